From an optimization exercise on the open Yosys and OpenROAD flow, aimed at small area and a short achievable clock period; shortcuts taken in it are not production practice. The RTL was checked by simulation tests, not by an equivalence proof against the original design. The runs stand in the order in which they began. Some may have run side by side, so a run need not build on the results above it, and the first need not be the original design. The series may have gaps, and a smaller design here may also do less where the tests do not look. No activity file was given, so power comes from the tool's default toggle rates.

<file path="flow/design.v">
`timescale 1ns / 1ps
module mux32(control, a, b, out);
    input                   control;
    input   [31:0]           a;
    input   [31:0]           b;
    output  reg [31:0]    out;
    always @(*) begin
        case(control)
            0:out = a;
            1:out = b;
        endcase
    end
endmodule
`timescale 1ns / 1ps
module mux6(control, a, b, out);
    input                   control;
    input   [4:0]           a;
    input   [4:0]           b;
    output  reg [4:0]    out;
    always @(*) begin
        case(control)
            0:out = a;
            1:out = b;
        endcase
    end
endmodule
`timescale 1ns / 1ps
module mux4input(pcsrc, in0, imm, in2, in3, out);
    input [1:0] pcsrc;
    input [31:0] in0;
    input [31:0] in2;
    input [31:0] in3;
    input [31:0] imm;
    output reg [31:0] out;
    reg [31:0] temp;
    always @(*) begin
        temp = in0 + imm;
        case (pcsrc)
            0: out = in0;
            1: out = {14'b0, temp[17:0]};
            2: out = in2;
            3: out = in3;
        endcase
    end
endmodule
`timescale 1ns / 1ps
module selection(shift, a, b, out);
    input                   shift;
    input   [31:0]          a;
    input   [4:0]           b;
    output  reg [31:0]    out;
    always @(*) begin
        case(shift)
            0:out = a;
            1:out = b;
        endcase
    end
endmodule
`timescale 1ns / 1ps
module sign(imm, sext, out);
    input   [15:0]  imm;
    input           sext;
    output reg [31:0]   out;
    always @(*) begin
        if (sext) begin
            if (imm[15])
                out = {16'hffff, imm[15:0]};
            else 
                out = {16'h0000, imm[15:0]};
        end
        else 
            out = {16'h0000, imm[15:0]};
    end
endmodule
`timescale 1ns / 1ps
module instruction(ins, op, func, rs, rt, rd, sa, imm, addr);
    input   [31:0]  ins;
    output  [5:0]   op;
    output  [5:0]   func;
    output  [4:0]   rs;
    output  [4:0]   rt;
    output  [4:0]   rd;
    output  [4:0]   sa;
    output  [15:0]  imm;
    output  [25:0]  addr;
    assign op = {ins[31:26]};
    assign rs = {ins[25:21]};
    assign rt = {ins[20:16]};
    assign rd = {ins[15:11]};
    assign sa = {ins[10:6]};
    assign func = {ins[5:0]};
    assign imm = {ins[15:0]};
    assign addr = {ins[25:0]};
endmodule
`timescale 1ns / 1ps
module control(zero, op, func, m2reg, pcsrc, wmem, aluc, shift, aluimm, wreg, regrt, sext, jal);
     input          zero;
     input  [5:0]   op;
     input  [5:0]   func;
     output reg         m2reg;
     output reg [1:0]   pcsrc;
     output reg         wmem;
     output reg [3:0]   aluc;
     output reg         shift;
     output reg         aluimm;
     output reg         wreg;
     output reg         regrt;
     output reg         sext;
     output reg         jal;
     always @(zero, op, func) begin
        m2reg = 0;
        pcsrc = 0;
        wmem = 0;
        aluc = 4'b0;
        shift = 0;
        aluimm = 0;
        wreg = 0;
        regrt = 0;
        sext = 0;
        jal = 0;
        if (op == 0) begin
            wreg = 1;
            regrt = 0;
            jal = 0;
            m2reg = 0;
            shift = 0;
            aluimm = 0;
            wmem = 0;
            pcsrc = 0;
            case(func)
                6'b100000:         aluc = 4'b0;  
                6'b100010:         aluc = 4'b100;    
                6'b100100:         aluc = 4'b001;    
                6'b100101:         aluc = 4'b101;    
                6'b100110:         aluc = 4'b010;    
                6'b0:              aluc = 4'b0011;   
                6'b10:             aluc = 4'b0111;   
                6'b11:             aluc = 4'b1111;   
                6'b1000:           aluc = 4'b110;    
                default:           wreg = 1'b0;      
            endcase
            if (func == 6'b001000) begin
                wreg = 1'b0;
                pcsrc = 2'b10;
            end
            case(aluc)
                4'b0011: shift = 1;
                4'b0111: shift = 1;
                4'b1111: shift = 1;
            endcase
        end
        else begin
            regrt = 1;
            jal = 0;
            m2reg = 0;
            shift = 0;
            wmem = 0;
            pcsrc = 0;
            case(op)
                6'b001000:begin
                    wreg = 1;
                    aluimm = 1;
                    sext = 1;
                    aluc = 4'b0;
                end
                6'b001100: begin
                    wreg = 1;
                    aluimm = 1;
                    sext = 0;
                    aluc = 4'b1;
                end
                6'b001101:begin
                     wreg = 1;
                     aluimm = 1;
                     sext = 0;
                     aluc = 4'b101;
                end
                6'b001110:begin
                     wreg = 1;
                     aluimm = 1;
                     sext = 0;
                     aluc = 4'b010;
                end
                6'b100011:begin
                     wreg = 1; 
                     m2reg = 1;
                     aluimm = 1;
                     sext = 1;
                     aluc = 4'b0;
                end
                6'b101011:begin
                    wreg = 0;
                    aluimm = 1;
                    sext = 1;
                    aluc = 4'b0;
                    wmem = 1;
                end
                6'b000100:begin
                    wreg = 0;
                    aluimm = 0;
                    sext = 1;
                    aluc = 4'b010;
                    if (zero)
                        pcsrc = 2'b01;                    
                end
                6'b000101:begin
                    wreg = 0;
                    aluimm = 0;
                    sext = 1;
                    aluc = 4'b010;
                    if (~zero)
                        pcsrc = 2'b01;                    
                end
                6'b001111:begin
                    wreg = 1;
                    aluimm = 1;
                    aluc = 4'b110;
                end
                6'b000010:begin
                    wreg = 0;
                    pcsrc = 2'b11;
                end
                6'b000011:begin
                    wreg = 1;
                    jal = 1;
                    pcsrc = 2'b11;
                end                
                default: wreg = 0;   
            endcase
        end
     end
endmodule
`timescale 1ns / 1ps
module alu(aluc, a, b, r, zero);
    input   [3:0]   aluc;
    input   [31:0]  a;
    input   [31:0]  b;
    output reg [31:0]  r;
    output reg         zero;
    always @(aluc, a, b) begin
        r = 32'b0;
        zero = (a == b);
        case (aluc)
            4'b0000:  r = a+b;
            4'b0100:  r = a-b;
            4'b0001:  r = a&b;
            4'b0101:  r = a|b;
            4'b0011:  r = b << a;
            4'b0111:  r = b >> a;
            4'b1111:  r = $signed(b) >>> a;
            4'b0010:  r = a^b;
            4'b0110:  r = {b[15:0],16'b0};        
        endcase
    end
endmodule
`timescale 1ns / 1ps
module regfile (rna,rnb,d,wn,we,clk,clrn,qa,qb);      
    input  [31:0] d;                                  
    input   [4:0] rna;                                
    input   [4:0] rnb;                                
    input   [4:0] wn;                                 
    input         we;                                 
    input         clk, clrn;                          
    output wire [31:0] qa, qb;                             
    reg    [31:0] register [0:31];                    
    assign qa = (rna == 0)? 0 : register[rna];        
    assign qb = (rnb == 0)? 0 : register[rnb];        
    integer i;     
    always @(posedge clk or negedge clrn)             
        if (!clrn)begin                         
            for (i = 11; i < 32; i = i + 1)                 
                 register[i]  <= 0;                    
            register[0] <= 32'h0;
            register[1] <= 32'ha00000aa;
            register[2] <= 32'h10000011;
            register[3] <= 32'h20000022;
            register[4] <= 32'h30000033;
            register[5] <= 32'h40000044;
            register[6] <= 32'h50000055;
            register[7] <= 32'h60000066;
            register[8] <= 32'h00000002;
            register[9] <= 32'h80000088;
            register[10] <= 32'h90000099;
        end
        else                    
            if ((wn != 0) && we)                      
                register[wn] <= d;                    
endmodule 
`timescale 1ns / 1ps
module program_counter(in, clk, reset, current, next, out);
    input [31:0] in;
    input       clk;
    input       reset;
    output  reg [31:0]  current;
    output  reg [31:0]  next; 
    output  reg      out;   
    reg     [31:0]  pc;
    wire    [2:0]   increment;
    assign increment = 4;
    always @(posedge clk, negedge reset) begin
        if (!reset)
            pc <= 0;
        else
            pc <= in;
    end
    always @(*) begin
        current = pc;
        next = pc + increment;
        if (pc == 32'h5c)
            out = 1;
        else
            out = 0;
    end
endmodule
`timescale 1ns / 1ps
module cpu(clk, clrn, o, imem_addr, imem_data, dmem_addr, dmem_wdata, dmem_we, dmem_rdata);
    input                    clk;
    input                    clrn;
    output                   o;
    output          [31:0]   imem_addr;
    input           [31:0]   imem_data;
    output          [31:0]   dmem_addr;
    output          [31:0]   dmem_wdata;
    output                   dmem_we;
    input           [31:0]   dmem_rdata;
    wire            [31:0]   out;
    wire            [31:0]  pc;
    wire            [31:0]  current;
    wire            [31:0]  next;
    wire             [5:0]   op;
    wire             [5:0]   func;
    wire             [4:0]   rs;
    wire             [4:0]   rt;
    wire             [4:0]   rd;
    wire            [4:0]    sa;
    wire            [15:0]  imm;
    wire            [25:0]  addr;
    wire                    zero;
    wire                    m2reg;
    wire             [1:0]  pcsrc;
    wire                    wmem;    
    wire             [3:0]   aluc;
    wire                    shift;
    wire                    aluimm;
    wire                     wreg;
    wire                    regrt;
    wire                    sext;
    wire                    jal;
    wire            [4:0]   wnn;
    wire            [4:0]   wn;
    wire            [31:0]  d;
    wire            [31:0]   qa;
    wire            [31:0]   qb;
    wire            [31:0]   a;
    wire            [31:0]  imm_ext;
    wire            [31:0]   b;
    wire            [31:0]  r;
    wire            [31:0]  dataout;
    program_counter m_counter(pc, clk, clrn, current, next, o);
    assign imem_addr = current;
    instruction m_instruction(imem_data, op, func, rs, rt, rd, sa, imm, addr);
    control m_control(zero, op, func, m2reg, pcsrc, wmem, aluc, shift, aluimm, wreg, regrt, sext, jal);
    mux6 mux_wn(regrt, rd, rt, wnn);
    mux6 mux_j(jal, wnn, 5'b11111, wn);
    mux32 mux_d(jal, out, next, d);
    regfile m_regfile(rs,rt,d,wn,wreg,clk,clrn,qa,qb);
    selection select(shift, qa, sa, a);
    sign m_sign(imm, sext, imm_ext);
    mux32 mux_b(aluimm, qb, imm_ext, b);
    alu Alu(aluc, a, b, r, zero);
    assign dmem_addr  = r;
    assign dmem_wdata = qb;
    assign dmem_we    = wmem;
    assign dataout    = dmem_rdata;
    mux32 mux_datamem(m2reg, r, dataout, out);
    mux4input mux_4input(pcsrc, next, {14'b0, imm_ext[15:0], 2'b0}, qa, {4'b0, addr[25:0], 2'b0}, pc);
endmodule
</file>
<file path="flow/run.sh">
#!/bin/bash
# synth_recipe.tcl (not shown) runs the flow's synth.tcl, then flattens the netlist and writes it again
# the make line also repeats each setting of config.mk as NAME=value (left out here)
make -C /OpenROAD-flow-scripts/flow DESIGN_CONFIG=/design/flow/config.mk WORK_HOME=/design/flow/orfs CLKGATE_MAP_FILE= SYNTH_SCRIPT=/design/flow/synth_recipe.tcl finish
</file>
<file path="flow/constraint.sdc">
create_clock -name core_clock -period 12.0 [get_ports {clk}]
set_input_delay 2.4000 -clock core_clock [delete_from_list [all_inputs] [get_ports {clk}]]
set_output_delay 2.4000 -clock core_clock [all_outputs]
set_load 0.01 [all_outputs]
</file>
<file path="flow/config.mk">
export PLATFORM = sky130hd
export DESIGN_NAME = cpu
export DESIGN_NICKNAME = cpu
export VERILOG_FILES = /design/flow/design.v
export SDC_FILE = /design/flow/constraint.sdc
export NUM_CORES = 4
export LEC_CHECK = 0
export CAP_MARGIN = 20
export CORE_MARGIN = 2
export CORE_UTILIZATION = 30
export SETUP_SLACK_MARGIN = 0.5
export SLEW_MARGIN = 20
</file>
==> metrics.cfg, run 1 <==
[clock_network]
path_clk_slew_ns = 0.07
cts_buffer_depth = 3
clk_latency_ns = 0.85
postCtsHoldBufs = 0
cts_buffers = 117
cts.sinks = 1024
cts_root_buffer = clkbuf_16
tritoncts = built
htreeDepth = 3

[timing]
grt_setup_unrepaired = true
fin_crit_ns = 11.60
setup_viol = 0
slew_viol_final = 0
setup_slack_ns = 0.399
finClkSkew_ns = 0.0888
tightest_slew_ns = 1.32
fin_crit_sh_pct = 96.7
relSlewSlack_pct = 9.85
fmaxAchievable_ghz = 0.0862
hold_viol = 0

[floorplan]
die_x_um = 475
rows = 173
io_pins = 164
core_area_um2 = 221000
start_util_pct = 30.1
die_h_um = 475
die_area_um2 = 226000

[worst_hold_path]
min_from = m_regfile.register[11][9]$_DFFE_PN0P_
hold_depth = 2
min_path_type = flip-flop to flip-flop
whs_endpoint = m_regfile.register[11][9]$_DFFE_PN0P_

[layout]
drive_gt1_share_pct = 21.5
fillers = 22500
post-route-util_pct = 36.8
nets = 8341
area_delta_synth_final_pct = 22.2

[critical_path]
crit_type = input pin to primary output
crit_buf_inv = 9
worst_r2r_path_depth = 27
start_kind = input pin
reg2reg_to = m_regfile.register[21][24]$_DFFE_PN0P_
reg2reg_from = m_regfile.register[11][10]$_DFFE_PN0P_
cpMostUsedCell = buf_4
critical_path_arrival_ns = 9.20
end_kind = primary output
critPathSlowestCell = a21oi_1
r2r_setup_slack_ns = 4.78
critPathTopFamily = buffers and inverters
max_stage_delay_ns = 0.77
worstPathRequired_ns = 9.60
path_cells = buf_4, buf_4, or3b_2, nor2_4, buf_4, buf_4, buf_4, a22oi_1, nand4_1, o31ai_1, buf_4, a21oi_1, clkinv_1, mux2_2, mux2i_1, a22oi_2, o22ai_1, nor4_2, buf_4, o211ai_1, clkdlybuf4s50_1
critical_path.max_fanout = 20

[synth]
syn_inst = 7710
synth_area_um2 = 66600
ys_warn_count = 10
synth-edff-count = 0
synth_top_cells_by_area = dfrtp_1, nand2_1, mux2_2, o21ai_0, and3_1
ys_types = 120
synth_top_cell_area_share_pct = 36.8
async_reset_ff_share_pct = 100
synthFlopType = dfrtp_1
syn_avg_cell_area_um2 = 8.64
synth_top_area_cell = dfrtp_1
ys_seq_area_share_pct = 38.5
ys_ff_latch = 1024

[routing]
vias = 77100
drtIter0Drc = 14200
firstDrtPassIters = 9
drc = 0
wl_um = 499000
wl_per_cell_um = 44.2
ant_nets = 0
routed_via_density = 6.83

[global_routing]
grt_pass1_wl_um = 657000
grt_max_degree = 174
grt_use_total_pct = 42.8
antenna_found_initial = 82
first_global_vias = 70600
overflow = 0

[pwr]
peakVddDrop_uv = 114
power_frac_seq_pct = 36.4
p_sw_mw = 4.34
internal_power_mw = 7.05
p_leak_nw = 36.3
clockPowerShare_pct = 35.1
swShare_pct = 38.1
powerDensity_nw_per_um2 = 140
comb_power_share_pct = 28.5

[placed_design]
pre_cts_ws_ns = -0.127
place.gp.congestion = 1.10
hpwl_um = 359000
port_buffers = 163

[status]
status = complete, no violations

[run]
max-cap-violations = 0

-- worst min-delay path, delay by kind of cell (launching register included) --
kind	cells	cell delay, ns
flops	1	0.35
compound gates	1	0.06
simple gates	1	0.05
-- logic make-up after synthesis --
logic type | after synthesis | synth area share [%]
buf+inv | 854 | 5.62
compound gates | 2371 | 23.9
xor+xnor | 62 | 0.815
simple gates | 2800 | 20.9
flops | 1024 | 38.5
fa+ha+maj | 115 | 2.19
mux | 484 | 8.00
-- stage by stage --
step	instances	power (mW)	cell area (µm²)	hold slack (ns)	setup TNS, ns
final	11300	11.4	81400	0.497	0
after detailed placement	11000	7.22	76300	0.481	-0.127
after CTS	11200	11.2	80700	0.494	0
after global routing	11200	11.6	81300	0.511	0
after global placement	11000	7.21	76200	0.466	-0.581
after floorplan	7710	5.38	66600	0.450	0
-- layout make-up --
type / instances / area [µm²] / share of cell area (%)
flip-flops and latches: 1024 / 25700 / 31.5
inverters: 131 / 502 / 0.616
diodes: 52 / 130 / 0.160
well taps: 2975 / 3720 / 4.57
multi-input cells: 5834 / 38300 / 47.0
repair buffers: 1052 / 8940 / 11.0
clock buffers: 153 / 3260 / 4.01
clock inverters: 67 / 896 / 1.10
-- worst max-delay path by stage --
stage          depth (start not counted)            end  slack (ns)     startpoint
5_1_grt                               26  dmem_addr[24]        0.47  imem_data[16]
6_report                              21  dmem_addr[26]        0.40  imem_data[16]
4_1_cts                               24  dmem_addr[24]        0.52  imem_data[25]
3_3_place_gp                          21  dmem_addr[26]       -0.33  imem_data[25]
2_1_floorplan                         28  dmem_addr[20]        1.84  imem_data[25]
3_5_place_dp                          20  dmem_addr[23]       -0.13  imem_data[25]
-- flip-flops by register name (all words and copies together), names as in the netlist --
| signal | flops |
|---|---|
| m_regfile.register | 992 |
| m_counter.pc | 32 |
-- cells in the final DEF, fill, tap and decap left out, drive strengths merged, types with 83 or more instances in the layout --
cell | synthesis | routed
nand4 | 151 | 151
dfrtp | 981 | 981
nand3 | 264 | 264
ha | 112 | 112
mux2i | 148 | 148
inv | 127 | 130
clkdlybuf4s50 | 0 | 152
o21ai | 720 | 720
o31ai | 127 | 127
a21oi | 310 | 310
a22oi | 384 | 384
a31oi | 83 | 83
clkbuf | 514 | 155
buf | 209 | 898
nor3 | 92 | 92
nand2 | 1012 | 1012
nor2 | 422 | 423
and3 | 526 | 526
a2111oi | 151 | 151
mux2 | 333 | 333
-- what timing repair did --
item / CTS / global route
pin swaps: 8 / 14
resized for setup: 17 / 66
gates cloned: 1 / 1
endpoints found under the hold margin: 0 / 0
buffers inserted: 14 / 32
endpoints found under the setup margin: 28 / 27
-- cell usage after synthesis, types with 120 or more instances --
master     number
buf_2         120
o21ai_0       679
mux2_2        331
nor2_1        401
mux2i_1       146
clkbuf_1      513
nand4_1       151
o31ai_1       124
a2111oi_0     142
dfrtp_1       981
a21oi_1       308
nand2_1      1011
nand3_1       263
and3_1        525
a22oi_1       382
-- layer usage --
metal	global-route usage, %	routed length, µm
met1	54.7	190000
met4	29.7	43500
met3	17.4	71100
met5	0	368
met2	58.0	194000
-- power groups by stage --
stage	logic [mW]	registers, mW	clock network [mW]
finish	3.24	4.15	4.00
floorplan	1.41	3.97	0
global route	3.30	4.15	4.14
detailed placement	3.05	4.17	0
CTS	3.07	4.11	4.00
global placement	3.04	4.17	0
==> run 2: changes to the inputs <==
==> flow/design.v (replaced) <==
`timescale 1ns / 1ps
module regfile (rna, rnb, d, wn, we, clk, clrn, qa, qb);
    input  [31:0] d;
    input   [4:0] rna;
    input   [4:0] rnb;
    input   [4:0] wn;
    input         we;
    input         clk, clrn;
    output [31:0] qa, qb;
    wire   [31:0] register [1:31];
    reg    [31:1] valid;
    function [31:0] rstval;
        input [4:0] n;
        case (n)
            5'd1:    rstval = 32'ha00000aa;
            5'd2:    rstval = 32'h10000011;
            5'd3:    rstval = 32'h20000022;
            5'd4:    rstval = 32'h30000033;
            5'd5:    rstval = 32'h40000044;
            5'd6:    rstval = 32'h50000055;
            5'd7:    rstval = 32'h60000066;
            5'd8:    rstval = 32'h00000002;
            5'd9:    rstval = 32'h80000088;
            5'd10:   rstval = 32'h90000099;
            default: rstval = 32'h0;
        endcase
    endfunction
    wire [31:1] deca, decb, decw;
    genvar i;
    generate
        for (i = 1; i < 32; i = i + 1) begin : g_dec
            assign deca[i] = (rna == i);
            assign decb[i] = (rnb == i);
            assign decw[i] = we && (wn == i);
        end
    endgenerate
    reg [31:0] ra, rb;
    integer k;
    always @(*) begin
        ra = 32'b0;
        rb = 32'b0;
        for (k = 1; k < 32; k = k + 1) begin
            ra = ra | ({32{deca[k] & valid[k]}} & register[k])
                    | ({32{deca[k] & ~valid[k]}} & rstval(k));
            rb = rb | ({32{decb[k] & valid[k]}} & register[k])
                    | ({32{decb[k] & ~valid[k]}} & rstval(k));
        end
    end
    assign qa = ra;
    assign qb = rb;
    always @(posedge clk or negedge clrn)
        if (!clrn)
            valid <= 31'b0;
        else
            valid <= valid | decw;
    generate
        for (i = 1; i < 32; i = i + 1) begin : g_reg
            reg [31:0] q;
            always @(posedge clk)
                if (decw[i])
                    q <= d;
            assign register[i] = q;
        end
    endgenerate
endmodule
`timescale 1ns / 1ps
module cpu(clk, clrn, o, imem_addr, imem_data, dmem_addr, dmem_wdata, dmem_we, dmem_rdata);
    input                    clk;
    input                    clrn;
    output                   o;
    output          [31:0]   imem_addr;
    input           [31:0]   imem_data;
    output          [31:0]   dmem_addr;
    output          [31:0]   dmem_wdata;
    output                   dmem_we;
    input           [31:0]   dmem_rdata;
    reg             [31:0]   pc;
    wire            [31:0]   pc4 = pc + 32'd4;
    assign imem_addr = pc;
    assign o = (pc == 32'h5c);
    wire             [5:0]   op   = imem_data[31:26];
    wire             [4:0]   rs   = imem_data[25:21];
    wire             [4:0]   rt   = imem_data[20:16];
    wire             [4:0]   rd   = imem_data[15:11];
    wire             [4:0]   sa   = imem_data[10:6];
    wire             [5:0]   fn   = imem_data[5:0];
    wire            [15:0]   imm  = imem_data[15:0];
    wire            [25:0]   tgt  = imem_data[25:0];
    wire rtype  = (op == 6'h00);
    wire r_add  = rtype && (fn == 6'h20);
    wire r_sub  = rtype && (fn == 6'h22);
    wire r_and  = rtype && (fn == 6'h24);
    wire r_or   = rtype && (fn == 6'h25);
    wire r_xor  = rtype && (fn == 6'h26);
    wire r_sll  = rtype && (fn == 6'h00);
    wire r_srl  = rtype && (fn == 6'h02);
    wire r_sra  = rtype && (fn == 6'h03);
    wire r_jr   = rtype && (fn == 6'h08);
    wire i_addi = (op == 6'h08);
    wire i_andi = (op == 6'h0c);
    wire i_ori  = (op == 6'h0d);
    wire i_xori = (op == 6'h0e);
    wire i_lui  = (op == 6'h0f);
    wire i_lw   = (op == 6'h23);
    wire i_sw   = (op == 6'h2b);
    wire i_beq  = (op == 6'h04);
    wire i_bne  = (op == 6'h05);
    wire i_j    = (op == 6'h02);
    wire i_jal  = (op == 6'h03);
    wire r_alu  = r_add | r_sub | r_and | r_or | r_xor | r_sll | r_srl | r_sra;
    wire i_alu  = i_addi | i_andi | i_ori | i_xori | i_lui | i_lw;
    wire wreg   = r_alu | i_alu | i_jal;
    wire [4:0] wn = i_jal ? 5'd31 : (rtype ? rd : rt);
    wire            [31:0]   qa, qb, wd;
    regfile m_regfile(rs, rt, wd, wn, wreg, clk, clrn, qa, qb);
    wire            [31:0]   simm = {{16{imm[15]}}, imm};
    wire            [31:0]   asum = qa + simm;
    assign dmem_addr  = asum;
    assign dmem_wdata = qb;
    assign dmem_we    = i_sw;
    wire            [31:0]   addsub = qa + (fn[1] ? ~qb : qb) + {31'b0, fn[1]};
    wire            [31:0]   lb = rtype ? qb : {16'b0, imm};
    wire            [31:0]   land = qa & lb;
    wire            [31:0]   lor  = qa | lb;
    wire            [31:0]   lxor = qa ^ lb;
    function [31:0] rev32;
        input [31:0] x;
        integer n;
        for (n = 0; n < 32; n = n + 1)
            rev32[n] = x[31 - n];
    endfunction
    wire                     shl  = ~fn[1];
    wire            [31:0]   shin = shl ? rev32(qb) : qb;
    wire                     fill = fn[0] & qb[31];
    wire            [32:0]   shx  = $signed({fill, shin}) >>> sa;
    wire            [31:0]   shout = shl ? rev32(shx[31:0]) : shx[31:0];
    assign wd = ({32{r_add | r_sub}}      & addsub)
              | ({32{i_addi}}             & asum)
              | ({32{r_and | i_andi}}     & land)
              | ({32{r_or  | i_ori}}      & lor)
              | ({32{r_xor | i_xori}}     & lxor)
              | ({32{r_sll | r_srl | r_sra}} & shout)
              | ({32{i_lui}}              & {imm, 16'b0})
              | ({32{i_lw}}               & dmem_rdata)
              | ({32{i_jal}}              & pc4);
    wire                     eq  = (qa == qb);
    wire            [17:0]   bt  = pc4[17:0] + {imm, 2'b00};
    wire                     br  = (i_beq & eq) | (i_bne & ~eq);
    wire            [31:0]   npc = r_jr          ? qa :
                                   br            ? {14'b0, bt} :
                                   (i_j | i_jal) ? {4'b0, tgt, 2'b00} :
                                                   pc4;
    always @(posedge clk or negedge clrn)
        if (!clrn)
            pc <= 32'b0;
        else
            pc <= npc;
endmodule
==> run 2 against run 1 <==
Now fails the layout checks on antenna violations. Flip-flop and latch count up 31. Sequential power about the same. Fmax up 0.58%. First-iteration DRC count down 9.0%. Critical path depth unchanged. Setup slack better by 0.066 ns. Global-route usage up 3.9 points. Worst hold slack better by 0.14 ns. Clock-buffer cell count up 10. Register-to-register slack worse by 1.4 ns. Highest routed layer unchanged. Routed wire length down 1.5%.
==> metrics.cfg, run 2 <==
[timing]
grt_setup_unrepaired = true  ; unchanged
slew_viol_final = 0  ; unchanged
fin_crit_sh_pct = 96.1  ; was 96.7%
finClkSkew_ns = 0.0503  ; was 0.0888 ns
hold_viol = 0  ; unchanged
setup_viol = 0  ; unchanged
tightest_slew_ns = 1.35  ; was 1.32 ns
fmaxAchievable_ghz = 0.0867  ; was 0.0862 GHz
relSlewSlack_pct = 10.3  ; was 9.85%
final.setup.tns_ns = 0  ; unchanged
fin_crit_ns = 11.53  ; was 11.60 ns

[floorplan]
die_h_um = 450  ; was 475 µm
io_pins = 164  ; unchanged
rows = 163  ; was 173
die_x_um = 450  ; was 475 µm
start_util_pct = 30.2  ; was 30.1%
die_area_um2 = 202000  ; was 226000 µm²
core_area_um2 = 197000  ; was 221000 µm²

[layout]
largest_register_ffs = 992  ; unchanged
layout_common_cells = edfxtp_1, buf_4, nand2_1  ; was dfrtp_1, nand2_1, buf_4
final_cell_area_um2 = 72200  ; was 81400 µm²
nets = 5990  ; was 8341
largestRegisters = m_regfile.g.q x992, pc x32, m_regfile.valid x31  ; was m_regfile.register x992, m_counter.pc x32
post-route-util_pct = 36.6  ; was 36.8%
regMostFlops = m_regfile.g.q  ; was m_regfile.register
final_common_cell = edfxtp_1  ; was dfrtp_1
drive_gt1_share_pct = 16.6  ; was 21.5%
area_delta_synth_final_pct = 21.1  ; was 22.2%
fillers = 19600  ; was 22500

[placed_design]
place.gp.congestion = 1.09  ; was 1.10
hpwl_um = 343000  ; was 359000 µm
placed_area_um2 = 67500  ; was 76300 µm²
port_buffers = 163  ; unchanged

[critical_path]
worstPathRequired_ns = 9.60  ; about the same
critical_path_arrival_ns = 9.13  ; was 9.20 ns
reg2reg_from = m_regfile.valid[5]$_DFF_PN0_  ; was m_regfile.register[11][10]$_DFFE_PN0P_
cp.depth = 21  ; unchanged
path_cells = buf_2, buf_4, and2_1, and3_1, a2111oi_1, nand3_1, or4_1, ha_1, a211o_1, a21oi_1, o21bai_1, a22oi_1, a22oi_1, buf_4, a311oi_1, o31ai_1, nand2_1, nand2b_1, a21oi_1, xnor2_1, clkdlybuf4s50_1  ; was buf_4, buf_4, or3b_2, nor2_4, buf_4, buf_4, buf_4, a22oi_1, nand4_1, o31ai_1, buf_4, a21oi_1, clkinv_1, mux2_2, mux2i_1, a22oi_2, o22ai_1, nor4_2, buf_4, o211ai_1, clkdlybuf4s50_1
end_kind = primary output  ; unchanged
critical_path.max_fanout = 14  ; was 20
critPathSlowestCell = a2111oi_1  ; was a21oi_1
reg2reg_to = pc[25]$_DFF_PN0_  ; was m_regfile.register[21][24]$_DFFE_PN0P_
r2r_setup_slack_ns = 3.35  ; was 4.78 ns
worst_r2r_path_depth = 16  ; was 27
critPathTopFamily = compound AO/OA/AOI/OAI gates  ; was buffers and inverters
crit_type = input pin to primary output  ; unchanged
start_kind = input pin  ; unchanged
max_stage_delay_ns = 0.77  ; about the same
crit_buf_inv = 4  ; was 9

[global_routing]
grt_max_degree = 64  ; was 174
antenna_found_initial = 79  ; was 82
overflow = 0  ; unchanged
grt_pass1_wl_um = 618000  ; was 657000 µm
grt_use_met2_pct = 64.9  ; was 58.0%
grt_use_total_pct = 46.7  ; was 42.8%
top_usage_layer = met2  ; unchanged
grt_use_met1_pct = 55.0  ; was 54.7%
first_global_vias = 58000  ; was 70600
use_met3_pct = 21.7  ; was 17.4%

[worst_hold_path]
min_path_type = flip-flop to flip-flop  ; unchanged
min_from = pc[1]$_DFFE_PN0P_  ; was m_regfile.register[11][9]$_DFFE_PN0P_
hold_depth = 2  ; unchanged
whs_endpoint = pc[1]$_DFFE_PN0P_  ; was m_regfile.register[11][9]$_DFFE_PN0P_

[synth]
ys_ff_latch = 1055  ; was 1024
synth_top_family_by_area = simple AND/OR/NAND/NOR gates  ; was compound AO/OA/AOI/OAI gates
synth_top_cells_by_area = edfxtp_1, a22oi_1, and3_1, ha_1, nand4_1  ; was dfrtp_1, nand2_1, mux2_2, o21ai_0, and3_1
async_reset_ff_share_pct = 5.97  ; was 100%
synth_compound_area_share_pct = 16.8  ; was 23.9%
yosys.area_share.simple_pct = 19.0  ; was 20.9%
ys_seq_area_share_pct = 52.6  ; was 38.5%
synth-edff-count = 992  ; was 0
synth_xor_area_share_pct = 2.23  ; was 0.815%
synthAdderAreaFrac_pct = 3.06  ; was 2.19%
ys_types = 100  ; was 120
synth_common_cells = edfxtp_1, nand2_1, and3_1  ; was nand2_1, dfrtp_1, o21ai_0
syn_inst = 5407  ; was 7710
synth_top_cell_area_share_pct = 50.0  ; was 36.8%
synthFlopType = edfxtp_1  ; was dfrtp_1
synthMuxAreaShare_pct = 2.05  ; was 8.00%
ys_warn_count = 2  ; was 10
synth_area_um2 = 59600  ; was 66600 µm²
synth_most_common_cell = edfxtp_1  ; was nand2_1
synth_top_area_cell = edfxtp_1  ; was dfrtp_1
syn_avg_cell_area_um2 = 11.0  ; was 8.64 µm²

[clock_network]
clk_latency_ns = 0.85  ; about the same
tritoncts = built  ; unchanged
postCtsSetupRepairBufs = 0  ; was 14
htreeDepth = 4  ; was 3
cts_buffer_depth = 3  ; unchanged
path_clk_slew_ns = 0.06  ; was 0.07 ns
cts_buffers = 131  ; was 117
cts.sinks = 1055  ; was 1024
cts_root_buffer = clkbuf_16  ; unchanged

[pwr]
internal_power_mw = 7.13  ; was 7.05 mW
p_leak_nw = 26.7  ; was 36.3 nW
comb_power_share_pct = 22.1  ; was 28.5%
clockPowerShare_pct = 38.9  ; was 35.1%
powerDensity_nw_per_um2 = 149  ; was 140 nW/µm²
p_sw_mw = 3.59  ; was 4.34 mW
swShare_pct = 33.5  ; was 38.1%
power_frac_seq_pct = 39.0  ; was 36.4%
peakVddDrop_uv = 92.9  ; was 114 µV

[routing]
vias = 64400  ; was 77100
ant_nets = 2  ; was 0
drc = 0  ; unchanged
firstDrtPassIters = 10  ; was 9
wl_um = 491000  ; was 499000 µm
routed_via_density = 7.46  ; was 6.83
drtIter0Drc = 13000  ; was 14200
wl_per_cell_um = 56.9  ; was 44.2 µm

[status]
so.violations = antenna violations
status = failed layout checks  ; was complete, no violations

[run]
max-cap-violations = 0  ; unchanged

[run 2: how the worst max path moves through the flow]
| stage | start | end | slack, ns |
|---|---|---|---|
| 6_report | imem_data[22] | dmem_addr[30] | 0.47 |
| 5_1_grt | imem_data[25] | dmem_addr[30] | 0.48 |
| 4_1_cts | imem_data[22] | dmem_addr[30] | 0.60 |
| 3_5_place_dp | imem_data[22] | dmem_addr[30] | 0.66 |
| 3_3_place_gp | imem_data[25] | dmem_addr[30] | 0.45 |
| 2_1_floorplan | imem_data[25] | dmem_addr[30] | 2.80 |
[run 2: per-layer routing]
layer	wire length, µm	vias to the layer above
met1	172000	32300
li1	-	22600
met4	49700	40
met2	195000	7258
met5	445	-
met3	74000	2269
[run 2: layout make-up]
cell class / instances / area (µm²) / area share, %
tap: 2640 / 3300 / 4.58
clock inverter: 78 / 922 / 1.28
clock buffer: 163 / 3460 / 4.80
sequential: 1055 / 31400 / 43.5
inverter: 140 / 526 / 0.728
timing repair buffer: 707 / 6050 / 8.39
multi-input combinational: 3745 / 26300 / 36.4
antenna: 100 / 250 / 0.347
[run 2: logic make-up after synthesis]
family / after synthesis
multiplexers: 85
adder cells (fa/ha/maj): 144
XOR/XNOR: 152
buffers and inverters: 607
flip-flops: 1055
AND/OR/NAND/NOR: 2058
AO/OA/AOI/OAI: 1306
[run 2: power by group through the flow]
stage | clock [mW] | sequential, mW | combinational (mW)
after floorplan | 0 | 4.22 | 0.979
after global routing | 4.30 | 4.18 | 2.35
final | 4.17 | 4.18 | 2.37
after CTS | 4.16 | 4.17 | 2.24
after detailed placement | 0 | 4.25 | 2.23
after global placement | 0 | 4.25 | 2.24
[run 2: tightest hold or removal path, delay by kind of cell (launching register included)]
| kind | cells | cell delay (ns) |
|---|---|---|
| AOI/OAI and AO/OA | 1 | 0.06 |
| DFF | 1 | 0.45 |
| and+or+nand+nor | 1 | 0.09 |
[run 2: through the flow]
step                      setup slack (ns)  hold WS [ns]  power [mW]  instances
after floorplan                       2.80         0.487        5.20       5407
after global placement               0.455         0.598        6.49       8282
after detailed placement             0.663         0.609        6.48       8286
after CTS                            0.600         0.620        10.6       8527
after global routing                 0.482         0.649        10.8       8541
final                                0.466         0.635        10.7       8628
[run 2: repair_timing]
action / CTS / global route
resized for setup: 0 / 7
hold buffers: 0 / 0
setup endpoints to repair: 0 / 5
==> run 3: changes to the inputs <==
--- a/flow/design.v
+++ b/flow/design.v
@@ -1,3 +1,59 @@
+`timescale 1ns / 1ps
+module g_a22oi(a1, a2, b1, b2, y);
+    input a1, a2, b1, b2;
+    output y;
+    assign y = ~((a1 & a2) | (b1 & b2));
+endmodule
+module g_a21oi(a1, a2, b1, y);
+    input a1, a2, b1;
+    output y;
+    assign y = ~((a1 & a2) | b1);
+endmodule
+module g_o21ai(a1, a2, b1, y);
+    input a1, a2, b1;
+    output y;
+    assign y = ~((a1 | a2) & b1);
+endmodule
+module g_nand4(a, b, c, d, y);
+    input a, b, c, d;
+    output y;
+    assign y = ~(a & b & c & d);
+endmodule
+module g_nand2(a, b, y);
+    input a, b;
+    output y;
+    assign y = ~(a & b);
+endmodule
+module g_nor2(a, b, y);
+    input a, b;
+    output y;
+    assign y = ~(a | b);
+endmodule
+module g_and2(a, b, y);
+    input a, b;
+    output y;
+    assign y = a & b;
+endmodule
+module g_xor2(a, b, y);
+    input a, b;
+    output y;
+    assign y = a ^ b;
+endmodule
+module g_inv(a, y);
+    input a;
+    output y;
+    assign y = ~a;
+endmodule
+module g_mux2(a0, a1, s, y);
+    input a0, a1, s;
+    output y;
+    assign y = s ? a1 : a0;
+endmodule
+module g_or2(a, b, y);
+    input a, b;
+    output y;
+    assign y = a | b;
+endmodule
 `timescale 1ns / 1ps
 module regfile (rna, rnb, d, wn, we, clk, clrn, qa, qb);
     input  [31:0] d;
@@ -34,20 +90,31 @@
             assign decw[i] = we && (wn == i);
         end
     endgenerate
-    reg [31:0] ra, rb;
+    wire [31:1] sa_v = deca & valid;
+    wire [31:1] sb_v = decb & valid;
+    wire [31:1] sa_c = deca & ~valid;
+    wire [31:1] sb_c = decb & ~valid;
+    reg  [31:0] ca, cb;
     integer k;
     always @(*) begin
-        ra = 32'b0;
-        rb = 32'b0;
-        for (k = 1; k < 32; k = k + 1) begin
-            ra = ra | ({32{deca[k] & valid[k]}} & register[k])
-                    | ({32{deca[k] & ~valid[k]}} & rstval(k));
-            rb = rb | ({32{decb[k] & valid[k]}} & register[k])
-                    | ({32{decb[k] & ~valid[k]}} & rstval(k));
+        ca = 32'b0;
+        cb = 32'b0;
+        for (k = 1; k < 11; k = k + 1) begin
+            ca = ca | ({32{sa_c[k]}} & rstval(k));
+            cb = cb | ({32{sb_c[k]}} & rstval(k));
         end
     end
-    assign qa = ra;
-    assign qb = rb;
+    generate
+        for (i = 0; i < 32; i = i + 1) begin : g_rd
+            wire [31:1] col;
+            genvar j;
+            for (j = 1; j < 32; j = j + 1) begin : g_col
+                assign col[j] = register[j][i];
+            end
+            rdbit m_a(sa_v, col, ca[i], qa[i]);
+            rdbit m_b(sb_v, col, cb[i], qb[i]);
+        end
+    endgenerate
     always @(posedge clk or negedge clrn)
         if (!clrn)
             valid <= 31'b0;
@@ -62,6 +129,28 @@
             assign register[i] = q;
         end
     endgenerate
+endmodule
+module rdbit(s, d, e, q);
+    input  [30:0] s;
+    input  [30:0] d;
+    input         e;
+    output        q;
+    wire   [15:0] n1;
+    wire    [3:0] n2;
+    wire    [1:0] n3;
+    genvar j;
+    generate
+        for (j = 0; j < 15; j = j + 1) begin : g_l1
+            g_a22oi m(s[2*j], d[2*j], s[2*j+1], d[2*j+1], n1[j]);
+        end
+        for (j = 0; j < 4; j = j + 1) begin : g_l2
+            g_nand4 m(n1[4*j], n1[4*j+1], n1[4*j+2], n1[4*j+3], n2[j]);
+        end
+    endgenerate
+    g_a21oi m_l1e(s[30], d[30], e, n1[15]);
+    g_nor2 m_l3a(n2[0], n2[1], n3[0]);
+    g_nor2 m_l3b(n2[2], n2[3], n3[1]);
+    g_nand2 m_l4(n3[0], n3[1], q);
 endmodule
 `timescale 1ns / 1ps
 module cpu(clk, clrn, o, imem_addr, imem_data, dmem_addr, dmem_wdata, dmem_we, dmem_rdata);
@@ -114,26 +203,20 @@
     wire            [31:0]   qa, qb, wd;
     regfile m_regfile(rs, rt, wd, wn, wreg, clk, clrn, qa, qb);
     wire            [31:0]   simm = {{16{imm[15]}}, imm};
-    wire            [31:0]   asum = qa + simm;
+    wire            [31:0]   asum;
+    addr_adder m_addr(qa, imm, asum);
     assign dmem_addr  = asum;
     assign dmem_wdata = qb;
     assign dmem_we    = i_sw;
-    wire            [31:0]   addsub = qa + (fn[1] ? ~qb : qb) + {31'b0, fn[1]};
+    wire            [31:0]   addsub;
+    wire                     eq;
+    add_sub m_addsub(qa, qb, ~rtype | fn[1], addsub, eq);
     wire            [31:0]   lb = rtype ? qb : {16'b0, imm};
     wire            [31:0]   land = qa & lb;
     wire            [31:0]   lor  = qa | lb;
     wire            [31:0]   lxor = qa ^ lb;
-    function [31:0] rev32;
-        input [31:0] x;
-        integer n;
-        for (n = 0; n < 32; n = n + 1)
-            rev32[n] = x[31 - n];
-    endfunction
-    wire                     shl  = ~fn[1];
-    wire            [31:0]   shin = shl ? rev32(qb) : qb;
-    wire                     fill = fn[0] & qb[31];
-    wire            [32:0]   shx  = $signed({fill, shin}) >>> sa;
-    wire            [31:0]   shout = shl ? rev32(shx[31:0]) : shx[31:0];
+    wire            [31:0]   shout;
+    shifter m_shift(qb, sa, fn[1:0], shout);
     assign wd = ({32{r_add | r_sub}}      & addsub)
               | ({32{i_addi}}             & asum)
               | ({32{r_and | i_andi}}     & land)
@@ -143,7 +226,6 @@
               | ({32{i_lui}}              & {imm, 16'b0})
               | ({32{i_lw}}               & dmem_rdata)
               | ({32{i_jal}}              & pc4);
-    wire                     eq  = (qa == qb);
     wire            [17:0]   bt  = pc4[17:0] + {imm, 2'b00};
     wire                     br  = (i_beq & eq) | (i_bne & ~eq);
     wire            [31:0]   npc = r_jr          ? qa :
@@ -156,3 +238,142 @@
         else
             pc <= npc;
 endmodule
+module addr_adder(a, imm, s);
+    input           [31:0]   a;
+    input           [15:0]   imm;
+    output          [31:0]   s;
+    wire            [15:0]   p0, g0;
+    wire            [15:0]   ng1, np1, g2, p2, ng3, np3, g4;
+    genvar i;
+    generate
+        for (i = 0; i < 16; i = i + 1) begin : g_pre
+            g_xor2 m_p0(a[i], imm[i], p0[i]);
+            g_and2 m_g0(a[i], imm[i], g0[i]);
+            if (i >= 1) begin : l1
+                g_a21oi m_g(p0[i], g0[i-1], g0[i], ng1[i]);
+                g_nand2 m_p(p0[i], p0[i-1], np1[i]);
+            end else begin : l1
+                g_nand2 m_g(a[i], imm[i], ng1[i]);
+                assign np1[i] = 1'b1;
+            end
+            if (i >= 2) begin : l2
+                g_o21ai m_g(np1[i], ng1[i-2], ng1[i], g2[i]);
+                g_nor2 m_p(np1[i], np1[i-2], p2[i]);
+            end else begin : l2
+                g_inv m_g(ng1[i], g2[i]);
+                assign p2[i] = 1'b0;
+            end
+            if (i >= 4) begin : l3
+                g_a21oi m_g(p2[i], g2[i-4], g2[i], ng3[i]);
+                g_nand2 m_p(p2[i], p2[i-4], np3[i]);
+            end else begin : l3
+                g_inv m_g(g2[i], ng3[i]);
+                assign np3[i] = 1'b1;
+            end
+            if (i >= 8) begin : l4
+                g_o21ai m_g(np3[i], ng3[i-8], ng3[i], g4[i]);
+            end else begin : l4
+                g_inv m_g(ng3[i], g4[i]);
+            end
+            if (i >= 1) begin : sm
+                g_xor2 m_s(p0[i], g4[i-1], s[i]);
+            end
+        end
+    endgenerate
+    assign s[0] = p0[0];
+    wire                     c16 = g4[15];
+    wire            [15:0]   ah = a[31:16];
+    wire            [15:0]   o1, z1, o2, z2, o3, z3, o4, z4;
+    generate
+        for (i = 0; i < 16; i = i + 1) begin : g_hp
+            if (i >= 1) begin : l1
+                g_nand2 m_o(ah[i], ah[i-1], o1[i]);
+                g_or2   m_z(ah[i], ah[i-1], z1[i]);
+            end else begin : l1
+                g_inv   m_o(ah[i], o1[i]);
+                assign z1[i] = ah[i];
+            end
+            if (i >= 2) begin : l2
+                g_nor2  m_o(o1[i], o1[i-2], o2[i]);
+                g_nor2  m_z(z1[i], z1[i-2], z2[i]);
+            end else begin : l2
+                g_inv   m_o(o1[i], o2[i]);
+                g_inv   m_z(z1[i], z2[i]);
+            end
+            if (i >= 4) begin : l3
+                g_nand2 m_o(o2[i], o2[i-4], o3[i]);
+                g_nand2 m_z(z2[i], z2[i-4], z3[i]);
+            end else begin : l3
+                g_inv   m_o(o2[i], o3[i]);
+                g_inv   m_z(z2[i], z3[i]);
+            end
+            if (i >= 8) begin : l4
+                g_nor2  m_o(o3[i], o3[i-8], o4[i]);
+                g_nor2  m_z(z3[i], z3[i-8], z4[i]);
+            end else begin : l4
+                g_inv   m_o(o3[i], o4[i]);
+                g_inv   m_z(z3[i], z4[i]);
+            end
+        end
+    endgenerate
+    wire            [15:0]   allone  = {o4[14:0], 1'b1};
+    wire            [15:0]   allzero = {z4[14:0], 1'b1};
+    wire                     sg = imm[15];
+    wire            [15:0]   hi1 = ah ^ (allone & {16{~sg}});
+    wire            [15:0]   hi0 = ah ^ (allzero & {16{sg}});
+    generate
+        for (i = 0; i < 16; i = i + 1) begin : g_sel
+            g_mux2 m(hi0[i], hi1[i], c16, s[16+i]);
+        end
+    endgenerate
+endmodule
+module add_sub(a, b, sub, s, eq);
+    input           [31:0]   a, b;
+    input                    sub;
+    output          [31:0]   s;
+    output                   eq;
+    wire            [31:0]   bb = b ^ {32{sub}};
+    wire            [31:0]   p = a ^ bb;
+    wire            [31:0]   g = a & bb;
+    reg             [31:0]   G, P;
+    integer i, l;
+    always @(*) begin
+        G = g;
+        P = p;
+        G[0] = g[0] | (p[0] & sub);
+        for (l = 0; l < 5; l = l + 1)
+            for (i = (2 << l) - 1; i < 32; i = i + (2 << l)) begin
+                G[i] = G[i] | (P[i] & G[i - (1 << l)]);
+                P[i] = P[i] & P[i - (1 << l)];
+            end
+        for (l = 3; l >= 0; l = l - 1)
+            for (i = 3 * (1 << l) - 1; i < 32; i = i + (2 << l)) begin
+                G[i] = G[i] | (P[i] & G[i - (1 << l)]);
+                P[i] = P[i] & P[i - (1 << l)];
+            end
+    end
+    assign s = p ^ {G[30:0], sub};
+    assign eq = &p;
+endmodule
+module shifter(x, n, f, y);
+    input           [31:0]   x;
+    input            [4:0]   n;
+    input            [1:0]   f;
+    output          [31:0]   y;
+    wire                     shl  = ~f[1];
+    wire             [4:0]   r    = shl ? -n : n;
+    wire            [31:0]   r0 = r[0] ? {x[0],     x[31:1]}  : x;
+    wire            [31:0]   r1 = r[1] ? {r0[1:0],  r0[31:2]} : r0;
+    wire            [31:0]   r2 = r[2] ? {r1[3:0],  r1[31:4]} : r1;
+    wire            [31:0]   r3 = r[3] ? {r2[7:0],  r2[31:8]} : r2;
+    wire            [31:0]   r4 = r[4] ? {r3[15:0], r3[31:16]} : r3;
+    wire            [31:0]   keep;
+    genvar i;
+    generate
+        for (i = 0; i < 32; i = i + 1) begin : g_keep
+            assign keep[i] = shl ? (i >= n) : (i <= 31 - n);
+        end
+    endgenerate
+    wire                     fill = f[0] & x[31];
+    assign y = (r4 & keep) | ({32{fill}} & ~keep);
+endmodule
==> flow/flow/run.sh (new file) <==
#!/bin/bash
# Layout flow: the standard flow, with one step added after synthesis
# (downsize.tcl: every combinational cell goes back to its smallest size, and
# the flow's timing repair sizes up what the timing needs) and more antenna
# repair passes after detailed routing.
set -euo pipefail
bash standard.sh synth > synth.log 2>&1
DS_ODB=orfs/results/$FLOW_PLATFORM/cpu/base/1_synth.odb \
    openroad -no_init -exit flow/downsize.tcl > downsize.log 2>&1
bash standard.sh MAX_REPAIR_ANTENNAS_ITER_DRT=10 finish > finish.log 2>&1
==> flow/flow/downsize.tcl (new file) <==
# Swap every combinational cell that synthesis sized up back to the smallest
# cell of the same function; the flow's timing repair sizes up what it needs.
set odb $::env(DS_ODB)
read_db $odb
set db [ord::get_db]
set block [ord::get_db_block]
# smallest-area master for each function family name
array set best {}
foreach lib [$db getLibs] {
  foreach m [$lib getMasters] {
    set n [$m getName]
    if {[regexp {^(sky130_fd_sc_hd__[a-z0-9]+)_(\d+)$} $n -> fam sz]} {
      set a [expr {[$m getWidth] * [$m getHeight]}]
      if {![info exists best($fam)] || $a < [lindex $best($fam) 1]} {
        set best($fam) [list $m $a]
      }
    }
  }
}
set skip {dfrtp dfstp dfxtp edfxtp dfrbp dfsbp dfbbn dfbbp dfxbp edfxbp sdfxtp buf clkbuf conb tapvpwrvgnd dlygate4sd3 dlymetal6s2s clkdlybuf4s15 clkdlybuf4s18 clkdlybuf4s25 clkdlybuf4s50}
set n 0
foreach inst [$block getInsts] {
  set m [$inst getMaster]
  set name [$m getName]
  if {![regexp {^(sky130_fd_sc_hd__([a-z0-9]+))_(\d+)$} $name -> fam base sz]} continue
  if {[lsearch -exact $skip $base] >= 0} continue
  if {![info exists best($fam)]} continue
  set bm [lindex $best($fam) 0]
  if {[$bm getName] ne $name} {
    $inst swapMaster $bm
    incr n
  }
}
puts "downsized $n instances"
write_db $odb
==> flow/standard.sh (new file) <==
#!/bin/bash
# synth_recipe.tcl (not shown) runs the flow's synth.tcl, then flattens the netlist and writes it again
# the make line also repeats each setting of config.mk as NAME=value (left out here)
make -C /OpenROAD-flow-scripts/flow DESIGN_CONFIG=/design/flow/config.mk WORK_HOME=/design/flow/orfs CLKGATE_MAP_FILE= SYNTH_SCRIPT=/design/flow/synth_recipe.tcl "${@:-finish}"
--- a/flow/config.mk
+++ b/flow/config.mk
@@ -7,6 +7,9 @@
 export LEC_CHECK = 0
 export CAP_MARGIN = 20
 export CORE_MARGIN = 2
-export CORE_UTILIZATION = 30
-export SETUP_SLACK_MARGIN = 0.5
+export CORE_UTILIZATION = 45
+export SETUP_SLACK_MARGIN = 4.5
 export SLEW_MARGIN = 20
+export SYNTH_HIERARCHICAL = 1
+export SYNTH_MINIMUM_KEEP_SIZE = 0
+export TNS_END_PERCENT = 0
removed: flow/run.sh
==> run 3 against run 2 <==
Sequential power is essentially flat. Setup slack better by 2.9 ns. Critical path depth is 11 lower. Highest routed layer unchanged. Combinational power fell by about 30%. Global-route usage is 10 points lower. Die area is 39% lower. Utilization up 18 points. Synthesized area fell by 9.2%. Non-clock buffer count fell by 293. The run now finishes clean. Total power shrank 14%. Synthesized cell count shrank 18%. Routed wire length is 50% lower.
==> metrics.cfg, run 3 <==
[critical_path]
start_kind = input pin  ; unchanged
worstPathRequired_ns = 9.60  ; about the same
critical_path_arrival_ns = 6.19  ; was 9.13 ns
crit_type = input pin to primary output  ; unchanged
end_kind = primary output  ; unchanged
critical_path.max_fanout = 16  ; was 14

[clock_network]
tritoncts = built  ; unchanged
cts_buffer_depth = 3  ; unchanged
htreeDepth = 3  ; was 4
clk_latency_ns = 0.73  ; was 0.85 ns
cts_root_buffer = clkbuf_16  ; unchanged
postCtsHoldBufs = 0  ; unchanged
cts_buffers = 108  ; was 131
cts.sinks = 1055  ; unchanged
path_clk_slew_ns = 0.07  ; was 0.06 ns

[pwr]
p_leak_nw = 22.9  ; was 26.7 nW
powerDensity_nw_per_um2 = 143  ; was 149 nW/µm²
peakVddDrop_uv = 109  ; was 92.9 µV

[layout]
drive_gt1_share_pct = 14.8  ; was 16.6%
regMostFlops = m_regfile.g.q  ; unchanged
fillers = 10100  ; was 19600
area_delta_synth_final_pct = 19.9  ; was 21.1%
layout_common_cells = edfxtp_1, a22oi_1, nand2_1  ; was edfxtp_1, buf_4, nand2_1
nets = 5124  ; was 5990
largestRegisters = m_regfile.g.q x992, pc x32, m_regfile.valid x31  ; unchanged
largest_register_ffs = 992  ; unchanged
final_common_cell = edfxtp_1  ; unchanged
post-route-util_pct = 54.2  ; was 36.6%

[timing]
hold_viol = 0  ; unchanged
relSlewSlack_pct = 23.5  ; was 10.3%
setup_viol = 0  ; unchanged
slew_viol_final = 0  ; unchanged
grt_setup_unrepaired = true  ; unchanged
final.setup.tns_ns = 0  ; unchanged
finClkSkew_ns = 0.0432  ; was 0.0503 ns
fin_crit_ns = 8.59  ; was 11.53 ns
fin_crit_sh_pct = 71.6  ; was 96.1%
fmaxAchievable_ghz = 0.116  ; was 0.0867 GHz
tightest_slew_ns = 1.15  ; was 1.35 ns

[worst_hold_path]
min_path_type = flip-flop to flip-flop  ; unchanged

[synth]
ys_warn_count = 9  ; was 2
synth_area_um2 = 54100  ; was 59600 µm²
syn_inst = 4432  ; was 5407
syn_avg_cell_area_um2 = 12.2  ; was 11.0 µm²

[routing]
ant_nets = 0  ; was 2
firstDrtPassIters = 12  ; was 10
drc = 0  ; unchanged
drtIter0Drc = 8716  ; was 13000
wl_um = 244000  ; was 491000 µm
vias = 46900  ; was 64400
wl_per_cell_um = 36.8  ; was 56.9 µm
routed_via_density = 7.07  ; was 7.46

[floorplan]
core_area_um2 = 120000  ; was 197000 µm²
die_area_um2 = 123000  ; was 202000 µm²
start_util_pct = 45.2  ; was 30.2%
io_pins = 164  ; unchanged
die_h_um = 351  ; was 450 µm
die_x_um = 351  ; was 450 µm
rows = 127  ; was 163

[global_routing]
overflow = 0  ; unchanged
grt_max_degree = 52  ; was 64
antenna_found_initial = 15  ; was 79
grt_pass1_wl_um = 317000  ; was 618000 µm
first_global_vias = 42200  ; was 58000
grt_use_total_pct = 36.6  ; was 46.7%

[placed_design]
place.gp.congestion = 1.06  ; was 1.09
port_buffers = 163  ; unchanged
hpwl_um = 151000  ; was 343000 µm

[run]
max-cap-violations = 0  ; unchanged

[status]
status = complete, no violations  ; was failed layout checks

==> run 3: cell count changes in the layout (fill, tap and decap cells not counted), sizes merged, moves of 93 or more <==
cell,before,now
a2111oi,141,3
buf,553,258
diode,100,7
nor2,159,300
o2111ai,101,1
nand2,451,327
nand3,221,39
nor3,191,20
and3,334,99
a22oi,307,978
==> run 3: worst max-delay path: stages <==
cell and delay, ns:
dlymetal6s2s_1 0.28, and2b_2 0.37, and2_0 0.30, and3_2 0.37, buf_4 0.26, a22oi_1 0.21, nand4_1 0.30, nor2_1 0.53
nand2_1 0.49, clkdlybuf4s50_1 0.63
==> run 3: path summary, 6_finish.rpt <==
check | from | to | slack, ns | cells past startpoint
min reg2reg | pc[0]$_DFFE_PN0P_ | pc[0]$_DFFE_PN0P_ | 0.60 | 2
min in group asynchronous | clrn | pc[5]$_DFF_PN0_ | 1.52 | 1
max in group asynchronous | clrn | m_regfile.valid[16]$_DFF_PN0_ | 9.34 | 2
min | pc[0]$_DFFE_PN0P_ | pc[0]$_DFFE_PN0P_ | 0.60 | 2
max | imem_data[16] | dmem_wdata[21] | 3.41 | 10
max reg2reg | m_regfile.valid[2]$_DFF_PN0_ | m_regfile.g_reg[6].q[13]$_DFFE_PP_ | 5.33 | 22
==> run 3: report_power, final <==
group / switching, mW / internal (mW) / leakage, nW / total (mW)
logic: 1.05 / 0.611 / 10.9 / 1.66
registers: 0.132 / 4.07 / 10.3 / 4.20
clock network: 1.47 / 1.92 / 1.73 / 3.39
total: 2.65 / 6.60 / 22.9 / 9.25
==> run 3: metal layers <==
layer	global-route usage [%]	wire, µm	vias up
met5	0	293	-
met1	49.4	89200	23100
met2	51.4	100000	3981
met4	20.9	16600	6
met3	12.2	37800	705
li1	-	-	19100
==> run 3: final cells by class <==
type | instances | area [µm²] | share of cell area [%]
diodes | 7 | 17.5 | 0.0270
clock buffers | 135 | 2850 | 4.39
clock inverters | 68 | 662 | 1.02
inverters | 153 | 574 | 0.885
multi-input cells | 3191 | 23700 | 36.5
flip-flops and latches | 1055 | 31400 | 48.3
well taps | 1612 | 2020 | 3.11
repair buffers | 414 | 3750 | 5.77
==> run 3: through the flow <==
| stage | cells | setup slack (ns) | hold WS, ns | power, mW | area, µm² |
|---|---|---|---|---|---|
| global route | 6628 | 3.50 | 0.662 | 9.49 | 64900 |
| finish | 6635 | 3.41 | 0.604 | 9.25 | 64900 |
| floorplan | 4471 | 4.48 | 0.459 | 5.06 | 54500 |
| CTS | 6517 | 2.17 | 0.499 | 9.09 | 62700 |
| global placement | 6313 | 1.50 | 0.478 | 5.75 | 59100 |
| detailed placement | 6313 | 1.47 | 0.487 | 5.75 | 59100 |
==> run 3: repair_timing <==
action / 4_1_cts / 5_1_grt
gates resized for setup: 14 / 349
buffers inserted: 1 / 78
gates cloned: 0 / 33
setup endpoints to repair: 1086 / 1086
pin swaps: 1 / 77
==> run 4: changes to the inputs <==
--- a/flow/design.v
+++ b/flow/design.v
@@ -54,6 +54,26 @@
     output y;
     assign y = a | b;
 endmodule
+module g_nand3(a, b, c, y);
+    input a, b, c;
+    output y;
+    assign y = ~(a & b & c);
+endmodule
+module g_mux2i(a0, a1, s, y);
+    input a0, a1, s;
+    output y;
+    assign y = ~(s ? a1 : a0);
+endmodule
+module g_xnor2(a, b, y);
+    input a, b;
+    output y;
+    assign y = ~(a ^ b);
+endmodule
+module g_maj(a, b, c, y);
+    input a, b, c;
+    output y;
+    assign y = (a & b) | (c & (a | b));
+endmodule
 `timescale 1ns / 1ps
 module regfile (rna, rnb, d, wn, we, clk, clrn, qa, qb);
     input  [31:0] d;
@@ -138,6 +158,7 @@
     wire   [15:0] n1;
     wire    [3:0] n2;
     wire    [1:0] n3;
+    wire          ne;
     genvar j;
     generate
         for (j = 0; j < 15; j = j + 1) begin : g_l1
@@ -147,10 +168,11 @@
             g_nand4 m(n1[4*j], n1[4*j+1], n1[4*j+2], n1[4*j+3], n2[j]);
         end
     endgenerate
-    g_a21oi m_l1e(s[30], d[30], e, n1[15]);
+    g_nand2 m_l1e(s[30], d[30], n1[15]);
     g_nor2 m_l3a(n2[0], n2[1], n3[0]);
     g_nor2 m_l3b(n2[2], n2[3], n3[1]);
-    g_nand2 m_l4(n3[0], n3[1], q);
+    g_inv m_ne(e, ne);
+    g_nand3 m_l4(n3[0], n3[1], ne, q);
 endmodule
 `timescale 1ns / 1ps
 module cpu(clk, clrn, o, imem_addr, imem_data, dmem_addr, dmem_wdata, dmem_we, dmem_rdata);
@@ -319,11 +341,11 @@
     wire            [15:0]   allone  = {o4[14:0], 1'b1};
     wire            [15:0]   allzero = {z4[14:0], 1'b1};
     wire                     sg = imm[15];
-    wire            [15:0]   hi1 = ah ^ (allone & {16{~sg}});
-    wire            [15:0]   hi0 = ah ^ (allzero & {16{sg}});
+    wire            [15:0]   nhi1 = ~(ah ^ (allone & {16{~sg}}));
+    wire            [15:0]   nhi0 = ~(ah ^ (allzero & {16{sg}}));
     generate
         for (i = 0; i < 16; i = i + 1) begin : g_sel
-            g_mux2 m(hi0[i], hi1[i], c16, s[16+i]);
+            g_mux2i m(nhi0[i], nhi1[i], c16, s[16+i]);
         end
     endgenerate
 endmodule
@@ -332,28 +354,58 @@
     input                    sub;
     output          [31:0]   s;
     output                   eq;
-    wire            [31:0]   bb = b ^ {32{sub}};
-    wire            [31:0]   p = a ^ bb;
-    wire            [31:0]   g = a & bb;
-    reg             [31:0]   G, P;
-    integer i, l;
-    always @(*) begin
-        G = g;
-        P = p;
-        G[0] = g[0] | (p[0] & sub);
-        for (l = 0; l < 5; l = l + 1)
-            for (i = (2 << l) - 1; i < 32; i = i + (2 << l)) begin
-                G[i] = G[i] | (P[i] & G[i - (1 << l)]);
-                P[i] = P[i] & P[i - (1 << l)];
-            end
-        for (l = 3; l >= 0; l = l - 1)
-            for (i = 3 * (1 << l) - 1; i < 32; i = i + (2 << l)) begin
-                G[i] = G[i] | (P[i] & G[i - (1 << l)]);
-                P[i] = P[i] & P[i - (1 << l)];
+    wire            [31:0]   bb, p, g;
+    wire            [31:0]   g1, p1, g2, p2, g3, p3, g4, p4, g5;
+    genvar i;
+    generate
+        for (i = 0; i < 32; i = i + 1) begin : g_b
+            g_xor2 m_bb(b[i], sub, bb[i]);
+            g_xor2 m_p(a[i], bb[i], p[i]);
+            if (i > 0) begin : g0
+                g_and2 m_g(a[i], bb[i], g[i]);
+            end else begin : g0
+                g_maj m_g(a[i], bb[i], sub, g[i]);
             end
-    end
-    assign s = p ^ {G[30:0], sub};
-    assign eq = &p;
+            if (i >= 1) begin : l1
+                g_a21oi m_g(p[i], g[i-1], g[i], g1[i]);
+                g_nand2 m_p(p[i], p[i-1], p1[i]);
+            end else begin : l1
+                g_inv m_g(g[i], g1[i]);
+                assign p1[i] = 1'b1;
+            end
+            if (i >= 2) begin : l2
+                g_o21ai m_g(p1[i], g1[i-2], g1[i], g2[i]);
+                g_nor2 m_p(p1[i], p1[i-2], p2[i]);
+            end else begin : l2
+                g_inv m_g(g1[i], g2[i]);
+                assign p2[i] = 1'b0;
+            end
+            if (i >= 4) begin : l3
+                g_a21oi m_g(p2[i], g2[i-4], g2[i], g3[i]);
+                g_nand2 m_p(p2[i], p2[i-4], p3[i]);
+            end else begin : l3
+                g_inv m_g(g2[i], g3[i]);
+                assign p3[i] = 1'b1;
+            end
+            if (i >= 8) begin : l4
+                g_o21ai m_g(p3[i], g3[i-8], g3[i], g4[i]);
+                g_nor2 m_p(p3[i], p3[i-8], p4[i]);
+            end else begin : l4
+                g_inv m_g(g3[i], g4[i]);
+                assign p4[i] = 1'b0;
+            end
+            if (i >= 16) begin : l5
+                g_a21oi m_g(p4[i], g4[i-16], g4[i], g5[i]);
+            end else begin : l5
+                g_inv m_g(g4[i], g5[i]);
+            end
+            if (i >= 1) begin : sm
+                g_xnor2 m_s(p[i], g5[i-1], s[i]);
+            end
+        end
+    endgenerate
+    g_xor2 m_s0(p[0], sub, s[0]);
+    g_and2 m_eq(p4[31], p4[15], eq);
 endmodule
 module shifter(x, n, f, y);
     input           [31:0]   x;
==> flow/flow/run.sh (replaced) <==
#!/bin/bash
# Layout flow: the standard flow, with one step added after synthesis
# (downsize.tcl: every combinational cell goes back to its smallest size, and
# the flow's timing repair sizes up what the timing needs), buf_2 as the port
# buffers, and more antenna repair passes after detailed routing.
set -euo pipefail
bash standard.sh synth > synth.log 2>&1
DS_ODB=orfs/results/$FLOW_PLATFORM/cpu/base/1_synth.odb \
    openroad -no_init -exit flow/downsize.tcl > downsize.log 2>&1
bash standard.sh "BUFFER_PORTS_ARGS=-buffer_cell sky130_fd_sc_hd__buf_2" \
    MAX_REPAIR_ANTENNAS_ITER_DRT=10 finish > finish.log 2>&1
--- a/flow/config.mk
+++ b/flow/config.mk
@@ -8,6 +8,8 @@
 export CAP_MARGIN = 20
 export CORE_MARGIN = 2
 export CORE_UTILIZATION = 45
+export CTS_BUF_LIST = sky130_fd_sc_hd__clkbuf_8
+export CTS_CLUSTER_SIZE = 20
 export SETUP_SLACK_MARGIN = 4.5
 export SLEW_MARGIN = 20
 export SYNTH_HIERARCHICAL = 1
==> run 4 against run 3 <==
Utilization increased by 1.0 points. Via count up 7.2%. Clock power down 11%. Flip-flop and latch count unchanged. Largest cell class unchanged. Still clean. Non-clock buffer count increased by 128. Design area rose by 3.3%. Global-route usage grew 4.6 points. Critical path type unchanged.
==> metrics.cfg, run 4 <==
[status]
status = complete, no violations  ; unchanged

[clock_network]
cts_root_buffer = clkbuf_8  ; was clkbuf_16
clk_latency_ns = 0.95  ; was 0.73 ns
cts_buffers = 173  ; was 108
cts_buffer_depth = 3  ; unchanged
cts.sinks = 1055  ; unchanged
htreeDepth = 4  ; was 3
postCtsHoldBufs = 0  ; unchanged
path_clk_slew_ns = 0.05  ; was 0.07 ns
tritoncts = built  ; unchanged

[timing]
relSlewSlack_pct = 25.5  ; was 23.5%
fin_crit_ns = 8.25  ; was 8.59 ns
setup_viol = 0  ; unchanged
fmaxAchievable_ghz = 0.121  ; was 0.116 GHz
tightest_slew_ns = 1.12  ; was 1.15 ns
hold_slack_ns = 0.632  ; was 0.604 ns
hold_viol = 0  ; unchanged
grt_setup_unrepaired = true  ; unchanged
setup_slack_ns = 3.75  ; was 3.41 ns
slew_viol_final = 0  ; unchanged
finClkSkew_ns = 0.0555  ; was 0.0432 ns
final.setup.tns_ns = 0  ; unchanged
fin_crit_sh_pct = 68.7  ; was 71.6%

[routing]
wl_per_cell_um = 37.0  ; was 36.8 µm
wl_um = 265000  ; was 244000 µm
routed_via_density = 7.01  ; was 7.07
vias = 50300  ; was 46900
drc = 0  ; unchanged
drtIter0Drc = 9024  ; was 8716
firstDrtPassIters = 9  ; was 12
ant_nets = 0  ; unchanged

[pwr]
p_total_mw = 9.05  ; was 9.25 mW
powerDensity_nw_per_um2 = 135  ; was 143 nW/µm²
peakVddDrop_uv = 107  ; was 109 µV
p_leak_nw = 24.3  ; was 22.9 nW

[global_routing]
top_usage_layer = met2  ; unchanged
grt_use_total_pct = 41.2  ; was 36.6%
grt_use_met1_pct = 52.1  ; was 49.4%
use_met3_pct = 15.8  ; was 12.2%
grt_use_met2_pct = 58.9  ; was 51.4%
grt_pass1_wl_um = 361000  ; was 317000 µm
antenna_found_initial = 12  ; was 15
first_global_vias = 46800  ; was 42200
grt_max_degree = 57  ; was 52
overflow = 0  ; unchanged

[layout]
area_delta_synth_final_pct = 22.2  ; was 19.9%
drive_gt1_share_pct = 21.8  ; was 14.8%
largestRegisters = m_regfile.g.q x992, pc x32, m_regfile.valid x31  ; unchanged
largest_register_ffs = 992  ; unchanged
regMostFlops = m_regfile.g.q  ; unchanged
final_common_cell = edfxtp_1  ; unchanged
nets = 5547  ; was 5124
post-route-util_pct = 55.3  ; was 54.2%
layout_common_cells = edfxtp_1, a22oi_1, nand2_1, buf_4, inv_1  ; was edfxtp_1, a22oi_1, nand2_1

[critical_path]
start_kind = input pin  ; unchanged
critical_path.max_fanout = 12  ; was 16
worstPathRequired_ns = 9.60  ; about the same
crit_type = input pin to primary output  ; unchanged
critical_path_arrival_ns = 5.85  ; was 6.19 ns
end_kind = primary output  ; unchanged

[floorplan]
die_x_um = 353  ; was 351 µm
start_util_pct = 45.2  ; about the same
core_area_um2 = 121000  ; was 120000 µm²
rows = 128  ; was 127
die_area_um2 = 125000  ; was 123000 µm²
die_h_um = 353  ; was 351 µm
io_pins = 164  ; unchanged

[synth]
syn_inst = 4684  ; was 4432
synth_area_um2 = 54900  ; was 54100 µm²
syn_avg_cell_area_um2 = 11.7  ; was 12.2 µm²
ys_warn_count = 8  ; was 9

[placed_design]
place.gp.congestion = 1.03  ; was 1.06
pre_cts_ws_ns = 2.08  ; was 1.47 ns
port_buffers = 163  ; unchanged
hpwl_um = 159000  ; was 151000 µm

[worst_hold_path]
min_path_type = flip-flop to flip-flop  ; unchanged

[run]
max-cap-violations = 0  ; unchanged

==> run 4: cell count changes in the layout (fill, tap and decap cells not counted), sizes merged, moves of 33 or more <==
cell           before  now
inv               161  295
o21ai              88  121
clkdlybuf4s50     122    0
buf               258  540
nand3              39  118
clkbuf            141  175
nor2              300  345
==> run 4: worst max-delay path: stages <==
cell and delay, ns:
buf_2 0.20, and2_0 0.30, and2b_1 0.30, and3_1 0.45, buf_4 0.33, a22oi_1 0.23, nand4_1 0.41, nor2_2 0.45
nand3_2 0.44, buf_2 0.30
==> run 4: report_power, final <==
group          switching (mW)  total (mW)  internal [mW]
sequential              0.133        4.20           4.07
combinational            1.21        1.83          0.622
clock                    1.54        3.02           1.48
==> run 4: repair_timing <==
action,in CTS,in global routing
resized for setup,402,89
pin swaps,177,91
gates cloned,59,1
endpoints found under the hold margin,0,0
setup endpoints to repair,921,811
setup buffers,180,35
==> run 4: through the flow <==
step / cells / instance area, µm²
4_1_cts: 7123 / 66400
2_1_floorplan: 4723 / 55400
3_5_place_dp: 6567 / 59300
6_report: 7166 / 67100
5_1_grt: 7160 / 67100
3_3_place_gp: 6566 / 59300
==> run 4: final timing paths <==
kind	startpoint	end	slack (ns)	cells past startpoint
max	imem_data[18]	dmem_wdata[18]	3.75	10
max reg2reg	m_regfile.valid[11]$_DFF_PN0_	pc[24]$_DFF_PN0_	5.41	18
min in group asynchronous	clrn	pc[7]$_DFF_PN0_	1.31	1
min reg2reg	pc[0]$_DFFE_PN0P_	pc[0]$_DFFE_PN0P_	0.63	2
max in group asynchronous	clrn	m_regfile.valid[15]$_DFF_PN0_	9.47	2
min	pc[0]$_DFFE_PN0P_	pc[0]$_DFFE_PN0P_	0.63	2
==> run 4: final cells by class <==
class,count,area (µm²)
multi-input cells,3390,25400
clock inverters,142,796
well taps,1625,2030
inverters,230,863
clock buffers,175,2410
repair buffers,542,4170
diodes,7,17.5
fillers,10500,54300
flip-flops and latches,1055,31400
==> run 4: routing by layer <==
layer | share of wire [%] | routed length [µm]
met1 | 35 | 93200
met2 | 42 | 111000
met3 | 15 | 40200
met4 | 7.8 | 20700
met5 | 0.058 | 155
==> run 5: changes to the inputs <==
==> flow/design.v: back to that of run 3 <==
==> flow/flow/run.sh (replaced) <==
#!/bin/bash
# Layout flow: the standard flow, with one step added after synthesis
# (downsize.tcl: every combinational cell goes back to its smallest size, and
# the flow's timing repair sizes up what the timing needs), buf_2 as the port
# buffers, a clock tree of clkbuf_8 without dummy loads, and more antenna
# repair passes after detailed routing.
set -euo pipefail
bash standard.sh synth > synth.log 2>&1
DS_ODB=orfs/results/$FLOW_PLATFORM/cpu/base/1_synth.odb \
    openroad -no_init -exit flow/downsize.tcl > downsize.log 2>&1
bash standard.sh "BUFFER_PORTS_ARGS=-buffer_cell sky130_fd_sc_hd__buf_2" \
    "CTS_ARGS=-sink_clustering_enable -repair_clock_nets -sink_clustering_size 20 -buf_list sky130_fd_sc_hd__clkbuf_8 -dont_use_dummy_load" \
    MAX_REPAIR_ANTENNAS_ITER_DRT=10 finish > finish.log 2>&1
--- a/flow/config.mk
+++ b/flow/config.mk
@@ -8,8 +8,6 @@
 export CAP_MARGIN = 20
 export CORE_MARGIN = 2
 export CORE_UTILIZATION = 45
-export CTS_BUF_LIST = sky130_fd_sc_hd__clkbuf_8
-export CTS_CLUSTER_SIZE = 20
 export SETUP_SLACK_MARGIN = 4.5
 export SLEW_MARGIN = 20
 export SYNTH_HIERARCHICAL = 1
==> run 5 against run 4 <==
Still clean on timing, DRC and antenna. Setup slack got worse by 0.21 ns. Global-route usage decreased by 1.8 points. Clock skew increased by 0.070 ns. Synthesized area decreased by 1.4%. Register-to-register slack got worse by 0.27 ns. Sequential power about the same. Die area decreased by 1.3%. Synthesized cell count decreased by 5.4%.
==> metrics.cfg, run 5 <==
[status]
status = complete, no violations  ; unchanged

[timing]
setup_viol = 0  ; unchanged
fin_crit_sh_pct = 70.5  ; was 68.7%
tightest_slew_ns = 1.11  ; was 1.12 ns
fmaxAchievable_ghz = 0.118  ; was 0.121 GHz
relSlewSlack_pct = 26.0  ; was 25.5%
hold_viol = 0  ; unchanged
final.setup.tns_ns = 0  ; unchanged
finClkSkew_ns = 0.126  ; was 0.0555 ns
grt_setup_unrepaired = true  ; unchanged
fin_crit_ns = 8.46  ; was 8.25 ns
slew_viol_final = 0  ; unchanged

[global_routing]
overflow = 0  ; unchanged
antenna_found_initial = 9  ; was 12
first_global_vias = 43900  ; was 46800
grt_pass1_wl_um = 337000  ; was 361000 µm
grt_use_total_pct = 39.4  ; was 41.2%
grt_max_degree = 50  ; was 57

[clock_network]
htreeDepth = 4  ; unchanged
cts_buffer_depth = 3  ; unchanged
postCtsHoldBufs = 0  ; unchanged
cts_buffers = 173  ; unchanged
cts.sinks = 1055  ; unchanged
tritoncts = built  ; unchanged
path_clk_slew_ns = 0.06  ; was 0.05 ns
clk_latency_ns = 0.94  ; was 0.95 ns
cts_root_buffer = clkbuf_8  ; unchanged

[layout]
post-route-util_pct = 52.5  ; was 55.3%
final_common_cell = edfxtp_1  ; unchanged
multi_input_area_um2 = 23600  ; was 25400 µm²
drive_gt1_share_pct = 17.1  ; was 21.8%
register_area_um2 = 31400  ; unchanged
nets = 5181  ; was 5547
area_delta_synth_final_pct = 16.0  ; was 22.2%
layout_common_cells = edfxtp_1, a22oi_1, nand2_1  ; was edfxtp_1, a22oi_1, nand2_1, buf_4, inv_1
largestRegisters = m_regfile.g.q x992, pc x32, m_regfile.valid x31  ; unchanged
regMostFlops = m_regfile.g.q  ; unchanged
largest_register_ffs = 992  ; unchanged
fin_cells = 6597  ; was 7166
fillers = 10300  ; was 10500

[routing]
firstDrtPassIters = 8  ; was 9
wl_um = 248000  ; was 265000 µm
vias = 47500  ; was 50300
drc = 0  ; unchanged
drtIter0Drc = 8750  ; was 9024
ant_nets = 0  ; unchanged
wl_per_cell_um = 37.5  ; was 37.0 µm
routed_via_density = 7.20  ; was 7.01

[critical_path]
crit_type = input pin to primary output  ; unchanged
worstPathRequired_ns = 9.60  ; about the same
critPathTopFamily = simple AND/OR/NAND/NOR gates  ; unchanged
r2r_setup_slack_ns = 5.14  ; was 5.41 ns
max_stage_delay_ns = 0.43  ; was 0.45 ns
critPathSlowestCell = nor2_4  ; was and3_1
worst_r2r_path_depth = 21  ; was 18
start_kind = input pin  ; unchanged
end_kind = primary output  ; unchanged
reg2reg_from = m_regfile.valid[2]$_DFF_PN0_  ; was m_regfile.valid[11]$_DFF_PN0_
critical_path.max_fanout = 16  ; was 12
reg2reg_to = m_regfile.g_reg[22].q[15]$_DFFE_PP_  ; was pc[24]$_DFF_PN0_
critical_path_arrival_ns = 6.06  ; was 5.85 ns
crit_buf_inv = 4  ; was 3
path_cells = buf_4, nor2b_4, buf_4, and3_2, a22oi_1, nand4_1, nor2_4, nand2_4, xor2_2, nand2_1, nor2_2, nand2_1, o21ai_4, buf_12, mux2_1, buf_2  ; was buf_2, and2_0, and2b_1, and3_1, buf_4, a22oi_1, nand4_1, nor2_2, nand3_2, buf_2

[worst_hold_path]
min_path_type = flip-flop to flip-flop  ; unchanged
min_from = pc[1]$_DFFE_PN0P_  ; was pc[0]$_DFFE_PN0P_
hold_depth = 2  ; unchanged
whs_endpoint = pc[1]$_DFFE_PN0P_  ; was pc[0]$_DFFE_PN0P_

[placed_design]
port_buffers = 163  ; unchanged
place.gp.congestion = 1.04  ; was 1.03
placed_cells = 6276  ; was 6567
hpwl_um = 143000  ; was 159000 µm

[synth]
syn_inst = 4432  ; was 4684
synth_area_um2 = 54100  ; was 54900 µm²
ys_warn_count = 9  ; was 8
syn_avg_cell_area_um2 = 12.2  ; was 11.7 µm²

[floorplan]
rows = 127  ; was 128
die_h_um = 351  ; was 353 µm
die_area_um2 = 123000  ; was 125000 µm²
io_pins = 164  ; unchanged
core_area_um2 = 120000  ; was 121000 µm²
start_util_pct = 45.2  ; about the same
die_x_um = 351  ; was 353 µm

[run]
max-cap-violations = 0  ; unchanged

[pwr]
peakVddDrop_uv = 93.6  ; was 107 µV
p_leak_nw = 22.1  ; was 24.3 nW
powerDensity_nw_per_um2 = 133  ; was 135 nW/µm²
p_total_mw = 8.34  ; was 9.05 mW

run 5: cell types whose count changed in the layout (fill, tap and decap cells not counted), sizes merged, moves of 30 or more:
cell | previous run | this run
buf | 540 | 397
o21ai | 121 | 88
ha | 88 | 118
clkinv | 69 | 1
inv | 295 | 152
xor2 | 128 | 97
nand3 | 118 | 39
nor2 | 345 | 300
run 5: area by class of cell:
class,count,share of cell area (%)
flip-flops and latches,1055,49.9
multi-input cells,3200,37.5
repair buffers,397,4.58
clock buffers,173,3.79
well taps,1612,3.21
inverters,153,0.915
diodes,7,0.0279
run 5: metrics by stage:
stage               hold WS [ns]  area [µm²]  setup slack [ns]
floorplan                  0.459       54500              4.48
global placement           0.476       58000              2.41
detailed placement         0.484       58000              2.33
CTS                        0.592       62600              3.80
global route               0.642       62800              3.55
finish                     0.590       62800              3.54
run 5: layer usage:
| layer | vias to the layer above | track usage (%) | part of all wire, % |
|---|---|---|---|
| met5 | - | 1.37 | 0.073 |
| met4 | 4 | 23.9 | 7.4 |
| met3 | 864 | 15.7 | 16 |
| met2 | 4157 | 54.8 | 41 |
| met1 | 23400 | 51.4 | 36 |
| li1 | 19100 | - | - |
run 5: tightest hold or removal path, stage by stage (launching register included):
cell and delay (ns):
dfrtp_1 0.41, nand3_1 0.08, o21ai_0 0.07
run 5: worst max-delay path by stage:
stage	slack (ns)	start	depth (start not counted)	end
finish	3.54	imem_data[22]	16	dmem_addr[28]
global route	3.55	imem_data[22]	16	dmem_addr[28]
CTS	3.80	imem_data[21]	16	dmem_addr[28]
detailed placement	2.33	imem_data[21]	14	dmem_addr[28]
global placement	2.41	imem_data[21]	14	dmem_addr[19]
floorplan	4.48	imem_data[21]	13	dmem_addr[17]
run 5: timing repair:
item	4_1_cts	5_1_grt
resized for setup	236	19
pin swaps	69	18
cloned	41	1
setup endpoints to repair	791	882
setup buffers	86	13
run 5: power breakdown:
part           switching [mW]  leakage [nW]  total, mW  internal [mW]
Clock                    1.32          1.24       2.58           1.26
Sequential              0.129          10.3       4.20           4.07
Combinational            1.04          10.6       1.56          0.519
Total                    2.49          22.1       8.34           5.85
==> run 6: changes to the inputs <==
--- a/flow/design.v
+++ b/flow/design.v
@@ -54,15 +54,40 @@
     output y;
     assign y = a | b;
 endmodule
+module g_a222oi(a1, a2, b1, b2, c1, c2, y);
+    input a1, a2, b1, b2, c1, c2;
+    output y;
+    assign y = ~((a1 & a2) | (b1 & b2) | (c1 & c2));
+endmodule
+module g_nand3(a, b, c, y);
+    input a, b, c;
+    output y;
+    assign y = ~(a & b & c);
+endmodule
+module g_nor3(a, b, c, y);
+    input a, b, c;
+    output y;
+    assign y = ~(a | b | c);
+endmodule
+module g_xnor2(a, b, y);
+    input a, b;
+    output y;
+    assign y = ~(a ^ b);
+endmodule
+module g_mux2i(a0, a1, s, y);
+    input a0, a1, s;
+    output y;
+    assign y = ~(s ? a1 : a0);
+endmodule
 `timescale 1ns / 1ps
-module regfile (rna, rnb, d, wn, we, clk, clrn, qa, qb);
+module regfile (rna, rnb, d, wn, we, clk, clrn, nqa, nqb);
     input  [31:0] d;
     input   [4:0] rna;
     input   [4:0] rnb;
     input   [4:0] wn;
     input         we;
     input         clk, clrn;
-    output [31:0] qa, qb;
+    output [31:0] nqa, nqb;
     wire   [31:0] register [1:31];
     reg    [31:1] valid;
     function [31:0] rstval;
@@ -111,8 +136,8 @@
             for (j = 1; j < 32; j = j + 1) begin : g_col
                 assign col[j] = register[j][i];
             end
-            rdbit m_a(sa_v, col, ca[i], qa[i]);
-            rdbit m_b(sb_v, col, cb[i], qb[i]);
+            rdbit m_a(sa_v, col, ca[i], nqa[i]);
+            rdbit m_b(sb_v, col, cb[i], nqb[i]);
         end
     endgenerate
     always @(posedge clk or negedge clrn)
@@ -130,27 +155,24 @@
         end
     endgenerate
 endmodule
-module rdbit(s, d, e, q);
+module rdbit(s, d, e, nq);
     input  [30:0] s;
     input  [30:0] d;
     input         e;
-    output        q;
-    wire   [15:0] n1;
-    wire    [3:0] n2;
-    wire    [1:0] n3;
+    output        nq;
+    wire   [10:0] n1;
+    wire    [2:0] n2;
     genvar j;
     generate
-        for (j = 0; j < 15; j = j + 1) begin : g_l1
-            g_a22oi m(s[2*j], d[2*j], s[2*j+1], d[2*j+1], n1[j]);
-        end
-        for (j = 0; j < 4; j = j + 1) begin : g_l2
-            g_nand4 m(n1[4*j], n1[4*j+1], n1[4*j+2], n1[4*j+3], n2[j]);
+        for (j = 0; j < 10; j = j + 1) begin : g_l1
+            g_a222oi m(s[3*j], d[3*j], s[3*j+1], d[3*j+1], s[3*j+2], d[3*j+2], n1[j]);
         end
     endgenerate
-    g_a21oi m_l1e(s[30], d[30], e, n1[15]);
-    g_nor2 m_l3a(n2[0], n2[1], n3[0]);
-    g_nor2 m_l3b(n2[2], n2[3], n3[1]);
-    g_nand2 m_l4(n3[0], n3[1], q);
+    g_a21oi m_l1e(s[30], d[30], e, n1[10]);
+    g_nand4 m_l2a(n1[0], n1[1], n1[2], n1[3], n2[0]);
+    g_nand4 m_l2b(n1[4], n1[5], n1[6], n1[7], n2[1]);
+    g_nand3 m_l2c(n1[8], n1[9], n1[10], n2[2]);
+    g_nor3 m_l3(n2[0], n2[1], n2[2], nq);
 endmodule
 `timescale 1ns / 1ps
 module cpu(clk, clrn, o, imem_addr, imem_data, dmem_addr, dmem_wdata, dmem_we, dmem_rdata);
@@ -200,11 +222,13 @@
     wire i_alu  = i_addi | i_andi | i_ori | i_xori | i_lui | i_lw;
     wire wreg   = r_alu | i_alu | i_jal;
     wire [4:0] wn = i_jal ? 5'd31 : (rtype ? rd : rt);
-    wire            [31:0]   qa, qb, wd;
-    regfile m_regfile(rs, rt, wd, wn, wreg, clk, clrn, qa, qb);
+    wire            [31:0]   nqa, nqb, wd;
+    regfile m_regfile(rs, rt, wd, wn, wreg, clk, clrn, nqa, nqb);
+    wire            [31:0]   qa = ~nqa;
+    wire            [31:0]   qb = ~nqb;
     wire            [31:0]   simm = {{16{imm[15]}}, imm};
     wire            [31:0]   asum;
-    addr_adder m_addr(qa, imm, asum);
+    addr_adder m_addr(nqa, imm, asum);
     assign dmem_addr  = asum;
     assign dmem_wdata = qb;
     assign dmem_we    = i_sw;
@@ -238,22 +262,23 @@
         else
             pc <= npc;
 endmodule
-module addr_adder(a, imm, s);
-    input           [31:0]   a;
+module addr_adder(na, imm, s);
+    input           [31:0]   na;
     input           [15:0]   imm;
     output          [31:0]   s;
-    wire            [15:0]   p0, g0;
+    wire            [15:0]   p0, g0, nimm;
     wire            [15:0]   ng1, np1, g2, p2, ng3, np3, g4;
     genvar i;
     generate
         for (i = 0; i < 16; i = i + 1) begin : g_pre
-            g_xor2 m_p0(a[i], imm[i], p0[i]);
-            g_and2 m_g0(a[i], imm[i], g0[i]);
+            g_xnor2 m_p0(na[i], imm[i], p0[i]);
+            g_inv m_ni(imm[i], nimm[i]);
+            g_nor2 m_g0(na[i], nimm[i], g0[i]);
             if (i >= 1) begin : l1
                 g_a21oi m_g(p0[i], g0[i-1], g0[i], ng1[i]);
                 g_nand2 m_p(p0[i], p0[i-1], np1[i]);
             end else begin : l1
-                g_nand2 m_g(a[i], imm[i], ng1[i]);
+                g_or2 m_g(na[i], nimm[i], ng1[i]);
                 assign np1[i] = 1'b1;
             end
             if (i >= 2) begin : l2
@@ -282,16 +307,17 @@
     endgenerate
     assign s[0] = p0[0];
     wire                     c16 = g4[15];
-    wire            [15:0]   ah = a[31:16];
+    wire            [15:0]   nah = na[31:16];
+    wire            [15:0]   ah = ~nah;
     wire            [15:0]   o1, z1, o2, z2, o3, z3, o4, z4;
     generate
         for (i = 0; i < 16; i = i + 1) begin : g_hp
             if (i >= 1) begin : l1
-                g_nand2 m_o(ah[i], ah[i-1], o1[i]);
-                g_or2   m_z(ah[i], ah[i-1], z1[i]);
+                g_or2   m_o(nah[i], nah[i-1], o1[i]);
+                g_nand2 m_z(nah[i], nah[i-1], z1[i]);
             end else begin : l1
-                g_inv   m_o(ah[i], o1[i]);
-                assign z1[i] = ah[i];
+                assign o1[i] = nah[i];
+                g_inv   m_z(nah[i], z1[i]);
             end
             if (i >= 2) begin : l2
                 g_nor2  m_o(o1[i], o1[i-2], o2[i]);
@@ -319,11 +345,11 @@
     wire            [15:0]   allone  = {o4[14:0], 1'b1};
     wire            [15:0]   allzero = {z4[14:0], 1'b1};
     wire                     sg = imm[15];
-    wire            [15:0]   hi1 = ah ^ (allone & {16{~sg}});
-    wire            [15:0]   hi0 = ah ^ (allzero & {16{sg}});
+    wire            [15:0]   nhi1 = ~(ah ^ (allone & {16{~sg}}));
+    wire            [15:0]   nhi0 = ~(ah ^ (allzero & {16{sg}}));
     generate
         for (i = 0; i < 16; i = i + 1) begin : g_sel
-            g_mux2 m(hi0[i], hi1[i], c16, s[16+i]);
+            g_mux2i m(nhi0[i], nhi1[i], c16, s[16+i]);
         end
     endgenerate
 endmodule
==> run 6 against run 5 <==
Final cell count is 9.0% lower. Utilization shrank 0.69 points. Clock-buffer cell count shrank 4. Sequential power is essentially flat. First-iteration DRC count up 16%. Routed wire length decreased by 7.1%. Synthesized cell count is 11% lower. Critical path depth unchanged. Critical path type is now input pin to flip-flop. Combinational power is essentially flat. Now fails the layout checks on max-slew violations. Fmax decreased by 4.5%. Synthesized area is 3.2% lower.
==> metrics.cfg, run 6 <==
[layout]
post-route-util_pct = 51.8  ; was 52.5%
layout_common_cells = edfxtp_1, a222oi_1, nand2_1  ; was edfxtp_1, a22oi_1, nand2_1
nets = 4672  ; was 5181
largest_register_ffs = 992  ; unchanged
final_common_cell = edfxtp_1  ; unchanged
regMostFlops = m_regfile.g.q  ; unchanged
largestRegisters = m_regfile.g.q x992, pc x32, m_regfile.valid x31  ; unchanged
drive_gt1_share_pct = 17.0  ; was 17.1%
area_delta_synth_final_pct = 14.6  ; was 16.0%

[floorplan]
start_util_pct = 45.2  ; about the same
core_area_um2 = 116000  ; was 120000 µm²
die_h_um = 345  ; was 351 µm
io_pins = 164  ; unchanged
rows = 125  ; was 127
die_area_um2 = 119000  ; was 123000 µm²
die_x_um = 345  ; was 351 µm

[timing]
fmaxAchievable_ghz = 0.113  ; was 0.118 GHz
hold_viol = 0  ; unchanged
slew_viol_final = 3  ; was 0
setup_slack_ns = 3.15  ; was 3.54 ns
grt_setup_unrepaired = true  ; unchanged
fin_crit_sh_pct = 73.8  ; was 70.5%
relSlewSlack_pct = -21.2  ; was 26.0%
fin_crit_ns = 8.85  ; was 8.46 ns
tightest_slew_ns = 1.82  ; was 1.11 ns
finClkSkew_ns = 0.143  ; was 0.126 ns
final.setup.tns_ns = 0  ; unchanged
setup_viol = 0  ; unchanged

[synth]
synth_area_um2 = 52400  ; was 54100 µm²
syn_inst = 3963  ; was 4432
syn_avg_cell_area_um2 = 13.2  ; was 12.2 µm²
ys_warn_count = 9  ; unchanged

[global_routing]
grt_pass1_wl_um = 316000  ; was 337000 µm
grt_use_total_pct = 37.2  ; was 39.4%
overflow = 0  ; unchanged
grt_max_degree = 64  ; was 50
first_global_vias = 41800  ; was 43900
antenna_found_initial = 18  ; was 9

[critical_path]
worstPathRequired_ns = 12.27  ; was 9.60 ns
worst_r2r_path_depth = 13  ; was 21
crit_type = input pin to flip-flop  ; was input pin to primary output
end_kind = flip-flop  ; was primary output
critical_path.max_fanout = 31  ; was 16
critical_path_arrival_ns = 9.12  ; was 6.06 ns
start_kind = input pin  ; unchanged

[clock_network]
cts_buffer_depth = 3  ; unchanged
tritoncts = built  ; unchanged
cts_buffers = 169  ; was 173
path_clk_slew_ns = 0.05  ; was 0.06 ns
clk_latency_ns = 0.91  ; was 0.94 ns
htreeDepth = 4  ; unchanged
cts.sinks = 1055  ; unchanged
cts_root_buffer = clkbuf_8  ; unchanged

[worst_hold_path]
min_path_type = flip-flop to flip-flop  ; unchanged
hold_depth = 1  ; was 2

[routing]
ant_nets = 0  ; unchanged
vias = 44700  ; was 47500
wl_um = 230000  ; was 248000 µm
drc = 0  ; unchanged
firstDrtPassIters = 15  ; was 8
routed_via_density = 7.44  ; was 7.20
wl_per_cell_um = 38.3  ; was 37.5 µm
drtIter0Drc = 10200  ; was 8750

[placed_design]
hpwl_um = 146000  ; was 143000 µm
port_buffers = 163  ; unchanged
pre_cts_ws_ns = 2.21  ; was 2.33 ns
place.gp.congestion = 1.04  ; about the same

[pwr]
p_total_mw = 8.27  ; was 8.34 mW
p_leak_nw = 21.7  ; was 22.1 nW
peakVddDrop_uv = 75.2  ; was 93.6 µV
powerDensity_nw_per_um2 = 138  ; was 133 nW/µm²

[run]
max-cap-violations = 1  ; was 0

[status]
status = failed layout checks  ; was complete, no violations
so.violations = max-slew violations

## run 6: critical path, cell delays in order
cell	delay, ns
buf_2	0.19
nor2b_1	0.26
and2_0	0.25
and3_1	0.51
buf_4	0.34
a222oi_1	0.40
nand4_1	0.34
nor3_1	0.63
inv_1	0.51
mux2i_1	0.84
mux2i_1	0.26
mux2i_1	0.34
mux4_2	0.29
a21oi_1	0.17
a221oi_1	0.54
nand2_1	0.81
## run 6: area by class of cell
cell class	count	area (µm²)
clock buffers	169	2330
flip-flops and latches	1055	31400
diodes	13	32.5
multi-input cells	2658	21100
repair buffers	382	2560
well taps	1524	1910
fillers	9846	55900
inverters	205	769
## run 6: metrics by stage
| step | hold WS (ns) | cells | area [µm²] |
|---|---|---|---|
| finish | 0.497 | 6006 | 60000 |
| global route | 0.518 | 5997 | 60000 |
| CTS | 0.492 | 5982 | 59800 |
| detailed placement | 0.474 | 5747 | 56600 |
| global placement | 0.474 | 5747 | 56600 |
| floorplan | 0.448 | 4002 | 52600 |
## run 6: final timing paths
path / slack, ns / from / to
max in group asynchronous: 9.60 / clrn / m_regfile.valid[9]$_DFF_PN0_
worst min register to register: 0.50 / m_regfile.valid[31]$_DFF_PN0_ / m_regfile.valid[31]$_DFF_PN0_
worst min-delay path: 0.50 / m_regfile.valid[31]$_DFF_PN0_ / m_regfile.valid[31]$_DFF_PN0_
worst max-delay path: 3.15 / imem_data[17] / m_regfile.g_reg[8].q[5]$_DFFE_PP_
min in group asynchronous: 1.70 / clrn / pc[1]$_DFFE_PN0P_
worst max register to register: 4.86 / m_regfile.valid[1]$_DFF_PN0_ / m_regfile.g_reg[8].q[5]$_DFFE_PP_
## run 6: power breakdown
part / total [mW] / leakage, nW / internal [mW] / switching, mW
clock: 2.52 / 1.22 / 1.23 / 1.28
combinational: 1.55 / 10.3 / 0.530 / 1.02
sequential: 4.20 / 10.2 / 4.07 / 0.125
## run 6: repair_timing
| action | 4_1_cts | 5_1_grt |
|---|---|---|
| gates cloned | 20 | 1 |
| hold buffers | 0 | 0 |
| pin swaps | 64 | 24 |
| setup buffers | 46 | 10 |
| resized for setup | 91 | 19 |
| endpoints found under the setup margin | 1034 | 1086 |
## run 6: per-layer routing
| layer | track usage (%) | part of all wire (%) | up-vias |
|---|---|---|---|
| li1 | - | - | 18000 |
| met1 | 46.8 | 34 | 21700 |
| met2 | 53.6 | 42 | 4126 |
| met3 | 12.3 | 16 | 815 |
| met4 | 27.2 | 8.6 | 10 |
| met5 | 0 | 0.040 | - |
==> run 7: changes to the inputs <==
==> flow/flow/run.sh (replaced) <==
#!/bin/bash
# Layout flow: the standard flow, with one step added after synthesis
# (downsize.tcl: every combinational cell goes back to its smallest size, and
# the flow's timing repair sizes up what the timing needs), buf_2 as the port
# buffers, a clock tree of clkbuf_8/clkbuf_16 in clusters of at most 16 sinks
# and 70 um without dummy loads, and more antenna repair passes after
# detailed routing.
set -euo pipefail
bash standard.sh synth > synth.log 2>&1
DS_ODB=orfs/results/$FLOW_PLATFORM/cpu/base/1_synth.odb \
    openroad -no_init -exit flow/downsize.tcl > downsize.log 2>&1
bash standard.sh "BUFFER_PORTS_ARGS=-buffer_cell sky130_fd_sc_hd__buf_2" \
    "CTS_ARGS=-sink_clustering_enable -repair_clock_nets -sink_clustering_size 16 -sink_clustering_max_diameter 70 -buf_list {sky130_fd_sc_hd__clkbuf_8 sky130_fd_sc_hd__clkbuf_16} -dont_use_dummy_load" \
    MAX_REPAIR_ANTENNAS_ITER_DRT=10 finish > finish.log 2>&1
==> run 7 against run 6 <==
Clock skew down 0.044 ns. Clock power down 4%. Worst hold slack worse by 0.0043 ns. Clock-buffer cell count down 87. Synthesized area unchanged. Flip-flop and latch count unchanged. Fmax up 3.1%. Design area up 1.3%. The layout still fails its checks (max-slew violations). Register-to-register slack better by 0.34 ns.
==> metrics.cfg, run 7 <==
[floorplan]
io_pins = 164  ; unchanged
rows = 125  ; unchanged
die_h_um = 345  ; unchanged
core_area_um2 = 116000  ; unchanged
die_area_um2 = 119000  ; unchanged
start_util_pct = 45.2  ; unchanged
die_x_um = 345  ; unchanged

[global_routing]
grt_max_degree = 64  ; unchanged
grt_use_total_pct = 36.9  ; was 37.2%
first_global_vias = 41000  ; was 41800
overflow = 0  ; unchanged
grt_pass1_wl_um = 315000  ; was 316000 µm
antenna_found_initial = 17  ; was 18

[synth]
syn_avg_cell_area_um2 = 13.2  ; unchanged
synth_area_um2 = 52400  ; unchanged
syn_inst = 3963  ; unchanged
ys_warn_count = 9  ; unchanged

[clock_network]
cts.sinks = 1055  ; unchanged
cts_root_buffer = clkbuf_16  ; was clkbuf_8
tritoncts = built  ; unchanged
postCtsHoldBufs = 0  ; unchanged
path_clk_slew_ns = 0.06  ; was 0.05 ns
cts_buffers = 82  ; was 169
htreeDepth = 3  ; was 4
clk_latency_ns = 0.71  ; was 0.91 ns
cts_buffer_depth = 3  ; unchanged

[timing]
hold_slack_ns = 0.493  ; was 0.497 ns
grt_setup_unrepaired = true  ; unchanged
fin_crit_ns = 8.59  ; was 8.85 ns
finClkSkew_ns = 0.0990  ; was 0.143 ns
tightest_slew_ns = 1.80  ; was 1.82 ns
slew_viol_final = 3  ; unchanged
fmaxAchievable_ghz = 0.116  ; was 0.113 GHz
final.setup.tns_ns = 0  ; unchanged
fin_crit_sh_pct = 71.6  ; was 73.8%
relSlewSlack_pct = -20.0  ; was -21.2%
hold_viol = 0  ; unchanged
setup_viol = 0  ; unchanged

[worst_hold_path]
min_path_type = flip-flop to flip-flop  ; unchanged

[layout]
nets = 4631  ; was 4672
fillers = 9766  ; was 9846
drive_gt1_share_pct = 17.7  ; was 17.0%
layout_common_cells = edfxtp_1, a222oi_1, nand2_1  ; unchanged
multi_input_area_um2 = 21500  ; was 21100 µm²
final_common_cell = edfxtp_1  ; unchanged
register_area_um2 = 31400  ; unchanged
largestRegisters = m_regfile.g.q x992, pc x32, m_regfile.valid x31  ; unchanged
largest_register_ffs = 992  ; unchanged
regMostFlops = m_regfile.g.q  ; unchanged
area_delta_synth_final_pct = 16.0  ; was 14.6%

[pwr]
powerDensity_nw_per_um2 = 135  ; was 138 nW/µm²
p_leak_nw = 21.9  ; was 21.7 nW
p_total_mw = 8.21  ; was 8.27 mW
peakVddDrop_uv = 95.3  ; was 75.2 µV

[critical_path]
end_kind = primary output  ; was flip-flop
crit_type = input pin to primary output  ; was input pin to flip-flop
start_kind = input pin  ; unchanged
critical_path_arrival_ns = 6.19  ; was 9.12 ns
worstPathRequired_ns = 9.60  ; was 12.27 ns
critical_path.max_fanout = 13  ; was 31

[routing]
wl_per_cell_um = 39.0  ; was 38.3 µm
wl_um = 232000  ; was 230000 µm
routed_via_density = 7.54  ; was 7.44
vias = 44900  ; was 44700
drc = 0  ; unchanged
ant_nets = 0  ; unchanged
drtIter0Drc = 10600  ; was 10200
firstDrtPassIters = 15  ; unchanged

[placed_design]
port_buffers = 163  ; unchanged
hpwl_um = 146000  ; unchanged
place.gp.congestion = 1.04  ; unchanged

[status]
status = failed layout checks  ; unchanged
so.violations = max-slew violations  ; unchanged

[run]
max-cap-violations = 1  ; unchanged

-- run 7: power breakdown --
group | internal (mW) | switching (mW) | leakage (nW)
registers | 4.06 | 0.124 | 10.2
clock network | 1.20 | 1.22 | 1.01
logic | 0.562 | 1.04 | 10.7
-- run 7: final timing paths --
| kind | cells after the start | from | slack, ns | endpoint |
|---|---|---|---|---|
| max in group asynchronous | 2 | clrn | 9.40 | m_regfile.valid[11]$_DFF_PN0_ |
| worst max-delay path | 20 | imem_data[23] | 3.41 | dmem_addr[21] |
| worst max register to register | 14 | m_regfile.valid[9]$_DFF_PN0_ | 5.20 | m_regfile.g_reg[25].q[7]$_DFFE_PP_ |
| min in group asynchronous | 2 | clrn | 1.96 | m_regfile.valid[21]$_DFF_PN0_ |
| worst min-delay path | 1 | m_regfile.valid[27]$_DFF_PN0_ | 0.49 | m_regfile.valid[27]$_DFF_PN0_ |
| worst min register to register | 1 | m_regfile.valid[27]$_DFF_PN0_ | 0.49 | m_regfile.valid[27]$_DFF_PN0_ |
-- run 7: worst max-delay path, stage by stage --
cell      delay [ns]
buf_12          0.13
nand2_1         0.11
nor2_4          0.12
and3_4          0.30
buf_12          0.16
a222oi_1        0.38
nand4_1         0.54
nor3_4          0.27
buf_4           0.22
buf_4           0.15
nor2_1          0.06
a21oi_2         0.18
o21ai_2         0.09
a21oi_2         0.20
o21ai_4         0.09
buf_6           0.13
buf_12          0.14
buf_12          0.15
mux2i_2         0.18
buf_2           0.16
-- run 7: metrics by stage --
stage | area, µm² | worst slack, ns | util [%] | cells
after floorplan | 52600 | 4.25 | - | 4002
after global placement | 56600 | 2.21 | 48.8 | 5747
final | 60800 | 3.41 | 52.4 | 5957
after CTS | 59500 | 3.48 | 51.4 | 5895
after global routing | 60800 | 3.50 | 52.4 | 5956
after detailed placement | 56600 | 2.21 | 48.8 | 5747
-- run 7: routing by layer --
layer	GRT usage [%]	up-vias	routed length, µm
li1	-	17900	-
met1	47.5	22000	79100
met2	53.6	4167	96700
met3	10.7	800	36000
met4	26.3	8	20200
met5	0	-	59
-- run 7: repair_timing --
| item | 4_1_cts | 5_1_grt |
|---|---|---|
| buffers inserted | 46 | 47 |
| gates resized for setup | 93 | 146 |
| hold endpoints to repair | 0 | 0 |
| cloned | 20 | 10 |
| pin swaps | 64 | 106 |
| endpoints found under the setup margin | 1055 | 1086 |
-- run 7: area by class of cell --
cell class,count,share of cell area [%]
Inverter,205,1.27
Clock buffer,82,3.38
Antenna cell,5,0.0206
Sequential cell,1055,51.6
Timing Repair Buffer,425,5.19
Multi-Input combinational cell,2661,35.4
Tap cell,1524,3.14
==> run 8: changes to the inputs <==
--- a/flow/design.v
+++ b/flow/design.v
@@ -136,8 +136,13 @@
             for (j = 1; j < 32; j = j + 1) begin : g_col
                 assign col[j] = register[j][i];
             end
-            rdbit m_a(sa_v, col, ca[i], nqa[i]);
-            rdbit m_b(sb_v, col, cb[i], nqb[i]);
+            if (i < 8 || i >= 28) begin : c
+                rdbit m_a(sa_v, col, ca[i], nqa[i]);
+                rdbit m_b(sb_v, col, cb[i], nqb[i]);
+            end else begin : nc
+                rdbit_nc m_a(sa_v, col, nqa[i]);
+                rdbit_nc m_b(sb_v, col, nqb[i]);
+            end
         end
     endgenerate
     always @(posedge clk or negedge clrn)
@@ -174,6 +179,24 @@
     g_nand3 m_l2c(n1[8], n1[9], n1[10], n2[2]);
     g_nor3 m_l3(n2[0], n2[1], n2[2], nq);
 endmodule
+module rdbit_nc(s, d, nq);
+    input  [30:0] s;
+    input  [30:0] d;
+    output        nq;
+    wire   [10:0] n1;
+    wire    [2:0] n2;
+    genvar j;
+    generate
+        for (j = 0; j < 10; j = j + 1) begin : g_l1
+            g_a222oi m(s[3*j], d[3*j], s[3*j+1], d[3*j+1], s[3*j+2], d[3*j+2], n1[j]);
+        end
+    endgenerate
+    g_nand2 m_l1e(s[30], d[30], n1[10]);
+    g_nand4 m_l2a(n1[0], n1[1], n1[2], n1[3], n2[0]);
+    g_nand4 m_l2b(n1[4], n1[5], n1[6], n1[7], n2[1]);
+    g_nand3 m_l2c(n1[8], n1[9], n1[10], n2[2]);
+    g_nor3 m_l3(n2[0], n2[1], n2[2], nq);
+endmodule
 `timescale 1ns / 1ps
 module cpu(clk, clrn, o, imem_addr, imem_data, dmem_addr, dmem_wdata, dmem_we, dmem_rdata);
     input                    clk;
@@ -234,13 +257,13 @@
     assign dmem_we    = i_sw;
     wire            [31:0]   addsub;
     wire                     eq;
-    add_sub m_addsub(qa, qb, ~rtype | fn[1], addsub, eq);
+    add_sub m_addsub(nqa, nqb, ~rtype | fn[1], addsub, eq);
     wire            [31:0]   lb = rtype ? qb : {16'b0, imm};
     wire            [31:0]   land = qa & lb;
     wire            [31:0]   lor  = qa | lb;
     wire            [31:0]   lxor = qa ^ lb;
     wire            [31:0]   shout;
-    shifter m_shift(qb, sa, fn[1:0], shout);
+    shifter m_shift(nqb, sa, fn[1:0], shout);
     assign wd = ({32{r_add | r_sub}}      & addsub)
               | ({32{i_addi}}             & asum)
               | ({32{r_and | i_andi}}     & land)
@@ -353,8 +376,10 @@
         end
     endgenerate
 endmodule
-module add_sub(a, b, sub, s, eq);
-    input           [31:0]   a, b;
+module add_sub(na, nb, sub, s, eq);
+    input           [31:0]   na, nb;
+    wire            [31:0]   a = ~na;
+    wire            [31:0]   b = ~nb;
     input                    sub;
     output          [31:0]   s;
     output                   eq;
@@ -381,8 +406,9 @@
     assign s = p ^ {G[30:0], sub};
     assign eq = &p;
 endmodule
-module shifter(x, n, f, y);
-    input           [31:0]   x;
+module shifter(nx, n, f, y);
+    input           [31:0]   nx;
+    wire            [31:0]   x = ~nx;
     input            [4:0]   n;
     input            [1:0]   f;
     output          [31:0]   y;
==> flow/flow/run.sh (replaced) <==
#!/bin/bash
# Layout flow: the standard flow, with one step added after synthesis
# (downsize.tcl: every combinational cell goes back to its smallest size, and
# the flow's timing repair sizes up what the timing needs), buf_2 as the port
# buffers, a clock tree of clkbuf_8/clkbuf_16 in clusters of at most 16 sinks
# and 70 um without dummy loads, no gate cloning in timing repair, and more
# antenna repair passes after detailed routing.
set -euo pipefail
bash standard.sh synth > synth.log 2>&1
DS_ODB=orfs/results/$FLOW_PLATFORM/cpu/base/1_synth.odb \
    openroad -no_init -exit flow/downsize.tcl > downsize.log 2>&1
bash standard.sh "BUFFER_PORTS_ARGS=-buffer_cell sky130_fd_sc_hd__buf_2" \
    "CTS_ARGS=-sink_clustering_enable -repair_clock_nets -sink_clustering_size 16 -sink_clustering_max_diameter 70 -buf_list {sky130_fd_sc_hd__clkbuf_8 sky130_fd_sc_hd__clkbuf_16} -dont_use_dummy_load" \
    SKIP_GATE_CLONING=1 MAX_REPAIR_ANTENNAS_ITER_DRT=10 finish > finish.log 2>&1
--- a/flow/config.mk
+++ b/flow/config.mk
@@ -5,11 +5,11 @@
 export SDC_FILE = /design/flow/constraint.sdc
 export NUM_CORES = 4
 export LEC_CHECK = 0
-export CAP_MARGIN = 20
+export CAP_MARGIN = 30
 export CORE_MARGIN = 2
 export CORE_UTILIZATION = 45
 export SETUP_SLACK_MARGIN = 4.5
-export SLEW_MARGIN = 20
+export SLEW_MARGIN = 40
 export SYNTH_HIERARCHICAL = 1
 export SYNTH_MINIMUM_KEEP_SIZE = 0
 export TNS_END_PERCENT = 0
==> run 8 against run 7 <==
Critical path depth rose by 1. Via count decreased by 0.23%. Clock power is essentially flat. Flip-flop and latch count unchanged. Global-route usage rose by 1.4 points. First-iteration DRC count grew 1.2%. The run now finishes clean. Synthesized cell count increased by 1.0%. Final cell count is 0.29% higher. Non-clock buffer count up 40. Register-to-register slack improved by 0.02 ns. Synthesized area rose by 0.62%.
==> metrics.cfg, run 8 <==
[floorplan]
die_h_um = 346  ; was 345 µm
io_pins = 164  ; unchanged
rows = 125  ; unchanged
die_area_um2 = 120000  ; was 119000 µm²
core_area_um2 = 116000  ; about the same
die_x_um = 346  ; was 345 µm
start_util_pct = 45.4  ; was 45.2%

[critical_path]
reg2reg_to = m_regfile.g_reg[29].q[22]$_DFFE_PP_  ; was m_regfile.g_reg[25].q[7]$_DFFE_PP_
worstPathRequired_ns = 12.36  ; was 9.60 ns
critical_path.max_fanout = 32  ; was 13
critical_path_arrival_ns = 9.12  ; was 6.19 ns
worst_r2r_path_depth = 18  ; was 14
crit_type = input pin to flip-flop  ; was input pin to primary output
reg2reg_from = m_regfile.valid[24]$_DFF_PN0_  ; was m_regfile.valid[9]$_DFF_PN0_
end_kind = flip-flop  ; was primary output
start_kind = input pin  ; unchanged
r2r_setup_slack_ns = 5.22  ; was 5.20 ns

[routing]
wl_per_cell_um = 39.6  ; was 39.0 µm
vias = 44800  ; was 44900
drtIter0Drc = 10800  ; was 10600
drc = 0  ; unchanged
ant_nets = 0  ; unchanged
wl_um = 237000  ; was 232000 µm
routed_via_density = 7.50  ; was 7.54
firstDrtPassIters = 17  ; was 15

[layout]
nets = 4649  ; was 4631
largest_register_ffs = 992  ; unchanged
drive_gt1_share_pct = 17.1  ; was 17.7%
area_delta_synth_final_pct = 15.4  ; was 16.0%
final_common_cell = edfxtp_1  ; unchanged
largestRegisters = m_regfile.g.q x992, pc x32, m_regfile.valid x31  ; unchanged
layout_common_cells = edfxtp_1, a222oi_1, buf_4  ; was edfxtp_1, a222oi_1, nand2_1
regMostFlops = m_regfile.g.q  ; unchanged
fillers = 9891  ; was 9766

[pwr]
swShare_pct = 29.6  ; was 29.0%
comb_power_share_pct = 21.3  ; was 19.6%
power_frac_seq_pct = 49.6  ; was 51.0%
p_leak_nw = 22.2  ; was 21.9 nW
peakVddDrop_uv = 96.6  ; was 95.3 µV
clockPowerShare_pct = 29.1  ; was 29.4%
p_total_mw = 8.38  ; was 8.21 mW
powerDensity_nw_per_um2 = 138  ; was 135 nW/µm²
p_sw_mw = 2.48  ; was 2.39 mW
internal_power_mw = 5.90  ; was 5.83 mW

[global_routing]
grt_pass1_wl_um = 325000  ; was 315000 µm
first_global_vias = 42000  ; was 41000
grt_max_degree = 64  ; unchanged
grt_use_total_pct = 38.4  ; was 36.9%
antenna_found_initial = 11  ; was 17
overflow = 0  ; unchanged

[placed_design]
place.gp.congestion = 1.00  ; was 1.04
port_buffers = 163  ; unchanged
hpwl_um = 154000  ; was 146000 µm

[synth]
syn_avg_cell_area_um2 = 13.2  ; about the same
synth_area_um2 = 52700  ; was 52400 µm²
syn_inst = 4003  ; was 3963
ys_warn_count = 9  ; unchanged

[timing]
fin_crit_sh_pct = 73.0  ; was 71.6%
slew_viol_final = 0  ; was 3
fmaxAchievable_ghz = 0.114  ; was 0.116 GHz
fin_crit_ns = 8.77  ; was 8.59 ns
tightest_slew_ns = 0.965  ; was 1.80 ns
hold_viol = 0  ; unchanged
final.setup.tns_ns = 0  ; unchanged
finClkSkew_ns = 0.0808  ; was 0.0990 ns
setup_viol = 0  ; unchanged
relSlewSlack_pct = 35.7  ; was -20.0%
grt_setup_unrepaired = true  ; unchanged

[status]
status = complete, no violations  ; was failed layout checks

[clock_network]
cts_buffer_depth = 3  ; unchanged
postCtsHoldBufs = 0  ; unchanged
cts_root_buffer = clkbuf_16  ; unchanged
cts.sinks = 1055  ; unchanged
path_clk_slew_ns = 0.06  ; about the same
cts_buffers = 82  ; unchanged
tritoncts = built  ; unchanged
htreeDepth = 3  ; unchanged
clk_latency_ns = 0.70  ; was 0.71 ns

[worst_hold_path]
min_from = m_regfile.valid[18]$_DFF_PN0_  ; was m_regfile.valid[27]$_DFF_PN0_
hold_depth = 1  ; unchanged
min_path_type = flip-flop to flip-flop  ; unchanged
whs_endpoint = m_regfile.valid[18]$_DFF_PN0_  ; was m_regfile.valid[27]$_DFF_PN0_

[run]
max-cap-violations = 0  ; was 1

run 8: cell type report:
cell class,count,area [µm²],share of cell area (%)
Multi-Input combinational cell,2611,21200,34.8
Antenna cell,4,10.0,0.0164
Inverter,233,875,1.44
Timing Repair Buffer,465,3440,5.66
Sequential cell,1055,31400,51.5
Tap cell,1524,1910,3.13
Clock buffer,82,2050,3.37
run 8: timing repair:
action | CTS | global route
endpoints found under the setup margin | 780 | 838
hold endpoints to repair | 0 | 0
gates resized for setup | 143 | 8
pin swaps | 80 | 9
setup buffers | 81 | 1
run 8: power groups by stage:
| stage | Clock (mW) | Combinational, mW | Sequential (mW) |
|---|---|---|---|
| 2_1_floorplan | 0 | 0.981 | 4.21 |
| 3_3_place_gp | 0 | 1.64 | 4.23 |
| 3_5_place_dp | 0 | 1.64 | 4.23 |
| 4_1_cts | 2.45 | 1.72 | 4.15 |
| 5_1_grt | 2.58 | 1.89 | 4.16 |
| 6_report | 2.44 | 1.78 | 4.16 |
run 8: per-layer routing:
metal	vias to the layer above	wire length (µm)	global-route usage, %
met3	838	36700	13.1
met1	22000	81700	48.8
met4	7	20600	27.1
met2	4009	97500	54.7
met5	-	89	0.160
li1	18000	-	-
run 8: critical path, stage by stage:
cell and delay (ns):
buf_2 0.25, and2b_1 0.31, and2_0 0.25, and3_1 0.19, buf_4 0.31, a222oi_1 0.38, nand4_1 0.50, nor3_2 0.63
buf_4 0.23, xnor2_1 0.08, ha_1 0.34, nand4_1 0.19, or2_0 0.33, o221ai_1 0.50, a41o_1 0.29, fa_1 0.45
a222oi_1 0.56, nand3_1 0.15, a221oi_1 0.30, o221ai_2 0.17, buf_4 0.27
run 8: worst max path at each step:
stage | cells after the start | slack (ns) | startpoint | end
floorplan | 12 | 4.20 | imem_data[22] | dmem_addr[23]
global placement | 13 | 1.89 | imem_data[22] | dmem_addr[30]
detailed placement | 14 | 2.21 | imem_data[22] | dmem_addr[26]
CTS | 16 | 3.59 | imem_data[25] | dmem_addr[26]
global route | 16 | 3.31 | imem_data[25] | dmem_addr[29]
finish | 21 | 3.23 | imem_data[17] | m_regfile.g_reg[29].q[22]$_DFFE_PP_
run 8: metrics by stage:
step | hold slack (ns) | area, µm² | utilization [%] | instances | setup slack, ns
5_1_grt | 0.539 | 60800 | 52.4 | 5971 | 3.31
6_report | 0.512 | 60900 | 52.4 | 5974 | 3.23
4_1_cts | 0.509 | 60800 | 52.3 | 5968 | 3.59
3_5_place_dp | 0.489 | 57200 | 49.2 | 5805 | 2.21
3_3_place_gp | 0.488 | 57100 | 49.2 | 5804 | 1.89
2_1_floorplan | 0.448 | 52900 | - | 4003 | 4.20
==> run 9: changes to the inputs <==
==> flow/design.v: back to that of run 6 <==
==> run 9 against run 8 <==
Total power down 2.3%. Setup slack better by 0.24 ns. Worst hold slack worse by 0.0076 ns. Non-clock buffer count down 23. Clock-buffer cell count unchanged. Synthesized area down 0.61%. Global-route usage down 1.5 points. Routed wire length down 4.0%. Sequential share of layout area down 0.19 points. First-iteration DRC count down 4.5%. Design area up 0.37%. Synthesized cell count down 1.0%. Highest routed layer unchanged.
==> metrics.cfg, run 9 <==
[status]
status = complete, no violations  ; unchanged

[critical_path]
max_stage_delay_ns = 0.47  ; was 0.63 ns
end_kind = flip-flop  ; unchanged
critPathTopFamily = compound AO/OA/AOI/OAI gates  ; was simple AND/OR/NAND/NOR gates
crit_buf_inv = 4  ; unchanged
critPathSlowestCell = and3_1  ; was nor3_2
worstPathRequired_ns = 12.37  ; was 12.36 ns
path_cells = buf_2, and2b_1, and2_0, and3_1, buf_4, a222oi_1, nand3_1, nor3_2, inv_1, xor2_1, ha_1, a21oi_1, o21ai_0, nor2_2, o31ai_2, a21oi_1, fa_1, xnor2_1, a221oi_1, o211ai_1, buf_4  ; was buf_2, and2b_1, and2_0, and3_1, buf_4, a222oi_1, nand4_1, nor3_2, buf_4, xnor2_1, ha_1, nand4_1, or2_0, o221ai_1, a41o_1, fa_1, a222oi_1, nand3_1, a221oi_1, o221ai_2, buf_4
critical_path_arrival_ns = 8.90  ; was 9.12 ns
crit_type = input pin to flip-flop  ; unchanged
critical_path.max_fanout = 31  ; was 32
start_kind = input pin  ; unchanged

[layout]
multi_input_area_um2 = 21200  ; about the same
fin_cells = 5955  ; was 5974
final_common_cell = edfxtp_1  ; unchanged
largestRegisters = m_regfile.g.q x992, pc x32, m_regfile.valid x31  ; unchanged
fillers = 9650  ; was 9891
drive_gt1_share_pct = 17.4  ; was 17.1%
area_delta_synth_final_pct = 16.6  ; was 15.4%
largest_register_ffs = 992  ; unchanged
regMostFlops = m_regfile.g.q  ; unchanged
register_area_um2 = 31400  ; unchanged
layout_common_cells = edfxtp_1, a222oi_1, nand2_1  ; was edfxtp_1, a222oi_1, buf_4
nets = 4624  ; was 4649

[run]
max-cap-violations = 0  ; unchanged

[timing]
final.setup.tns_ns = 0  ; unchanged
slew_viol_final = 0  ; unchanged
grt_setup_unrepaired = true  ; unchanged
setup_viol = 0  ; unchanged
hold_slack_ns = 0.504  ; was 0.512 ns
fin_crit_sh_pct = 71.1  ; was 73.0%
tightest_slew_ns = 0.968  ; was 0.965 ns
finClkSkew_ns = 0.0986  ; was 0.0808 ns
relSlewSlack_pct = 33.6  ; was 35.7%
fin_crit_ns = 8.53  ; was 8.77 ns
fmaxAchievable_ghz = 0.117  ; was 0.114 GHz
hold_viol = 0  ; unchanged

[synth]
syn_inst = 3963  ; was 4003
ys_warn_count = 9  ; unchanged
synth_area_um2 = 52400  ; was 52700 µm²
syn_avg_cell_area_um2 = 13.2  ; about the same

[floorplan]
die_h_um = 345  ; was 346 µm
rows = 125  ; unchanged
die_area_um2 = 119000  ; was 120000 µm²
die_x_um = 345  ; was 346 µm
start_util_pct = 45.2  ; was 45.4%
io_pins = 164  ; unchanged
core_area_um2 = 116000  ; about the same

[clock_network]
cts_buffers = 82  ; unchanged
cts_buffer_depth = 3  ; unchanged
cts_root_buffer = clkbuf_16  ; unchanged
clk_latency_ns = 0.70  ; about the same
postCtsHoldBufs = 0  ; unchanged
tritoncts = built  ; unchanged
htreeDepth = 3  ; unchanged
path_clk_slew_ns = 0.07  ; was 0.06 ns
cts.sinks = 1055  ; unchanged

[pwr]
comb_power_share_pct = 19.5  ; was 21.3%
powerDensity_nw_per_um2 = 134  ; was 138 nW/µm²
swShare_pct = 28.8  ; was 29.6%
p_sw_mw = 2.35  ; was 2.48 mW
power_frac_seq_pct = 51.0  ; was 49.6%
p_leak_nw = 22.0  ; was 22.2 nW
clockPowerShare_pct = 29.6  ; was 29.1%
internal_power_mw = 5.83  ; was 5.90 mW
peakVddDrop_uv = 99.4  ; was 96.6 µV

[global_routing]
grt_use_total_pct = 36.9  ; was 38.4%
overflow = 0  ; unchanged
grt_pass1_wl_um = 315000  ; was 325000 µm
first_global_vias = 41300  ; was 42000
grt_max_degree = 64  ; unchanged
antenna_found_initial = 13  ; was 11

[placed_design]
placed_cells = 5751  ; was 5805
hpwl_um = 146000  ; was 154000 µm
place.gp.congestion = 1.04  ; was 1.00
port_buffers = 163  ; unchanged

[routing]
drc = 0  ; unchanged
drtIter0Drc = 10300  ; was 10800
wl_per_cell_um = 38.1  ; was 39.6 µm
wl_um = 227000  ; was 237000 µm
ant_nets = 0  ; unchanged
vias = 44300  ; was 44800
routed_via_density = 7.45  ; was 7.50
firstDrtPassIters = 14  ; was 17

[worst_hold_path]
min_path_type = flip-flop to flip-flop  ; unchanged

==> run 9: cell types whose count changed in the layout (fill, tap and decap cells not counted), moves of 21 or more <==
cell / previous run / this run
buf_4: 268 / 207
nand2_1: 259 / 238
conb_1: 0 / 40
mux2_1: 48 / 4
inv_1: 232 / 204
xor2_1: 32 / 79
mux2i_1: 91 / 125
a221oi_1: 26 / 57
a21oi_1: 120 / 166
xnor2_1: 99 / 59
==> run 9: path summary, 6_finish.rpt <==
| kind | start | endpoint | slack (ns) | depth (start not counted) |
|---|---|---|---|---|
| hold / removal | m_regfile.valid[27]$_DFF_PN0_ | m_regfile.valid[27]$_DFF_PN0_ | 0.50 | 1 |
| max in group asynchronous | clrn | m_regfile.valid[28]$_DFF_PN0_ | 9.67 | 2 |
| hold reg to reg | m_regfile.valid[27]$_DFF_PN0_ | m_regfile.valid[27]$_DFF_PN0_ | 0.50 | 1 |
| setup / recovery | imem_data[17] | m_regfile.g_reg[11].q[23]$_DFFE_PP_ | 3.47 | 21 |
| min in group asynchronous | clrn | pc[6]$_DFF_PN0_ | 1.83 | 2 |
| setup reg to reg | m_regfile.valid[9]$_DFF_PN0_ | m_regfile.g_reg[2].q[5]$_DFFE_PP_ | 5.41 | 13 |
==> run 9: final cells by class <==
type / count / area share, %
Antenna cell: 10 / 0.0410
Tap cell: 1524 / 3.12
Inverter: 205 / 1.26
Clock buffer: 82 / 3.36
Sequential cell: 1055 / 51.4
Timing Repair Buffer: 442 / 6.07
Multi-Input combinational cell: 2637 / 34.8
==> run 9: per-layer routing <==
metal  track usage, %  part of all wire [%]  up-vias
met2             53.9                    42     3975
li1                 -                     -    17900
met3             11.0                    15      707
met5                0                0.0053        -
met4             25.7                   8.2        2
met1             47.1                    35    21800
==> run 9: repair_timing <==
item                                   4_1_cts  5_1_grt
buffers inserted                           107        3
pin swaps                                  118       14
gates resized for setup                    184       14
gates cloned                                 0        0
setup endpoints to repair                 1055     1085
endpoints found under the hold margin        0        0
==> run 9: power by group through the flow <==
stage	clock network [mW]	registers, mW	logic [mW]
after global placement	0	4.24	1.42
after floorplan	0	4.22	0.856
after CTS	2.43	4.16	1.52
after global routing	2.56	4.17	1.67
final	2.42	4.17	1.60
after detailed placement	0	4.24	1.43
==> run 9: per-stage QoR <==
stage	utilization, %	setup WS [ns]	power, mW	cell area (µm²)
2_1_floorplan	-	4.25	5.07	52600
3_3_place_gp	48.8	2.21	5.66	56600
3_5_place_dp	48.9	2.37	5.67	56700
4_1_cts	52.5	3.72	8.12	60900
5_1_grt	52.7	3.47	8.41	61100
6_report	52.7	3.47	8.18	61100
==> run 10: changes to the inputs <==
==> flow/flow/run.sh (replaced) <==
#!/bin/bash
# Layout flow: the standard flow, with one step added after synthesis
# (downsize.tcl: every combinational cell goes back to its smallest size, and
# the flow's timing repair sizes up what the timing needs), buf_2 as the port
# buffers, a clock tree of clkbuf_8/clkbuf_16 in clusters of at most 16 sinks
# and 70 um without dummy loads, and more antenna repair passes after
# detailed routing.
set -euo pipefail
bash standard.sh synth > synth.log 2>&1
DS_ODB=orfs/results/$FLOW_PLATFORM/cpu/base/1_synth.odb \
    openroad -no_init -exit flow/downsize.tcl > downsize.log 2>&1
bash standard.sh "BUFFER_PORTS_ARGS=-buffer_cell sky130_fd_sc_hd__buf_2" \
    "CTS_ARGS=-sink_clustering_enable -repair_clock_nets -sink_clustering_size 16 -sink_clustering_max_diameter 70 -buf_list {sky130_fd_sc_hd__clkbuf_8 sky130_fd_sc_hd__clkbuf_16} -dont_use_dummy_load" \
    MAX_REPAIR_ANTENNAS_ITER_DRT=10 finish > finish.log 2>&1
==> run 10 against run 9 <==
Still clean on timing, DRC and antenna. Routed wire length increased by 2.1%. Synthesized cell count unchanged. Non-clock buffer count decreased by 2. Clock skew increased by 0.0049 ns. Final cell count increased by 0.44%. Sequential share of layout area decreased by 0.096 points. Die area unchanged. Critical path depth decreased by 5. Synthesized area unchanged. Clock-buffer cell count unchanged. Combinational power about the same. Critical path type is now input pin to primary output.
==> metrics.cfg, run 10 <==
[layout]
nets = 4647  ; was 4624
area_delta_synth_final_pct = 16.8  ; was 16.6%
largest_register_ffs = 992  ; unchanged
final_common_cell = edfxtp_1  ; unchanged
drive_gt1_share_pct = 18.2  ; was 17.4%
layout_common_cells = edfxtp_1, a222oi_1, nand2_1  ; unchanged
largestRegisters = m_regfile.g.q x992, pc x32, m_regfile.valid x31  ; unchanged
final_cell_area_um2 = 61200  ; was 61100 µm²
regMostFlops = m_regfile.g.q  ; unchanged

[floorplan]
io_pins = 164  ; unchanged
rows = 125  ; unchanged
core_area_um2 = 116000  ; unchanged
die_x_um = 345  ; unchanged
die_h_um = 345  ; unchanged
die_area_um2 = 119000  ; unchanged
start_util_pct = 45.2  ; unchanged

[timing]
grt_setup_unrepaired = true  ; unchanged
tightest_slew_ns = 1.08  ; was 0.968 ns
fin_crit_ns = 8.60  ; was 8.53 ns
fin_crit_sh_pct = 71.6  ; was 71.1%
hold_viol = 0  ; unchanged
slew_viol_final = 0  ; unchanged
setup_viol = 0  ; unchanged
fmaxAchievable_ghz = 0.116  ; was 0.117 GHz
finClkSkew_ns = 0.104  ; was 0.0986 ns
final.setup.tns_ns = 0  ; unchanged
relSlewSlack_pct = 25.9  ; was 33.6%

[global_routing]
overflow = 0  ; unchanged
antenna_found_initial = 18  ; was 13
first_global_vias = 41400  ; was 41300
grt_max_degree = 64  ; unchanged
grt_pass1_wl_um = 318000  ; was 315000 µm
grt_use_total_pct = 37.4  ; was 36.9%

[clock_network]
cts_buffers = 82  ; unchanged
clk_latency_ns = 0.71  ; was 0.70 ns
tritoncts = built  ; unchanged
htreeDepth = 3  ; unchanged
cts_root_buffer = clkbuf_16  ; unchanged
cts.sinks = 1055  ; unchanged
path_clk_slew_ns = 0.06  ; was 0.07 ns
cts_buffer_depth = 3  ; unchanged
postCtsHoldBufs = 0  ; unchanged

[run]
max-cap-violations = 0  ; unchanged

[routing]
ant_nets = 0  ; unchanged
wl_per_cell_um = 38.7  ; was 38.1 µm
wl_um = 232000  ; was 227000 µm
firstDrtPassIters = 12  ; was 14
vias = 44900  ; was 44300
drc = 0  ; unchanged
drtIter0Drc = 10100  ; was 10300
routed_via_density = 7.51  ; was 7.45

[critical_path]
r2r_setup_slack_ns = 5.21  ; was 5.41 ns
cp.depth = 16  ; was 21
worst_r2r_path_depth = 13  ; unchanged
critical_path_arrival_ns = 6.20  ; was 8.90 ns
max_stage_delay_ns = 0.52  ; was 0.47 ns
start_kind = input pin  ; unchanged
crit_buf_inv = 5  ; was 4
worstPathRequired_ns = 9.60  ; was 12.37 ns
cp-startpoint = imem_data[24]  ; was imem_data[17]
end_kind = primary output  ; was flip-flop
reg2reg_from = m_regfile.valid[9]$_DFF_PN0_  ; unchanged
critical_path.max_fanout = 16  ; was 31
path_cells = buf_12, and3b_2, and3_4, buf_12, a222oi_1, nand4_1, nor3_4, buf_4, nor2_1, a21oi_2, o21ai_2, buf_4, a21oi_1, o21ai_0, xor2_1, buf_2  ; was buf_2, and2b_1, and2_0, and3_1, buf_4, a222oi_1, nand3_1, nor3_2, inv_1, xor2_1, ha_1, a21oi_1, o21ai_0, nor2_2, o31ai_2, a21oi_1, fa_1, xnor2_1, a221oi_1, o211ai_1, buf_4
critPathTopFamily = simple AND/OR/NAND/NOR gates  ; was compound AO/OA/AOI/OAI gates
reg2reg_to = m_regfile.g_reg[2].q[5]$_DFFE_PP_  ; unchanged
critPathSlowestCell = nand4_1  ; was and3_1
crit_type = input pin to primary output  ; was input pin to flip-flop

[placed_design]
port_buffers = 163  ; unchanged
hpwl_um = 146000  ; unchanged
placed_area_um2 = 56700  ; unchanged
place.gp.congestion = 1.04  ; unchanged

[pwr]
powerDensity_nw_per_um2 = 135  ; was 134 nW/µm²
p_leak_nw = 22.1  ; was 22.0 nW
peakVddDrop_uv = 100  ; was 99.4 µV

[synth]
ys_warn_count = 9  ; unchanged
syn_inst = 3963  ; unchanged
synth_area_um2 = 52400  ; unchanged
syn_avg_cell_area_um2 = 13.2  ; unchanged

[worst_hold_path]
min_from = m_regfile.valid[30]$_DFF_PN0_  ; was m_regfile.valid[27]$_DFF_PN0_
min_path_type = flip-flop to flip-flop  ; unchanged
hold_depth = 1  ; unchanged
whs_endpoint = m_regfile.valid[30]$_DFF_PN0_  ; was m_regfile.valid[27]$_DFF_PN0_

[status]
status = complete, no violations  ; unchanged

-- run 10: stage by stage --
stage	std cells	hold WS (ns)	power (mW)	worst slack [ns]	util [%]
finish	5981	0.502	8.24	3.40	52.8
global route	5973	0.514	8.45	3.55	52.8
CTS	5913	0.495	8.11	3.56	51.7
detailed placement	5751	0.473	5.67	2.37	48.9
global placement	5747	0.474	5.66	2.21	48.8
floorplan	4002	0.448	5.07	4.25	-
-- run 10: worst max-delay path by stage --
| stage | slack [ns] | endpoint |
|---|---|---|
| after global placement | 2.21 | dmem_addr[22] |
| after detailed placement | 2.37 | dmem_addr[26] |
| final | 3.40 | dmem_addr[12] |
| after CTS | 3.56 | dmem_addr[26] |
| after global routing | 3.55 | dmem_addr[29] |
| after floorplan | 4.25 | dmem_addr[30] |
-- run 10: worst reg2reg max path: cells and delay by family, from the launching register on --
kind / cells / cell delay [ns]
AOI/OAI and AO/OA: 3 / 1.20
DFF: 1 / 0.59
muxes: 4 / 1.82
and+or+nand+nor: 4 / 1.87
buffers and inverters: 2 / 0.84
-- run 10: what timing repair did --
action,in CTS,in global routing
endpoints found under the setup margin,1055,1086
pin swaps,77,95
buffers inserted,57,46
resized for setup,106,128
cloned,23,6
-- run 10: area by class of cell --
cell class	instances	area (µm²)
Clock buffer	82	2050
Antenna cell	13	32.5
Multi-Input combinational cell	2662	21700
Sequential cell	1055	31400
Timing Repair Buffer	440	3400
Tap cell	1524	1910
Fill cell	9670	54700
Inverter	205	769
-- run 10: per-layer routing --
| metal | wire, µm | vias to the layer above | track usage [%] |
|---|---|---|---|
| met1 | 79200 | 22000 | 47.3 |
| met5 | 65 | - | 0 |
| li1 | - | 18000 | - |
| met3 | 35900 | 834 | 12.2 |
| met4 | 20800 | 10 | 28.0 |
| met2 | 95700 | 4146 | 53.4 |
-- run 10: report_power, final --
part	total (mW)	internal, mW	switching, mW
combinational	1.63	0.577	1.05
sequential	4.19	4.06	0.125
clock	2.42	1.20	1.22
total	8.24	5.84	2.40
==> run 11: changes to the inputs <==
==> flow/flow/run.sh (replaced) <==
#!/bin/bash
# Layout flow: the standard flow, with one step added after synthesis
# (downsize.tcl: every combinational cell goes back to its smallest size, and
# the flow's timing repair sizes up what the timing needs), buf_2 as the port
# buffers, a clock tree of clkbuf_8/clkbuf_16 in clusters of at most 16 sinks
# and 70 um without dummy loads, no gate cloning in timing repair, and more
# antenna repair passes after detailed routing.
set -euo pipefail
bash standard.sh synth > synth.log 2>&1
DS_ODB=orfs/results/$FLOW_PLATFORM/cpu/base/1_synth.odb \
    openroad -no_init -exit flow/downsize.tcl > downsize.log 2>&1
bash standard.sh "BUFFER_PORTS_ARGS=-buffer_cell sky130_fd_sc_hd__buf_2" \
    "CTS_ARGS=-sink_clustering_enable -repair_clock_nets -sink_clustering_size 16 -sink_clustering_max_diameter 70 -buf_list {sky130_fd_sc_hd__clkbuf_8 sky130_fd_sc_hd__clkbuf_16} -dont_use_dummy_load" \
    SKIP_GATE_CLONING=1 MAX_REPAIR_ANTENNAS_ITER_DRT=10 finish > finish.log 2>&1
--- a/flow/config.mk
+++ b/flow/config.mk
@@ -7,7 +7,7 @@
 export LEC_CHECK = 0
 export CAP_MARGIN = 30
 export CORE_MARGIN = 2
-export CORE_UTILIZATION = 45
+export CORE_UTILIZATION = 50
 export SETUP_SLACK_MARGIN = 4.5
 export SLEW_MARGIN = 40
 export SYNTH_HIERARCHICAL = 1
==> run 11 against run 10 <==
Still clean on timing, DRC and antenna. Setup slack lost 0.024 ns. Critical path depth grew 1. Register-to-register slack improved by 0.24 ns. Via count decreased by 0.11%. Fmax is 0.28% lower. Largest power group unchanged.
==> metrics.cfg, run 11 <==
[placed_design]
port_buffers = 163  ; unchanged
placed_cells = 5612  ; was 5751
place.gp.congestion = 1.09  ; was 1.04
hpwl_um = 155000  ; was 146000 µm

[clock_network]
tritoncts = built  ; unchanged
cts_root_buffer = clkbuf_16  ; unchanged
path_clk_slew_ns = 0.08  ; was 0.06 ns
cts.sinks = 1055  ; unchanged
cts_buffer_depth = 3  ; unchanged
htreeDepth = 3  ; unchanged
cts_buffers = 80  ; was 82
clk_latency_ns = 0.68  ; was 0.71 ns

[layout]
nets = 4654  ; was 4647
layout_common_cells = edfxtp_1, a222oi_1, buf_4  ; was edfxtp_1, a222oi_1, nand2_1
final_common_cell = edfxtp_1  ; unchanged
post-route-util_pct = 59.0  ; was 52.8%
area_delta_synth_final_pct = 16.8  ; about the same
fillers = 8324  ; was 9670
regMostFlops = m_regfile.g.q  ; unchanged
largest_register_ffs = 992  ; unchanged
fin_cells = 5835  ; was 5981
drive_gt1_share_pct = 18.6  ; was 18.2%
largestRegisters = m_regfile.g.q x992, pc x32, m_regfile.valid x31  ; unchanged

[floorplan]
core_area_um2 = 104000  ; was 116000 µm²
start_util_pct = 50.5  ; was 45.2%
die_area_um2 = 107000  ; was 119000 µm²
die_x_um = 328  ; was 345 µm
rows = 118  ; was 125
io_pins = 164  ; unchanged
die_h_um = 328  ; was 345 µm

[critical_path]
path_cells = buf_6, and2_4, and3_4, buf_12, a222oi_1, nand4_1, nor3_4, buf_6, xnor2_4, nand2_4, o21ai_4, a21oi_4, o21ai_4, buf_12, buf_12, mux2i_2, buf_2  ; was buf_12, and3b_2, and3_4, buf_12, a222oi_1, nand4_1, nor3_4, buf_4, nor2_1, a21oi_2, o21ai_2, buf_4, a21oi_1, o21ai_0, xor2_1, buf_2
crit_type = input pin to primary output  ; unchanged
crit_buf_inv = 6  ; was 5
worstPathRequired_ns = 9.60  ; about the same
cp.depth = 17  ; was 16
crit_path_end = dmem_addr[24]  ; was dmem_addr[12]
critPathSlowestCell = nand4_1  ; unchanged
reg2reg_from = m_regfile.valid[7]$_DFF_PN0_  ; was m_regfile.valid[9]$_DFF_PN0_
end_kind = primary output  ; unchanged
reg2reg_to = m_regfile.g_reg[16].q[14]$_DFFE_PP_  ; was m_regfile.g_reg[2].q[5]$_DFFE_PP_
start_kind = input pin  ; unchanged
worst_r2r_path_depth = 17  ; was 13
max_stage_delay_ns = 0.74  ; was 0.52 ns
cpMostUsedCell = buf_12
critPathTopFamily = simple AND/OR/NAND/NOR gates  ; unchanged
critical_path.max_fanout = 12  ; was 16
critical_path_arrival_ns = 6.22  ; was 6.20 ns
r2r_setup_slack_ns = 5.45  ; was 5.21 ns
cp-startpoint = imem_data[21]  ; was imem_data[24]

[routing]
wl_per_cell_um = 40.7  ; was 38.7 µm
firstDrtPassIters = 14  ; was 12
wl_met3_um = 35000  ; was 35900 µm
drc = 0  ; unchanged
wl_um = 237000  ; was 232000 µm
routed_via_density = 7.69  ; was 7.51
route.top_layer_used = met5  ; unchanged
drtIter0Drc = 10700  ; was 10100
ant_nets = 0  ; unchanged
routedLengthMet1_um = 79100  ; was 79200 µm
vias = 44900  ; about the same
wl_met2_um = 101000  ; was 95700 µm

[timing]
relSlewSlack_pct = 34.2  ; was 25.9%
grt_setup_unrepaired = true  ; unchanged
tightest_slew_ns = 0.984  ; was 1.08 ns
fin_crit_sh_pct = 71.8  ; was 71.6%
slew_viol_final = 0  ; unchanged
fmaxAchievable_ghz = 0.116  ; about the same
finClkSkew_ns = 0.0628  ; was 0.104 ns
hold_slack_ns = 0.515  ; was 0.502 ns
final.setup.tns_ns = 0  ; unchanged
setup_viol = 0  ; unchanged
fin_crit_ns = 8.62  ; was 8.60 ns
hold_viol = 0  ; unchanged

[synth]
ys_warn_count = 9  ; unchanged
synth_area_um2 = 52400  ; unchanged
syn_inst = 3963  ; unchanged
syn_avg_cell_area_um2 = 13.2  ; unchanged

[run]
max-cap-violations = 0  ; unchanged

[global_routing]
grt_pass1_wl_um = 324000  ; was 318000 µm
overflow = 0  ; unchanged
antenna_found_initial = 4  ; was 18
grt_use_total_pct = 43.3  ; was 37.4%
first_global_vias = 41800  ; was 41400
grt_max_degree = 64  ; unchanged

[pwr]
p_sw_mw = 2.42  ; was 2.40 mW
peakVddDrop_uv = 127  ; was 100 µV
comb_power_share_pct = 20.4  ; was 19.7%
power_frac_seq_pct = 50.6  ; was 50.8%
swShare_pct = 29.4  ; was 29.1%
p_total_mw = 8.24  ; about the same
powerDensity_nw_per_um2 = 135  ; about the same
internal_power_mw = 5.82  ; was 5.84 mW
p_leak_nw = 22.2  ; was 22.1 nW
clockPowerShare_pct = 29.0  ; was 29.4%

[worst_hold_path]
min_path_type = flip-flop to flip-flop  ; unchanged

[status]
status = complete, no violations  ; unchanged

==> run 11: changes by cell type in the layout (fill, tap and decap cells not counted), sizes merged <==
cell    before  now
and3        92   68
nand3      113  112
diode       13    4
buf        436  474
clkbuf      86   80
==> run 11: per-layer routing <==
metal	track usage (%)	up-vias
met3	12.1	853
met5	0	-
met1	54.1	22000
li1	-	17900
met2	63.8	4107
met4	33.6	4
==> run 11: repair_timing <==
action,in CTS,in global routing
setup buffers,119,20
resized for setup,207,34
pin swaps,98,21
endpoints found under the setup margin,1055,1086
gates cloned,0,0
hold buffers,0,0
==> run 11: worst min path at each step <==
stage / from / end / slack [ns] / cells after the start
4_1_cts: m_regfile.valid[19]$_DFF_PN0_ / m_regfile.valid[19]$_DFF_PN0_ / 0.50 / 1
3_3_place_gp: m_regfile.valid[19]$_DFF_PN0_ / m_regfile.valid[19]$_DFF_PN0_ / 0.47 / 1
2_1_floorplan: m_regfile.valid[13]$_DFF_PN0_ / m_regfile.valid[13]$_DFF_PN0_ / 0.45 / 1
6_report: m_regfile.valid[12]$_DFF_PN0_ / m_regfile.valid[12]$_DFF_PN0_ / 0.52 / 1
3_5_place_dp: m_regfile.valid[19]$_DFF_PN0_ / m_regfile.valid[19]$_DFF_PN0_ / 0.48 / 1
5_1_grt: m_regfile.valid[13]$_DFF_PN0_ / m_regfile.valid[13]$_DFF_PN0_ / 0.53 / 1
==> run 11: worst register-to-register path: stages (launching register included) <==
cell	delay, ns
dfrtp_1	0.43
and3_2	0.40
buf_4	0.33
a222oi_1	0.42
nand4_1	0.37
nor3_4	0.55
inv_1	0.40
mux2i_1	0.23
fa_1	0.42
nand3b_1	0.21
a21oi_1	0.28
nor2_1	0.19
o21ai_0	0.19
a21o_1	0.17
fa_1	0.41
a222oi_1	0.23
a21boi_0	0.46
nand3_4	0.42
==> run 11: layout make-up <==
cell class / instances / area (µm²) / share of cell area (%)
well taps: 1380 / 1730 / 2.82
inverters: 205 / 769 / 1.26
diodes: 4 / 10.0 / 0.0163
flip-flops and latches: 1055 / 31400 / 51.2
clock buffers: 80 / 2000 / 3.27
repair buffers: 474 / 3840 / 6.28
multi-input cells: 2637 / 21500 / 35.1
==> run 11: stage by stage <==
| step | area [µm²] | setup WS (ns) |
|---|---|---|
| 2_1_floorplan | 52600 | 4.25 |
| 3_3_place_gp | 56500 | 1.97 |
| 3_5_place_dp | 56700 | 2.20 |
| 4_1_cts | 60800 | 3.76 |
| 5_1_grt | 61200 | 3.38 |
| 6_report | 61200 | 3.38 |
==> run 11: power groups by stage <==
stage	Sequential [mW]	Combinational (mW)	Clock, mW
final	4.17	1.68	2.39
after floorplan	4.22	0.856	0
after global placement	4.24	1.48	0
after detailed placement	4.24	1.50	0
after CTS	4.16	1.60	2.40
after global routing	4.17	1.75	2.52

[separate check: timing with driven ports]
Ports are ideal in the flow. The routed layouts listed here were re-timed in OpenROAD.
Step 1 sets driving cells, clkbuf_16 on the clock port and buf_2 on the other inputs (assumed; they add their load-dependent delay and slew).
Step 2 times the ports against the registers' clock, not the clock port: input delays grow and output delays shrink by t, the midpoint of the rising clock arrivals with the driver on.
Slacks: no drivers / after step 1 / after step 2; pairs: no drivers / after step 1.
| run | t (ns) | setup slack, ns | worst setup path after step 2 | slew at the worst register clock pin (ns) | pins driven straight from the clock port |
|---|---|---|---|---|---|
| run 1 | 0.894 | 0.399 / 0.345 / 0.345 | input to output | 0.09 / 0.09 | 1 |
| run 2 | 0.921 | 0.466 / 0.446 / 0.446 | input to output | 0.07 / 0.07 | 1 |
| run 3 | 0.780 | 3.410 / 3.382 / 2.786 | input to register | 0.07 / 0.07 | 1 |
| run 4 | 0.999 | 3.751 / 3.617 / 2.832 | input to register | 0.07 / 0.07 | 1 |
| run 5 | 0.944 | 3.545 / 3.510 / 2.696 | input to register | 0.07 / 0.07 | 1 |
| run 6 | 0.908 | 3.150 / 3.182 / 2.285 | input to register | 0.07 / 0.07 | 1 |
| run 7 | 0.732 | 3.414 / 3.270 / 2.841 | input to register | 0.08 / 0.08 | 1 |
| run 8 | 0.736 | 3.234 / 3.285 / 2.548 | input to register | 0.08 / 0.08 | 1 |
| run 9 | 0.726 | 3.470 / 3.436 / 2.779 | input to register | 0.08 / 0.08 | 1 |
| run 10 | 0.731 | 3.403 / 3.344 / 2.853 | input to register | 0.08 / 0.08 | 1 |
| run 11 | 0.713 | 3.378 / 3.320 / 2.742 | input to register | 0.08 / 0.08 | 1 |
For run 4, which loses most, drivers alone change the setup slack by -0.134 ns; drivers and shift together by -0.919 ns.
